Background: an optimization exercise with open tools, aiming at small area, a short achievable clock period and few clock cycles. Do not read the settings as production practice.
At most, simulation tests tie the RTL to the original design; equivalence was not proved.
Order is by start time. A run may have started before the one above it ended, and the first run may already hold edits.
Not every run is shown, and edits may drop behaviour that the tests do not exercise.
The RTL of run 5 was laid out without a check of its function.
No activity file was given, so power comes from the tool's default toggle rates.

==> design/flow/design.v <==
module alu #(
    parameter INST_W = 4,
    parameter INT_W  = 6,
    parameter FRAC_W = 10,
    parameter DATA_W = INT_W + FRAC_W
)(
    input                      i_clk,
    input                      i_rst_n,
    input                      i_in_valid,
    output                     o_busy,
    input         [INST_W-1:0] i_inst,
    input  signed [DATA_W-1:0] i_data_a,
    input  signed [DATA_W-1:0] i_data_b,
    output                     o_out_valid,
    output        [DATA_W-1:0] o_data
);
localparam S_IDLE = 2'b00;
localparam S_BUSY = 2'b01;
localparam S_OUTPUT = 2'b10;
reg [1:0] state, state_nxt;
reg [INST_W-1:0]    inst, inst_nxt;
reg [DATA_W-1:0]    data_a, data_a_nxt;
reg [DATA_W-1:0]    data_b, data_b_nxt;
reg                 o_busy_reg, o_busy_reg_nxt;
reg                 o_out_valid_reg, o_out_valid_reg_nxt;
reg [DATA_W-1:0]    o_data_reg, o_data_reg_nxt;
reg [$clog2(DATA_W)-1:0] counter, counter_nxt;
reg [35:0] accumulation, accumulation_nxt;
reg accumulation_done, accumulation_done_nxt;
reg [DATA_W-1:0] matrix[0:7];
reg [DATA_W-1:0] matrix_nxt[0:7];
integer i;
genvar gv;
genvar gv1, gv2, gv3;
assign o_busy = o_busy_reg;
assign o_out_valid = o_out_valid_reg;
assign o_data = o_data_reg;
wire [DATA_W-1:0] addition, subtraction;
wire [2*DATA_W-1:0] mul[0:15];
wire [2*DATA_W-1:0] multiplication;
wire [35:0] mac;
wire [11:0] sin_data;  
wire [23:0] pwr2[0:11], pwr2_add;  
wire [21:0] sin_data_pwr2;  
wire [43:0] pwr3[0:21], pwr3_add;  
wire [31:0] sin_data_pwr3;  
wire [63:0] pwr5[0:31], pwr5_add;  
wire [51:0] sin_data_pwr5;  
wire [51:0] first, third, fifth;
wire [103:0] first_mul;  
wire [103:0] third_mul[0:4];  
wire [103:0] fifth_mul[0:1];  
wire [103:0] taylor_add;
wire [61:0] taylor;  
assign addition = data_a + data_b;
assign subtraction = data_a - data_b;
generate
    for (gv=0; gv<16; gv=gv+1) begin : mul_assignment
        if (gv == 0) assign mul[gv] = (data_b[gv]) ? {{DATA_W{data_a[15]}}, data_a} : {(2*DATA_W){1'b0}};
        else assign mul[gv] = (data_b[gv]) ? {{(DATA_W-gv){data_a[15]}}, data_a, {gv{1'b0}}} : {(2*DATA_W){1'b0}};
    end
endgenerate
assign multiplication = mul[0] + mul[1] + mul[2] + mul[3] + mul[4] + mul[5] + mul[6] + mul[7]
                      + mul[8] + mul[9] + mul[10] + mul[11] + mul[12] + mul[13] + mul[14] - mul[15];
assign mac = {{4{multiplication[31]}}, multiplication} + accumulation;
assign sin_data = data_a[11:0];
generate
    for (gv1=0; gv1<12; gv1=gv1+1) begin : pwr2_assignment
        if (gv1 == 0) assign pwr2[gv1] = (sin_data[gv1]) ? {{12{sin_data[11]}}, sin_data} : {24{1'b0}};
        else assign pwr2[gv1] = (sin_data[gv1]) ? {{(12-gv1){sin_data[11]}}, sin_data, {gv1{1'b0}}} : {24{1'b0}};
    end
endgenerate
assign pwr2_add = pwr2[0] + pwr2[1] + pwr2[2] + pwr2[3] + pwr2[4] + pwr2[5] 
                + pwr2[6] + pwr2[7] + pwr2[8] + pwr2[9] + pwr2[10] - pwr2[11];
assign sin_data_pwr2 = pwr2_add[21:0];
generate
    for (gv2=0; gv2<22; gv2=gv2+1) begin : pwr3_assignment
        if (gv2 == 0) assign pwr3[gv2] = (sin_data[gv2]) ? {{22{sin_data_pwr2[21]}}, sin_data_pwr2} : {44{1'b0}};
        else if (gv2 >= 12) assign pwr3[gv2] = (sin_data[11]) ? {{(22-gv2){sin_data_pwr2[21]}}, sin_data_pwr2, {gv2{1'b0}}} : {44{1'b0}};
        else assign pwr3[gv2] = (sin_data[gv2]) ? {{(22-gv2){sin_data_pwr2[21]}}, sin_data_pwr2, {gv2{1'b0}}} : {44{1'b0}};
    end
endgenerate
assign pwr3_add = pwr3[0] + pwr3[1] + pwr3[2] + pwr3[3] + pwr3[4] + pwr3[5] 
                + pwr3[6] + pwr3[7] + pwr3[8] + pwr3[9] + pwr3[10] + pwr3[11]
                + pwr3[12] + pwr3[13] + pwr3[14] + pwr3[15] + pwr3[16] + pwr3[17]
                + pwr3[18] + pwr3[19] + pwr3[20] - pwr3[21];
assign sin_data_pwr3 = pwr3_add[31:0];
generate
    for (gv3=0; gv3<32; gv3=gv3+1) begin : pwr5_assignment
        if (gv3 == 0) assign pwr5[gv3] = (sin_data_pwr2[gv3]) ? {{32{sin_data_pwr3[31]}}, sin_data_pwr3} : {66{1'b0}};
        else if (gv3 >= 22) assign pwr5[gv3] = (sin_data_pwr2[21]) ? {{(32-gv3){sin_data_pwr3[31]}}, sin_data_pwr3, {gv3{1'b0}}} : {66{1'b0}};
        else assign pwr5[gv3] = (sin_data_pwr2[gv3]) ? {{(32-gv3){sin_data_pwr3[31]}}, sin_data_pwr3, {gv3{1'b0}}} : {66{1'b0}};
    end
endgenerate
assign pwr5_add = pwr5[0] + pwr5[1] + pwr5[2] + pwr5[3] + pwr5[4] + pwr5[5] 
                + pwr5[6] + pwr5[7] + pwr5[8] + pwr5[9] + pwr5[10] + pwr5[11]
                + pwr5[12] + pwr5[13] + pwr5[14] + pwr5[15] + pwr5[16] + pwr5[17]
                + pwr5[18] + pwr5[19] + pwr5[20] + pwr5[21] + pwr5[22] + pwr5[23]
                + pwr5[24] + pwr5[25] + pwr5[26] + pwr5[27] + pwr5[28] + pwr5[29]
                + pwr5[30] - pwr5[31];
assign sin_data_pwr5 = pwr5_add[51:0];
assign first = {sin_data, {40{1'b0}}};
assign third = {sin_data_pwr3, {20{1'b0}}};
assign fifth = sin_data_pwr5;
assign first_mul = {{42{first[51]}}, first, {10{1'b0}}};
assign third_mul[0] = {{52{third[51]}}, third};
assign third_mul[1] = {{51{third[51]}}, third, 1'b0};
assign third_mul[2] = {{49{third[51]}}, third, {3{1'b0}}};
assign third_mul[3] = {{47{third[51]}}, third, {5{1'b0}}};
assign third_mul[4] = {{45{third[51]}}, third, {7{1'b0}}};
assign fifth_mul[0] = {{52{fifth[51]}}, fifth};
assign fifth_mul[1] = {{49{fifth[51]}}, fifth, {3{1'b0}}};
assign taylor_add = first_mul - third_mul[0] - third_mul[1] - third_mul[2] - third_mul[3] - third_mul[4] + fifth_mul[0] + fifth_mul[1];
assign taylor = taylor_add[61:0];
always @(*) begin
    state_nxt = state;
    inst_nxt = inst;
    data_a_nxt = data_a;
    data_b_nxt = data_b;
    o_busy_reg_nxt = o_busy_reg;
    o_out_valid_reg_nxt = o_out_valid_reg;
    o_data_reg_nxt = o_data_reg;
    counter_nxt = counter;
    accumulation_nxt = accumulation;
    accumulation_done_nxt = accumulation_done;
    for (i=0; i<8; i=i+1) begin
        matrix_nxt[i] = matrix[i];
    end
    case (state)
    S_IDLE: begin
        if (i_in_valid) begin
            inst_nxt = i_inst;
            if (i_inst == 4'b1001) begin
                if (counter == 4'b0111) begin
                    for(i=0; i<8; i=i+1) begin
                        matrix_nxt[i][1:0] = i_data_a[(14-i*2)+:2];
                    end
                    state_nxt = S_BUSY;
                    counter_nxt = 4'b0000;
                    o_busy_reg_nxt = 1'b1;
                end
                else begin
                    for(i=0; i<8; i=i+1) begin
                        matrix_nxt[i][(14-counter*2)+:2] = i_data_a[(14-i*2)+:2];
                    end
                    counter_nxt = counter + 1;
                end
            end
            else begin
                state_nxt = S_BUSY;
                data_a_nxt = i_data_a;
                data_b_nxt = i_data_b;
                o_busy_reg_nxt = 1'b1;
            end
        end
    end
    S_BUSY: begin
        case (inst)
        4'b0000: begin  
            if (!data_a[15] && !data_b[15]) begin
                if (addition[15]) o_data_reg_nxt = {1'b0, {(DATA_W-1){1'b1}}};
                else o_data_reg_nxt = addition;
            end
            else if (data_a[15] && data_b[15]) begin
                if (!addition[15]) o_data_reg_nxt = {1'b1, {(DATA_W-1){1'b0}}};
                else o_data_reg_nxt = addition;
            end
            else begin
                o_data_reg_nxt = addition;
            end
            state_nxt = S_OUTPUT;
            o_out_valid_reg_nxt = 1'b1;
        end
        4'b0001: begin  
            if (!data_a[15] && data_b[15]) begin
                if (subtraction[15]) o_data_reg_nxt = {1'b0, {(DATA_W-1){1'b1}}};
                else o_data_reg_nxt = subtraction;
            end
            else if (data_a[15] && !data_b[15]) begin
                if (!subtraction[15]) o_data_reg_nxt = {1'b1, {(DATA_W-1){1'b0}}};
                else o_data_reg_nxt = subtraction;
            end
            else begin
                o_data_reg_nxt = subtraction;
            end
            state_nxt = S_OUTPUT;
            o_out_valid_reg_nxt = 1'b1;
        end
        4'b0010: begin  
            if (!accumulation_done) begin
                accumulation_done_nxt = 1'b1;
                if (!multiplication[31] && !accumulation[35]) begin
                    if (mac[35]) accumulation_nxt = {1'b0, {35{1'b1}}};
                    else accumulation_nxt = mac;
                end
                else if (multiplication[31] && accumulation[35]) begin
                    if (!mac[35]) accumulation_nxt = {1'b1, {35{1'b0}}};
                    else accumulation_nxt = mac;
                end
                else begin
                    accumulation_nxt = mac;
                end
            end
            else begin
                accumulation_done_nxt = 1'b0;
                if (accumulation[35] == 1'b0) begin
                    if (accumulation[34:0] >= {{10{1'b0}}, {16{1'b1}}, {9{1'b0}}}) o_data_reg_nxt = {1'b0, {(DATA_W-1){1'b1}}};
                    else if (accumulation[9:0] >= {1'b1, {9{1'b0}}}) o_data_reg_nxt = accumulation[25:10] + 16'b1;
                    else o_data_reg_nxt = accumulation[25:10];
                end
                else begin
                    if (accumulation[34:0] <= {{10{1'b1}}, {16{1'b0}}, {9{1'b1}}}) o_data_reg_nxt = {1'b1, {(DATA_W-1){1'b0}}};
                    else if (accumulation[9:0] >= {1'b1, {9{1'b0}}}) o_data_reg_nxt = accumulation[25:10] + 16'b1;
                    else o_data_reg_nxt = accumulation[25:10];
                end
                state_nxt = S_OUTPUT;
                o_out_valid_reg_nxt = 1'b1;
            end
        end
        4'b0011: begin  
            if (taylor[49:0] >= {1'b1, {49{1'b0}}}) o_data_reg_nxt = {{4{taylor[61]}}, taylor[61:50]} + 12'b1;
            else o_data_reg_nxt = {{4{taylor[61]}}, taylor[61:50]};
            state_nxt = S_OUTPUT;
            o_out_valid_reg_nxt = 1'b1;
        end
        4'b0100: begin  
            for (i=0; i<15; i=i+1) begin
                o_data_reg_nxt[i] = data_a[i] ^ data_a[i+1];
            end
            o_data_reg_nxt[15] = data_a[15];
            state_nxt = S_OUTPUT;
            o_out_valid_reg_nxt = 1'b1;
        end
        4'b0101: begin  
            if (counter == 4'b1111) begin
                if (data_a[0]) begin
                    for (i=0; i<15; i=i+1) begin
                        o_data_reg_nxt[i+1] = data_b[i];
                    end
                    o_data_reg_nxt[0] = ~data_b[15];
                end
                else begin
                    o_data_reg_nxt = data_b;
                end
                state_nxt = S_OUTPUT;
                o_out_valid_reg_nxt = 1'b1;
                counter_nxt = 4'b0000;
            end
            else begin
                if (data_a[0]) begin
                    for (i=0; i<15; i=i+1) begin
                        data_b_nxt[i+1] = data_b[i];
                    end
                    data_b_nxt[0] = ~data_b[15];
                end
                else begin
                    data_b_nxt = data_b;
                end
                data_a_nxt = data_a >> 1;
                counter_nxt = counter + 1;
            end
        end
        4'b0110: begin  
            if (data_b == 4'b0000) begin
                o_data_reg_nxt = data_a;
                state_nxt = S_OUTPUT;
                o_out_valid_reg_nxt = 1'b1;
            end
            else begin
                data_b_nxt = data_b - 1;
                for (i=0; i<15; i=i+1) begin
                    data_a_nxt[i] = data_a[i+1];
                end
                data_a_nxt[15] = data_a[0];
            end
        end
        4'b0111: begin  
            if (data_a[15]) begin
                o_data_reg_nxt = {{12{1'b0}}, counter};
                state_nxt = S_OUTPUT;
                o_out_valid_reg_nxt = 1'b1;
                counter_nxt = 4'b0000;
            end
            else begin
                if (counter == 4'b1111) begin
                    o_data_reg_nxt = {{11{1'b0}}, 5'b10000};
                    state_nxt = S_OUTPUT;
                    o_out_valid_reg_nxt = 1'b1;
                    counter_nxt = 4'b0000;
                end
                else begin
                    data_a_nxt = data_a << 1;
                    counter_nxt = counter + 1;
                end
            end
        end
        4'b1000: begin  
            for (i=0; i<13; i=i+1) begin
                o_data_reg_nxt[i] = (data_a[i+:4] == data_b[(15-i)-:4]);
            end
            o_data_reg_nxt[15:13] = 3'b000;
            state_nxt = S_OUTPUT;
            o_out_valid_reg_nxt = 1'b1;
        end
        4'b1001: begin  
            o_data_reg_nxt = matrix[0];
            counter_nxt = counter + 1;
            state_nxt = S_OUTPUT;
            o_out_valid_reg_nxt = 1'b1;
        end
        default: begin
        end
        endcase
    end
    S_OUTPUT: begin
        if (inst == 4'b1001) begin
            if (counter == 4'b1000) begin
                counter_nxt = 4'b0000;
                state_nxt = S_IDLE;
                o_busy_reg_nxt = 1'b0;
                o_out_valid_reg_nxt = 1'b0;
            end
            else begin
                o_data_reg_nxt = matrix[counter[2:0]];
                counter_nxt = counter + 1;
                o_out_valid_reg_nxt = 1'b1;
            end
        end
        else begin
            state_nxt = S_IDLE;
            o_busy_reg_nxt = 1'b0;
            o_out_valid_reg_nxt = 1'b0;
        end
    end
    default: begin
    end
    endcase
end
always @(posedge i_clk or negedge i_rst_n) begin
    if (!i_rst_n) begin  
        state <= S_IDLE;
        inst <= {INST_W{1'b0}};
        data_a <= {DATA_W{1'b0}};
        data_b <= {DATA_W{1'b0}};
        o_busy_reg <= 1'b0;
        o_out_valid_reg <= 1'b0;
        o_data_reg <= {DATA_W{1'b0}};
        counter <= {($clog2(DATA_W)){1'b0}};
        accumulation <= {36{1'b0}};
        accumulation_done <= 1'b0;
        for (i=0; i<8; i=i+1) begin
            matrix[i] <= {DATA_W{1'b0}};
        end
    end
    else begin
        state <= state_nxt;
        inst <= inst_nxt;
        data_a <= data_a_nxt;
        data_b <= data_b_nxt;
        o_busy_reg <= o_busy_reg_nxt;
        o_out_valid_reg <= o_out_valid_reg_nxt;
        o_data_reg <= o_data_reg_nxt;
        counter <= counter_nxt;
        accumulation <= accumulation_nxt;
        accumulation_done <= accumulation_done_nxt;
        for (i=0; i<8; i=i+1) begin
            matrix[i] <= matrix_nxt[i];
        end
    end
end
endmodule
==> design/flow/run.sh <==
#!/bin/bash
# synth_recipe.tcl (not shown) runs the flow's synth.tcl, then flattens the netlist and writes it again
# the make line also repeats each setting of config.mk as NAME=value (left out here)
make -C /OpenROAD-flow-scripts/flow DESIGN_CONFIG=/design/flow/config.mk WORK_HOME=/design/flow/orfs CLKGATE_MAP_FILE= SYNTH_SCRIPT=/design/flow/synth_recipe.tcl finish
==> design/flow/config.mk <==
export PLATFORM = sky130hd
export DESIGN_NAME = alu
export DESIGN_NICKNAME = alu
export VERILOG_FILES = /design/flow/design.v
export SDC_FILE = /design/flow/constraint.sdc
export NUM_CORES = 4
export LEC_CHECK = 0
export CAP_MARGIN = 20
export CORE_MARGIN = 2
export CORE_UTILIZATION = 40
export SLEW_MARGIN = 20
==> design/flow/constraint.sdc <==
create_clock -name core_clock -period 27.0 [get_ports {i_clk}]
set_input_delay 5.4000 -clock core_clock [delete_from_list [all_inputs] [get_ports {i_clk}]]
set_output_delay 5.4000 -clock core_clock [all_outputs]
set_load 0.01 [all_outputs]
==> qor.yml, run 1 <==
rr_worst_depth: 85
avgSynthCellArea_sq_um: 9.22
first_iter_violations: 4241
grt_usage: 0.244
cts_tree: "done"
overflow: 0
ios: 57
ys_top_cells_by_count: "inv_1, fa_1, nand2_1, ha_1, nor2_1"
cts-root-buf: "clkbuf_16"
syn_inst: 8445
hp-class: "reg -> reg"
ys.flop_type: "dfrtp_1"
ant_nets: 0
slew_headroom: 0.179
gp_congestion: 0.968
routedWlPerCell_um: 21.5
crit_fanout: 30
htree_num_levels: 1
drcViolationCount: 0
top_regs: "matrix: 128 flops, accumulation: 36 flops"
drive_above_1_share: 0.0527
port_buffers: 56
ys_seq_area_frac: 0.0723
slowest_stage: "xnor2_2"
ys_async_sr_fraction: 1.00
rsz0062_at_grt: "false"
synth.most_common_cell: "inv_1"
cpMostUsedCell: "fa_1"
top_register: "matrix"
ys_seq_elements: 225
start_kind: "flip-flop"
status: "complete, no violations"
syn_nets: 10900
yosys.area.top_type: "fa_1"
hold_viol_final: 0
maxSlewViolCount: 0
first_pass_iters: 6
core_sq_um: 193000
grt_max_degree: 104
clock_sinks: 225
first_global_vias: 62800
syn_to_final_growth_pct: 6.40
via_per_inst: 5.28
clockBufferDepth: 3
syn_area_sq_um: 77800
cp-end-kind: "flip-flop"
path_class: "reg -> reg"
vias: 57600
die_area_sq_um: 198000
hold_depth: 1
numCtsBuffers: 26
rows: 161
yosysWarnings: 3
tns_ns: 0
start_util: 0.403
cp_data_required_time_ns: 27.45
antenna_found_initial: 3
fmax_mhz: 39.0
chipWidth_um: 445
grt_pass1_wl_um: 374000
insertion_delay_ns: 0.59
fp.dieH_um: 445
final_nets: 10800
synth_edf_count: 0
tightest_slew_ns: 1.22
ys_top_cells_by_area: "fa_1, ha_1, inv_1"
ctsHoldBuffers: 0
cp.arrival_ns: 26.08
period_needed_ns: 25.63
routed_wl_um: 235000
skew_ns: 0.0355
clkSlewWorstSetupHoldPaths_ns: 0.06
drv_cap: 0
setup_viol: 0
largest_register_ffs: 128
critical_path.max_stage_delay_ns: 0.89
synth_cell_types: 90
dp_hpwl_um: 192000
yosys.area.top_type_share: 0.461
finalCritPeriodShare: 0.949
==> area by class of cell <==
class / count / area [sq um]
fillers: 18900 / 110000
clock inverters: 15 / 210
clock buffers: 33 / 707
flip-flops and latches: 225 / 5650
well taps: 2526 / 3160
inverters: 2131 / 8000
diodes: 3 / 7.51
multi-input cells: 5768 / 63400
repair buffers: 201 / 1660
==> metrics by stage <==
step | std cells | hold WS, ns | utilization | cell area, sq um | setup slack, ns
floorplan | 8445 | 0.461 | - | 77800 | 2.58
global placement | 10800 | 0.464 | 0.424 | 81800 | 0.485
detailed placement | 10800 | 0.468 | 0.424 | 81800 | 0.707
CTS | 10900 | 0.487 | 0.429 | 82700 | 0.641
global route | 10900 | 0.512 | 0.429 | 82800 | 0.0338
finish | 10900 | 0.480 | 0.429 | 82800 | 1.37
==> cells in the final DEF, fill, tap and decap left out, drive strengths merged, types with 71 or more instances in the layout <==
cell / n
a21oi: 263
fa: 1791
inv: 2125
nor2: 331
buf: 146
and2: 159
xor2: 84
a21o: 106
o21ai: 257
mux2: 149
nand2b: 71
ha: 658
xnor2: 202
nand2: 1053
dfrtp: 225
==> critical path, delay by kind of cell, from the launching register on <==
| family | cells | cell delay (ns) |
|---|---|---|
| adders and majority gates | 28 | 12.85 |
| DFF | 1 | 0.67 |
| and+or+nand+nor | 15 | 3.28 |
| xor gates and xnor gates | 5 | 1.78 |
| AOI/OAI and AO/OA | 21 | 4.67 |
| buffers and inverters | 16 | 2.18 |
==> per-layer routing <==
layer  routed length, um  up-vias  global-route usage
li1                    -    25300                   -
met1               98900    30000               0.333
met2              112000     1971               0.409
met3               16500      351              0.0344
met4                7250        2              0.0615
met5                   8        -                   0
==> what timing repair did <==
| action | CTS | global route |
|---|---|---|
| gates resized for setup | 0 | 8 |
| setup buffers | 0 | 2 |
| setup endpoints to repair | 0 | 14 |
==> worst paths after layout <==
path,startpoint,endpoint,slack [ns]
max,data_a[2]$_DFFE_PN0P_,o_data_reg[11]$_DFFE_PN0P_,1.37
min,o_data_reg[0]$_DFFE_PN0P_,o_data_reg[0]$_DFFE_PN0P_,0.48
max reg2reg,data_a[2]$_DFFE_PN0P_,o_data_reg[11]$_DFFE_PN0P_,1.37
min reg2reg,o_data_reg[0]$_DFFE_PN0P_,o_data_reg[0]$_DFFE_PN0P_,0.48
max in group asynchronous,i_rst_n,matrix[3][12]$_DFFE_PN0P_,20.23
min in group asynchronous,i_rst_n,o_busy_reg$_DFFE_PN0P_,4.88
==> kinds of logic after synthesis <==
group | Yosys count | share of synthesized area
adders and majority gates | 2449 | 0.567
muxes | 159 | 0.0228
DFF | 225 | 0.0723
AOI/OAI and AO/OA | 944 | 0.0771
xor gates and xnor gates | 289 | 0.0336
and+or+nand+nor | 1927 | 0.109
buffers and inverters | 2452 | 0.118
Testbench counts, summed over its fixed seeds: cycles 21,628.
Power of run 1 is not shown: default switching activity piles up to over one toggle a cycle in this logic, so the estimate is an artifact.
==> run 2: changes to the inputs <==
==> design/flow/design.v (replaced) <==
module alu #(
    parameter INST_W = 4,
    parameter INT_W  = 6,
    parameter FRAC_W = 10,
    parameter DATA_W = INT_W + FRAC_W
)(
    input                      i_clk,
    input                      i_rst_n,
    input                      i_in_valid,
    output                     o_busy,
    input         [INST_W-1:0] i_inst,
    input  signed [DATA_W-1:0] i_data_a,
    input  signed [DATA_W-1:0] i_data_b,
    output                     o_out_valid,
    output        [DATA_W-1:0] o_data
);
reg        s0_res;       
reg        s0_row;       
reg        s1_res;       
reg        s1_mac;       
reg  [2:0] row_cnt;      
reg  [3:0] t_cnt;        
reg        busy_r;
reg        out_valid_r;
wire acc_row  = i_in_valid && (i_inst == 4'b1001);
wire last_row = acc_row && (row_cnt == 3'd7);
always @(posedge i_clk or negedge i_rst_n) begin
    if (!i_rst_n) begin
        s0_res      <= 1'b0;
        s0_row      <= 1'b0;
        s1_res      <= 1'b0;
        s1_mac      <= 1'b0;
        row_cnt     <= 3'd0;
        t_cnt       <= 4'd0;
        busy_r      <= 1'b0;
        out_valid_r <= 1'b0;
    end else begin
        s0_res      <= i_in_valid && (i_inst != 4'b1001);
        s0_row      <= acc_row;
        s1_res      <= s0_res;
        s1_mac      <= s0_res && (op0 == 4'b0010);
        if (acc_row) row_cnt <= row_cnt + 3'd1;
        if (last_row) t_cnt <= 4'd7;
        else if (t_cnt != 4'd0) t_cnt <= t_cnt + 4'd1;
        busy_r      <= last_row || (busy_r && (t_cnt != 4'd13));
        out_valid_r <= s1_res || t_cnt[3];
    end
end
assign o_busy      = busy_r;
assign o_out_valid = out_valid_r;
reg [3:0]  op0;
reg [15:0] a0, b0;
always @(posedge i_clk) begin
    op0 <= i_inst;
    a0  <= i_data_a;
    b0  <= i_data_b;
end
reg [15:0] m [0:7];
integer i;
always @(posedge i_clk) begin
    if (s0_row) begin
        for (i = 0; i < 8; i = i + 1)
            m[i] <= {m[i][13:0], a0[(14-i*2)+:2]};
    end
end
wire [15:0] add_r = a0 + b0;
wire [15:0] sub_r = a0 - b0;
reg  [15:0] add_s, sub_s;
always @(*) begin
    if (!a0[15] && !b0[15] && add_r[15])      add_s = 16'h7FFF;
    else if (a0[15] && b0[15] && !add_r[15])  add_s = 16'h8000;
    else                                      add_s = add_r;
    if (!a0[15] && b0[15] && sub_r[15])       sub_s = 16'h7FFF;
    else if (a0[15] && !b0[15] && !sub_r[15]) sub_s = 16'h8000;
    else                                      sub_s = sub_r;
end
wire signed [15:0] ma = a0;
wire signed [15:0] mb = b0;
wire signed [31:0] prod = ma * mb;
wire [11:0] sin_x = a0[11:0];
wire [10:0] sin_u = sin_x[11] ? (~sin_x[10:0] + 11'd1) : sin_x[10:0];
wire [12:0] sin_rom;
localparam [2047:0] SIN_T0 = 2048'h71c70e3c78f0e1e1e1f0f83e0f81f01f80ff00ff800fff800007fffffffffff80000fff800ff807f80f7871e38f1c71ce38c739c6739cc663319998cccccc9999b3266cd9366d936c926dbffe003ff007f807f80fc07e07e07c1f83e1f078471e38e71c71ce39c639ce718ce7398ce63399ccc66633333199999999b33332666ccd993266c99326c9b26c9b64db649b6d924924924924925b6d24b6d25b4b696d2d2d2d2d2d2d296b4a5ad294a5294a56b5a95ad4ad4ad5a952a54a952ad5aa55aad56ab55aa955aab556aa9556aaa5556aaa95554aaaad55556aaaaab55555552aaaaaaaaa55555555555555552aaaaaaaaaaaaaaaaaaaaaaaaaaaaaaaaaaaa;
assign sin_rom[0] = SIN_T0[sin_u];
localparam [2047:0] SIN_T1 = 2048'hfc0fe03f80fe01fe00ff801ff800fff8000ffff8000007fffffffffffffffffffff000000ffff8000f7f81fc0fe07e0fc0f83e0783e0f87c3e1e1f0f0f0f1e1e3c3870e1c78e1c70e38e3fffffc00007fff8000fff8007ff801ffc01ff8007e03f07e07e0fc1f83e0f81f0f83e0f07c3e1f0f8783c3c3e1e1e1e1e3c3c3c7870f1e1c3870e1c38f1c38f1c78e3871c71e38e38e38e38e39c71c738e39c738e71ce31ce31ce31ce738c631ce739ce7398c6319ce7318ce6319cc67319cce63399cce673399cce66333998cce6673339998ccce66673333199998cccccc666666633333333339999999999999999ccccccccccccccccccccccccccccccccccccc;
assign sin_rom[1] = SIN_T1[sin_u];
localparam [2047:0] SIN_T2 = 2048'h3ffe0007ffe0001ffff800007fffff800000007fffffffffffffffffffffffffffffffff3fffffff08001fff0007ff000ffc007fc00ff803fe01ff00ff01fe03fc07f01f80fe07f03f03ffffffffff80000000ffffff800001ffffe000078003ff8007ff001ffc00ffe00ffdff007fc01ff007fc03fc01fe01fe03fc03f807f01fe03f80fe03f01fc0fe07f03f81f81fc0fc0fc0fc0fc1f81f83f03e07c0f81f03e0fc1f03e0f83f07c1f07c1f07c1f07c1e0f83e0f07c1e0f87c1e0f07c3e1f0f87c3e1f0f87c3c1e0f0f8783c3e1e0f0f078783c3c1e1e1f0f0f0f87878783c3c3c3c3c1e1e1e1e1e1e1e1e0f0f0f0f0f0f0f0f0f0f0f0f0f0f0f0f0f0f0;
assign sin_rom[2] = SIN_T2[sin_u];
localparam [2047:0] SIN_T3 = 2048'h1ffffffe000000007ffffffffff8000000000000000000000000000000000000000003fffffffffffe0000007fffff000007ffff00003fffe0000fffe0003fff8001fff0007ffc003ffffffffffffffffff000000000001fffffffffffffc000007ffffe00000fffff00000007fffe00007fffc0001fffe0003fffc0007ffe0003fff0003ffe000fff8003ffe001fff000fff000ffe001ffc003ff800ffe003ff001ffc00ffc007fe007fe007fe007fe00ffc00ff801ff007fe00ff803fe00ff803fe00ff803fe00ff007fc03fe00ff007f803fc01fe01ff00ff007f807fc03fc03fc01fe01fe01fe01fe00ff00ff00ff00ff00ff00ff00ff00ff00ff00;
assign sin_rom[3] = SIN_T3[sin_u];
localparam [2047:0] SIN_T4 = 2048'h1fffffffffffffffffff8000000000000000000000000000000000000000003ffffffff00000000007ffffffffff8000000003ffffffff00000003ffffffe0000007fffffdfffffffffffffffffffffffffffffe00000000000000000007ffffffffff0000000000007ffffffff800000001fffffffc00000007ffffffc0000003ffffff0000003fffffe000000ffffff000001fffffc00000fffffc00001fffff000007ffff800007ffff80000fffff00001ffff80000ffffc0000ffffc0000ffffc0000ffff80003ffff00007fffc0001fffe0000ffff80007fffc0003fffe0001fffe0001ffff0000ffff0000ffff0000ffff0000ffff0000;
assign sin_rom[4] = SIN_T4[sin_u];
localparam [2047:0] SIN_T5 = 2048'h7ffffffffffffffffffffffffffffffffffffffffffffffffffffffffffff800000000000000000003fffffffffffffffc00000000000007fffffffffffffffffffffffffffffffffffffffffffffffffffffff8000000000000000001ffff800000000000000001fffffffffffffff800000000000003ffffffffffffc000000000000fffffffffffe00000000000ffffffffffe00000000007fffffffff8000000000fffffffffe000000000fffffffff000000000fffffffff000000003ffffffff800000001ffffffff000000007fffffffc00000001fffffffe00000000ffffffff00000000ffffffff00000000;
assign sin_rom[5] = SIN_T5[sin_u];
localparam [2047:0] SIN_T6 = 2048'h3ffffffffffffffffffffffffffffffffffffffc000000000000000000000000000007fffffffffffffffffffffffffffffffffffffffffffff800000000000000000000000000000000000000000000000001fffffffffffffffffffffffffffffc0000000000000000000000000fffffffffffffffffffffff0000000000000000000007fffffffffffffffffff0000000000000000000ffffffffffffffffff000000000000000003ffffffffffffffffe00000000000000007fffffffffffffffe0000000000000000ffffffffffffffff0000000000000000;
assign sin_rom[6] = SIN_T6[sin_u];
localparam [2047:0] SIN_T7 = 2048'h3ffffffff0000000000000000000000000000000000000000000000000000000000007fffffe0000000000000000000000000000000000000007fffffffffffffffffffffffffffffffffffffffffffffffffe0000000000000000000000000000000000000000000000000000000ffffffffffffffffffffffffffffffffffffffffffff800000000000000000000000000000000000000fffffffffffffffffffffffffffffffffffc0000000000000000000000000000000007ffffffffffffffffffffffffffffffff00000000000000000000000000000000;
assign sin_rom[7] = SIN_T7[sin_u];
localparam [2047:0] SIN_T8 = 2048'h3ffffffffffffffffffffffffffffffffffffffffffffffffffffffffffffffffffff80000000000000000000000000000000000000000000007fffffffffffffffffffffffffffffffffffffffffffffffffffffffffffffffffffffffffffffffffffffffffffffffffffffffff00000000000000000000000000000000000000000000000000000000000000000000000000000000000fffffffffffffffffffffffffffffffffffffffffffffffffffffffffffffffffffff80000000000000000000000000000000000000000000000000000000000000000;
assign sin_rom[8] = SIN_T8[sin_u];
localparam [2047:0] SIN_T9 = 2048'h3ffffffff0000000000000000000000000000000000000000000000000000000000000000001ffffffffffffffffffffffffffffffffffffffffffffffffffffffffffffffffffffffffffffffffffffffffffffffffffffffffffffffffffffffffffffffffffffffffffffffffffffffffffffffffffffffffffffffffffffffffffffffffffffffffffffffffffffffffffffffffffff00000000000000000000000000000000000000000000000000000000000000000000000000000000000000000000000000000000000000000000000000000000000000;
assign sin_rom[9] = SIN_T9[sin_u];
localparam [2047:0] SIN_T10 = 2048'h3ffffffffffffffffffffffffffffffffffffffffffffffffffffffffffffffffffffffffffffffffffffffffffffffffffffffffffffffffff80000000000000000000000000000000000000000000000000000000000000000000000000000000000000000000000000000000000000000000000000000000000000000000000000000000000000000000000000000000000000000000000000000000000000000000000000000000000000000000000000000000000000000000000000000000000000000000000000000000000000000000000000000000000;
assign sin_rom[10] = SIN_T10[sin_u];
localparam [2047:0] SIN_T11 = 2048'hffffffffffffffffffffffffffffffffffffffffffffffffffffffffffffffffffffffffffc00000000000000000000000000000000000000000000000000000000000000000000000000000000000000000000000000000000000000000000000000000000000000000000000000000000000000000000000000000000000000000000000000000000000000000000000000000000000000000000000000000000000000000000000000000000000000000000000000000000000000000000000000000000000000000000000000000000000000000000000000000000000000000000000000000000000000000000000000000000000000000000000000000;
assign sin_rom[11] = SIN_T11[sin_u];
localparam [2047:0] SIN_T12 = 2048'hffffffffffffffffffffffffffffffffffffffffffffffffffffffffffffffffffffffffffc00000000000000000000000000000000000000000000000000000000000000000000000000000000000000000000000000000000000000000000000000000000000000000000000000000000000000000000000000000000000000000000000000000000000000000000000000000000000000000000000000000000000000000000000000000000000000000000000000000000000000000000000000000000000000000000000000000000000000000000000000000000000000000000000000000000000000000000000000000000000000000000000000000;
assign sin_rom[12] = SIN_T12[sin_u];
wire [12:0] sin_s = sin_x[11] ? (~sin_rom + 13'd1) : sin_rom;
wire [15:0] sin_r = (sin_x == 12'h800) ? 16'hF800 : {{3{sin_s[12]}}, sin_s};
wire [15:0] gray_r = a0 ^ {1'b0, a0[15:1]};
reg  [4:0] ones;
integer j;
always @(*) begin
    ones = 5'd0;
    for (j = 0; j < 16; j = j + 1) ones = ones + {4'd0, a0[j]};
end
wire [31:0] lrcw_w = {b0, ~b0} << ones;
wire [15:0] lrcw_r = lrcw_w[31:16];
wire [31:0] rot_w = {a0, a0} >> b0[3:0];
wire [15:0] rot_r = rot_w[15:0];
reg  [4:0] clz;
integer k;
always @(*) begin
    clz = 5'd16;
    for (k = 0; k < 16; k = k + 1) if (a0[k]) clz = 5'd15 - k[4:0];
end
wire [15:0] clz_r = {11'd0, clz};
reg  [15:0] rm_r;
integer n;
always @(*) begin
    for (n = 0; n < 13; n = n + 1) rm_r[n] = (a0[n+:4] == b0[(15-n)-:4]);
    rm_r[15:13] = 3'b000;
end
reg [15:0] res0;
always @(*) begin
    case (op0)
    4'b0000: res0 = add_s;
    4'b0001: res0 = sub_s;
    4'b0011: res0 = sin_r;
    4'b0100: res0 = gray_r;
    4'b0101: res0 = lrcw_r;
    4'b0110: res0 = rot_r;
    4'b0111: res0 = clz_r;
    default: res0 = rm_r;
    endcase
end
reg [31:0] r1;
always @(posedge i_clk) begin
    r1 <= (op0 == 4'b0010) ? prod : {16'd0, res0};
end
reg  [35:0] acc;
wire [35:0] mac = {{4{r1[31]}}, r1} + acc;
reg  [35:0] acc_n;
always @(*) begin
    if (!r1[31] && !acc[35] && mac[35])      acc_n = {1'b0, {35{1'b1}}};
    else if (r1[31] && acc[35] && !mac[35])  acc_n = {1'b1, {35{1'b0}}};
    else                                     acc_n = mac;
end
reg [15:0] mac_r;
always @(*) begin
    if (acc_n[35] == 1'b0) begin
        if (acc_n[34:0] >= {{10{1'b0}}, {16{1'b1}}, {9{1'b0}}}) mac_r = 16'h7FFF;
        else mac_r = acc_n[25:10] + {15'd0, acc_n[9]};
    end else begin
        if (acc_n[34:0] <= {{10{1'b1}}, {16{1'b0}}, {9{1'b1}}}) mac_r = 16'h8000;
        else mac_r = acc_n[25:10] + {15'd0, acc_n[9]};
    end
end
always @(posedge i_clk or negedge i_rst_n) begin
    if (!i_rst_n) acc <= 36'd0;
    else if (s1_mac) acc <= acc_n;
end
reg [15:0] o_data_r;
always @(posedge i_clk) begin
    if (t_cnt[3])    o_data_r <= m[t_cnt[2:0]];
    else if (s1_mac) o_data_r <= mac_r;
    else             o_data_r <= r1[15:0];
end
assign o_data = o_data_r;
endmodule
==> run 2 against run 1 <==
Still clean on timing, DRC and antenna. Area after synthesis down 53%. Worst hold slack lost 0.054 ns. Critical path depth fell by 59. Worst setup slack improved by 17 ns. Final area fell by 53%. Register-to-register slack better by 17 ns. Non-clock buffer count fell by 43. Global-route usage increased by 7.7 points. Cell count is 50% lower. Via count is 37% lower.
==> qor.yml, run 2 <==
status: "complete, no violations"
crit_fanout: 28
yosys.area_share.adder: 0.240
post_cts_resized: 0
synth_top_family_by_area: "compound AO/OA/AOI/OAI gates"
hold_viol_final: 0
antenna_found_initial: 7
synth-simple-area-share: 0.165
critical_path.max_stage_delay_ns: 0.83
hold_ws_ns: 0.425
hp-class: "reg -> reg"
yosys.area.top_type: "fa_1"
insertion_delay_ns: 0.59
top_regs: "m: 128 flops, acc: 36 flops, r1: 32 flops"
dp_hpwl_um: 110000
synth_compound_gate_area_share: 0.248
final_cell_mix: "inv_1, nand2_1, nor2_1"
register_area_sq_um: 6760
routed_wl_um: 153000
synthXorXnorAreaFrac: 0.0312
routedWlPerCell_um: 28.0
maxSlewViolCount: 0
pre_cts_slack_ns: 18.65
finalPower_mw: 4.63
first_global_vias: 34800
syn_inst: 4413
critical-path-top-delay-family: "simple AND/OR/NAND/NOR gates"
syn_area_sq_um: 36300
p_per_area_nw_per_um2: 120
cts-root-buf: "clkbuf_16"
ys_top_cells_by_count: "inv_1, nand2_1, nor2_1, a21oi_1, fa_1"
clock_sinks: 261
drive_above_1_share: 0.0709
drv_cap: 0
clockBufferDepth: 3
ys_top_cells_by_area: "fa_1, edfxtp_1, ha_1"
placed_cells: 5416
critPathBufInv: 8
finalCritPeriodShare: 0.330
ir_worst_vdd_mv: 0.182
syn_to_final_growth_pct: 6.62
start_util: 0.403
top_register: "m"
grt_max_degree: 115
yosys.area.top_type_share: 0.152
overflow: 0
fill_cells: 9089
met2_length_um: 64300
instances_no_fill: 5481
grt_pass1_wl_um: 227000
ys_seq_elements: 261
cp.arrival_ns: 9.36
rows: 110
chipWidth_um: 305
p_leak_nw: 15.9
tns_ns: 0
highest_layer: "met5"
ys_async_sr_fraction: 0.188
vias: 36100
setup_viol: 0
drcViolationCount: 0
first_iter_violations: 5202
slowest_stage: "ha_1"
ys_seq_area_frac: 0.186
gp_congestion: 1.04
final_nets: 4845
ant_nets: 0
slew_headroom: 0.201
ctsHoldBuffers: 0
htree_num_levels: 2
wl_met1_um: 63100
multi_input_area_sq_um: 26300
rsz0062_at_grt: "false"
synth.most_common_cell: "inv_1"
skew_ns: 0.0397
yosysWarnings: 2
fp.dieH_um: 305
start_kind: "flip-flop"
grt_usage: 0.321
avgSynthCellArea_sq_um: 8.22
tightest_slew_ns: 1.19
clkSlewWorstSetupHoldPaths_ns: 0.08
post_cts_buffers: 0
fin_ws_ns: 18.10
post-route-util: 0.430
first_pass_iters: 7
core_sq_um: 90000
cpMostUsedCell: "ha_1"
period_needed_ns: 8.90
port_buffers: 56
dr_wl_met3_um: 17600
via_per_inst: 6.59
largest_register_ffs: 128
ys.flop_type: "edfxtp_1"
final_cell_area_sq_um: 38700
cp-end-kind: "flip-flop"
synth_cell_types: 121
place_area_sq_um: 37600
cts_tree: "done"
path_class: "reg -> reg"
synthMuxAreaShare: 0.0371
numCtsBuffers: 34
syn_nets: 4982
fmax_mhz: 112
synth_edf_count: 128
die_area_sq_um: 93200
cp_data_required_time_ns: 27.46
ios: 57
mostFrequentLayoutCell: "inv_1"
==> run 2: final timing paths <==
| kind | slack, ns | start | depth (start not counted) | endpoint |
|---|---|---|---|---|
| setup / recovery | 18.10 | a0[0]$_DFF_P_ | 26 | r1[12]$_DFF_P_ |
| hold / removal | 0.43 | m[0][7]$_DFFE_PP_ | 0 | m[0][9]$_DFFE_PP_ |
| min in group asynchronous | 4.74 | i_rst_n | 1 | acc[22]$_DFFE_PN0P_ |
| max in group asynchronous | 21.38 | i_rst_n | 2 | s0_row$_DFF_PN0_ |
| hold reg to reg | 0.43 | m[0][7]$_DFFE_PP_ | 0 | m[0][9]$_DFFE_PP_ |
| setup reg to reg | 18.10 | a0[0]$_DFF_P_ | 26 | r1[12]$_DFF_P_ |
==> run 2: layer usage <==
layer,vias up,global-route usage
met3,590,0.0840
met1,17600,0.439
met2,2311,0.475
met5,-,0.00258
met4,10,0.146
li1,15600,-
==> run 2: logic make-up (layout without fill, tap and decap cells) <==
group,count (synthesis),count (layout)
AO/OA/AOI/OAI,1329,1329
XOR/XNOR,127,127
adder cells (fa/ha/maj),533,533
buffers and inverters,785,672
flip-flops,261,261
multiplexers,114,114
other,0,5
AND/OR/NAND/NOR,1264,1264
==> run 2: final cells by class <==
cell class / instances / area share
multi-input combinational: 3367 / 0.680
sequential: 261 / 0.175
inverter: 454 / 0.0441
tap: 1176 / 0.0380
timing repair buffer: 158 / 0.0348
clock buffer: 47 / 0.0238
clock inverter: 13 / 0.00453
antenna: 5 / 0.000323
==> run 2: where the power goes <==
part	leakage [nW]	switching, mW	internal, mW	total, mW
clock	0.517	0.192	0.262	0.453
sequential	2.44	0.0431	0.469	0.512
combinational	13.0	2.28	1.39	3.67
Testbench counts for the RTL of run 2, summed over its fixed seeds: cycles 3,586.
==> run 3: changes to the inputs <==
--- a/design/flow/design.v
+++ b/design/flow/design.v
@@ -16,2 +16,9 @@
 );
+reg [3:0]  op0;
+reg [15:0] a0, b0;
+always @(posedge i_clk) begin
+    op0 <= i_inst;
+    a0  <= i_data_a;
+    b0  <= i_data_b;
+end
 reg        s0_res;       
@@ -22,6 +29,9 @@
 reg  [3:0] t_cnt;        
+reg        row7;         
 reg        busy_r;
 reg        out_valid_r;
+reg        s1_sin;       
+reg        s1_neg;       
 wire acc_row  = i_in_valid && (i_inst == 4'b1001);
-wire last_row = acc_row && (row_cnt == 3'd7);
+wire last_row = acc_row && row7;
 always @(posedge i_clk or negedge i_rst_n) begin
@@ -33,2 +43,5 @@
         row_cnt     <= 3'd0;
+        row7        <= 1'b0;
+        s1_sin      <= 1'b0;
+        s1_neg      <= 1'b0;
         t_cnt       <= 4'd0;
@@ -41,3 +54,8 @@
         s1_mac      <= s0_res && (op0 == 4'b0010);
-        if (acc_row) row_cnt <= row_cnt + 3'd1;
+        if (acc_row) begin
+            row_cnt <= row_cnt + 3'd1;
+            row7    <= (row_cnt == 3'd6);
+        end
+        s1_sin      <= (op0 == 4'b0011);
+        s1_neg      <= a0[11];
         if (last_row) t_cnt <= 4'd7;
@@ -50,9 +68,2 @@
 assign o_out_valid = out_valid_r;
-reg [3:0]  op0;
-reg [15:0] a0, b0;
-always @(posedge i_clk) begin
-    op0 <= i_inst;
-    a0  <= i_data_a;
-    b0  <= i_data_b;
-end
 reg [15:0] m [0:7];
@@ -76,5 +87,391 @@
 end
-wire signed [15:0] ma = a0;
-wire signed [15:0] mb = b0;
-wire signed [31:0] prod = ma * mb;
+wire [15:0] ma = a0;
+wire [15:0] mb = b0;
+wire bm_w1 = mb[1];
+wire bm_w2 = mb[0] ^ 1'b0;
+wire bm_w3 = (mb[1] & ~mb[0] & ~1'b0) | (~mb[1] & mb[0] & 1'b0);
+wire bm_w4 = ((bm_w2 & ma[0])) ^ bm_w1;
+wire bm_w5 = ((bm_w2 & ma[1]) | (bm_w3 & ma[0])) ^ bm_w1;
+wire bm_w6 = ((bm_w2 & ma[2]) | (bm_w3 & ma[1])) ^ bm_w1;
+wire bm_w7 = ((bm_w2 & ma[3]) | (bm_w3 & ma[2])) ^ bm_w1;
+wire bm_w8 = ((bm_w2 & ma[4]) | (bm_w3 & ma[3])) ^ bm_w1;
+wire bm_w9 = ((bm_w2 & ma[5]) | (bm_w3 & ma[4])) ^ bm_w1;
+wire bm_w10 = ((bm_w2 & ma[6]) | (bm_w3 & ma[5])) ^ bm_w1;
+wire bm_w11 = ((bm_w2 & ma[7]) | (bm_w3 & ma[6])) ^ bm_w1;
+wire bm_w12 = ((bm_w2 & ma[8]) | (bm_w3 & ma[7])) ^ bm_w1;
+wire bm_w13 = ((bm_w2 & ma[9]) | (bm_w3 & ma[8])) ^ bm_w1;
+wire bm_w14 = ((bm_w2 & ma[10]) | (bm_w3 & ma[9])) ^ bm_w1;
+wire bm_w15 = ((bm_w2 & ma[11]) | (bm_w3 & ma[10])) ^ bm_w1;
+wire bm_w16 = ((bm_w2 & ma[12]) | (bm_w3 & ma[11])) ^ bm_w1;
+wire bm_w17 = ((bm_w2 & ma[13]) | (bm_w3 & ma[12])) ^ bm_w1;
+wire bm_w18 = ((bm_w2 & ma[14]) | (bm_w3 & ma[13])) ^ bm_w1;
+wire bm_w19 = ((bm_w2 & ma[15]) | (bm_w3 & ma[14])) ^ bm_w1;
+wire bm_w20 = ~(((bm_w2 & ma[15]) | (bm_w3 & ma[15])) ^ bm_w1);
+wire bm_w21 = mb[3];
+wire bm_w22 = mb[2] ^ mb[1];
+wire bm_w23 = (mb[3] & ~mb[2] & ~mb[1]) | (~mb[3] & mb[2] & mb[1]);
+wire bm_w24 = ((bm_w22 & ma[0])) ^ bm_w21;
+wire bm_w25 = ((bm_w22 & ma[1]) | (bm_w23 & ma[0])) ^ bm_w21;
+wire bm_w26 = ((bm_w22 & ma[2]) | (bm_w23 & ma[1])) ^ bm_w21;
+wire bm_w27 = ((bm_w22 & ma[3]) | (bm_w23 & ma[2])) ^ bm_w21;
+wire bm_w28 = ((bm_w22 & ma[4]) | (bm_w23 & ma[3])) ^ bm_w21;
+wire bm_w29 = ((bm_w22 & ma[5]) | (bm_w23 & ma[4])) ^ bm_w21;
+wire bm_w30 = ((bm_w22 & ma[6]) | (bm_w23 & ma[5])) ^ bm_w21;
+wire bm_w31 = ((bm_w22 & ma[7]) | (bm_w23 & ma[6])) ^ bm_w21;
+wire bm_w32 = ((bm_w22 & ma[8]) | (bm_w23 & ma[7])) ^ bm_w21;
+wire bm_w33 = ((bm_w22 & ma[9]) | (bm_w23 & ma[8])) ^ bm_w21;
+wire bm_w34 = ((bm_w22 & ma[10]) | (bm_w23 & ma[9])) ^ bm_w21;
+wire bm_w35 = ((bm_w22 & ma[11]) | (bm_w23 & ma[10])) ^ bm_w21;
+wire bm_w36 = ((bm_w22 & ma[12]) | (bm_w23 & ma[11])) ^ bm_w21;
+wire bm_w37 = ((bm_w22 & ma[13]) | (bm_w23 & ma[12])) ^ bm_w21;
+wire bm_w38 = ((bm_w22 & ma[14]) | (bm_w23 & ma[13])) ^ bm_w21;
+wire bm_w39 = ((bm_w22 & ma[15]) | (bm_w23 & ma[14])) ^ bm_w21;
+wire bm_w40 = ~(((bm_w22 & ma[15]) | (bm_w23 & ma[15])) ^ bm_w21);
+wire bm_w41 = mb[5];
+wire bm_w42 = mb[4] ^ mb[3];
+wire bm_w43 = (mb[5] & ~mb[4] & ~mb[3]) | (~mb[5] & mb[4] & mb[3]);
+wire bm_w44 = ((bm_w42 & ma[0])) ^ bm_w41;
+wire bm_w45 = ((bm_w42 & ma[1]) | (bm_w43 & ma[0])) ^ bm_w41;
+wire bm_w46 = ((bm_w42 & ma[2]) | (bm_w43 & ma[1])) ^ bm_w41;
+wire bm_w47 = ((bm_w42 & ma[3]) | (bm_w43 & ma[2])) ^ bm_w41;
+wire bm_w48 = ((bm_w42 & ma[4]) | (bm_w43 & ma[3])) ^ bm_w41;
+wire bm_w49 = ((bm_w42 & ma[5]) | (bm_w43 & ma[4])) ^ bm_w41;
+wire bm_w50 = ((bm_w42 & ma[6]) | (bm_w43 & ma[5])) ^ bm_w41;
+wire bm_w51 = ((bm_w42 & ma[7]) | (bm_w43 & ma[6])) ^ bm_w41;
+wire bm_w52 = ((bm_w42 & ma[8]) | (bm_w43 & ma[7])) ^ bm_w41;
+wire bm_w53 = ((bm_w42 & ma[9]) | (bm_w43 & ma[8])) ^ bm_w41;
+wire bm_w54 = ((bm_w42 & ma[10]) | (bm_w43 & ma[9])) ^ bm_w41;
+wire bm_w55 = ((bm_w42 & ma[11]) | (bm_w43 & ma[10])) ^ bm_w41;
+wire bm_w56 = ((bm_w42 & ma[12]) | (bm_w43 & ma[11])) ^ bm_w41;
+wire bm_w57 = ((bm_w42 & ma[13]) | (bm_w43 & ma[12])) ^ bm_w41;
+wire bm_w58 = ((bm_w42 & ma[14]) | (bm_w43 & ma[13])) ^ bm_w41;
+wire bm_w59 = ((bm_w42 & ma[15]) | (bm_w43 & ma[14])) ^ bm_w41;
+wire bm_w60 = ~(((bm_w42 & ma[15]) | (bm_w43 & ma[15])) ^ bm_w41);
+wire bm_w61 = mb[7];
+wire bm_w62 = mb[6] ^ mb[5];
+wire bm_w63 = (mb[7] & ~mb[6] & ~mb[5]) | (~mb[7] & mb[6] & mb[5]);
+wire bm_w64 = ((bm_w62 & ma[0])) ^ bm_w61;
+wire bm_w65 = ((bm_w62 & ma[1]) | (bm_w63 & ma[0])) ^ bm_w61;
+wire bm_w66 = ((bm_w62 & ma[2]) | (bm_w63 & ma[1])) ^ bm_w61;
+wire bm_w67 = ((bm_w62 & ma[3]) | (bm_w63 & ma[2])) ^ bm_w61;
+wire bm_w68 = ((bm_w62 & ma[4]) | (bm_w63 & ma[3])) ^ bm_w61;
+wire bm_w69 = ((bm_w62 & ma[5]) | (bm_w63 & ma[4])) ^ bm_w61;
+wire bm_w70 = ((bm_w62 & ma[6]) | (bm_w63 & ma[5])) ^ bm_w61;
+wire bm_w71 = ((bm_w62 & ma[7]) | (bm_w63 & ma[6])) ^ bm_w61;
+wire bm_w72 = ((bm_w62 & ma[8]) | (bm_w63 & ma[7])) ^ bm_w61;
+wire bm_w73 = ((bm_w62 & ma[9]) | (bm_w63 & ma[8])) ^ bm_w61;
+wire bm_w74 = ((bm_w62 & ma[10]) | (bm_w63 & ma[9])) ^ bm_w61;
+wire bm_w75 = ((bm_w62 & ma[11]) | (bm_w63 & ma[10])) ^ bm_w61;
+wire bm_w76 = ((bm_w62 & ma[12]) | (bm_w63 & ma[11])) ^ bm_w61;
+wire bm_w77 = ((bm_w62 & ma[13]) | (bm_w63 & ma[12])) ^ bm_w61;
+wire bm_w78 = ((bm_w62 & ma[14]) | (bm_w63 & ma[13])) ^ bm_w61;
+wire bm_w79 = ((bm_w62 & ma[15]) | (bm_w63 & ma[14])) ^ bm_w61;
+wire bm_w80 = ~(((bm_w62 & ma[15]) | (bm_w63 & ma[15])) ^ bm_w61);
+wire bm_w81 = mb[9];
+wire bm_w82 = mb[8] ^ mb[7];
+wire bm_w83 = (mb[9] & ~mb[8] & ~mb[7]) | (~mb[9] & mb[8] & mb[7]);
+wire bm_w84 = ((bm_w82 & ma[0])) ^ bm_w81;
+wire bm_w85 = ((bm_w82 & ma[1]) | (bm_w83 & ma[0])) ^ bm_w81;
+wire bm_w86 = ((bm_w82 & ma[2]) | (bm_w83 & ma[1])) ^ bm_w81;
+wire bm_w87 = ((bm_w82 & ma[3]) | (bm_w83 & ma[2])) ^ bm_w81;
+wire bm_w88 = ((bm_w82 & ma[4]) | (bm_w83 & ma[3])) ^ bm_w81;
+wire bm_w89 = ((bm_w82 & ma[5]) | (bm_w83 & ma[4])) ^ bm_w81;
+wire bm_w90 = ((bm_w82 & ma[6]) | (bm_w83 & ma[5])) ^ bm_w81;
+wire bm_w91 = ((bm_w82 & ma[7]) | (bm_w83 & ma[6])) ^ bm_w81;
+wire bm_w92 = ((bm_w82 & ma[8]) | (bm_w83 & ma[7])) ^ bm_w81;
+wire bm_w93 = ((bm_w82 & ma[9]) | (bm_w83 & ma[8])) ^ bm_w81;
+wire bm_w94 = ((bm_w82 & ma[10]) | (bm_w83 & ma[9])) ^ bm_w81;
+wire bm_w95 = ((bm_w82 & ma[11]) | (bm_w83 & ma[10])) ^ bm_w81;
+wire bm_w96 = ((bm_w82 & ma[12]) | (bm_w83 & ma[11])) ^ bm_w81;
+wire bm_w97 = ((bm_w82 & ma[13]) | (bm_w83 & ma[12])) ^ bm_w81;
+wire bm_w98 = ((bm_w82 & ma[14]) | (bm_w83 & ma[13])) ^ bm_w81;
+wire bm_w99 = ((bm_w82 & ma[15]) | (bm_w83 & ma[14])) ^ bm_w81;
+wire bm_w100 = ~(((bm_w82 & ma[15]) | (bm_w83 & ma[15])) ^ bm_w81);
+wire bm_w101 = mb[11];
+wire bm_w102 = mb[10] ^ mb[9];
+wire bm_w103 = (mb[11] & ~mb[10] & ~mb[9]) | (~mb[11] & mb[10] & mb[9]);
+wire bm_w104 = ((bm_w102 & ma[0])) ^ bm_w101;
+wire bm_w105 = ((bm_w102 & ma[1]) | (bm_w103 & ma[0])) ^ bm_w101;
+wire bm_w106 = ((bm_w102 & ma[2]) | (bm_w103 & ma[1])) ^ bm_w101;
+wire bm_w107 = ((bm_w102 & ma[3]) | (bm_w103 & ma[2])) ^ bm_w101;
+wire bm_w108 = ((bm_w102 & ma[4]) | (bm_w103 & ma[3])) ^ bm_w101;
+wire bm_w109 = ((bm_w102 & ma[5]) | (bm_w103 & ma[4])) ^ bm_w101;
+wire bm_w110 = ((bm_w102 & ma[6]) | (bm_w103 & ma[5])) ^ bm_w101;
+wire bm_w111 = ((bm_w102 & ma[7]) | (bm_w103 & ma[6])) ^ bm_w101;
+wire bm_w112 = ((bm_w102 & ma[8]) | (bm_w103 & ma[7])) ^ bm_w101;
+wire bm_w113 = ((bm_w102 & ma[9]) | (bm_w103 & ma[8])) ^ bm_w101;
+wire bm_w114 = ((bm_w102 & ma[10]) | (bm_w103 & ma[9])) ^ bm_w101;
+wire bm_w115 = ((bm_w102 & ma[11]) | (bm_w103 & ma[10])) ^ bm_w101;
+wire bm_w116 = ((bm_w102 & ma[12]) | (bm_w103 & ma[11])) ^ bm_w101;
+wire bm_w117 = ((bm_w102 & ma[13]) | (bm_w103 & ma[12])) ^ bm_w101;
+wire bm_w118 = ((bm_w102 & ma[14]) | (bm_w103 & ma[13])) ^ bm_w101;
+wire bm_w119 = ((bm_w102 & ma[15]) | (bm_w103 & ma[14])) ^ bm_w101;
+wire bm_w120 = ~(((bm_w102 & ma[15]) | (bm_w103 & ma[15])) ^ bm_w101);
+wire bm_w121 = mb[13];
+wire bm_w122 = mb[12] ^ mb[11];
+wire bm_w123 = (mb[13] & ~mb[12] & ~mb[11]) | (~mb[13] & mb[12] & mb[11]);
+wire bm_w124 = ((bm_w122 & ma[0])) ^ bm_w121;
+wire bm_w125 = ((bm_w122 & ma[1]) | (bm_w123 & ma[0])) ^ bm_w121;
+wire bm_w126 = ((bm_w122 & ma[2]) | (bm_w123 & ma[1])) ^ bm_w121;
+wire bm_w127 = ((bm_w122 & ma[3]) | (bm_w123 & ma[2])) ^ bm_w121;
+wire bm_w128 = ((bm_w122 & ma[4]) | (bm_w123 & ma[3])) ^ bm_w121;
+wire bm_w129 = ((bm_w122 & ma[5]) | (bm_w123 & ma[4])) ^ bm_w121;
+wire bm_w130 = ((bm_w122 & ma[6]) | (bm_w123 & ma[5])) ^ bm_w121;
+wire bm_w131 = ((bm_w122 & ma[7]) | (bm_w123 & ma[6])) ^ bm_w121;
+wire bm_w132 = ((bm_w122 & ma[8]) | (bm_w123 & ma[7])) ^ bm_w121;
+wire bm_w133 = ((bm_w122 & ma[9]) | (bm_w123 & ma[8])) ^ bm_w121;
+wire bm_w134 = ((bm_w122 & ma[10]) | (bm_w123 & ma[9])) ^ bm_w121;
+wire bm_w135 = ((bm_w122 & ma[11]) | (bm_w123 & ma[10])) ^ bm_w121;
+wire bm_w136 = ((bm_w122 & ma[12]) | (bm_w123 & ma[11])) ^ bm_w121;
+wire bm_w137 = ((bm_w122 & ma[13]) | (bm_w123 & ma[12])) ^ bm_w121;
+wire bm_w138 = ((bm_w122 & ma[14]) | (bm_w123 & ma[13])) ^ bm_w121;
+wire bm_w139 = ((bm_w122 & ma[15]) | (bm_w123 & ma[14])) ^ bm_w121;
+wire bm_w140 = ~(((bm_w122 & ma[15]) | (bm_w123 & ma[15])) ^ bm_w121);
+wire bm_w141 = mb[15];
+wire bm_w142 = mb[14] ^ mb[13];
+wire bm_w143 = (mb[15] & ~mb[14] & ~mb[13]) | (~mb[15] & mb[14] & mb[13]);
+wire bm_w144 = ((bm_w142 & ma[0])) ^ bm_w141;
+wire bm_w145 = ((bm_w142 & ma[1]) | (bm_w143 & ma[0])) ^ bm_w141;
+wire bm_w146 = ((bm_w142 & ma[2]) | (bm_w143 & ma[1])) ^ bm_w141;
+wire bm_w147 = ((bm_w142 & ma[3]) | (bm_w143 & ma[2])) ^ bm_w141;
+wire bm_w148 = ((bm_w142 & ma[4]) | (bm_w143 & ma[3])) ^ bm_w141;
+wire bm_w149 = ((bm_w142 & ma[5]) | (bm_w143 & ma[4])) ^ bm_w141;
+wire bm_w150 = ((bm_w142 & ma[6]) | (bm_w143 & ma[5])) ^ bm_w141;
+wire bm_w151 = ((bm_w142 & ma[7]) | (bm_w143 & ma[6])) ^ bm_w141;
+wire bm_w152 = ((bm_w142 & ma[8]) | (bm_w143 & ma[7])) ^ bm_w141;
+wire bm_w153 = ((bm_w142 & ma[9]) | (bm_w143 & ma[8])) ^ bm_w141;
+wire bm_w154 = ((bm_w142 & ma[10]) | (bm_w143 & ma[9])) ^ bm_w141;
+wire bm_w155 = ((bm_w142 & ma[11]) | (bm_w143 & ma[10])) ^ bm_w141;
+wire bm_w156 = ((bm_w142 & ma[12]) | (bm_w143 & ma[11])) ^ bm_w141;
+wire bm_w157 = ((bm_w142 & ma[13]) | (bm_w143 & ma[12])) ^ bm_w141;
+wire bm_w158 = ((bm_w142 & ma[14]) | (bm_w143 & ma[13])) ^ bm_w141;
+wire bm_w159 = ((bm_w142 & ma[15]) | (bm_w143 & ma[14])) ^ bm_w141;
+wire bm_w160 = ~(((bm_w142 & ma[15]) | (bm_w143 & ma[15])) ^ bm_w141);
+wire bm_w161 = bm_w14 ^ bm_w32;
+wire bm_w162 = bm_w14 & bm_w32;
+wire bm_w163 = bm_w15 ^ bm_w33;
+wire bm_w164 = bm_w15 & bm_w33;
+wire bm_w165 = bm_w16 ^ bm_w34 ^ bm_w52;
+wire bm_w166 = (bm_w16 & bm_w34) | (bm_w16 & bm_w52) | (bm_w34 & bm_w52);
+wire bm_w167 = bm_w70 ^ bm_w88;
+wire bm_w168 = bm_w70 & bm_w88;
+wire bm_w169 = bm_w17 ^ bm_w35 ^ bm_w53;
+wire bm_w170 = (bm_w17 & bm_w35) | (bm_w17 & bm_w53) | (bm_w35 & bm_w53);
+wire bm_w171 = bm_w71 ^ bm_w89;
+wire bm_w172 = bm_w71 & bm_w89;
+wire bm_w173 = bm_w18 ^ bm_w36 ^ bm_w54;
+wire bm_w174 = (bm_w18 & bm_w36) | (bm_w18 & bm_w54) | (bm_w36 & bm_w54);
+wire bm_w175 = bm_w72 ^ bm_w90 ^ bm_w108;
+wire bm_w176 = (bm_w72 & bm_w90) | (bm_w72 & bm_w108) | (bm_w90 & bm_w108);
+wire bm_w177 = bm_w126 ^ bm_w144;
+wire bm_w178 = bm_w126 & bm_w144;
+wire bm_w179 = bm_w19 ^ bm_w37 ^ bm_w55;
+wire bm_w180 = (bm_w19 & bm_w37) | (bm_w19 & bm_w55) | (bm_w37 & bm_w55);
+wire bm_w181 = bm_w73 ^ bm_w91 ^ bm_w109;
+wire bm_w182 = (bm_w73 & bm_w91) | (bm_w73 & bm_w109) | (bm_w91 & bm_w109);
+wire bm_w183 = bm_w127 ^ bm_w145;
+wire bm_w184 = bm_w127 & bm_w145;
+wire bm_w185 = bm_w20 ^ bm_w38 ^ bm_w56;
+wire bm_w186 = (bm_w20 & bm_w38) | (bm_w20 & bm_w56) | (bm_w38 & bm_w56);
+wire bm_w187 = bm_w74 ^ bm_w92 ^ bm_w110;
+wire bm_w188 = (bm_w74 & bm_w92) | (bm_w74 & bm_w110) | (bm_w92 & bm_w110);
+wire bm_w189 = bm_w128 ^ bm_w146 ^ 1'b1;
+wire bm_w190 = (bm_w128 & bm_w146) | (bm_w128 & 1'b1) | (bm_w146 & 1'b1);
+wire bm_w191 = bm_w39 ^ bm_w57 ^ bm_w75;
+wire bm_w192 = (bm_w39 & bm_w57) | (bm_w39 & bm_w75) | (bm_w57 & bm_w75);
+wire bm_w193 = bm_w93 ^ bm_w111 ^ bm_w129;
+wire bm_w194 = (bm_w93 & bm_w111) | (bm_w93 & bm_w129) | (bm_w111 & bm_w129);
+wire bm_w195 = bm_w147 ^ 1'b1;
+wire bm_w196 = bm_w147 & 1'b1;
+wire bm_w197 = bm_w40 ^ bm_w58 ^ bm_w76;
+wire bm_w198 = (bm_w40 & bm_w58) | (bm_w40 & bm_w76) | (bm_w58 & bm_w76);
+wire bm_w199 = bm_w94 ^ bm_w112 ^ bm_w130;
+wire bm_w200 = (bm_w94 & bm_w112) | (bm_w94 & bm_w130) | (bm_w112 & bm_w130);
+wire bm_w201 = bm_w59 ^ bm_w77 ^ bm_w95;
+wire bm_w202 = (bm_w59 & bm_w77) | (bm_w59 & bm_w95) | (bm_w77 & bm_w95);
+wire bm_w203 = bm_w113 ^ bm_w131;
+wire bm_w204 = bm_w113 & bm_w131;
+wire bm_w205 = bm_w60 ^ bm_w78 ^ bm_w96;
+wire bm_w206 = (bm_w60 & bm_w78) | (bm_w60 & bm_w96) | (bm_w78 & bm_w96);
+wire bm_w207 = bm_w79 ^ bm_w97;
+wire bm_w208 = bm_w79 & bm_w97;
+wire bm_w209 = bm_w10 ^ bm_w28;
+wire bm_w210 = bm_w10 & bm_w28;
+wire bm_w211 = bm_w11 ^ bm_w29;
+wire bm_w212 = bm_w11 & bm_w29;
+wire bm_w213 = bm_w12 ^ bm_w30 ^ bm_w48;
+wire bm_w214 = (bm_w12 & bm_w30) | (bm_w12 & bm_w48) | (bm_w30 & bm_w48);
+wire bm_w215 = bm_w66 ^ bm_w84;
+wire bm_w216 = bm_w66 & bm_w84;
+wire bm_w217 = bm_w13 ^ bm_w31 ^ bm_w49;
+wire bm_w218 = (bm_w13 & bm_w31) | (bm_w13 & bm_w49) | (bm_w31 & bm_w49);
+wire bm_w219 = bm_w67 ^ bm_w85;
+wire bm_w220 = bm_w67 & bm_w85;
+wire bm_w221 = bm_w161 ^ bm_w50 ^ bm_w68;
+wire bm_w222 = (bm_w161 & bm_w50) | (bm_w161 & bm_w68) | (bm_w50 & bm_w68);
+wire bm_w223 = bm_w86 ^ bm_w104 ^ bm_w101;
+wire bm_w224 = (bm_w86 & bm_w104) | (bm_w86 & bm_w101) | (bm_w104 & bm_w101);
+wire bm_w225 = bm_w162 ^ bm_w163 ^ bm_w51;
+wire bm_w226 = (bm_w162 & bm_w163) | (bm_w162 & bm_w51) | (bm_w163 & bm_w51);
+wire bm_w227 = bm_w69 ^ bm_w87 ^ bm_w105;
+wire bm_w228 = (bm_w69 & bm_w87) | (bm_w69 & bm_w105) | (bm_w87 & bm_w105);
+wire bm_w229 = bm_w164 ^ bm_w165 ^ bm_w167;
+wire bm_w230 = (bm_w164 & bm_w165) | (bm_w164 & bm_w167) | (bm_w165 & bm_w167);
+wire bm_w231 = bm_w106 ^ bm_w124 ^ bm_w121;
+wire bm_w232 = (bm_w106 & bm_w124) | (bm_w106 & bm_w121) | (bm_w124 & bm_w121);
+wire bm_w233 = bm_w166 ^ bm_w168 ^ bm_w169;
+wire bm_w234 = (bm_w166 & bm_w168) | (bm_w166 & bm_w169) | (bm_w168 & bm_w169);
+wire bm_w235 = bm_w171 ^ bm_w107 ^ bm_w125;
+wire bm_w236 = (bm_w171 & bm_w107) | (bm_w171 & bm_w125) | (bm_w107 & bm_w125);
+wire bm_w237 = bm_w170 ^ bm_w172 ^ bm_w173;
+wire bm_w238 = (bm_w170 & bm_w172) | (bm_w170 & bm_w173) | (bm_w172 & bm_w173);
+wire bm_w239 = bm_w175 ^ bm_w177 ^ bm_w141;
+wire bm_w240 = (bm_w175 & bm_w177) | (bm_w175 & bm_w141) | (bm_w177 & bm_w141);
+wire bm_w241 = bm_w174 ^ bm_w176 ^ bm_w178;
+wire bm_w242 = (bm_w174 & bm_w176) | (bm_w174 & bm_w178) | (bm_w176 & bm_w178);
+wire bm_w243 = bm_w179 ^ bm_w181 ^ bm_w183;
+wire bm_w244 = (bm_w179 & bm_w181) | (bm_w179 & bm_w183) | (bm_w181 & bm_w183);
+wire bm_w245 = bm_w180 ^ bm_w182 ^ bm_w184;
+wire bm_w246 = (bm_w180 & bm_w182) | (bm_w180 & bm_w184) | (bm_w182 & bm_w184);
+wire bm_w247 = bm_w185 ^ bm_w187 ^ bm_w189;
+wire bm_w248 = (bm_w185 & bm_w187) | (bm_w185 & bm_w189) | (bm_w187 & bm_w189);
+wire bm_w249 = bm_w186 ^ bm_w188 ^ bm_w190;
+wire bm_w250 = (bm_w186 & bm_w188) | (bm_w186 & bm_w190) | (bm_w188 & bm_w190);
+wire bm_w251 = bm_w191 ^ bm_w193 ^ bm_w195;
+wire bm_w252 = (bm_w191 & bm_w193) | (bm_w191 & bm_w195) | (bm_w193 & bm_w195);
+wire bm_w253 = bm_w192 ^ bm_w194 ^ bm_w196;
+wire bm_w254 = (bm_w192 & bm_w194) | (bm_w192 & bm_w196) | (bm_w194 & bm_w196);
+wire bm_w255 = bm_w197 ^ bm_w199 ^ bm_w148;
+wire bm_w256 = (bm_w197 & bm_w199) | (bm_w197 & bm_w148) | (bm_w199 & bm_w148);
+wire bm_w257 = bm_w198 ^ bm_w200 ^ bm_w201;
+wire bm_w258 = (bm_w198 & bm_w200) | (bm_w198 & bm_w201) | (bm_w200 & bm_w201);
+wire bm_w259 = bm_w203 ^ bm_w149 ^ 1'b1;
+wire bm_w260 = (bm_w203 & bm_w149) | (bm_w203 & 1'b1) | (bm_w149 & 1'b1);
+wire bm_w261 = bm_w202 ^ bm_w204 ^ bm_w205;
+wire bm_w262 = (bm_w202 & bm_w204) | (bm_w202 & bm_w205) | (bm_w204 & bm_w205);
+wire bm_w263 = bm_w114 ^ bm_w132 ^ bm_w150;
+wire bm_w264 = (bm_w114 & bm_w132) | (bm_w114 & bm_w150) | (bm_w132 & bm_w150);
+wire bm_w265 = bm_w206 ^ bm_w207 ^ bm_w115;
+wire bm_w266 = (bm_w206 & bm_w207) | (bm_w206 & bm_w115) | (bm_w207 & bm_w115);
+wire bm_w267 = bm_w133 ^ bm_w151 ^ 1'b1;
+wire bm_w268 = (bm_w133 & bm_w151) | (bm_w133 & 1'b1) | (bm_w151 & 1'b1);
+wire bm_w269 = bm_w208 ^ bm_w80 ^ bm_w98;
+wire bm_w270 = (bm_w208 & bm_w80) | (bm_w208 & bm_w98) | (bm_w80 & bm_w98);
+wire bm_w271 = bm_w116 ^ bm_w134 ^ bm_w152;
+wire bm_w272 = (bm_w116 & bm_w134) | (bm_w116 & bm_w152) | (bm_w134 & bm_w152);
+wire bm_w273 = bm_w99 ^ bm_w117 ^ bm_w135;
+wire bm_w274 = (bm_w99 & bm_w117) | (bm_w99 & bm_w135) | (bm_w117 & bm_w135);
+wire bm_w275 = bm_w153 ^ 1'b1;
+wire bm_w276 = bm_w153 & 1'b1;
+wire bm_w277 = bm_w100 ^ bm_w118 ^ bm_w136;
+wire bm_w278 = (bm_w100 & bm_w118) | (bm_w100 & bm_w136) | (bm_w118 & bm_w136);
+wire bm_w279 = bm_w119 ^ bm_w137;
+wire bm_w280 = bm_w119 & bm_w137;
+wire bm_w281 = bm_w8 ^ bm_w26;
+wire bm_w282 = bm_w8 & bm_w26;
+wire bm_w283 = bm_w9 ^ bm_w27;
+wire bm_w284 = bm_w9 & bm_w27;
+wire bm_w285 = bm_w209 ^ bm_w46 ^ bm_w64;
+wire bm_w286 = (bm_w209 & bm_w46) | (bm_w209 & bm_w64) | (bm_w46 & bm_w64);
+wire bm_w287 = bm_w210 ^ bm_w211 ^ bm_w47;
+wire bm_w288 = (bm_w210 & bm_w211) | (bm_w210 & bm_w47) | (bm_w211 & bm_w47);
+wire bm_w289 = bm_w212 ^ bm_w213 ^ bm_w215;
+wire bm_w290 = (bm_w212 & bm_w213) | (bm_w212 & bm_w215) | (bm_w213 & bm_w215);
+wire bm_w291 = bm_w214 ^ bm_w216 ^ bm_w217;
+wire bm_w292 = (bm_w214 & bm_w216) | (bm_w214 & bm_w217) | (bm_w216 & bm_w217);
+wire bm_w293 = bm_w218 ^ bm_w220 ^ bm_w221;
+wire bm_w294 = (bm_w218 & bm_w220) | (bm_w218 & bm_w221) | (bm_w220 & bm_w221);
+wire bm_w295 = bm_w222 ^ bm_w224 ^ bm_w225;
+wire bm_w296 = (bm_w222 & bm_w224) | (bm_w222 & bm_w225) | (bm_w224 & bm_w225);
+wire bm_w297 = bm_w226 ^ bm_w228 ^ bm_w229;
+wire bm_w298 = (bm_w226 & bm_w228) | (bm_w226 & bm_w229) | (bm_w228 & bm_w229);
+wire bm_w299 = bm_w230 ^ bm_w232 ^ bm_w233;
+wire bm_w300 = (bm_w230 & bm_w232) | (bm_w230 & bm_w233) | (bm_w232 & bm_w233);
+wire bm_w301 = bm_w234 ^ bm_w236 ^ bm_w237;
+wire bm_w302 = (bm_w234 & bm_w236) | (bm_w234 & bm_w237) | (bm_w236 & bm_w237);
+wire bm_w303 = bm_w238 ^ bm_w240 ^ bm_w241;
+wire bm_w304 = (bm_w238 & bm_w240) | (bm_w238 & bm_w241) | (bm_w240 & bm_w241);
+wire bm_w305 = bm_w242 ^ bm_w244 ^ bm_w245;
+wire bm_w306 = (bm_w242 & bm_w244) | (bm_w242 & bm_w245) | (bm_w244 & bm_w245);
+wire bm_w307 = bm_w246 ^ bm_w248 ^ bm_w249;
+wire bm_w308 = (bm_w246 & bm_w248) | (bm_w246 & bm_w249) | (bm_w248 & bm_w249);
+wire bm_w309 = bm_w250 ^ bm_w252 ^ bm_w253;
+wire bm_w310 = (bm_w250 & bm_w252) | (bm_w250 & bm_w253) | (bm_w252 & bm_w253);
+wire bm_w311 = bm_w254 ^ bm_w256 ^ bm_w257;
+wire bm_w312 = (bm_w254 & bm_w256) | (bm_w254 & bm_w257) | (bm_w256 & bm_w257);
+wire bm_w313 = bm_w258 ^ bm_w260 ^ bm_w261;
+wire bm_w314 = (bm_w258 & bm_w260) | (bm_w258 & bm_w261) | (bm_w260 & bm_w261);
+wire bm_w315 = bm_w262 ^ bm_w264 ^ bm_w265;
+wire bm_w316 = (bm_w262 & bm_w264) | (bm_w262 & bm_w265) | (bm_w264 & bm_w265);
+wire bm_w317 = bm_w266 ^ bm_w268 ^ bm_w269;
+wire bm_w318 = (bm_w266 & bm_w268) | (bm_w266 & bm_w269) | (bm_w268 & bm_w269);
+wire bm_w319 = bm_w270 ^ bm_w272 ^ bm_w273;
+wire bm_w320 = (bm_w270 & bm_w272) | (bm_w270 & bm_w273) | (bm_w272 & bm_w273);
+wire bm_w321 = bm_w274 ^ bm_w276 ^ bm_w277;
+wire bm_w322 = (bm_w274 & bm_w276) | (bm_w274 & bm_w277) | (bm_w276 & bm_w277);
+wire bm_w323 = bm_w278 ^ bm_w279 ^ bm_w155;
+wire bm_w324 = (bm_w278 & bm_w279) | (bm_w278 & bm_w155) | (bm_w279 & bm_w155);
+wire bm_w325 = bm_w280 ^ bm_w120 ^ bm_w138;
+wire bm_w326 = (bm_w280 & bm_w120) | (bm_w280 & bm_w138) | (bm_w120 & bm_w138);
+wire bm_w327 = bm_w139 ^ bm_w157;
+wire bm_w328 = bm_w139 & bm_w157;
+wire bm_w329 = bm_w6 ^ bm_w24;
+wire bm_w330 = bm_w6 & bm_w24;
+wire bm_w331 = bm_w7 ^ bm_w25;
+wire bm_w332 = bm_w7 & bm_w25;
+wire bm_w333 = bm_w281 ^ bm_w44 ^ bm_w41;
+wire bm_w334 = (bm_w281 & bm_w44) | (bm_w281 & bm_w41) | (bm_w44 & bm_w41);
+wire bm_w335 = bm_w282 ^ bm_w283 ^ bm_w45;
+wire bm_w336 = (bm_w282 & bm_w283) | (bm_w282 & bm_w45) | (bm_w283 & bm_w45);
+wire bm_w337 = bm_w284 ^ bm_w285 ^ bm_w61;
+wire bm_w338 = (bm_w284 & bm_w285) | (bm_w284 & bm_w61) | (bm_w285 & bm_w61);
+wire bm_w339 = bm_w286 ^ bm_w287 ^ bm_w65;
+wire bm_w340 = (bm_w286 & bm_w287) | (bm_w286 & bm_w65) | (bm_w287 & bm_w65);
+wire bm_w341 = bm_w288 ^ bm_w289 ^ bm_w81;
+wire bm_w342 = (bm_w288 & bm_w289) | (bm_w288 & bm_w81) | (bm_w289 & bm_w81);
+wire bm_w343 = bm_w290 ^ bm_w291 ^ bm_w219;
+wire bm_w344 = (bm_w290 & bm_w291) | (bm_w290 & bm_w219) | (bm_w291 & bm_w219);
+wire bm_w345 = bm_w292 ^ bm_w293 ^ bm_w223;
+wire bm_w346 = (bm_w292 & bm_w293) | (bm_w292 & bm_w223) | (bm_w293 & bm_w223);
+wire bm_w347 = bm_w294 ^ bm_w295 ^ bm_w227;
+wire bm_w348 = (bm_w294 & bm_w295) | (bm_w294 & bm_w227) | (bm_w295 & bm_w227);
+wire bm_w349 = bm_w296 ^ bm_w297 ^ bm_w231;
+wire bm_w350 = (bm_w296 & bm_w297) | (bm_w296 & bm_w231) | (bm_w297 & bm_w231);
+wire bm_w351 = bm_w298 ^ bm_w299 ^ bm_w235;
+wire bm_w352 = (bm_w298 & bm_w299) | (bm_w298 & bm_w235) | (bm_w299 & bm_w235);
+wire bm_w353 = bm_w300 ^ bm_w301 ^ bm_w239;
+wire bm_w354 = (bm_w300 & bm_w301) | (bm_w300 & bm_w239) | (bm_w301 & bm_w239);
+wire bm_w355 = bm_w302 ^ bm_w303 ^ bm_w243;
+wire bm_w356 = (bm_w302 & bm_w303) | (bm_w302 & bm_w243) | (bm_w303 & bm_w243);
+wire bm_w357 = bm_w304 ^ bm_w305 ^ bm_w247;
+wire bm_w358 = (bm_w304 & bm_w305) | (bm_w304 & bm_w247) | (bm_w305 & bm_w247);
+wire bm_w359 = bm_w306 ^ bm_w307 ^ bm_w251;
+wire bm_w360 = (bm_w306 & bm_w307) | (bm_w306 & bm_w251) | (bm_w307 & bm_w251);
+wire bm_w361 = bm_w308 ^ bm_w309 ^ bm_w255;
+wire bm_w362 = (bm_w308 & bm_w309) | (bm_w308 & bm_w255) | (bm_w309 & bm_w255);
+wire bm_w363 = bm_w310 ^ bm_w311 ^ bm_w259;
+wire bm_w364 = (bm_w310 & bm_w311) | (bm_w310 & bm_w259) | (bm_w311 & bm_w259);
+wire bm_w365 = bm_w312 ^ bm_w313 ^ bm_w263;
+wire bm_w366 = (bm_w312 & bm_w313) | (bm_w312 & bm_w263) | (bm_w313 & bm_w263);
+wire bm_w367 = bm_w314 ^ bm_w315 ^ bm_w267;
+wire bm_w368 = (bm_w314 & bm_w315) | (bm_w314 & bm_w267) | (bm_w315 & bm_w267);
+wire bm_w369 = bm_w316 ^ bm_w317 ^ bm_w271;
+wire bm_w370 = (bm_w316 & bm_w317) | (bm_w316 & bm_w271) | (bm_w317 & bm_w271);
+wire bm_w371 = bm_w318 ^ bm_w319 ^ bm_w275;
+wire bm_w372 = (bm_w318 & bm_w319) | (bm_w318 & bm_w275) | (bm_w319 & bm_w275);
+wire bm_w373 = bm_w320 ^ bm_w321 ^ bm_w154;
+wire bm_w374 = (bm_w320 & bm_w321) | (bm_w320 & bm_w154) | (bm_w321 & bm_w154);
+wire bm_w375 = bm_w322 ^ bm_w323 ^ 1'b1;
+wire bm_w376 = (bm_w322 & bm_w323) | (bm_w322 & 1'b1) | (bm_w323 & 1'b1);
+wire bm_w377 = bm_w324 ^ bm_w325 ^ bm_w156;
+wire bm_w378 = (bm_w324 & bm_w325) | (bm_w324 & bm_w156) | (bm_w325 & bm_w156);
+wire bm_w379 = bm_w326 ^ bm_w327 ^ 1'b1;
+wire bm_w380 = (bm_w326 & bm_w327) | (bm_w326 & 1'b1) | (bm_w327 & 1'b1);
+wire bm_w381 = bm_w328 ^ bm_w140 ^ bm_w158;
+wire bm_w382 = (bm_w328 & bm_w140) | (bm_w328 & bm_w158) | (bm_w140 & bm_w158);
+wire bm_w383 = bm_w159 ^ 1'b1;
+wire bm_w384 = bm_w159 & 1'b1;
+wire [31:0] bm_x = {1'b1, bm_w384, bm_w382, bm_w380, bm_w378, bm_w376, bm_w374, bm_w372, bm_w370, bm_w368, bm_w366, bm_w364, bm_w362, bm_w360, bm_w358, bm_w356, bm_w354, bm_w352, bm_w350, bm_w348, bm_w346, bm_w344, bm_w342, bm_w340, bm_w338, bm_w336, bm_w334, bm_w332, bm_w330, bm_w329, bm_w5, bm_w4};
+wire [31:0] bm_y = {1'b0, bm_w160, bm_w383, bm_w381, bm_w379, bm_w377, bm_w375, bm_w373, bm_w371, bm_w369, bm_w367, bm_w365, bm_w363, bm_w361, bm_w359, bm_w357, bm_w355, bm_w353, bm_w351, bm_w349, bm_w347, bm_w345, bm_w343, bm_w341, bm_w339, bm_w337, bm_w335, bm_w333, bm_w331, bm_w21, 1'b0, bm_w1};
+wire [31:0] prod = bm_x + bm_y;
 wire [11:0] sin_x = a0[11:0];
@@ -108,4 +505,3 @@
 assign sin_rom[12] = SIN_T12[sin_u];
-wire [12:0] sin_s = sin_x[11] ? (~sin_rom + 13'd1) : sin_rom;
-wire [15:0] sin_r = (sin_x == 12'h800) ? 16'hF800 : {{3{sin_s[12]}}, sin_s};
+wire [12:0] sin_m = {sin_rom[12], sin_rom[11] | (sin_x == 12'h800), sin_rom[10:0]};
 wire [15:0] gray_r = a0 ^ {1'b0, a0[15:1]};
@@ -139,3 +535,3 @@
     4'b0001: res0 = sub_s;
-    4'b0011: res0 = sin_r;
+    4'b0011: res0 = {3'b000, sin_m};
     4'b0100: res0 = gray_r;
@@ -173,2 +569,3 @@
 end
+wire [12:0] sin_s = s1_neg ? (~r1[12:0] + 13'd1) : r1[12:0];
 reg [15:0] o_data_r;
@@ -177,2 +574,3 @@
     else if (s1_mac) o_data_r <= mac_r;
+    else if (s1_sin) o_data_r <= {{3{sin_s[12]}}, sin_s};
     else             o_data_r <= r1[15:0];
--- a/design/flow/config.mk
+++ b/design/flow/config.mk
@@ -7,2 +7,3 @@
 export LEC_CHECK = 0
+export ABC_AREA = 1
 export CAP_MARGIN = 20
==> run 3 against run 2 <==
Still clean on timing, DRC and antenna. Utilization is 0.78 points higher. Die area is 16% lower. Worst setup slack better by 1.6 ns. Register-to-register slack better by 2.1 ns. Total power down 19%. Sequential power is 5.7% higher. Maximum frequency is 23% higher. Global-route usage decreased by 0.086 points. Critical path depth shrank 19. Area after synthesis down 16%. Critical endpoint is now t_cnt[1]$_DFFE_PN0P_. Highest routed layer unchanged.
==> qor.yml, run 3 <==
insertion_delay_ns: 0.58
critPathBufInv: 2
post-route-util: 0.438
drive_above_1_share: 0.0478
maxSlewViolCount: 0
cp.arrival_ns: 7.72
ys_top_cells_by_area: "nand2_1, edfxtp_1, ha_1"
mostFrequentLayoutCell: "nand2_1"
ys_seq_elements: 264
dp_hpwl_um: 95300
ys_async_sr_fraction: 0.197
synth_cell_types: 63
setup_viol: 0
syn_area_sq_um: 30400
crit_chain: "clkdlybuf4s50_1 -> nand2_1 -> nor3_1 -> nand2_1 -> nor2_1 -> inv_1 -> o211ai_1"
post_cts_buffers: 0
routed_wl_um: 129000
grt_pass1_wl_um: 194000
diodes: 0
drv_cap: 0
clockBufferDepth: 3
finalPower_mw: 3.74
synth_edf_count: 128
power_frac_clock: 0.122
ir_worst_vdd_mv: 0.119
top_regs: "m: 128 flops, acc: 36 flops, r1: 32 flops"
fmax_mhz: 138
grt_usage: 0.321
ant_nets: 0
cp-end-kind: "flip-flop"
syn_nets: 4918
ctsHoldBuffers: 0
numCtsBuffers: 34
slowest_stage: "nor3_1"
cts-root-buf: "clkbuf_16"
syn_to_final_growth_pct: 8.82
yosysWarnings: 2
htree_num_levels: 2
rows: 101
chipWidth_um: 280
path_class: "in -> reg"
cp_data_required_time_ns: 27.46
rsz0062_at_grt: "false"
finalCritPeriodShare: 0.269
final_cell_mix: "nand2_1, inv_1, o21ai_0"
overflow: 0
ios: 57
p_per_area_nw_per_um2: 113
critical_path.max_stage_delay_ns: 0.96
slew_headroom: 0.139
ys_seq_area_frac: 0.224
ys.flop_type: "edfxtp_1"
clock_sinks: 264
fp.dieH_um: 280
critical-path-top-delay-family: "simple AND/OR/NAND/NOR gates"
tns_ns: 0
port_buffers: 56
first_global_vias: 31400
skew_ns: 0.0463
start_util: 0.402
core_sq_um: 75700
final_nets: 4862
p_comb_frac: 0.733
avgSynthCellArea_sq_um: 6.60
placed_cells: 5498
crit_fanout: 5
status: "complete, no violations"
gp_congestion: 1.03
largest_register_ffs: 128
period_needed_ns: 7.25
first_pass_iters: 9
grt_max_degree: 67
top_register: "m"
fin_ws_ns: 19.75
instances_no_fill: 5560
post_cts_resized: 0
vias: 33600
cpMostUsedCell: "nand2_1"
seqPwrFrac: 0.145
yosys.area.top_type_share: 0.154
hp-class: "reg -> reg"
antenna_found_initial: 3
syn_inst: 4612
first_iter_violations: 4541
cts_tree: "done"
synth.most_common_cell: "nand2_1"
drcViolationCount: 0
start_kind: "input pin"
clkSlewWorstSetupHoldPaths_ns: 0.06
power.net_switching_mw: 2.12
die_area_sq_um: 78300
ys_top_cells_by_count: "nand2_1, inv_1, o21ai_0, nor2_1, a21oi_1"
tightest_slew_ns: 1.28
switching_share: 0.566
hold_viol_final: 0
p_leak_nw: 15.1
via_per_inst: 6.05
yosys.area.top_type: "nand2_1"
routedWlPerCell_um: 23.1
pre_cts_slack_ns: 19.35
p_int_mw: 1.62
[run 3: cell types whose count changed in the layout (fill, tap and decap cells not counted), sizes merged, moves of 40 or more]
cell,change
xor2,+136
nand3,+206
a21o,-43
nor3,-53
ha,-84
nand2,+854
o21ai,+122
o22ai,+77
a211oi,-52
nor4,-40
fa,-179
mux2i,-57
xnor2,-62
[run 3: worst paths after layout]
kind	from	end	slack (ns)	cells past startpoint
max in group asynchronous	i_rst_n	s0_row$_DFF_PN0_	21.43	2
setup reg to reg	a0[12]$_DFF_P_	r1[8]$_DFF_P_	20.16	23
hold / removal	s0_res$_DFF_PN0_	s1_res$_DFF_PN0_	0.39	0
setup / recovery	i_inst[3]	t_cnt[1]$_DFFE_PN0P_	19.75	7
min in group asynchronous	i_rst_n	out_valid_r$_DFF_PN0_	4.98	2
hold reg to reg	s0_res$_DFF_PN0_	s1_res$_DFF_PN0_	0.39	0
[run 3: cell families after synthesis]
family | Yosys count | synth area share
AO/OA/AOI/OAI | 1093 | 0.210
XOR/XNOR | 201 | 0.0583
adder cells (fa/ha/maj) | 267 | 0.133
buffers and inverters | 728 | 0.0928
flip-flops | 264 | 0.224
multiplexers | 6 | 0.00197
AND/OR/NAND/NOR | 2053 | 0.280
[run 3: through the flow]
stage | instance area [sq um] | hold WS (ns)
2_1_floorplan | 30400 | 0.354
3_3_place_gp | 32000 | 0.373
3_5_place_dp | 32000 | 0.374
4_1_cts | 33100 | 0.386
5_1_grt | 33100 | 0.398
6_report | 33100 | 0.385
[run 3: layout make-up]
cell class / instances / area (sq um)
well taps: 978 / 1220
fillers: 8026 / 42600
flip-flops and latches: 264 / 6830
inverters: 490 / 1840
multi-input cells: 3620 / 20900
repair buffers: 146 / 1230
clock buffers: 47 / 961
clock inverters: 15 / 170
[run 3: power by group through the flow]
stage / Combinational (mW) / Sequential, mW / Clock, mW
after detailed placement: 2.67 / 0.548 / 0
after global routing: 3.05 / 0.548 / 0.482
final: 2.74 / 0.541 / 0.457
after floorplan: 1.93 / 0.527 / 0
after global placement: 2.66 / 0.547 / 0
after CTS: 2.69 / 0.541 / 0.467
[run 3: per-layer routing]
| metal | vias up | share of wire | GRT usage |
|---|---|---|---|
| met4 | 2 | 0.049 | 0.131 |
| met5 | - | 0.00023 | 0 |
| met1 | 15600 | 0.42 | 0.448 |
| met2 | 2103 | 0.41 | 0.477 |
| li1 | 15500 | - | - |
| met3 | 427 | 0.11 | 0.0689 |
Testbench counts for the RTL of run 3, summed over its fixed seeds: cycles 3,586.
==> run 4: changes to the inputs <==
--- a/design/flow/design.v
+++ b/design/flow/design.v
@@ -16,26 +16,26 @@
 );
+reg        v0;
 reg [3:0]  op0;
 reg [15:0] a0, b0;
+reg        busy_r;
 always @(posedge i_clk) begin
     op0 <= i_inst;
-    a0  <= i_data_a;
     b0  <= i_data_b;
+    if (!busy_r) a0 <= i_data_a;
 end
-reg        s0_res;       
-reg        s0_row;       
 reg        s1_res;       
 reg        s1_mac;       
+reg        s1_sin;       
+reg        s1_neg;       
 reg  [2:0] row_cnt;      
 reg  [3:0] t_cnt;        
-reg        row7;         
-reg        busy_r;
 reg        out_valid_r;
-reg        s1_sin;       
-reg        s1_neg;       
-wire acc_row  = i_in_valid && (i_inst == 4'b1001);
-wire last_row = acc_row && row7;
+wire s0_res  = v0 && (op0 != 4'b1001);
+wire s0_row  = v0 && (op0 == 4'b1001);
+wire s0_last = s0_row && (row_cnt == 3'd7);
+wire rows7   = s0_row ? (row_cnt == 3'd6) : (row_cnt == 3'd7);
+wire mac0    = s0_res && (op0 == 4'b0010);
 always @(posedge i_clk or negedge i_rst_n) begin
     if (!i_rst_n) begin
-        s0_res      <= 1'b0;
-        s0_row      <= 1'b0;
+        v0          <= 1'b0;
         s1_res      <= 1'b0;
@@ -43,5 +43,2 @@
         row_cnt     <= 3'd0;
-        row7        <= 1'b0;
-        s1_sin      <= 1'b0;
-        s1_neg      <= 1'b0;
         t_cnt       <= 4'd0;
@@ -50,15 +47,9 @@
     end else begin
-        s0_res      <= i_in_valid && (i_inst != 4'b1001);
-        s0_row      <= acc_row;
+        v0          <= i_in_valid;
         s1_res      <= s0_res;
-        s1_mac      <= s0_res && (op0 == 4'b0010);
-        if (acc_row) begin
-            row_cnt <= row_cnt + 3'd1;
-            row7    <= (row_cnt == 3'd6);
-        end
-        s1_sin      <= (op0 == 4'b0011);
-        s1_neg      <= a0[11];
-        if (last_row) t_cnt <= 4'd7;
+        s1_mac      <= mac0;
+        if (s0_row) row_cnt <= row_cnt + 3'd1;
+        if (s0_last) t_cnt <= 4'd8;
         else if (t_cnt != 4'd0) t_cnt <= t_cnt + 4'd1;
-        busy_r      <= last_row || (busy_r && (t_cnt != 4'd13));
+        busy_r      <= (i_in_valid && rows7) || (busy_r && (t_cnt != 4'd13));
         out_valid_r <= s1_res || t_cnt[3];
@@ -66,22 +57,26 @@
 end
+always @(posedge i_clk) begin
+    s1_sin <= (op0 == 4'b0011);
+    s1_neg <= a0[11];
+end
 assign o_busy      = busy_r;
 assign o_out_valid = out_valid_r;
-reg [15:0] m [0:7];
+reg [13:0] m [0:7];
+reg [3:0]  r7lo;
 integer i;
 always @(posedge i_clk) begin
-    if (s0_row) begin
+    if (s0_row && !s0_last) begin
         for (i = 0; i < 8; i = i + 1)
-            m[i] <= {m[i][13:0], a0[(14-i*2)+:2]};
+            m[i] <= {m[i][11:0], a0[(14-i*2)+:2]};
     end
+    if (s0_last) r7lo <= a0[3:0];
 end
-wire [15:0] add_r = a0 + b0;
-wire [15:0] sub_r = a0 - b0;
-reg  [15:0] add_s, sub_s;
+wire        is_sub = op0[0];
+wire [15:0] bx     = is_sub ? ~b0 : b0;
+wire [15:0] sum_r  = a0 + bx + {15'd0, is_sub};
+reg  [15:0] addsub_r;
 always @(*) begin
-    if (!a0[15] && !b0[15] && add_r[15])      add_s = 16'h7FFF;
-    else if (a0[15] && b0[15] && !add_r[15])  add_s = 16'h8000;
-    else                                      add_s = add_r;
-    if (!a0[15] && b0[15] && sub_r[15])       sub_s = 16'h7FFF;
-    else if (a0[15] && !b0[15] && !sub_r[15]) sub_s = 16'h8000;
-    else                                      sub_s = sub_r;
+    if (!a0[15] && !bx[15] && sum_r[15])      addsub_r = 16'h7FFF;
+    else if (a0[15] && bx[15] && !sum_r[15])  addsub_r = 16'h8000;
+    else                                      addsub_r = sum_r;
 end
@@ -507,12 +502,14 @@
 wire [15:0] gray_r = a0 ^ {1'b0, a0[15:1]};
-reg  [4:0] ones;
+reg  [4:0] zeros;
 integer j;
 always @(*) begin
-    ones = 5'd0;
-    for (j = 0; j < 16; j = j + 1) ones = ones + {4'd0, a0[j]};
+    zeros = 5'd0;
+    for (j = 0; j < 16; j = j + 1) zeros = zeros + {4'd0, ~a0[j]};
 end
-wire [31:0] lrcw_w = {b0, ~b0} << ones;
-wire [15:0] lrcw_r = lrcw_w[31:16];
-wire [31:0] rot_w = {a0, a0} >> b0[3:0];
-wire [15:0] rot_r = rot_w[15:0];
+wire        is_lrcw = (op0 == 4'b0101);
+wire [15:0] fs_hi   = is_lrcw ? b0 : a0;
+wire [15:0] fs_lo   = is_lrcw ? ~b0 : a0;
+wire [4:0]  fs_sh   = is_lrcw ? zeros : {1'b0, b0[3:0]};
+wire [31:0] fs_w    = {fs_hi, fs_lo} >> fs_sh;
+wire [15:0] fs_r    = fs_w[15:0];
 reg  [4:0] clz;
@@ -533,10 +530,8 @@
     case (op0)
-    4'b0000: res0 = add_s;
-    4'b0001: res0 = sub_s;
-    4'b0011: res0 = {3'b000, sin_m};
-    4'b0100: res0 = gray_r;
-    4'b0101: res0 = lrcw_r;
-    4'b0110: res0 = rot_r;
-    4'b0111: res0 = clz_r;
-    default: res0 = rm_r;
+    4'b0000, 4'b0001: res0 = addsub_r;
+    4'b0011:          res0 = {3'b000, sin_m};
+    4'b0100:          res0 = gray_r;
+    4'b0101, 4'b0110: res0 = fs_r;
+    4'b0111:          res0 = clz_r;
+    default:          res0 = rm_r;
     endcase
@@ -544,5 +539,3 @@
 reg [31:0] r1;
-always @(posedge i_clk) begin
-    r1 <= (op0 == 4'b0010) ? prod : {16'd0, res0};
-end
+always @(posedge i_clk) r1 <= (op0 == 4'b0010) ? prod : {16'd0, res0};
 reg  [35:0] acc;
@@ -555,2 +548,6 @@
 end
+always @(posedge i_clk or negedge i_rst_n) begin
+    if (!i_rst_n) acc <= 36'd0;
+    else if (s1_mac) acc <= acc_n;
+end
 reg [15:0] mac_r;
@@ -565,10 +562,9 @@
 end
-always @(posedge i_clk or negedge i_rst_n) begin
-    if (!i_rst_n) acc <= 36'd0;
-    else if (s1_mac) acc <= acc_n;
-end
 wire [12:0] sin_s = s1_neg ? (~r1[12:0] + 13'd1) : r1[12:0];
+wire [2:0]  tc    = t_cnt[2:0];
+wire [1:0]  t_lst = (tc == 3'd6) ? r7lo[3:2] : (tc == 3'd7) ? r7lo[1:0] : a0[(14-tc*2)+:2];
+wire [15:0] t_col = {m[tc], t_lst};
 reg [15:0] o_data_r;
 always @(posedge i_clk) begin
-    if (t_cnt[3])    o_data_r <= m[t_cnt[2:0]];
+    if (t_cnt[3])    o_data_r <= t_col;
     else if (s1_mac) o_data_r <= mac_r;
==> run 4 against run 3 <==
Clock-buffer cell count down 4. Worst hold slack better by 0.059 ns. Register-to-register slack worse by 0.13 ns. Critical path depth down 6. Highest routed layer unchanged.
==> qor.yml, run 4 <==
post_cts_resized: 0
instances_no_fill: 5380
ios: 57
path_class: "reg -> out"
ys_seq_elements: 250
first_pass_iters: 9
syn_to_final_growth_pct: 8.34
drcViolationCount: 0
skew_ns: 0.0422
slowest_stage: "clkdlybuf4s50_1"
synth.most_common_cell: "nand2_1"
dp_hpwl_um: 94100
syn_nets: 4756
ys.flop_type: "edfxtp_1"
clock_sinks: 250
placed_cells: 5322
grt_max_degree: 81
numCtsBuffers: 30
hp-class: "reg -> reg"
crit_fanout: 3
rsz0062_at_grt: "false"
clkSlewWorstSetupHoldPaths_ns: 0.06
drive_above_1_share: 0.0514
chipWidth_um: 277
ys_async_sr_fraction: 0.192
cp_data_required_time_ns: 21.60
ys_top_cells_by_area: "nand2_1, edfxtp_1, ha_1"
setup_viol: 0
synth_cell_types: 65
yosys.area.top_type_share: 0.148
cp.arrival_ns: 1.57
ys_top_cells_by_count: "nand2_1, inv_1, o21ai_0, nor2_1, a21oi_1"
mostFrequentLayoutCell: "nand2_1"
yosysWarnings: 2
antenna_found_initial: 4
register_area_sq_um: 6570
period_needed_ns: 6.97
drv_cap: 0
hold_viol_final: 0
routed_wl_um: 128000
fmax_mhz: 143
start_util: 0.406
syn_area_sq_um: 29700
fp.dieH_um: 277
critPathBufInv: 1
ys_seq_area_frac: 0.221
post_cts_buffers: 0
ctsHoldBuffers: 0
overflow: 0
crit_chain: "clkdlybuf4s50_1"
htree_num_levels: 1
critical-path-top-delay-family: "buffers and inverters"
grt_pass1_wl_um: 192000
final_nets: 4685
cts-root-buf: "clkbuf_16"
cp-end-kind: "primary output"
cts_tree: "done"
finalCritPeriodShare: 0.258
clockBufferDepth: 3
first_iter_violations: 4819
gp_congestion: 1.05
synth_edf_count: 132
rows: 99
slew_headroom: 0.176
grt_usage: 0.323
avgSynthCellArea_sq_um: 6.66
yosys.area.top_type: "nand2_1"
top_regs: "m: 112 flops, acc: 36 flops, r1: 32 flops"
insertion_delay_ns: 0.61
core_sq_um: 73300
final_cell_area_sq_um: 32200
die_area_sq_um: 76600
top_register: "m"
largest_register_ffs: 112
first_global_vias: 30600
ant_nets: 0
maxSlewViolCount: 0
start_kind: "flip-flop"
critical_path.max_stage_delay_ns: 0.57
syn_inst: 4467
tns_ns: 0
routedWlPerCell_um: 23.8
final_cell_mix: "nand2_1, inv_1, o21ai_0"
vias: 32800
tightest_slew_ns: 1.23
fill_cells: 7767
port_buffers: 56
via_per_inst: 6.10
multi_input_area_sq_um: 20400
place_area_sq_um: 31200
status: "complete, no violations"
## run 4: logic make-up (layout without fill, tap and decap cells)
group,count (synthesis),after routing,share of synthesized area
buffers and inverters,719,672,0.0954
AND/OR/NAND/NOR,1939,1939,0.273
adder cells (fa/ha/maj),250,250,0.129
AO/OA/AOI/OAI,1082,1082,0.215
flip-flops,250,250,0.221
multiplexers,7,7,0.00236
XOR/XNOR,220,220,0.0648
other,0,1,0
## run 4: final timing paths
check | cells after the start | startpoint | slack, ns | endpoint
max in group asynchronous | 2 | i_rst_n | 21.56 | s1_mac$_DFF_PN0_
hold reg to reg | 0 | m[0][4]$_DFFE_PP_ | 0.44 | m[0][6]$_DFFE_PP_
setup reg to reg | 22 | a0[13]$_DFFE_PN_ | 20.03 | r1[9]$_DFF_P_
min in group asynchronous | 2 | i_rst_n | 4.93 | acc[12]$_DFFE_PN0P_
setup / recovery | 1 | busy_r$_DFF_PN0_ | 20.03 | o_busy
hold / removal | 0 | m[0][4]$_DFFE_PP_ | 0.44 | m[0][6]$_DFFE_PP_
## run 4: metal layers
layer,share of wire,wire (um),up-vias,global-route usage
li1,-,-,15000,-
met1,0.41,53000,15300,0.444
met2,0.42,54200,2115,0.490
met3,0.12,14800,442,0.0700
met4,0.048,6170,4,0.135
met5,0.00022,28,-,0
## run 4: final cells by class
type | count | area share
multi-input cells | 3498 | 0.634
flip-flops and latches | 250 | 0.204
inverters | 472 | 0.0550
repair buffers | 144 | 0.0384
well taps | 959 | 0.0372
clock buffers | 43 | 0.0261
clock inverters | 13 | 0.00509
diodes | 1 | 0.0000776
## run 4: through the flow
stage / util / hold slack, ns / worst slack, ns
global placement: 0.425 / 0.430 / 20.38
floorplan: - / 0.410 / 20.69
global route: 0.439 / 0.452 / 19.60
finish: 0.439 / 0.444 / 20.03
CTS: 0.439 / 0.447 / 20.01
detailed placement: 0.425 / 0.432 / 20.25
Testbench counts for the RTL of run 4, summed over its fixed seeds: cycles 3,586.
Power of run 4 is left out: the tool's default activity adds up to more than one toggle a clock period on the data nets, which glitch-free logic cannot reach.
==> run 5: changes to the inputs <==
--- a/design/flow/design.v
+++ b/design/flow/design.v
@@ -502,8 +502,27 @@
 wire [15:0] gray_r = a0 ^ {1'b0, a0[15:1]};
-reg  [4:0] zeros;
-integer j;
-always @(*) begin
-    zeros = 5'd0;
-    for (j = 0; j < 16; j = j + 1) zeros = zeros + {4'd0, ~a0[j]};
-end
+wire pc_w1 = ~a0[0] ^ ~a0[1] ^ ~a0[2];
+wire pc_w2 = (~a0[0] & ~a0[1]) | (~a0[0] & ~a0[2]) | (~a0[1] & ~a0[2]);
+wire pc_w3 = ~a0[3] ^ ~a0[4] ^ ~a0[5];
+wire pc_w4 = (~a0[3] & ~a0[4]) | (~a0[3] & ~a0[5]) | (~a0[4] & ~a0[5]);
+wire pc_w5 = ~a0[6] ^ ~a0[7] ^ ~a0[8];
+wire pc_w6 = (~a0[6] & ~a0[7]) | (~a0[6] & ~a0[8]) | (~a0[7] & ~a0[8]);
+wire pc_w7 = ~a0[9] ^ ~a0[10] ^ ~a0[11];
+wire pc_w8 = (~a0[9] & ~a0[10]) | (~a0[9] & ~a0[11]) | (~a0[10] & ~a0[11]);
+wire pc_w9 = ~a0[12] ^ ~a0[13] ^ ~a0[14];
+wire pc_w10 = (~a0[12] & ~a0[13]) | (~a0[12] & ~a0[14]) | (~a0[13] & ~a0[14]);
+wire pc_w11 = pc_w1 ^ pc_w3 ^ pc_w5;
+wire pc_w12 = (pc_w1 & pc_w3) | (pc_w1 & pc_w5) | (pc_w3 & pc_w5);
+wire pc_w13 = pc_w7 ^ pc_w9 ^ ~a0[15];
+wire pc_w14 = (pc_w7 & pc_w9) | (pc_w7 & ~a0[15]) | (pc_w9 & ~a0[15]);
+wire pc_w15 = pc_w2 ^ pc_w4 ^ pc_w6;
+wire pc_w16 = (pc_w2 & pc_w4) | (pc_w2 & pc_w6) | (pc_w4 & pc_w6);
+wire pc_w17 = pc_w12 ^ pc_w14 ^ pc_w15;
+wire pc_w18 = (pc_w12 & pc_w14) | (pc_w12 & pc_w15) | (pc_w14 & pc_w15);
+wire pc_w19 = pc_w17 ^ pc_w8 ^ pc_w10;
+wire pc_w20 = (pc_w17 & pc_w8) | (pc_w17 & pc_w10) | (pc_w8 & pc_w10);
+wire pc_w21 = pc_w20 ^ pc_w18 ^ pc_w16;
+wire pc_w22 = (pc_w20 & pc_w18) | (pc_w20 & pc_w16) | (pc_w18 & pc_w16);
+wire [4:0] pc_x = {1'b0, pc_w22, pc_w21, pc_w19, pc_w11};
+wire [4:0] pc_y = {1'b0, 1'b0, 1'b0, 1'b0, pc_w13};
+wire [4:0] zeros = pc_x + pc_y;
 wire        is_lrcw = (op0 == 4'b0101);
==> design/flow/flow/run.sh (new file) <==
#!/bin/bash
# The standard layout, with faster port buffers and timing repair aimed
# at a shorter period than the design's (the SDC itself is unchanged).
set -euo pipefail
bash standard.sh \
  BUFFER_PORTS_ARGS="-buffer_cell sky130_fd_sc_hd__buf_4" \
  SETUP_SLACK_MARGIN=20.5 \
  finish > standard.log 2>&1
==> design/flow/standard.sh (new file) <==
#!/bin/bash
# synth_recipe.tcl (not shown) runs the flow's synth.tcl, then flattens the netlist and writes it again
# the make line also repeats each setting of config.mk as NAME=value (left out here)
make -C /OpenROAD-flow-scripts/flow DESIGN_CONFIG=/design/flow/config.mk WORK_HOME=/design/flow/orfs CLKGATE_MAP_FILE= SYNTH_SCRIPT=/design/flow/synth_recipe.tcl "${@:-finish}"
removed: design/flow/run.sh
==> run 5 against run 4 <==
Global-route usage shrank 0.59 points. Final area shrank 0.87%. Synthesized cell count shrank 0.43%. Wire length shrank 1.7%. Critical path depth is the same. First-iteration DRC count shrank 6.7%. Cell count shrank 0.48%. Highest routed layer is now met4.
==> qor.yml, run 5 <==
mostFrequentLayoutCell: "nand2_1"
cp_data_required_time_ns: 21.60
antenna_found_initial: 1
die_area_sq_um: 76400
diodes: 0
syn_inst: 4448
min_from: "m[0][1]$_DFFE_PP_"
drv_cap: 0
hold_depth: 0
fill_cells: 7719
final_cell_mix: "nand2_1, inv_1, o21ai_0"
instances_no_fill: 5354
chipWidth_um: 276
ant_nets: 0
ys_top_cells_by_count: "nand2_1, inv_1, o21ai_0, nor2_1, a21oi_1"
dp_hpwl_um: 92700
overflow: 0
gp_congestion: 1.03
clock_sinks: 250
period_needed_ns: 6.54
hp-class: "reg -> reg"
start_kind: "flip-flop"
setup_viol: 0
grt_max_degree: 67
r2r_end: "r1[1]$_DFF_P_"
core_sq_um: 73200
synth_edf_count: 132
tightest_slew_ns: 1.16
whs_endpoint: "m[0][3]$_DFFE_PP_"
maxSlewViolCount: 0
drcViolationCount: 0
crit_fanout: 2
avgSynthCellArea_sq_um: 6.67
critPathLaunch: "busy_r$_DFF_PN0_"
largest_register_ffs: 112
critical_path.max_stage_delay_ns: 0.44
rows: 99
syn_area_sq_um: 29700
ys_async_sr_fraction: 0.192
cp-end-kind: "primary output"
rsz0062_at_grt: "true"
path_class: "reg -> out"
pre_cts_slack_ns: 20.50
hold_viol_final: 0
syn_nets: 4742
slew_headroom: 0.223
insertion_delay_ns: 0.60
grt_pass1_wl_um: 189000
status: "complete, no violations"
ys_top_cells_by_area: "nand2_1, edfxtp_1, ha_1"
fmax_mhz: 153
cts-root-buf: "clkbuf_16"
via_per_inst: 6.11
slowest_stage: "dfrtp_2"
vias: 32700
top_regs: "m: 112 flops, acc: 36 flops, r1: 32 flops"
grt_usage: 0.317
ys_seq_area_frac: 0.221
syn_to_final_growth_pct: 7.67
fin_ws_ns: 20.46
critical-path-top-delay-family: "flip-flops"
clockBufferDepth: 3
fp.dieH_um: 276
ys_seq_elements: 250
first_iter_violations: 4497
cts_tree: "done"
clkSlewWorstSetupHoldPaths_ns: 0.06
ys.flop_type: "edfxtp_1"
drive_above_1_share: 0.0621
cp.arrival_ns: 1.14
tns_ns: 0
crit_chain: "buf_6"
routedWlPerCell_um: 23.5
first_pass_iters: 9
ff2ff_setup_slack_ns: 20.75
yosys.area.top_type: "nand2_1"
routed_wl_um: 126000
yosys.area.top_type_share: 0.142
numCtsBuffers: 29
rr_worst_depth: 21
htree_num_levels: 1
critPathBufInv: 1
synth.most_common_cell: "nand2_1"
worstReg2RegStart: "a0[2]$_DFFE_PN_"
final_nets: 4666
ios: 57
port_buffers: 56
skew_ns: 0.0281
yosysWarnings: 2
first_global_vias: 30700
top_register: "m"
start_util: 0.405
finalCritPeriodShare: 0.242
placed_cells: 5297
synth_cell_types: 66
[run 5: routing by layer]
| layer | wire length, um | part of all wire | vias up | GRT usage |
|---|---|---|---|---|
| li1 | - | - | 15000 | - |
| met1 | 51800 | 0.41 | 15100 | 0.433 |
| met2 | 53600 | 0.43 | 2118 | 0.488 |
| met3 | 14400 | 0.11 | 478 | 0.0656 |
| met4 | 6150 | 0.049 | 0 | 0.125 |
| met5 | 0 | 0 | - | 0 |
[run 5: final cells by class]
class,instances,area [sq um],area share
clock buffer,46,900,0.0282
clock inverter,8,101,0.00317
inverter,476,1790,0.0560
multi-input combinational,3483,20400,0.638
sequential,250,6570,0.206
tap,959,1200,0.0376
timing repair buffer,132,998,0.0313
[run 5: worst max path at each step]
stage	end	slack, ns	cells past startpoint
global placement	r1[24]$_SDFF_PN0_	20.70	22
global route	o_busy	20.43	1
CTS	o_busy	20.43	1
finish	o_busy	20.46	1
detailed placement	r1[24]$_SDFF_PN0_	20.50	23
floorplan	m[0][0]$_DFFE_PP_	20.74	4
[run 5: per-stage QoR]
step / hold slack, ns / cell area (sq um) / utilization
4_1_cts: 0.441 / 31900 / 0.436
5_1_grt: 0.444 / 31900 / 0.436
3_3_place_gp: 0.423 / 30900 / 0.422
3_5_place_dp: 0.426 / 30900 / 0.422
2_1_floorplan: 0.410 / 29700 / -
6_report: 0.438 / 31900 / 0.436
[run 5: repair_timing]
| item | in CTS | in global routing |
|---|---|---|
| hold buffers | 0 | 0 |
| buffers inserted | 1 | 0 |
| endpoints found under the setup margin | 3 | 8 |
| gates resized for setup | 3 | 5 |
| pin swaps | 0 | 0 |
[run 5: logic make-up (layout without fill, tap and decap cells)]
logic type      after synthesis  after routing  synth area share
compound gates             1122           1122             0.224
xor+xnor                    205            205            0.0605
fa+ha+maj                   255            255             0.132
buf+inv                     715            662            0.0943
flops                       250            250             0.221
mux                           7              7           0.00240
simple gates               1894           1894             0.265
Power of run 5 is not shown: the default activity estimate is doubtful for this run.
==> run 6: changes to the inputs <==
--- a/design/flow/design.v
+++ b/design/flow/design.v
@@ -526,9 +526,13 @@
 wire [4:0] pc_y = {1'b0, 1'b0, 1'b0, 1'b0, pc_w13};
-wire [4:0] zeros = pc_x + pc_y;
+wire [4:0]  zeros   = pc_x + pc_y;
 wire        is_lrcw = (op0 == 4'b0101);
-wire [15:0] fs_hi   = is_lrcw ? b0 : a0;
-wire [15:0] fs_lo   = is_lrcw ? ~b0 : a0;
-wire [4:0]  fs_sh   = is_lrcw ? zeros : {1'b0, b0[3:0]};
-wire [31:0] fs_w    = {fs_hi, fs_lo} >> fs_sh;
-wire [15:0] fs_r    = fs_w[15:0];
+wire [15:0] rt_src  = is_lrcw ? b0 : a0;
+wire [3:0]  rt_amt  = is_lrcw ? zeros[3:0] : b0[3:0];
+wire [31:0] rt_w    = {rt_src, rt_src} >> rt_amt;
+reg  [15:0] lr_mask;
+integer j;
+always @(*) begin
+    for (j = 0; j < 16; j = j + 1) lr_mask[j] = is_lrcw && ({1'b0, zeros} < 6'd16 - j[5:0]);
+end
+wire [15:0] fs_r    = rt_w[15:0] ^ lr_mask;
 reg  [4:0] clz;
--- a/design/flow/config.mk
+++ b/design/flow/config.mk
@@ -10,3 +10,5 @@
 export CORE_MARGIN = 2
-export CORE_UTILIZATION = 40
+export CORE_UTILIZATION = 55
+export CTS_CLUSTER_DIAMETER = 80
+export CTS_CLUSTER_SIZE = 40
 export SLEW_MARGIN = 20
==> run 6 against run 5 <==
Clock skew rose by 0.037 ns. Critical path depth is the same. Maximum frequency up 0.34%. Worst setup slack better by 0.022 ns. Sequential share of layout area rose by 0.48 points. Via count fell by 1.1%.
==> qor.yml, run 6 <==
pre_cts_slack_ns: 19.83
ys_top_cells_by_area: "nand2_1, edfxtp_1, ha_1"
path_class: "reg -> out"
syn_to_final_growth_pct: 6.95
tightest_slew_ns: 1.14
clockBufferDepth: 3
chipWidth_um: 235
grt_usage: 0.419
maxSlewViolCount: 0
critPathBufInv: 1
clkSlewWorstSetupHoldPaths_ns: 0.11
ant_nets: 0
yosys.area.top_type: "nand2_1"
yosysWarnings: 2
syn_area_sq_um: 29200
drive_above_1_share: 0.0743
ff2ff_setup_slack_ns: 20.75
grt_pass1_wl_um: 176000
gp_congestion: 1.10
synthMuxAreaShare: 0.00103
critical-path-top-delay-family: "flip-flops"
cp_data_required_time_ns: 21.60
antenna_found_initial: 1
whs_endpoint: "m[6][5]$_DFFE_PP_"
final_cell_mix: "nand2_1, inv_1, nor2_1"
top_regs: "m: 112 flops, acc: 36 flops, r1: 32 flops"
rr_worst_depth: 25
fp.dieH_um: 235
ys_seq_area_frac: 0.225
synth.most_common_cell: "nand2_1"
critical_path.max_stage_delay_ns: 0.41
synthXorXnorAreaFrac: 0.0629
synth_top_family_by_area: "simple AND/OR/NAND/NOR gates"
htree_num_levels: 1
start_kind: "flip-flop"
port_buffers: 56
slew_headroom: 0.239
overflow: 0
yosys.area.top_type_share: 0.142
final_nets: 4630
hp-class: "reg -> reg"
critPathLaunch: "busy_r$_DFF_PN0_"
dp_hpwl_um: 86100
worstReg2RegStart: "a0[11]$_DFFE_PN_"
routed_wl_um: 119000
ys.flop_type: "edfxtp_1"
rows: 84
status: "complete, no violations"
fmax_mhz: 153
min_from: "m[6][3]$_DFFE_PP_"
first_iter_violations: 4979
clock_sinks: 250
ys_top_cells_by_count: "nand2_1, inv_1, nor2_1, o21ai_0, a21oi_1"
rsz0062_at_grt: "true"
mostFrequentLayoutCell: "nand2_1"
cp-end-kind: "primary output"
numCtsBuffers: 20
largest_register_ffs: 112
die_area_sq_um: 55000
cp.arrival_ns: 1.12
skew_ns: 0.0651
fin_ws_ns: 20.48
start_util: 0.556
synth_edf_count: 132
yosys.area_share.adder: 0.134
hold_depth: 0
r2r_end: "r1[30]$_SDFF_PN0_"
core_sq_um: 52600
ys_seq_elements: 250
routedWlPerCell_um: 23.6
hold_ws_ns: 0.432
period_needed_ns: 6.52
drv_cap: 0
first_pass_iters: 10
tns_ns: 0
first_global_vias: 29300
via_per_inst: 6.42
syn_nets: 4678
cts_tree: "done"
grt_max_degree: 81
ctsHoldBuffers: 0
hold_viol_final: 0
vias: 32400
insertion_delay_ns: 0.59
top_register: "m"
avgSynthCellArea_sq_um: 6.67
setup_viol: 0
slowest_stage: "dfrtp_1"
synth_compound_gate_area_share: 0.213
finalCritPeriodShare: 0.241
ios: 57
syn_inst: 4384
drcViolationCount: 0
synth-simple-area-share: 0.267
crit_chain: "buf_6"
cts-root-buf: "clkbuf_16"
ys_async_sr_fraction: 0.192
crit_fanout: 2
synth_cell_types: 70
-- run 6: cell count changes in the layout (fill, tap and decap cells not counted), sizes merged, moves of 6 or more --
| cell | change |
|---|---|
| a21oi | -9 |
| nor2 | +9 |
| o221ai | -8 |
| a22oi | +7 |
| buf | +24 |
| nor3 | -7 |
| xor2 | +8 |
| clkbuf | -26 |
| o211ai | +9 |
| o21ai | -12 |
| clkinvlp | +8 |
| inv | +22 |
| nand2 | -12 |
| a21o | -6 |
-- run 6: layer usage --
| metal | vias up | part of all wire | track usage | wire length (um) |
|---|---|---|---|---|
| li1 | 14700 | - | - | - |
| met1 | 14900 | 0.40 | 0.584 | 47900 |
| met2 | 2350 | 0.40 | 0.595 | 47600 |
| met3 | 448 | 0.15 | 0.154 | 18000 |
| met4 | 2 | 0.043 | 0.143 | 5160 |
| met5 | - | 0.00052 | 0 | 62 |
-- run 6: final cells by class --
cell class	instances	area (sq um)
clock buffers	20	500
clock inverters	16	270
multi-input cells	3409	19900
inverters	496	1900
fillers	5165	21300
diodes	1	2.50
well taps	688	861
flip-flops and latches	250	6580
repair buffers	156	1190
repair inverters	3	15.0
-- run 6: how the worst max path moves through the flow --
stage                                    to  slack, ns  depth (start not counted)
after global placement    r1[30]$_SDFF_PN0_      19.92                         25
final                                o_busy      20.48                          1
after CTS                 r1[30]$_SDFF_PN0_      20.42                         25
after global routing      r1[30]$_SDFF_PN0_      20.45                         24
after floorplan           m[0][0]$_DFFE_PP_      20.56                          9
after detailed placement  r1[30]$_SDFF_PN0_      19.83                         25
-- run 6: cells by family (layout without fill, tap and decap cells) --
kind of cell | after synthesis | count (layout)
other | 0 | 1
AND/OR/NAND/NOR | 1877 | 1877
buffers and inverters | 726 | 691
AO/OA/AOI/OAI | 1064 | 1065
XOR/XNOR | 209 | 209
multiplexers | 3 | 3
adder cells (fa/ha/maj) | 255 | 255
flip-flops | 250 | 250
-- run 6: per-stage QoR --
step | utilization | std cells | instance area [sq um]
2_1_floorplan | - | 4384 | 29200
3_3_place_gp | 0.573 | 4969 | 30100
3_5_place_dp | 0.573 | 4969 | 30100
4_1_cts | 0.588 | 5006 | 30900
5_1_grt | 0.595 | 5039 | 31300
6_report | 0.595 | 5039 | 31300
-- run 6: what timing repair did --
item,4_1_cts,5_1_grt
gates resized for setup,8,28
pin swaps,0,3
setup buffers,1,28
setup endpoints to repair,13,21
gates cloned,0,4
-- run 6: worst register-to-register path, cell delays in order, from the launching register on --
cell      delay, ns
edfxtp_1       0.48
buf_4          0.44
inv_1          0.12
buf_4          0.27
o22ai_1        0.27
xor2_1         0.20
fa_1           0.45
fa_1           0.47
fa_1           0.49
inv_1          0.05
fa_1           0.46
ha_1           0.47
nand2_1        0.11
nor2_1         0.16
nor3b_1        0.28
nand4_1        0.12
nand3_1        0.15
nand3_1        0.08
nand2_1        0.11
a21oi_1        0.11
o21ai_0        0.27
a31oi_1        0.18
nor2_1         0.11
o21ai_0        0.10
a21oi_1        0.15
nor2_1         0.06
Testbench counts for the RTL of run 6, summed over its fixed seeds: cycles 3,586.
Power of run 6 is not shown: default switching activity piles up to over one toggle a cycle in this logic, so the estimate is an artifact.
==> run 7: changes to the inputs <==
--- a/design/flow/config.mk
+++ b/design/flow/config.mk
@@ -10,5 +10,3 @@
 export CORE_MARGIN = 2
-export CORE_UTILIZATION = 55
-export CTS_CLUSTER_DIAMETER = 80
-export CTS_CLUSTER_SIZE = 40
+export CORE_UTILIZATION = 40
 export SLEW_MARGIN = 20
==> run 7 against run 6 <==
Maximum frequency is 0.16% lower. Worst hold slack barely moved. Synthesized cell count is the same. Highest routed layer unchanged. First-iteration DRC count shrank 7.9%. Clock skew down 0.024 ns. Global-route usage decreased by 10 points. Wire length increased by 3.4%. Area after synthesis unchanged. Utilization fell by 16 points. Worst setup slack lost 0.010 ns.
==> qor.yml, run 7 <==
ios: 57
overflow: 0
dp_hpwl_um: 90400
drive_above_1_share: 0.0721
drcViolationCount: 0
synthMuxAreaShare: 0.00103
synth.most_common_cell: "nand2_1"
top_regs: "m: 112 flops, acc: 36 flops, r1: 32 flops"
gp_congestion: 1.05
start_util: 0.403
status: "complete, no violations"
drv_cap: 0
first_global_vias: 30000
first_pass_iters: 7
mostFrequentLayoutCell: "nand2_1"
largest_register_ffs: 112
synth_top_family_by_area: "simple AND/OR/NAND/NOR gates"
dr_wl_met3_um: 13800
grt_max_degree: 64
critical_path.max_stage_delay_ns: 0.43
die_area_sq_um: 75200
maxSlewViolCount: 0
routedWlPerCell_um: 23.1
cp.arrival_ns: 1.13
port_buffers: 56
ctsHoldBuffers: 0
start_kind: "flip-flop"
path_class: "reg -> out"
ys_top_cells_by_count: "nand2_1, inv_1, nor2_1, o21ai_0, a21oi_1"
syn_area_sq_um: 29200
hp-class: "reg -> reg"
yosys.area_share.adder: 0.134
cp-end-kind: "primary output"
core_sq_um: 72600
top_register: "m"
syn_nets: 4678
yosysWarnings: 2
yosys.area.top_type: "nand2_1"
setup_viol: 0
slew_headroom: 0.304
cts_tree: "done"
ys_seq_area_frac: 0.225
clockBufferDepth: 3
avgSynthCellArea_sq_um: 6.67
highest_layer: "met5"
insertion_delay_ns: 0.60
clkSlewWorstSetupHoldPaths_ns: 0.06
ys_top_cells_by_area: "nand2_1, edfxtp_1, ha_1"
slowest_stage: "dfrtp_2"
htree_num_levels: 1
synthXorXnorAreaFrac: 0.0629
first_iter_violations: 4585
final_nets: 4624
ys.flop_type: "edfxtp_1"
chipWidth_um: 274
tns_ns: 0
cts-root-buf: "clkbuf_16"
met2_length_um: 52000
ys_seq_elements: 250
ys_async_sr_fraction: 0.192
ant_nets: 0
synth-simple-area-share: 0.267
grt_usage: 0.318
final_cell_mix: "nand2_1, inv_1, nor2_1"
syn_to_final_growth_pct: 8.25
clock_sinks: 250
synth_cell_types: 70
antenna_found_initial: 2
routed_wl_um: 123000
rows: 99
tightest_slew_ns: 1.04
synth_edf_count: 132
via_per_inst: 6.02
synth_compound_gate_area_share: 0.213
hold_viol_final: 0
numCtsBuffers: 29
rsz0062_at_grt: "true"
crit_fanout: 2
critPathBufInv: 1
yosys.area.top_type_share: 0.142
hold_ws_ns: 0.432
fmax_mhz: 153
period_needed_ns: 6.53
wl_met1_um: 51000
finalCritPeriodShare: 0.242
grt_pass1_wl_um: 185000
syn_inst: 4384
skew_ns: 0.0410
fp.dieH_um: 274
vias: 32000
critical-path-top-delay-family: "flip-flops"
crit_chain: "buf_6"
cp_data_required_time_ns: 21.60
run 7: changes by cell type in the layout (fill, tap and decap cells not counted), moves of 2 or more:
cell,change
buf_4,-11
clkbuf_16,+9
clkinv_2,+8
clkbuf_1,+6
inv_8,-4
clkinv_1,+3
clkinv_16,-3
clkinvlp_2,-3
inv_6,-3
inv_1,+2
nor2_1,+2
nor2_2,-2
run 7: what timing repair did:
| item | CTS | global route |
|---|---|---|
| setup buffers | 1 | 18 |
| resized for setup | 8 | 24 |
| pin swaps | 0 | 1 |
| endpoints found under the setup margin | 5 | 21 |
| hold endpoints to repair | 0 | 0 |
| gates cloned | 0 | 1 |
run 7: path summary, 6_finish.rpt:
path | depth (start not counted) | slack, ns | start | endpoint
setup / recovery | 1 | 20.47 | busy_r$_DFF_PN0_ | o_busy
hold / removal | 1 | 0.43 | s1_res$_DFF_PN0_ | out_valid_r$_DFF_PN0_
setup reg to reg | 24 | 20.74 | b0[2]$_DFF_P_ | r1[30]$_SDFF_PN0_
hold reg to reg | 1 | 0.43 | s1_res$_DFF_PN0_ | out_valid_r$_DFF_PN0_
max in group asynchronous | 1 | 21.63 | i_rst_n | busy_r$_DFF_PN0_
min in group asynchronous | 1 | 4.85 | i_rst_n | acc[13]$_DFFE_PN0P_
run 7: cell type report:
cell class | count | area [sq um]
fill | 7761 | 40900
sequential | 250 | 6580
multi-input combinational | 3409 | 19900
clock inverter | 19 | 194
tap | 959 | 1200
antenna | 1 | 2.50
clock buffer | 35 | 748
inverter | 496 | 1890
timing repair buffer | 144 | 1090
run 7: kinds of logic after synthesis:
| logic type | Yosys count |
|---|---|
| multiplexers | 3 |
| adder cells (fa/ha/maj) | 255 |
| AO/OA/AOI/OAI | 1064 |
| XOR/XNOR | 209 |
| AND/OR/NAND/NOR | 1877 |
| flip-flops | 250 |
| buffers and inverters | 726 |
run 7: per-layer routing:
metal	up-vias	track usage
met1	14800	0.441
met3	428	0.0600
met4	2	0.135
li1	14700	-
met2	2040	0.483
met5	-	0
run 7: through the flow:
| step | setup WS, ns | cell area [sq um] | utilization | cells |
|---|---|---|---|---|
| floorplan | 20.56 | 29200 | - | 4384 |
| finish | 20.47 | 31600 | 0.436 | 5313 |
| detailed placement | 20.16 | 30400 | 0.419 | 5238 |
| global route | 20.28 | 31600 | 0.436 | 5312 |
| global placement | 20.26 | 30400 | 0.419 | 5238 |
| CTS | 20.45 | 31400 | 0.433 | 5293 |
run 7: worst reg2reg max path: cells and delay by family, from the launching register on:
family	cells	cell delay, ns
AND/OR/NAND/NOR	11	1.80
XOR/XNOR	1	0.19
adder cells (fa/ha/maj)	5	2.40
buffers and inverters	1	0.06
flip-flops	1	0.74
AO/OA/AOI/OAI	6	0.94
Power of run 7 is left out for the same reason.
==> run 8: changes to the inputs <==
--- a/design/flow/design.v
+++ b/design/flow/design.v
@@ -19,3 +19,4 @@
 reg [15:0] a0, b0;
-reg        busy_r;
+reg        busy_r;       
+reg        busy_i;       
 always @(posedge i_clk) begin
@@ -23,3 +24,3 @@
     b0  <= i_data_b;
-    if (!busy_r) a0 <= i_data_a;
+    if (!busy_i) a0 <= i_data_a;
 end
@@ -37,2 +38,3 @@
 wire mac0    = s0_res && (op0 == 4'b0010);
+wire last_in = i_in_valid && rows7;
 always @(posedge i_clk or negedge i_rst_n) begin
@@ -45,2 +47,3 @@
         busy_r      <= 1'b0;
+        busy_i      <= 1'b0;
         out_valid_r <= 1'b0;
@@ -51,6 +54,7 @@
         if (s0_row) row_cnt <= row_cnt + 3'd1;
-        if (s0_last) t_cnt <= 4'd8;
+        if (last_in) t_cnt <= 4'd9;
         else if (t_cnt != 4'd0) t_cnt <= t_cnt + 4'd1;
-        busy_r      <= (i_in_valid && rows7) || (busy_r && (t_cnt != 4'd13));
-        out_valid_r <= s1_res || t_cnt[3];
+        busy_r      <= last_in || (busy_r && (t_cnt != 4'd13));
+        busy_i      <= last_in || (busy_i && (t_cnt != 4'd13));
+        out_valid_r <= last_in || s1_res || t_cnt[3];
     end
@@ -64,3 +68,3 @@
 reg [13:0] m [0:7];
-reg [3:0]  r7lo;
+reg [1:0]  r7lo;
 integer i;
@@ -71,3 +75,3 @@
     end
-    if (s0_last) r7lo <= a0[3:0];
+    if (s0_last) r7lo <= a0[1:0];
 end
@@ -587,7 +591,10 @@
 wire [2:0]  tc    = t_cnt[2:0];
-wire [1:0]  t_lst = (tc == 3'd6) ? r7lo[3:2] : (tc == 3'd7) ? r7lo[1:0] : a0[(14-tc*2)+:2];
+wire [1:0]  t_lst = (tc == 3'd7) ? r7lo : a0[(14-tc*2)+:2];
 wire [15:0] t_col = {m[tc], t_lst};
+wire [15:0] t_0   = s0_row ? {m[0][11:0], a0[15:14], i_data_a[15:14]}
+                           : {m[0], i_data_a[15:14]};
 reg [15:0] o_data_r;
 always @(posedge i_clk) begin
-    if (t_cnt[3])    o_data_r <= t_col;
+    if (last_in)     o_data_r <= t_0;
+    else if (t_cnt[3]) o_data_r <= t_col;
     else if (s1_mac) o_data_r <= mac_r;
==> run 8 against run 7 <==
Worst hold slack gained 0.013 ns. Area after synthesis grew 1.4%. Clock skew shrank 0.0054 ns.
==> qor.yml, run 8 <==
start_kind: "flip-flop"
numCtsBuffers: 29
tightest_slew_ns: 1.17
grt_usage: 0.315
largest_register_ffs: 112
grt_max_degree: 66
cts-root-buf: "clkbuf_16"
start_util: 0.405
grt_use_met1: 0.430
dp_hpwl_um: 91600
chipWidth_um: 276
via_per_inst: 6.03
synth-simple-area-share: 0.264
avgSynthCellArea_sq_um: 6.68
ys_async_sr_fraction: 0.197
ant_nets: 0
rsz0062_at_grt: "true"
cts_tree: "done"
synth_top_family_by_area: "simple AND/OR/NAND/NOR gates"
tns_ns: 0
fill_cells: 7811
maxSlewViolCount: 0
routed_wl_um: 125000
vias: 32300
hold_viol_final: 0
drv_cap: 0
htree_num_levels: 1
syn_to_final_growth_pct: 7.82
port_buffers: 56
drive_above_1_share: 0.0710
fmax_mhz: 154
ys_seq_area_frac: 0.220
status: "complete, no violations"
drcViolationCount: 0
register_area_sq_um: 6540
die_area_sq_um: 76300
routedWlPerCell_um: 23.4
insertion_delay_ns: 0.61
crit_fanout: 29
cp.arrival_ns: 7.07
gp_congestion: 1.05
clkSlewWorstSetupHoldPaths_ns: 0.08
ys.flop_type: "edfxtp_1"
synth_compound_gate_area_share: 0.214
clockBufferDepth: 3
ys_top_cells_by_area: "nand2_1, edfxtp_1, ha_1"
final_cell_mix: "nand2_1, inv_1, nor2_1"
synth_cell_types: 67
skew_ns: 0.0356
cp-end-kind: "flip-flop"
mostFrequentLayoutCell: "nand2_1"
synthMuxAreaShare: 0.000760
synth_edf_count: 130
path_class: "reg -> reg"
ios: 57
rows: 99
yosys.area_share.adder: 0.132
syn_area_sq_um: 29600
yosys.area.top_type: "nand2_1"
synth.most_common_cell: "nand2_1"
first_global_vias: 30400
fp.dieH_um: 276
grt_pass1_wl_um: 187000
clock_sinks: 249
syn_nets: 4732
finalCritPeriodShare: 0.241
cp_data_required_time_ns: 27.56
first_iter_violations: 4358
yosys.area.top_type_share: 0.137
grtUsageMet2: 0.478
yosysWarnings: 2
core_sq_um: 73200
top_regs: "m: 112 flops, acc: 36 flops, r1: 32 flops"
ys_top_cells_by_count: "nand2_1, inv_1, nor2_1, o21ai_0, a21oi_1"
period_needed_ns: 6.51
ys_seq_elements: 249
overflow: 0
use_met3: 0.0693
setup_viol: 0
multi_input_area_sq_um: 20200
hp-class: "reg -> reg"
synthXorXnorAreaFrac: 0.0674
top_usage_layer: "met2"
first_pass_iters: 8
final_nets: 4665
slew_headroom: 0.216
top_register: "m"
syn_inst: 4438
antenna_found_initial: 4
run 8: changes by cell type in the layout (fill, tap and decap cells not counted), moves of 6 or more:
cell,change
nand2_2,+17
xnor2_1,+16
a21oi_1,+7
nand4_1,+10
o21ai_0,-33
a21oi_2,+6
a211oi_1,+21
clkinvlp_4,-6
o211ai_1,-7
inv_1,+36
nand2_1,-29
o21ai_1,+8
or2_2,-6
a22o_1,+7
run 8: worst paths after layout:
path,slack [ns],depth (start not counted),start,end
min in group asynchronous,4.88,1,i_rst_n,acc[1]$_DFFE_PN0P_
max in group asynchronous,21.61,1,i_rst_n,acc[28]$_DFFE_PN0P_
max,20.49,26,a0[0]$_DFFE_PN_,r1[0]$_DFF_P_
min,0.44,0,m[4][0]$_DFFE_PP_,m[4][2]$_DFFE_PP_
min reg2reg,0.44,0,m[4][0]$_DFFE_PP_,m[4][2]$_DFFE_PP_
max reg2reg,20.49,26,a0[0]$_DFFE_PN_,r1[0]$_DFF_P_
run 8: layout make-up:
cell class                      instances  share of cell area
Clock buffer                           39              0.0258
Timing Repair Buffer                  143              0.0345
Tap cell                              959              0.0376
Sequential cell                       249               0.205
Clock inverter                         15             0.00454
Multi-Input combinational cell       3427               0.632
Timing Repair inverter                  1            0.000157
Antenna cell                            1           0.0000783
Inverter                              520              0.0613
run 8: metrics by stage:
step / hold slack, ns / setup slack [ns] / utilization / area [sq um] / std cells
after global placement: 0.430 / 19.85 / 0.422 / 30900 / 5294
after detailed placement: 0.432 / 19.80 / 0.422 / 30900 / 5295
after floorplan: 0.412 / 20.51 / - / 29600 / 4438
after CTS: 0.447 / 20.45 / 0.436 / 31900 / 5350
after global routing: 0.451 / 20.40 / 0.436 / 32000 / 5353
final: 0.444 / 20.49 / 0.436 / 32000 / 5354
run 8: metal layers:
layer	up-vias	wire, um
li1	14800	-
met3	486	14000
met2	2018	52500
met5	-	54
met1	15000	52000
met4	8	6660
run 8: kinds of logic after synthesis:
kind of cell               after synthesis
adders and majority gates              255
muxes                                    2
and+or+nand+nor                       1870
DFF                                    249
xor gates and xnor gates               228
AOI/OAI and AO/OA                     1072
buffers and inverters                  762
run 8: what timing repair did:
| item | in CTS | in global routing |
|---|---|---|
| endpoints found under the setup margin | 24 | 24 |
| endpoints found under the hold margin | 0 | 0 |
| pin swaps | 0 | 0 |
| gates resized for setup | 7 | 7 |
| hold buffers | 0 | 0 |
| gates cloned | 0 | 1 |
| setup buffers | 1 | 2 |
run 8: critical path, cell delays in order, from the launching register on:
cell,delay (ns)
edfxtp_1,0.36
buf_4,0.27
inv_1,0.10
buf_4,0.36
ha_1,0.56
inv_1,0.25
ha_1,0.33
nand2_1,0.08
o21ai_2,0.05
buf_4,0.29
nor2_1,0.68
inv_1,0.25
nand2_1,0.44
inv_1,0.19
nand2_1,0.17
nand2_1,0.08
nand2_1,0.06
nand3_1,0.07
o311ai_0,0.78
nand3_1,0.24
o21ai_1,0.23
nand3_1,0.18
nand2_1,0.14
inv_1,0.06
nand4_1,0.06
nand2_1,0.08
nand2_1,0.06
Testbench counts for the RTL of run 8, summed over its fixed seeds: cycles 3,420.
Power of run 8 is left out for the same reason.
==> run 9: changes to the inputs <==
--- a/design/flow/config.mk
+++ b/design/flow/config.mk
@@ -11,2 +11,4 @@
 export CORE_UTILIZATION = 40
+export CTS_CLUSTER_DIAMETER = 200
+export CTS_CLUSTER_SIZE = 22
 export SLEW_MARGIN = 20
==> run 9 against run 8 <==
Worst setup slack improved by 0.040 ns. Register-to-register slack improved by 0.05 ns. Sequential cell count unchanged. Die area unchanged. Synthesized cell count did not move. Utilization is 0.76 points lower.
==> qor.yml, run 9 <==
status: "complete, no violations"
ys_top_cells_by_area: "nand2_1, edfxtp_1, ha_1"
routedWlPerCell_um: 23.4
fmax_mhz: 155
clock_sinks: 249
ys_async_sr_fraction: 0.197
slew_headroom: 0.196
hold_ws_ns: 0.447
antenna_found_initial: 5
cp.arrival_ns: 1.07
ys_top_cells_by_count: "nand2_1, inv_1, nor2_1, o21ai_0, a21oi_1"
numCtsBuffers: 15
ys_seq_elements: 249
tightest_slew_ns: 1.20
grt_usage: 0.314
critical-path-top-delay-family: "flip-flops"
yosys.area.top_type: "nand2_1"
largest_register_ffs: 112
maxSlewViolCount: 0
overflow: 0
drv_cap: 0
syn_to_final_growth_pct: 5.94
grt_max_degree: 66
die_area_sq_um: 76300
first_global_vias: 30200
skew_ns: 0.0397
routed_wl_um: 125000
drive_above_1_share: 0.0639
setup_viol: 0
start_util: 0.405
vias: 32300
avgSynthCellArea_sq_um: 6.68
synth.most_common_cell: "nand2_1"
grt_pass1_wl_um: 186000
cp_data_required_time_ns: 21.60
yosysWarnings: 2
crit_chain: "buf_4"
yosys.area.top_type_share: 0.137
port_buffers: 56
crit_fanout: 1
fill_cells: 7871
cts_tree: "done"
hp-class: "reg -> reg"
dp_hpwl_um: 91600
syn_nets: 4732
drcViolationCount: 0
core_sq_um: 73200
clkSlewWorstSetupHoldPaths_ns: 0.09
critPathBufInv: 1
ys_seq_area_frac: 0.220
ant_nets: 0
gp_congestion: 1.05
mostFrequentLayoutCell: "nand2_1"
top_regs: "m: 112 flops, acc: 36 flops, r1: 32 flops"
critical_path.max_stage_delay_ns: 0.39
period_needed_ns: 6.47
cts-root-buf: "clkbuf_16"
clockBufferDepth: 3
synth_edf_count: 130
syn_inst: 4438
rsz0062_at_grt: "true"
htree_num_levels: 1
ys.flop_type: "edfxtp_1"
insertion_delay_ns: 0.54
cp-end-kind: "primary output"
finalCritPeriodShare: 0.240
fp.dieH_um: 276
fin_ws_ns: 20.53
pre_cts_slack_ns: 19.80
slowest_stage: "dfxtp_1"
final_cell_mix: "nand2_1, inv_1, nor2_1"
first_iter_violations: 4179
post-route-util: 0.429
chipWidth_um: 276
syn_area_sq_um: 29600
rows: 99
tns_ns: 0
ios: 57
final_nets: 4649
path_class: "reg -> out"
start_kind: "flip-flop"
hold_viol_final: 0
synth_cell_types: 67
top_register: "m"
first_pass_iters: 8
via_per_inst: 6.06
==> run 9: cell counts after synthesis <==
Identical to the previous run, type by type.
==> run 9: path summary, 6_finish.rpt <==
kind                                     startpoint                   to  slack [ns]  cells after the start
worst max register to register      a0[0]$_DFFE_PN_        r1[0]$_DFF_P_       20.54                     26
worst max-delay path            o_data_r[1]$_DFF_P_            o_data[1]       20.53                      1
min in group asynchronous                   i_rst_n   acc[0]$_DFFE_PN0P_        4.92                      1
max in group asynchronous                   i_rst_n  acc[30]$_DFFE_PN0P_       21.58                      1
worst min-delay path              m[2][6]$_DFFE_PP_    m[2][8]$_DFFE_PP_        0.45                      0
worst min register to register    m[2][6]$_DFFE_PP_    m[2][8]$_DFFE_PP_        0.45                      0
==> run 9: final cells by class <==
class | instances | area, sq um | area share
diodes | 1 | 2.50 | 0.0000797
clock buffers | 23 | 405 | 0.0129
clock inverters | 3 | 30.0 | 0.000956
inverters | 520 | 1960 | 0.0624
multi-input cells | 3427 | 20200 | 0.643
flip-flops and latches | 249 | 6530 | 0.208
well taps | 959 | 1200 | 0.0382
repair buffers | 141 | 1080 | 0.0345
repair inverters | 1 | 5.00 | 0.000159
==> run 9: metrics by stage <==
stage	area [sq um]	std cells
6_report	31400	5324
2_1_floorplan	29600	4438
5_1_grt	31400	5323
4_1_cts	31400	5321
3_3_place_gp	30900	5294
3_5_place_dp	30900	5295
==> run 9: repair_timing <==
item	in CTS	in global routing
resized for setup	3	7
gates cloned	0	1
buffers inserted	0	1
hold buffers	0	0
setup endpoints to repair	21	21
==> run 9: layer usage <==
layer	track usage	vias to the layer above	wire [um]
met1	0.430	15000	52000
li1	-	14800	-
met5	0	-	50
met3	0.0666	444	13700
met4	0.138	8	6210
met2	0.475	2058	52600
==> run 9: logic make-up (layout without fill, tap and decap cells) <==
kind of cell,Yosys count,count (layout),synth area share
AOI/OAI and AO/OA,1072,1072,0.214
xor gates and xnor gates,228,228,0.0674
adders and majority gates,255,255,0.132
buffers and inverters,762,688,0.102
DFF,249,249,0.220
muxes,2,2,0.000760
other,0,1,0
and+or+nand+nor,1870,1870,0.264
Power of run 9 is left out for the same reason.
==> run 10: changes to the inputs <==
--- a/design/flow/design.v
+++ b/design/flow/design.v
@@ -86,2 +86,3 @@
 end
+reg  [35:0] acc;
 wire [15:0] ma = a0;
@@ -248,168 +249,168 @@
 wire bm_w160 = ~(((bm_w142 & ma[15]) | (bm_w143 & ma[15])) ^ bm_w141);
-wire bm_w161 = bm_w14 ^ bm_w32;
-wire bm_w162 = bm_w14 & bm_w32;
-wire bm_w163 = bm_w15 ^ bm_w33;
-wire bm_w164 = bm_w15 & bm_w33;
-wire bm_w165 = bm_w16 ^ bm_w34 ^ bm_w52;
-wire bm_w166 = (bm_w16 & bm_w34) | (bm_w16 & bm_w52) | (bm_w34 & bm_w52);
-wire bm_w167 = bm_w70 ^ bm_w88;
-wire bm_w168 = bm_w70 & bm_w88;
-wire bm_w169 = bm_w17 ^ bm_w35 ^ bm_w53;
-wire bm_w170 = (bm_w17 & bm_w35) | (bm_w17 & bm_w53) | (bm_w35 & bm_w53);
-wire bm_w171 = bm_w71 ^ bm_w89;
-wire bm_w172 = bm_w71 & bm_w89;
-wire bm_w173 = bm_w18 ^ bm_w36 ^ bm_w54;
-wire bm_w174 = (bm_w18 & bm_w36) | (bm_w18 & bm_w54) | (bm_w36 & bm_w54);
-wire bm_w175 = bm_w72 ^ bm_w90 ^ bm_w108;
-wire bm_w176 = (bm_w72 & bm_w90) | (bm_w72 & bm_w108) | (bm_w90 & bm_w108);
-wire bm_w177 = bm_w126 ^ bm_w144;
-wire bm_w178 = bm_w126 & bm_w144;
-wire bm_w179 = bm_w19 ^ bm_w37 ^ bm_w55;
-wire bm_w180 = (bm_w19 & bm_w37) | (bm_w19 & bm_w55) | (bm_w37 & bm_w55);
-wire bm_w181 = bm_w73 ^ bm_w91 ^ bm_w109;
-wire bm_w182 = (bm_w73 & bm_w91) | (bm_w73 & bm_w109) | (bm_w91 & bm_w109);
-wire bm_w183 = bm_w127 ^ bm_w145;
-wire bm_w184 = bm_w127 & bm_w145;
-wire bm_w185 = bm_w20 ^ bm_w38 ^ bm_w56;
-wire bm_w186 = (bm_w20 & bm_w38) | (bm_w20 & bm_w56) | (bm_w38 & bm_w56);
-wire bm_w187 = bm_w74 ^ bm_w92 ^ bm_w110;
-wire bm_w188 = (bm_w74 & bm_w92) | (bm_w74 & bm_w110) | (bm_w92 & bm_w110);
-wire bm_w189 = bm_w128 ^ bm_w146 ^ 1'b1;
-wire bm_w190 = (bm_w128 & bm_w146) | (bm_w128 & 1'b1) | (bm_w146 & 1'b1);
-wire bm_w191 = bm_w39 ^ bm_w57 ^ bm_w75;
-wire bm_w192 = (bm_w39 & bm_w57) | (bm_w39 & bm_w75) | (bm_w57 & bm_w75);
-wire bm_w193 = bm_w93 ^ bm_w111 ^ bm_w129;
-wire bm_w194 = (bm_w93 & bm_w111) | (bm_w93 & bm_w129) | (bm_w111 & bm_w129);
-wire bm_w195 = bm_w147 ^ 1'b1;
-wire bm_w196 = bm_w147 & 1'b1;
-wire bm_w197 = bm_w40 ^ bm_w58 ^ bm_w76;
-wire bm_w198 = (bm_w40 & bm_w58) | (bm_w40 & bm_w76) | (bm_w58 & bm_w76);
-wire bm_w199 = bm_w94 ^ bm_w112 ^ bm_w130;
-wire bm_w200 = (bm_w94 & bm_w112) | (bm_w94 & bm_w130) | (bm_w112 & bm_w130);
-wire bm_w201 = bm_w59 ^ bm_w77 ^ bm_w95;
-wire bm_w202 = (bm_w59 & bm_w77) | (bm_w59 & bm_w95) | (bm_w77 & bm_w95);
-wire bm_w203 = bm_w113 ^ bm_w131;
-wire bm_w204 = bm_w113 & bm_w131;
-wire bm_w205 = bm_w60 ^ bm_w78 ^ bm_w96;
-wire bm_w206 = (bm_w60 & bm_w78) | (bm_w60 & bm_w96) | (bm_w78 & bm_w96);
-wire bm_w207 = bm_w79 ^ bm_w97;
-wire bm_w208 = bm_w79 & bm_w97;
-wire bm_w209 = bm_w10 ^ bm_w28;
-wire bm_w210 = bm_w10 & bm_w28;
-wire bm_w211 = bm_w11 ^ bm_w29;
-wire bm_w212 = bm_w11 & bm_w29;
-wire bm_w213 = bm_w12 ^ bm_w30 ^ bm_w48;
-wire bm_w214 = (bm_w12 & bm_w30) | (bm_w12 & bm_w48) | (bm_w30 & bm_w48);
-wire bm_w215 = bm_w66 ^ bm_w84;
-wire bm_w216 = bm_w66 & bm_w84;
-wire bm_w217 = bm_w13 ^ bm_w31 ^ bm_w49;
-wire bm_w218 = (bm_w13 & bm_w31) | (bm_w13 & bm_w49) | (bm_w31 & bm_w49);
-wire bm_w219 = bm_w67 ^ bm_w85;
-wire bm_w220 = bm_w67 & bm_w85;
-wire bm_w221 = bm_w161 ^ bm_w50 ^ bm_w68;
-wire bm_w222 = (bm_w161 & bm_w50) | (bm_w161 & bm_w68) | (bm_w50 & bm_w68);
-wire bm_w223 = bm_w86 ^ bm_w104 ^ bm_w101;
-wire bm_w224 = (bm_w86 & bm_w104) | (bm_w86 & bm_w101) | (bm_w104 & bm_w101);
-wire bm_w225 = bm_w162 ^ bm_w163 ^ bm_w51;
-wire bm_w226 = (bm_w162 & bm_w163) | (bm_w162 & bm_w51) | (bm_w163 & bm_w51);
-wire bm_w227 = bm_w69 ^ bm_w87 ^ bm_w105;
-wire bm_w228 = (bm_w69 & bm_w87) | (bm_w69 & bm_w105) | (bm_w87 & bm_w105);
-wire bm_w229 = bm_w164 ^ bm_w165 ^ bm_w167;
-wire bm_w230 = (bm_w164 & bm_w165) | (bm_w164 & bm_w167) | (bm_w165 & bm_w167);
-wire bm_w231 = bm_w106 ^ bm_w124 ^ bm_w121;
-wire bm_w232 = (bm_w106 & bm_w124) | (bm_w106 & bm_w121) | (bm_w124 & bm_w121);
-wire bm_w233 = bm_w166 ^ bm_w168 ^ bm_w169;
-wire bm_w234 = (bm_w166 & bm_w168) | (bm_w166 & bm_w169) | (bm_w168 & bm_w169);
-wire bm_w235 = bm_w171 ^ bm_w107 ^ bm_w125;
-wire bm_w236 = (bm_w171 & bm_w107) | (bm_w171 & bm_w125) | (bm_w107 & bm_w125);
-wire bm_w237 = bm_w170 ^ bm_w172 ^ bm_w173;
-wire bm_w238 = (bm_w170 & bm_w172) | (bm_w170 & bm_w173) | (bm_w172 & bm_w173);
-wire bm_w239 = bm_w175 ^ bm_w177 ^ bm_w141;
-wire bm_w240 = (bm_w175 & bm_w177) | (bm_w175 & bm_w141) | (bm_w177 & bm_w141);
-wire bm_w241 = bm_w174 ^ bm_w176 ^ bm_w178;
-wire bm_w242 = (bm_w174 & bm_w176) | (bm_w174 & bm_w178) | (bm_w176 & bm_w178);
-wire bm_w243 = bm_w179 ^ bm_w181 ^ bm_w183;
-wire bm_w244 = (bm_w179 & bm_w181) | (bm_w179 & bm_w183) | (bm_w181 & bm_w183);
-wire bm_w245 = bm_w180 ^ bm_w182 ^ bm_w184;
-wire bm_w246 = (bm_w180 & bm_w182) | (bm_w180 & bm_w184) | (bm_w182 & bm_w184);
-wire bm_w247 = bm_w185 ^ bm_w187 ^ bm_w189;
-wire bm_w248 = (bm_w185 & bm_w187) | (bm_w185 & bm_w189) | (bm_w187 & bm_w189);
-wire bm_w249 = bm_w186 ^ bm_w188 ^ bm_w190;
-wire bm_w250 = (bm_w186 & bm_w188) | (bm_w186 & bm_w190) | (bm_w188 & bm_w190);
-wire bm_w251 = bm_w191 ^ bm_w193 ^ bm_w195;
-wire bm_w252 = (bm_w191 & bm_w193) | (bm_w191 & bm_w195) | (bm_w193 & bm_w195);
-wire bm_w253 = bm_w192 ^ bm_w194 ^ bm_w196;
-wire bm_w254 = (bm_w192 & bm_w194) | (bm_w192 & bm_w196) | (bm_w194 & bm_w196);
-wire bm_w255 = bm_w197 ^ bm_w199 ^ bm_w148;
-wire bm_w256 = (bm_w197 & bm_w199) | (bm_w197 & bm_w148) | (bm_w199 & bm_w148);
-wire bm_w257 = bm_w198 ^ bm_w200 ^ bm_w201;
-wire bm_w258 = (bm_w198 & bm_w200) | (bm_w198 & bm_w201) | (bm_w200 & bm_w201);
-wire bm_w259 = bm_w203 ^ bm_w149 ^ 1'b1;
-wire bm_w260 = (bm_w203 & bm_w149) | (bm_w203 & 1'b1) | (bm_w149 & 1'b1);
-wire bm_w261 = bm_w202 ^ bm_w204 ^ bm_w205;
-wire bm_w262 = (bm_w202 & bm_w204) | (bm_w202 & bm_w205) | (bm_w204 & bm_w205);
-wire bm_w263 = bm_w114 ^ bm_w132 ^ bm_w150;
-wire bm_w264 = (bm_w114 & bm_w132) | (bm_w114 & bm_w150) | (bm_w132 & bm_w150);
-wire bm_w265 = bm_w206 ^ bm_w207 ^ bm_w115;
-wire bm_w266 = (bm_w206 & bm_w207) | (bm_w206 & bm_w115) | (bm_w207 & bm_w115);
-wire bm_w267 = bm_w133 ^ bm_w151 ^ 1'b1;
-wire bm_w268 = (bm_w133 & bm_w151) | (bm_w133 & 1'b1) | (bm_w151 & 1'b1);
-wire bm_w269 = bm_w208 ^ bm_w80 ^ bm_w98;
-wire bm_w270 = (bm_w208 & bm_w80) | (bm_w208 & bm_w98) | (bm_w80 & bm_w98);
-wire bm_w271 = bm_w116 ^ bm_w134 ^ bm_w152;
-wire bm_w272 = (bm_w116 & bm_w134) | (bm_w116 & bm_w152) | (bm_w134 & bm_w152);
-wire bm_w273 = bm_w99 ^ bm_w117 ^ bm_w135;
-wire bm_w274 = (bm_w99 & bm_w117) | (bm_w99 & bm_w135) | (bm_w117 & bm_w135);
-wire bm_w275 = bm_w153 ^ 1'b1;
-wire bm_w276 = bm_w153 & 1'b1;
-wire bm_w277 = bm_w100 ^ bm_w118 ^ bm_w136;
-wire bm_w278 = (bm_w100 & bm_w118) | (bm_w100 & bm_w136) | (bm_w118 & bm_w136);
-wire bm_w279 = bm_w119 ^ bm_w137;
-wire bm_w280 = bm_w119 & bm_w137;
-wire bm_w281 = bm_w8 ^ bm_w26;
-wire bm_w282 = bm_w8 & bm_w26;
-wire bm_w283 = bm_w9 ^ bm_w27;
-wire bm_w284 = bm_w9 & bm_w27;
-wire bm_w285 = bm_w209 ^ bm_w46 ^ bm_w64;
-wire bm_w286 = (bm_w209 & bm_w46) | (bm_w209 & bm_w64) | (bm_w46 & bm_w64);
-wire bm_w287 = bm_w210 ^ bm_w211 ^ bm_w47;
-wire bm_w288 = (bm_w210 & bm_w211) | (bm_w210 & bm_w47) | (bm_w211 & bm_w47);
-wire bm_w289 = bm_w212 ^ bm_w213 ^ bm_w215;
-wire bm_w290 = (bm_w212 & bm_w213) | (bm_w212 & bm_w215) | (bm_w213 & bm_w215);
-wire bm_w291 = bm_w214 ^ bm_w216 ^ bm_w217;
-wire bm_w292 = (bm_w214 & bm_w216) | (bm_w214 & bm_w217) | (bm_w216 & bm_w217);
-wire bm_w293 = bm_w218 ^ bm_w220 ^ bm_w221;
-wire bm_w294 = (bm_w218 & bm_w220) | (bm_w218 & bm_w221) | (bm_w220 & bm_w221);
-wire bm_w295 = bm_w222 ^ bm_w224 ^ bm_w225;
-wire bm_w296 = (bm_w222 & bm_w224) | (bm_w222 & bm_w225) | (bm_w224 & bm_w225);
-wire bm_w297 = bm_w226 ^ bm_w228 ^ bm_w229;
-wire bm_w298 = (bm_w226 & bm_w228) | (bm_w226 & bm_w229) | (bm_w228 & bm_w229);
-wire bm_w299 = bm_w230 ^ bm_w232 ^ bm_w233;
-wire bm_w300 = (bm_w230 & bm_w232) | (bm_w230 & bm_w233) | (bm_w232 & bm_w233);
-wire bm_w301 = bm_w234 ^ bm_w236 ^ bm_w237;
-wire bm_w302 = (bm_w234 & bm_w236) | (bm_w234 & bm_w237) | (bm_w236 & bm_w237);
-wire bm_w303 = bm_w238 ^ bm_w240 ^ bm_w241;
-wire bm_w304 = (bm_w238 & bm_w240) | (bm_w238 & bm_w241) | (bm_w240 & bm_w241);
-wire bm_w305 = bm_w242 ^ bm_w244 ^ bm_w245;
-wire bm_w306 = (bm_w242 & bm_w244) | (bm_w242 & bm_w245) | (bm_w244 & bm_w245);
-wire bm_w307 = bm_w246 ^ bm_w248 ^ bm_w249;
-wire bm_w308 = (bm_w246 & bm_w248) | (bm_w246 & bm_w249) | (bm_w248 & bm_w249);
-wire bm_w309 = bm_w250 ^ bm_w252 ^ bm_w253;
-wire bm_w310 = (bm_w250 & bm_w252) | (bm_w250 & bm_w253) | (bm_w252 & bm_w253);
-wire bm_w311 = bm_w254 ^ bm_w256 ^ bm_w257;
-wire bm_w312 = (bm_w254 & bm_w256) | (bm_w254 & bm_w257) | (bm_w256 & bm_w257);
-wire bm_w313 = bm_w258 ^ bm_w260 ^ bm_w261;
-wire bm_w314 = (bm_w258 & bm_w260) | (bm_w258 & bm_w261) | (bm_w260 & bm_w261);
-wire bm_w315 = bm_w262 ^ bm_w264 ^ bm_w265;
-wire bm_w316 = (bm_w262 & bm_w264) | (bm_w262 & bm_w265) | (bm_w264 & bm_w265);
-wire bm_w317 = bm_w266 ^ bm_w268 ^ bm_w269;
-wire bm_w318 = (bm_w266 & bm_w268) | (bm_w266 & bm_w269) | (bm_w268 & bm_w269);
-wire bm_w319 = bm_w270 ^ bm_w272 ^ bm_w273;
-wire bm_w320 = (bm_w270 & bm_w272) | (bm_w270 & bm_w273) | (bm_w272 & bm_w273);
-wire bm_w321 = bm_w274 ^ bm_w276 ^ bm_w277;
-wire bm_w322 = (bm_w274 & bm_w276) | (bm_w274 & bm_w277) | (bm_w276 & bm_w277);
-wire bm_w323 = bm_w278 ^ bm_w279 ^ bm_w155;
-wire bm_w324 = (bm_w278 & bm_w279) | (bm_w278 & bm_w155) | (bm_w279 & bm_w155);
-wire bm_w325 = bm_w280 ^ bm_w120 ^ bm_w138;
-wire bm_w326 = (bm_w280 & bm_w120) | (bm_w280 & bm_w138) | (bm_w120 & bm_w138);
+wire bm_w161 = bm_w18 ^ bm_w36;
+wire bm_w162 = bm_w18 & bm_w36;
+wire bm_w163 = bm_w19 ^ bm_w37;
+wire bm_w164 = bm_w19 & bm_w37;
+wire bm_w165 = bm_w20 ^ bm_w38 ^ bm_w56;
+wire bm_w166 = (bm_w20 & bm_w38) | (bm_w20 & bm_w56) | (bm_w38 & bm_w56);
+wire bm_w167 = bm_w39 ^ bm_w57;
+wire bm_w168 = bm_w39 & bm_w57;
+wire bm_w169 = bm_w12 ^ bm_w30;
+wire bm_w170 = bm_w12 & bm_w30;
+wire bm_w171 = bm_w13 ^ bm_w31;
+wire bm_w172 = bm_w13 & bm_w31;
+wire bm_w173 = bm_w14 ^ bm_w32 ^ bm_w50;
+wire bm_w174 = (bm_w14 & bm_w32) | (bm_w14 & bm_w50) | (bm_w32 & bm_w50);
+wire bm_w175 = bm_w68 ^ bm_w86;
+wire bm_w176 = bm_w68 & bm_w86;
+wire bm_w177 = bm_w15 ^ bm_w33 ^ bm_w51;
+wire bm_w178 = (bm_w15 & bm_w33) | (bm_w15 & bm_w51) | (bm_w33 & bm_w51);
+wire bm_w179 = bm_w69 ^ bm_w87;
+wire bm_w180 = bm_w69 & bm_w87;
+wire bm_w181 = bm_w16 ^ bm_w34 ^ bm_w52;
+wire bm_w182 = (bm_w16 & bm_w34) | (bm_w16 & bm_w52) | (bm_w34 & bm_w52);
+wire bm_w183 = bm_w70 ^ bm_w88 ^ bm_w106;
+wire bm_w184 = (bm_w70 & bm_w88) | (bm_w70 & bm_w106) | (bm_w88 & bm_w106);
+wire bm_w185 = bm_w124 ^ bm_w121;
+wire bm_w186 = bm_w124 & bm_w121;
+wire bm_w187 = bm_w17 ^ bm_w35 ^ bm_w53;
+wire bm_w188 = (bm_w17 & bm_w35) | (bm_w17 & bm_w53) | (bm_w35 & bm_w53);
+wire bm_w189 = bm_w71 ^ bm_w89 ^ bm_w107;
+wire bm_w190 = (bm_w71 & bm_w89) | (bm_w71 & bm_w107) | (bm_w89 & bm_w107);
+wire bm_w191 = bm_w125 ^ acc[13];
+wire bm_w192 = bm_w125 & acc[13];
+wire bm_w193 = bm_w161 ^ bm_w54 ^ bm_w72;
+wire bm_w194 = (bm_w161 & bm_w54) | (bm_w161 & bm_w72) | (bm_w54 & bm_w72);
+wire bm_w195 = bm_w90 ^ bm_w108 ^ bm_w126;
+wire bm_w196 = (bm_w90 & bm_w108) | (bm_w90 & bm_w126) | (bm_w108 & bm_w126);
+wire bm_w197 = bm_w144 ^ bm_w141 ^ acc[14];
+wire bm_w198 = (bm_w144 & bm_w141) | (bm_w144 & acc[14]) | (bm_w141 & acc[14]);
+wire bm_w199 = bm_w162 ^ bm_w163 ^ bm_w55;
+wire bm_w200 = (bm_w162 & bm_w163) | (bm_w162 & bm_w55) | (bm_w163 & bm_w55);
+wire bm_w201 = bm_w73 ^ bm_w91 ^ bm_w109;
+wire bm_w202 = (bm_w73 & bm_w91) | (bm_w73 & bm_w109) | (bm_w91 & bm_w109);
+wire bm_w203 = bm_w127 ^ bm_w145 ^ acc[15];
+wire bm_w204 = (bm_w127 & bm_w145) | (bm_w127 & acc[15]) | (bm_w145 & acc[15]);
+wire bm_w205 = bm_w164 ^ bm_w165 ^ bm_w74;
+wire bm_w206 = (bm_w164 & bm_w165) | (bm_w164 & bm_w74) | (bm_w165 & bm_w74);
+wire bm_w207 = bm_w92 ^ bm_w110 ^ bm_w128;
+wire bm_w208 = (bm_w92 & bm_w110) | (bm_w92 & bm_w128) | (bm_w110 & bm_w128);
+wire bm_w209 = bm_w146 ^ acc[16] ^ 1'b1;
+wire bm_w210 = (bm_w146 & acc[16]) | (bm_w146 & 1'b1) | (acc[16] & 1'b1);
+wire bm_w211 = bm_w166 ^ bm_w167 ^ bm_w75;
+wire bm_w212 = (bm_w166 & bm_w167) | (bm_w166 & bm_w75) | (bm_w167 & bm_w75);
+wire bm_w213 = bm_w93 ^ bm_w111 ^ bm_w129;
+wire bm_w214 = (bm_w93 & bm_w111) | (bm_w93 & bm_w129) | (bm_w111 & bm_w129);
+wire bm_w215 = bm_w147 ^ acc[17] ^ 1'b1;
+wire bm_w216 = (bm_w147 & acc[17]) | (bm_w147 & 1'b1) | (acc[17] & 1'b1);
+wire bm_w217 = bm_w168 ^ bm_w40 ^ bm_w58;
+wire bm_w218 = (bm_w168 & bm_w40) | (bm_w168 & bm_w58) | (bm_w40 & bm_w58);
+wire bm_w219 = bm_w76 ^ bm_w94 ^ bm_w112;
+wire bm_w220 = (bm_w76 & bm_w94) | (bm_w76 & bm_w112) | (bm_w94 & bm_w112);
+wire bm_w221 = bm_w130 ^ bm_w148 ^ acc[18];
+wire bm_w222 = (bm_w130 & bm_w148) | (bm_w130 & acc[18]) | (bm_w148 & acc[18]);
+wire bm_w223 = bm_w59 ^ bm_w77 ^ bm_w95;
+wire bm_w224 = (bm_w59 & bm_w77) | (bm_w59 & bm_w95) | (bm_w77 & bm_w95);
+wire bm_w225 = bm_w113 ^ bm_w131 ^ bm_w149;
+wire bm_w226 = (bm_w113 & bm_w131) | (bm_w113 & bm_w149) | (bm_w131 & bm_w149);
+wire bm_w227 = acc[19] ^ 1'b1;
+wire bm_w228 = acc[19] & 1'b1;
+wire bm_w229 = bm_w60 ^ bm_w78 ^ bm_w96;
+wire bm_w230 = (bm_w60 & bm_w78) | (bm_w60 & bm_w96) | (bm_w78 & bm_w96);
+wire bm_w231 = bm_w114 ^ bm_w132 ^ bm_w150;
+wire bm_w232 = (bm_w114 & bm_w132) | (bm_w114 & bm_w150) | (bm_w132 & bm_w150);
+wire bm_w233 = bm_w79 ^ bm_w97 ^ bm_w115;
+wire bm_w234 = (bm_w79 & bm_w97) | (bm_w79 & bm_w115) | (bm_w97 & bm_w115);
+wire bm_w235 = bm_w133 ^ bm_w151;
+wire bm_w236 = bm_w133 & bm_w151;
+wire bm_w237 = bm_w80 ^ bm_w98 ^ bm_w116;
+wire bm_w238 = (bm_w80 & bm_w98) | (bm_w80 & bm_w116) | (bm_w98 & bm_w116);
+wire bm_w239 = bm_w99 ^ bm_w117;
+wire bm_w240 = bm_w99 & bm_w117;
+wire bm_w241 = bm_w8 ^ bm_w26;
+wire bm_w242 = bm_w8 & bm_w26;
+wire bm_w243 = bm_w9 ^ bm_w27;
+wire bm_w244 = bm_w9 & bm_w27;
+wire bm_w245 = bm_w10 ^ bm_w28 ^ bm_w46;
+wire bm_w246 = (bm_w10 & bm_w28) | (bm_w10 & bm_w46) | (bm_w28 & bm_w46);
+wire bm_w247 = bm_w64 ^ bm_w61;
+wire bm_w248 = bm_w64 & bm_w61;
+wire bm_w249 = bm_w11 ^ bm_w29 ^ bm_w47;
+wire bm_w250 = (bm_w11 & bm_w29) | (bm_w11 & bm_w47) | (bm_w29 & bm_w47);
+wire bm_w251 = bm_w65 ^ acc[7];
+wire bm_w252 = bm_w65 & acc[7];
+wire bm_w253 = bm_w169 ^ bm_w48 ^ bm_w66;
+wire bm_w254 = (bm_w169 & bm_w48) | (bm_w169 & bm_w66) | (bm_w48 & bm_w66);
+wire bm_w255 = bm_w84 ^ bm_w81 ^ acc[8];
+wire bm_w256 = (bm_w84 & bm_w81) | (bm_w84 & acc[8]) | (bm_w81 & acc[8]);
+wire bm_w257 = bm_w170 ^ bm_w171 ^ bm_w49;
+wire bm_w258 = (bm_w170 & bm_w171) | (bm_w170 & bm_w49) | (bm_w171 & bm_w49);
+wire bm_w259 = bm_w67 ^ bm_w85 ^ acc[9];
+wire bm_w260 = (bm_w67 & bm_w85) | (bm_w67 & acc[9]) | (bm_w85 & acc[9]);
+wire bm_w261 = bm_w172 ^ bm_w173 ^ bm_w175;
+wire bm_w262 = (bm_w172 & bm_w173) | (bm_w172 & bm_w175) | (bm_w173 & bm_w175);
+wire bm_w263 = bm_w104 ^ bm_w101 ^ acc[10];
+wire bm_w264 = (bm_w104 & bm_w101) | (bm_w104 & acc[10]) | (bm_w101 & acc[10]);
+wire bm_w265 = bm_w174 ^ bm_w176 ^ bm_w177;
+wire bm_w266 = (bm_w174 & bm_w176) | (bm_w174 & bm_w177) | (bm_w176 & bm_w177);
+wire bm_w267 = bm_w179 ^ bm_w105 ^ acc[11];
+wire bm_w268 = (bm_w179 & bm_w105) | (bm_w179 & acc[11]) | (bm_w105 & acc[11]);
+wire bm_w269 = bm_w178 ^ bm_w180 ^ bm_w181;
+wire bm_w270 = (bm_w178 & bm_w180) | (bm_w178 & bm_w181) | (bm_w180 & bm_w181);
+wire bm_w271 = bm_w183 ^ bm_w185 ^ acc[12];
+wire bm_w272 = (bm_w183 & bm_w185) | (bm_w183 & acc[12]) | (bm_w185 & acc[12]);
+wire bm_w273 = bm_w182 ^ bm_w184 ^ bm_w186;
+wire bm_w274 = (bm_w182 & bm_w184) | (bm_w182 & bm_w186) | (bm_w184 & bm_w186);
+wire bm_w275 = bm_w187 ^ bm_w189 ^ bm_w191;
+wire bm_w276 = (bm_w187 & bm_w189) | (bm_w187 & bm_w191) | (bm_w189 & bm_w191);
+wire bm_w277 = bm_w188 ^ bm_w190 ^ bm_w192;
+wire bm_w278 = (bm_w188 & bm_w190) | (bm_w188 & bm_w192) | (bm_w190 & bm_w192);
+wire bm_w279 = bm_w193 ^ bm_w195 ^ bm_w197;
+wire bm_w280 = (bm_w193 & bm_w195) | (bm_w193 & bm_w197) | (bm_w195 & bm_w197);
+wire bm_w281 = bm_w194 ^ bm_w196 ^ bm_w198;
+wire bm_w282 = (bm_w194 & bm_w196) | (bm_w194 & bm_w198) | (bm_w196 & bm_w198);
+wire bm_w283 = bm_w199 ^ bm_w201 ^ bm_w203;
+wire bm_w284 = (bm_w199 & bm_w201) | (bm_w199 & bm_w203) | (bm_w201 & bm_w203);
+wire bm_w285 = bm_w200 ^ bm_w202 ^ bm_w204;
+wire bm_w286 = (bm_w200 & bm_w202) | (bm_w200 & bm_w204) | (bm_w202 & bm_w204);
+wire bm_w287 = bm_w205 ^ bm_w207 ^ bm_w209;
+wire bm_w288 = (bm_w205 & bm_w207) | (bm_w205 & bm_w209) | (bm_w207 & bm_w209);
+wire bm_w289 = bm_w206 ^ bm_w208 ^ bm_w210;
+wire bm_w290 = (bm_w206 & bm_w208) | (bm_w206 & bm_w210) | (bm_w208 & bm_w210);
+wire bm_w291 = bm_w211 ^ bm_w213 ^ bm_w215;
+wire bm_w292 = (bm_w211 & bm_w213) | (bm_w211 & bm_w215) | (bm_w213 & bm_w215);
+wire bm_w293 = bm_w212 ^ bm_w214 ^ bm_w216;
+wire bm_w294 = (bm_w212 & bm_w214) | (bm_w212 & bm_w216) | (bm_w214 & bm_w216);
+wire bm_w295 = bm_w217 ^ bm_w219 ^ bm_w221;
+wire bm_w296 = (bm_w217 & bm_w219) | (bm_w217 & bm_w221) | (bm_w219 & bm_w221);
+wire bm_w297 = bm_w218 ^ bm_w220 ^ bm_w222;
+wire bm_w298 = (bm_w218 & bm_w220) | (bm_w218 & bm_w222) | (bm_w220 & bm_w222);
+wire bm_w299 = bm_w223 ^ bm_w225 ^ bm_w227;
+wire bm_w300 = (bm_w223 & bm_w225) | (bm_w223 & bm_w227) | (bm_w225 & bm_w227);
+wire bm_w301 = bm_w224 ^ bm_w226 ^ bm_w228;
+wire bm_w302 = (bm_w224 & bm_w226) | (bm_w224 & bm_w228) | (bm_w226 & bm_w228);
+wire bm_w303 = bm_w229 ^ bm_w231 ^ acc[20];
+wire bm_w304 = (bm_w229 & bm_w231) | (bm_w229 & acc[20]) | (bm_w231 & acc[20]);
+wire bm_w305 = bm_w230 ^ bm_w232 ^ bm_w233;
+wire bm_w306 = (bm_w230 & bm_w232) | (bm_w230 & bm_w233) | (bm_w232 & bm_w233);
+wire bm_w307 = bm_w235 ^ acc[21] ^ 1'b1;
+wire bm_w308 = (bm_w235 & acc[21]) | (bm_w235 & 1'b1) | (acc[21] & 1'b1);
+wire bm_w309 = bm_w234 ^ bm_w236 ^ bm_w237;
+wire bm_w310 = (bm_w234 & bm_w236) | (bm_w234 & bm_w237) | (bm_w236 & bm_w237);
+wire bm_w311 = bm_w134 ^ bm_w152 ^ acc[22];
+wire bm_w312 = (bm_w134 & bm_w152) | (bm_w134 & acc[22]) | (bm_w152 & acc[22]);
+wire bm_w313 = bm_w238 ^ bm_w239 ^ bm_w135;
+wire bm_w314 = (bm_w238 & bm_w239) | (bm_w238 & bm_w135) | (bm_w239 & bm_w135);
+wire bm_w315 = bm_w153 ^ acc[23] ^ 1'b1;
+wire bm_w316 = (bm_w153 & acc[23]) | (bm_w153 & 1'b1) | (acc[23] & 1'b1);
+wire bm_w317 = bm_w240 ^ bm_w100 ^ bm_w118;
+wire bm_w318 = (bm_w240 & bm_w100) | (bm_w240 & bm_w118) | (bm_w100 & bm_w118);
+wire bm_w319 = bm_w136 ^ bm_w154 ^ acc[24];
+wire bm_w320 = (bm_w136 & bm_w154) | (bm_w136 & acc[24]) | (bm_w154 & acc[24]);
+wire bm_w321 = bm_w119 ^ bm_w137 ^ bm_w155;
+wire bm_w322 = (bm_w119 & bm_w137) | (bm_w119 & bm_w155) | (bm_w137 & bm_w155);
+wire bm_w323 = acc[25] ^ 1'b1;
+wire bm_w324 = acc[25] & 1'b1;
+wire bm_w325 = bm_w120 ^ bm_w138 ^ bm_w156;
+wire bm_w326 = (bm_w120 & bm_w138) | (bm_w120 & bm_w156) | (bm_w138 & bm_w156);
 wire bm_w327 = bm_w139 ^ bm_w157;
@@ -420,57 +421,140 @@
 wire bm_w332 = bm_w7 & bm_w25;
-wire bm_w333 = bm_w281 ^ bm_w44 ^ bm_w41;
-wire bm_w334 = (bm_w281 & bm_w44) | (bm_w281 & bm_w41) | (bm_w44 & bm_w41);
-wire bm_w335 = bm_w282 ^ bm_w283 ^ bm_w45;
-wire bm_w336 = (bm_w282 & bm_w283) | (bm_w282 & bm_w45) | (bm_w283 & bm_w45);
-wire bm_w337 = bm_w284 ^ bm_w285 ^ bm_w61;
-wire bm_w338 = (bm_w284 & bm_w285) | (bm_w284 & bm_w61) | (bm_w285 & bm_w61);
-wire bm_w339 = bm_w286 ^ bm_w287 ^ bm_w65;
-wire bm_w340 = (bm_w286 & bm_w287) | (bm_w286 & bm_w65) | (bm_w287 & bm_w65);
-wire bm_w341 = bm_w288 ^ bm_w289 ^ bm_w81;
-wire bm_w342 = (bm_w288 & bm_w289) | (bm_w288 & bm_w81) | (bm_w289 & bm_w81);
-wire bm_w343 = bm_w290 ^ bm_w291 ^ bm_w219;
-wire bm_w344 = (bm_w290 & bm_w291) | (bm_w290 & bm_w219) | (bm_w291 & bm_w219);
-wire bm_w345 = bm_w292 ^ bm_w293 ^ bm_w223;
-wire bm_w346 = (bm_w292 & bm_w293) | (bm_w292 & bm_w223) | (bm_w293 & bm_w223);
-wire bm_w347 = bm_w294 ^ bm_w295 ^ bm_w227;
-wire bm_w348 = (bm_w294 & bm_w295) | (bm_w294 & bm_w227) | (bm_w295 & bm_w227);
-wire bm_w349 = bm_w296 ^ bm_w297 ^ bm_w231;
-wire bm_w350 = (bm_w296 & bm_w297) | (bm_w296 & bm_w231) | (bm_w297 & bm_w231);
-wire bm_w351 = bm_w298 ^ bm_w299 ^ bm_w235;
-wire bm_w352 = (bm_w298 & bm_w299) | (bm_w298 & bm_w235) | (bm_w299 & bm_w235);
-wire bm_w353 = bm_w300 ^ bm_w301 ^ bm_w239;
-wire bm_w354 = (bm_w300 & bm_w301) | (bm_w300 & bm_w239) | (bm_w301 & bm_w239);
-wire bm_w355 = bm_w302 ^ bm_w303 ^ bm_w243;
-wire bm_w356 = (bm_w302 & bm_w303) | (bm_w302 & bm_w243) | (bm_w303 & bm_w243);
-wire bm_w357 = bm_w304 ^ bm_w305 ^ bm_w247;
-wire bm_w358 = (bm_w304 & bm_w305) | (bm_w304 & bm_w247) | (bm_w305 & bm_w247);
-wire bm_w359 = bm_w306 ^ bm_w307 ^ bm_w251;
-wire bm_w360 = (bm_w306 & bm_w307) | (bm_w306 & bm_w251) | (bm_w307 & bm_w251);
-wire bm_w361 = bm_w308 ^ bm_w309 ^ bm_w255;
-wire bm_w362 = (bm_w308 & bm_w309) | (bm_w308 & bm_w255) | (bm_w309 & bm_w255);
-wire bm_w363 = bm_w310 ^ bm_w311 ^ bm_w259;
-wire bm_w364 = (bm_w310 & bm_w311) | (bm_w310 & bm_w259) | (bm_w311 & bm_w259);
-wire bm_w365 = bm_w312 ^ bm_w313 ^ bm_w263;
-wire bm_w366 = (bm_w312 & bm_w313) | (bm_w312 & bm_w263) | (bm_w313 & bm_w263);
-wire bm_w367 = bm_w314 ^ bm_w315 ^ bm_w267;
-wire bm_w368 = (bm_w314 & bm_w315) | (bm_w314 & bm_w267) | (bm_w315 & bm_w267);
-wire bm_w369 = bm_w316 ^ bm_w317 ^ bm_w271;
-wire bm_w370 = (bm_w316 & bm_w317) | (bm_w316 & bm_w271) | (bm_w317 & bm_w271);
-wire bm_w371 = bm_w318 ^ bm_w319 ^ bm_w275;
-wire bm_w372 = (bm_w318 & bm_w319) | (bm_w318 & bm_w275) | (bm_w319 & bm_w275);
-wire bm_w373 = bm_w320 ^ bm_w321 ^ bm_w154;
-wire bm_w374 = (bm_w320 & bm_w321) | (bm_w320 & bm_w154) | (bm_w321 & bm_w154);
-wire bm_w375 = bm_w322 ^ bm_w323 ^ 1'b1;
-wire bm_w376 = (bm_w322 & bm_w323) | (bm_w322 & 1'b1) | (bm_w323 & 1'b1);
-wire bm_w377 = bm_w324 ^ bm_w325 ^ bm_w156;
-wire bm_w378 = (bm_w324 & bm_w325) | (bm_w324 & bm_w156) | (bm_w325 & bm_w156);
-wire bm_w379 = bm_w326 ^ bm_w327 ^ 1'b1;
-wire bm_w380 = (bm_w326 & bm_w327) | (bm_w326 & 1'b1) | (bm_w327 & 1'b1);
+wire bm_w333 = bm_w241 ^ bm_w44 ^ bm_w41;
+wire bm_w334 = (bm_w241 & bm_w44) | (bm_w241 & bm_w41) | (bm_w44 & bm_w41);
+wire bm_w335 = bm_w242 ^ bm_w243 ^ bm_w45;
+wire bm_w336 = (bm_w242 & bm_w243) | (bm_w242 & bm_w45) | (bm_w243 & bm_w45);
+wire bm_w337 = bm_w244 ^ bm_w245 ^ bm_w247;
+wire bm_w338 = (bm_w244 & bm_w245) | (bm_w244 & bm_w247) | (bm_w245 & bm_w247);
+wire bm_w339 = bm_w246 ^ bm_w248 ^ bm_w249;
+wire bm_w340 = (bm_w246 & bm_w248) | (bm_w246 & bm_w249) | (bm_w248 & bm_w249);
+wire bm_w341 = bm_w250 ^ bm_w252 ^ bm_w253;
+wire bm_w342 = (bm_w250 & bm_w252) | (bm_w250 & bm_w253) | (bm_w252 & bm_w253);
+wire bm_w343 = bm_w254 ^ bm_w256 ^ bm_w257;
+wire bm_w344 = (bm_w254 & bm_w256) | (bm_w254 & bm_w257) | (bm_w256 & bm_w257);
+wire bm_w345 = bm_w258 ^ bm_w260 ^ bm_w261;
+wire bm_w346 = (bm_w258 & bm_w260) | (bm_w258 & bm_w261) | (bm_w260 & bm_w261);
+wire bm_w347 = bm_w262 ^ bm_w264 ^ bm_w265;
+wire bm_w348 = (bm_w262 & bm_w264) | (bm_w262 & bm_w265) | (bm_w264 & bm_w265);
+wire bm_w349 = bm_w266 ^ bm_w268 ^ bm_w269;
+wire bm_w350 = (bm_w266 & bm_w268) | (bm_w266 & bm_w269) | (bm_w268 & bm_w269);
+wire bm_w351 = bm_w270 ^ bm_w272 ^ bm_w273;
+wire bm_w352 = (bm_w270 & bm_w272) | (bm_w270 & bm_w273) | (bm_w272 & bm_w273);
+wire bm_w353 = bm_w274 ^ bm_w276 ^ bm_w277;
+wire bm_w354 = (bm_w274 & bm_w276) | (bm_w274 & bm_w277) | (bm_w276 & bm_w277);
+wire bm_w355 = bm_w278 ^ bm_w280 ^ bm_w281;
+wire bm_w356 = (bm_w278 & bm_w280) | (bm_w278 & bm_w281) | (bm_w280 & bm_w281);
+wire bm_w357 = bm_w282 ^ bm_w284 ^ bm_w285;
+wire bm_w358 = (bm_w282 & bm_w284) | (bm_w282 & bm_w285) | (bm_w284 & bm_w285);
+wire bm_w359 = bm_w286 ^ bm_w288 ^ bm_w289;
+wire bm_w360 = (bm_w286 & bm_w288) | (bm_w286 & bm_w289) | (bm_w288 & bm_w289);
+wire bm_w361 = bm_w290 ^ bm_w292 ^ bm_w293;
+wire bm_w362 = (bm_w290 & bm_w292) | (bm_w290 & bm_w293) | (bm_w292 & bm_w293);
+wire bm_w363 = bm_w294 ^ bm_w296 ^ bm_w297;
+wire bm_w364 = (bm_w294 & bm_w296) | (bm_w294 & bm_w297) | (bm_w296 & bm_w297);
+wire bm_w365 = bm_w298 ^ bm_w300 ^ bm_w301;
+wire bm_w366 = (bm_w298 & bm_w300) | (bm_w298 & bm_w301) | (bm_w300 & bm_w301);
+wire bm_w367 = bm_w302 ^ bm_w304 ^ bm_w305;
+wire bm_w368 = (bm_w302 & bm_w304) | (bm_w302 & bm_w305) | (bm_w304 & bm_w305);
+wire bm_w369 = bm_w306 ^ bm_w308 ^ bm_w309;
+wire bm_w370 = (bm_w306 & bm_w308) | (bm_w306 & bm_w309) | (bm_w308 & bm_w309);
+wire bm_w371 = bm_w310 ^ bm_w312 ^ bm_w313;
+wire bm_w372 = (bm_w310 & bm_w312) | (bm_w310 & bm_w313) | (bm_w312 & bm_w313);
+wire bm_w373 = bm_w314 ^ bm_w316 ^ bm_w317;
+wire bm_w374 = (bm_w314 & bm_w316) | (bm_w314 & bm_w317) | (bm_w316 & bm_w317);
+wire bm_w375 = bm_w318 ^ bm_w320 ^ bm_w321;
+wire bm_w376 = (bm_w318 & bm_w320) | (bm_w318 & bm_w321) | (bm_w320 & bm_w321);
+wire bm_w377 = bm_w322 ^ bm_w324 ^ bm_w325;
+wire bm_w378 = (bm_w322 & bm_w324) | (bm_w322 & bm_w325) | (bm_w324 & bm_w325);
+wire bm_w379 = bm_w326 ^ bm_w327 ^ acc[27];
+wire bm_w380 = (bm_w326 & bm_w327) | (bm_w326 & acc[27]) | (bm_w327 & acc[27]);
 wire bm_w381 = bm_w328 ^ bm_w140 ^ bm_w158;
 wire bm_w382 = (bm_w328 & bm_w140) | (bm_w328 & bm_w158) | (bm_w140 & bm_w158);
-wire bm_w383 = bm_w159 ^ 1'b1;
-wire bm_w384 = bm_w159 & 1'b1;
-wire [31:0] bm_x = {1'b1, bm_w384, bm_w382, bm_w380, bm_w378, bm_w376, bm_w374, bm_w372, bm_w370, bm_w368, bm_w366, bm_w364, bm_w362, bm_w360, bm_w358, bm_w356, bm_w354, bm_w352, bm_w350, bm_w348, bm_w346, bm_w344, bm_w342, bm_w340, bm_w338, bm_w336, bm_w334, bm_w332, bm_w330, bm_w329, bm_w5, bm_w4};
-wire [31:0] bm_y = {1'b0, bm_w160, bm_w383, bm_w381, bm_w379, bm_w377, bm_w375, bm_w373, bm_w371, bm_w369, bm_w367, bm_w365, bm_w363, bm_w361, bm_w359, bm_w357, bm_w355, bm_w353, bm_w351, bm_w349, bm_w347, bm_w345, bm_w343, bm_w341, bm_w339, bm_w337, bm_w335, bm_w333, bm_w331, bm_w21, 1'b0, bm_w1};
-wire [31:0] prod = bm_x + bm_y;
+wire bm_w383 = bm_w159 ^ acc[29];
+wire bm_w384 = bm_w159 & acc[29];
+wire bm_w385 = bm_w4 ^ bm_w1;
+wire bm_w386 = bm_w4 & bm_w1;
+wire bm_w387 = bm_w5 ^ acc[1];
+wire bm_w388 = bm_w5 & acc[1];
+wire bm_w389 = bm_w329 ^ bm_w21 ^ acc[2];
+wire bm_w390 = (bm_w329 & bm_w21) | (bm_w329 & acc[2]) | (bm_w21 & acc[2]);
+wire bm_w391 = bm_w330 ^ bm_w331 ^ acc[3];
+wire bm_w392 = (bm_w330 & bm_w331) | (bm_w330 & acc[3]) | (bm_w331 & acc[3]);
+wire bm_w393 = bm_w332 ^ bm_w333 ^ acc[4];
+wire bm_w394 = (bm_w332 & bm_w333) | (bm_w332 & acc[4]) | (bm_w333 & acc[4]);
+wire bm_w395 = bm_w334 ^ bm_w335 ^ acc[5];
+wire bm_w396 = (bm_w334 & bm_w335) | (bm_w334 & acc[5]) | (bm_w335 & acc[5]);
+wire bm_w397 = bm_w336 ^ bm_w337 ^ acc[6];
+wire bm_w398 = (bm_w336 & bm_w337) | (bm_w336 & acc[6]) | (bm_w337 & acc[6]);
+wire bm_w399 = bm_w338 ^ bm_w339 ^ bm_w251;
+wire bm_w400 = (bm_w338 & bm_w339) | (bm_w338 & bm_w251) | (bm_w339 & bm_w251);
+wire bm_w401 = bm_w340 ^ bm_w341 ^ bm_w255;
+wire bm_w402 = (bm_w340 & bm_w341) | (bm_w340 & bm_w255) | (bm_w341 & bm_w255);
+wire bm_w403 = bm_w342 ^ bm_w343 ^ bm_w259;
+wire bm_w404 = (bm_w342 & bm_w343) | (bm_w342 & bm_w259) | (bm_w343 & bm_w259);
+wire bm_w405 = bm_w344 ^ bm_w345 ^ bm_w263;
+wire bm_w406 = (bm_w344 & bm_w345) | (bm_w344 & bm_w263) | (bm_w345 & bm_w263);
+wire bm_w407 = bm_w346 ^ bm_w347 ^ bm_w267;
+wire bm_w408 = (bm_w346 & bm_w347) | (bm_w346 & bm_w267) | (bm_w347 & bm_w267);
+wire bm_w409 = bm_w348 ^ bm_w349 ^ bm_w271;
+wire bm_w410 = (bm_w348 & bm_w349) | (bm_w348 & bm_w271) | (bm_w349 & bm_w271);
+wire bm_w411 = bm_w350 ^ bm_w351 ^ bm_w275;
+wire bm_w412 = (bm_w350 & bm_w351) | (bm_w350 & bm_w275) | (bm_w351 & bm_w275);
+wire bm_w413 = bm_w352 ^ bm_w353 ^ bm_w279;
+wire bm_w414 = (bm_w352 & bm_w353) | (bm_w352 & bm_w279) | (bm_w353 & bm_w279);
+wire bm_w415 = bm_w354 ^ bm_w355 ^ bm_w283;
+wire bm_w416 = (bm_w354 & bm_w355) | (bm_w354 & bm_w283) | (bm_w355 & bm_w283);
+wire bm_w417 = bm_w356 ^ bm_w357 ^ bm_w287;
+wire bm_w418 = (bm_w356 & bm_w357) | (bm_w356 & bm_w287) | (bm_w357 & bm_w287);
+wire bm_w419 = bm_w358 ^ bm_w359 ^ bm_w291;
+wire bm_w420 = (bm_w358 & bm_w359) | (bm_w358 & bm_w291) | (bm_w359 & bm_w291);
+wire bm_w421 = bm_w360 ^ bm_w361 ^ bm_w295;
+wire bm_w422 = (bm_w360 & bm_w361) | (bm_w360 & bm_w295) | (bm_w361 & bm_w295);
+wire bm_w423 = bm_w362 ^ bm_w363 ^ bm_w299;
+wire bm_w424 = (bm_w362 & bm_w363) | (bm_w362 & bm_w299) | (bm_w363 & bm_w299);
+wire bm_w425 = bm_w364 ^ bm_w365 ^ bm_w303;
+wire bm_w426 = (bm_w364 & bm_w365) | (bm_w364 & bm_w303) | (bm_w365 & bm_w303);
+wire bm_w427 = bm_w366 ^ bm_w367 ^ bm_w307;
+wire bm_w428 = (bm_w366 & bm_w367) | (bm_w366 & bm_w307) | (bm_w367 & bm_w307);
+wire bm_w429 = bm_w368 ^ bm_w369 ^ bm_w311;
+wire bm_w430 = (bm_w368 & bm_w369) | (bm_w368 & bm_w311) | (bm_w369 & bm_w311);
+wire bm_w431 = bm_w370 ^ bm_w371 ^ bm_w315;
+wire bm_w432 = (bm_w370 & bm_w371) | (bm_w370 & bm_w315) | (bm_w371 & bm_w315);
+wire bm_w433 = bm_w372 ^ bm_w373 ^ bm_w319;
+wire bm_w434 = (bm_w372 & bm_w373) | (bm_w372 & bm_w319) | (bm_w373 & bm_w319);
+wire bm_w435 = bm_w374 ^ bm_w375 ^ bm_w323;
+wire bm_w436 = (bm_w374 & bm_w375) | (bm_w374 & bm_w323) | (bm_w375 & bm_w323);
+wire bm_w437 = bm_w376 ^ bm_w377 ^ acc[26];
+wire bm_w438 = (bm_w376 & bm_w377) | (bm_w376 & acc[26]) | (bm_w377 & acc[26]);
+wire bm_w439 = bm_w378 ^ bm_w379 ^ 1'b1;
+wire bm_w440 = (bm_w378 & bm_w379) | (bm_w378 & 1'b1) | (bm_w379 & 1'b1);
+wire bm_w441 = bm_w380 ^ bm_w381 ^ acc[28];
+wire bm_w442 = (bm_w380 & bm_w381) | (bm_w380 & acc[28]) | (bm_w381 & acc[28]);
+wire bm_w443 = bm_w382 ^ bm_w383 ^ 1'b1;
+wire bm_w444 = (bm_w382 & bm_w383) | (bm_w382 & 1'b1) | (bm_w383 & 1'b1);
+wire bm_w445 = bm_w384 ^ bm_w160 ^ acc[30];
+wire bm_w446 = (bm_w384 & bm_w160) | (bm_w384 & acc[30]) | (bm_w160 & acc[30]);
+wire bm_w447 = acc[31] ^ 1'b1;
+wire bm_w448 = acc[31] & 1'b1;
+wire bm_w449 = acc[32] ^ 1'b1;
+wire bm_w450 = acc[32] & 1'b1;
+wire bm_w451 = acc[33] ^ 1'b1;
+wire bm_w452 = acc[33] & 1'b1;
+wire bm_w453 = acc[34] ^ 1'b1;
+wire bm_w454 = acc[34] & 1'b1;
+wire bm_w455 = acc[35] ^ 1'b1;
+wire bm_w456 = acc[35] & 1'b1;
+wire [35:0] bm_x = {bm_w454, bm_w452, bm_w450, bm_w448, bm_w446, bm_w444, bm_w442, bm_w440, bm_w438, bm_w436, bm_w434, bm_w432, bm_w430, bm_w428, bm_w426, bm_w424, bm_w422, bm_w420, bm_w418, bm_w416, bm_w414, bm_w412, bm_w410, bm_w408, bm_w406, bm_w404, bm_w402, bm_w400, bm_w398, bm_w396, bm_w394, bm_w392, bm_w390, bm_w388, bm_w386, bm_w385};
+wire [35:0] bm_y = {bm_w455, bm_w453, bm_w451, bm_w449, bm_w447, bm_w445, bm_w443, bm_w441, bm_w439, bm_w437, bm_w435, bm_w433, bm_w431, bm_w429, bm_w427, bm_w425, bm_w423, bm_w421, bm_w419, bm_w417, bm_w415, bm_w413, bm_w411, bm_w409, bm_w407, bm_w405, bm_w403, bm_w401, bm_w399, bm_w397, bm_w395, bm_w393, bm_w391, bm_w389, bm_w387, acc[0]};
+wire [35:0] mac   = bm_x + bm_y;
+wire        psign = (a0[15] ^ b0[15]) && (|a0) && (|b0);
+reg  [35:0] acc_n;
+always @(*) begin
+    if (!psign && !acc[35] && mac[35])      acc_n = {1'b0, {35{1'b1}}};
+    else if (psign && acc[35] && !mac[35])  acc_n = {1'b1, {35{1'b0}}};
+    else                                    acc_n = mac;
+end
+always @(posedge i_clk or negedge i_rst_n) begin
+    if (!i_rst_n) acc <= 36'd0;
+    else if (mac0) acc <= acc_n;
+end
 wire [11:0] sin_x = a0[11:0];
@@ -565,24 +649,12 @@
 end
-reg [31:0] r1;
-always @(posedge i_clk) r1 <= (op0 == 4'b0010) ? prod : {16'd0, res0};
-reg  [35:0] acc;
-wire [35:0] mac = {{4{r1[31]}}, r1} + acc;
-reg  [35:0] acc_n;
-always @(*) begin
-    if (!r1[31] && !acc[35] && mac[35])      acc_n = {1'b0, {35{1'b1}}};
-    else if (r1[31] && acc[35] && !mac[35])  acc_n = {1'b1, {35{1'b0}}};
-    else                                     acc_n = mac;
-end
-always @(posedge i_clk or negedge i_rst_n) begin
-    if (!i_rst_n) acc <= 36'd0;
-    else if (s1_mac) acc <= acc_n;
-end
+reg [15:0] r1;
+always @(posedge i_clk) r1 <= res0;
 reg [15:0] mac_r;
 always @(*) begin
-    if (acc_n[35] == 1'b0) begin
-        if (acc_n[34:0] >= {{10{1'b0}}, {16{1'b1}}, {9{1'b0}}}) mac_r = 16'h7FFF;
-        else mac_r = acc_n[25:10] + {15'd0, acc_n[9]};
+    if (acc[35] == 1'b0) begin
+        if (acc[34:0] >= {{10{1'b0}}, {16{1'b1}}, {9{1'b0}}}) mac_r = 16'h7FFF;
+        else mac_r = acc[25:10] + {15'd0, acc[9]};
     end else begin
-        if (acc_n[34:0] <= {{10{1'b1}}, {16{1'b0}}, {9{1'b1}}}) mac_r = 16'h8000;
-        else mac_r = acc_n[25:10] + {15'd0, acc_n[9]};
+        if (acc[34:0] <= {{10{1'b1}}, {16{1'b0}}, {9{1'b1}}}) mac_r = 16'h8000;
+        else mac_r = acc[25:10] + {15'd0, acc[9]};
     end
@@ -601,3 +673,3 @@
     else if (s1_sin) o_data_r <= {{3{sin_s[12]}}, sin_s};
-    else             o_data_r <= r1[15:0];
+    else             o_data_r <= r1;
 end
--- a/design/flow/config.mk
+++ b/design/flow/config.mk
@@ -11,4 +11,2 @@
 export CORE_UTILIZATION = 40
-export CTS_CLUSTER_DIAMETER = 200
-export CTS_CLUSTER_SIZE = 22
 export SLEW_MARGIN = 20
==> run 10 against run 9 <==
First-iteration DRC count is 4.5% lower. Sequential share of layout area down 0.90 points. Critical endpoint is now o_busy. Cell count is essentially flat. Clock-buffer cell count rose by 4. Clock skew down 0.0048 ns.
==> qor.yml, run 10 <==
status: "complete, no violations"
overflow: 0
hold_viol_final: 0
ys_seq_area_frac: 0.214
drive_above_1_share: 0.0744
ys_seq_elements: 233
syn_area_sq_um: 29000
hp-class: "reg -> reg"
vias: 31300
drcViolationCount: 0
maxSlewViolCount: 0
port_buffers: 56
start_kind: "flip-flop"
mostFrequentLayoutCell: "nand2_1"
insertion_delay_ns: 0.59
ys.flop_type: "edfxtp_1"
synth_top_family_by_area: "simple AND/OR/NAND/NOR gates"
slowest_stage: "dfrtp_1"
first_global_vias: 29700
cp_data_required_time_ns: 21.60
cts_tree: "done"
grt_usage: 0.324
syn_to_final_growth_pct: 7.81
cp.arrival_ns: 1.11
ios: 57
cts-root-buf: "clkbuf_16"
grt_pass1_wl_um: 185000
ctsHoldBuffers: 0
yosys.area_share.adder: 0.145
ys_async_sr_fraction: 0.210
chipWidth_um: 273
crit_fanout: 2
critPathBufInv: 1
cp-end-kind: "primary output"
clockBufferDepth: 3
via_per_inst: 5.88
first_iter_violations: 3989
avgSynthCellArea_sq_um: 6.59
yosys.area.top_type_share: 0.176
fp.dieH_um: 273
largest_register_ffs: 112
grt_max_degree: 69
crit_chain: "buf_6"
synth_compound_gate_area_share: 0.157
antenna_found_initial: 5
critical_path.max_stage_delay_ns: 0.42
ys_top_cells_by_area: "nand2_1, edfxtp_1, fa_1"
tns_ns: 0
first_pass_iters: 7
ff2ff_setup_slack_ns: 20.77
yosysWarnings: 2
ys_top_cells_by_count: "nand2_1, inv_1, nand3_1, nor2_1, a21oi_1"
synth_edf_count: 130
syn_inst: 4398
core_sq_um: 71600
rsz0062_at_grt: "true"
drv_cap: 0
synthXorXnorAreaFrac: 0.0701
ant_nets: 0
tightest_slew_ns: 1.15
fmax_mhz: 154
routedWlPerCell_um: 23.3
path_class: "reg -> out"
skew_ns: 0.0349
clock_sinks: 233
final_nets: 4653
htree_num_levels: 1
rows: 98
top_regs: "m: 112 flops, acc: 36 flops"
yosys.area.top_type: "nand2_1"
synth.most_common_cell: "nand2_1"
top_register: "m"
period_needed_ns: 6.51
synth_cell_types: 64
critical-path-top-delay-family: "flip-flops"
start_util: 0.405
setup_viol: 0
finalCritPeriodShare: 0.241
syn_nets: 4700
clkSlewWorstSetupHoldPaths_ns: 0.06
numCtsBuffers: 25
final_cell_mix: "nand2_1, inv_1, nand3_1"
routed_wl_um: 124000
die_area_sq_um: 74600
gp_congestion: 1.07
dp_hpwl_um: 90800
slew_headroom: 0.223
synthMuxAreaShare: 0.00112
synth-simple-area-share: 0.314
run 10: cell count changes in the layout (fill, tap and decap cells not counted), sizes merged, moves of 27 or more:
| cell | delta |
|---|---|
| nand3 | +108 |
| inv | -67 |
| a31oi | -30 |
| fa | +27 |
| o21ai | -78 |
| nor2 | -75 |
| nand2 | +270 |
run 10: metrics by stage:
stage | instances | utilization | setup slack [ns] | instance area [sq um] | hold WS (ns)
floorplan | 4398 | - | 20.50 | 29000 | 0.412
global placement | 5236 | 0.419 | 19.51 | 30000 | 0.428
detailed placement | 5236 | 0.419 | 19.34 | 30000 | 0.433
CTS | 5288 | 0.432 | 20.44 | 30900 | 0.447
global route | 5321 | 0.436 | 20.44 | 31200 | 0.447
finish | 5322 | 0.436 | 20.49 | 31300 | 0.446
run 10: area by class of cell:
class                      instances  area (sq um)
fill                            7656         40400
multi-input combinational       3475         20000
sequential                       233          6220
inverter                         456          1750
timing repair buffer             160          1230
tap                              950          1190
clock buffer                      27           633
clock inverter                    19           181
antenna                            2          5.00
run 10: worst paths after layout:
check,startpoint,to,depth (start not counted)
worst min-delay path,m[5][3]$_DFFE_PP_,m[5][5]$_DFFE_PP_,0
max in group asynchronous,i_rst_n,acc[2]$_DFFE_PN0P_,1
worst max register to register,a0[14]$_DFFE_PN_,acc[23]$_DFFE_PN0P_,24
worst min register to register,m[5][3]$_DFFE_PP_,m[5][5]$_DFFE_PP_,0
min in group asynchronous,i_rst_n,t_cnt[1]$_DFFE_PN0P_,1
worst max-delay path,busy_r$_DFF_PN0_,o_busy,1
run 10: per-layer routing:
layer  track usage  vias to the layer above  part of all wire
met2         0.514                     1783              0.44
met3        0.0518                      454             0.092
met4         0.197                        2             0.070
li1              -                    14400                 -
met1         0.415                    14700              0.40
met5             0                        -          0.000081
run 10: timing repair:
| action | 4_1_cts | 5_1_grt |
|---|---|---|
| setup buffers | 6 | 31 |
| gates resized for setup | 20 | 22 |
| hold endpoints to repair | 0 | 0 |
| pin swaps | 1 | 3 |
| endpoints found under the setup margin | 39 | 36 |
| cloned | 0 | 0 |
run 10: kinds of logic (layout without fill, tap and decap cells):
kind of cell,after synthesis,in the layout
XOR/XNOR,232,232
buffers and inverters,690,662
AO/OA/AOI/OAI,804,804
other,0,2
multiplexers,3,3
AND/OR/NAND/NOR,2173,2173
adder cells (fa/ha/maj),263,263
flip-flops,233,233
Testbench counts for the RTL of run 10, summed over its fixed seeds: cycles 3,420.
Power of run 10 is left out for the same reason.
==> run 11: changes to the inputs <==
--- a/design/flow/design.v
+++ b/design/flow/design.v
@@ -26,2 +26,5 @@
 end
+reg [10:0] u0;
+always @(posedge i_clk)
+    u0 <= i_data_a[11] ? (~i_data_a[10:0] + 11'd1) : i_data_a[10:0];
 reg        s1_res;       
@@ -560,3 +563,3 @@
 wire [11:0] sin_x = a0[11:0];
-wire [10:0] sin_u = sin_x[11] ? (~sin_x[10:0] + 11'd1) : sin_x[10:0];
+wire [10:0] sin_u = u0;
 wire [12:0] sin_rom;
==> run 11 against run 10 <==
Critical path depth is the same. Area after synthesis grew 1.8%. Clock skew grew 0.00099 ns. Non-clock buffer count shrank 10. Worst hold slack lost 0.0042 ns. Via count grew 0.59%. First-iteration DRC count grew 2.9%. Final area grew 2.3%. Synthesized cell count grew 1.3%. Utilization grew 0.17 points. Sequential cell count grew 11. Cell count grew 1.2%. Highest routed layer is now met4.
==> qor.yml, run 11 <==
gp_congestion: 1.07
htree_num_levels: 1
first_global_vias: 29800
port_buffers: 56
drv_cap: 0
synth_edf_count: 130
routedWlPerCell_um: 22.8
top_regs: "m: 112 flops, acc: 36 flops"
mostFrequentLayoutCell: "nand2_1"
slowest_stage: "dfrtp_1"
grt_pass1_wl_um: 184000
tightest_slew_ns: 1.14
ys_top_cells_by_count: "nand2_1, inv_1, nand3_1, nor2_1, o21ai_0"
ys_seq_area_frac: 0.218
fill_cells: 7670
slew_headroom: 0.235
cp_data_required_time_ns: 21.60
clockBufferDepth: 3
synth.most_common_cell: "nand2_1"
skew_ns: 0.0359
critPathBufInv: 1
core_sq_um: 73000
critPathLaunch: "busy_r$_DFF_PN0_"
first_iter_violations: 4104
yosys.area.top_type_share: 0.176
syn_nets: 4759
hp-class: "reg -> reg"
ant_nets: 0
hold_ws_ns: 0.442
insertion_delay_ns: 0.62
synth_cell_types: 66
hold_viol_final: 0
clkSlewWorstSetupHoldPaths_ns: 0.06
syn_inst: 4457
status: "complete, no violations"
syn_to_final_growth_pct: 8.32
period_needed_ns: 6.51
drive_above_1_share: 0.0739
fmax_mhz: 154
rr_worst_depth: 26
ctsHoldBuffers: 0
ys_top_cells_by_area: "nand2_1, edfxtp_1, fa_1"
die_area_sq_um: 76000
tns_ns: 0
maxSlewViolCount: 0
ff2ff_setup_slack_ns: 20.83
crit_chain: "buf_6"
crit_fanout: 2
cp_num_cells: 1
vias: 31500
antenna_found_initial: 2
top_register: "m"
cp.arrival_ns: 1.11
yosys.area.top_type: "nand2_1"
critPathCapture: "o_busy"
min_from: "m[6][6]$_DFFE_PP_"
chipWidth_um: 276
avgSynthCellArea_sq_um: 6.62
start_util: 0.404
first_pass_iters: 9
worstReg2RegStart: "b0[13]$_DFF_P_"
r2r_end: "acc[25]$_DFFE_PN0P_"
overflow: 0
ios: 57
fp.dieH_um: 276
ys_seq_elements: 244
setup_viol: 0
clock_sinks: 244
grt_max_degree: 80
start_kind: "flip-flop"
yosysWarnings: 2
critical-path-top-delay-family: "flip-flops"
dp_hpwl_um: 91300
final_cell_mix: "nand2_1, inv_1, nand3_1"
final_nets: 4705
rows: 99
routed_wl_um: 123000
cp-end-kind: "primary output"
grt_usage: 0.316
finalCritPeriodShare: 0.241
ys.flop_type: "edfxtp_1"
cts-root-buf: "clkbuf_16"
numCtsBuffers: 30
via_per_inst: 5.85
critical_path.max_stage_delay_ns: 0.40
cts_tree: "done"
drcViolationCount: 0
syn_area_sq_um: 29500
path_class: "reg -> out"
rsz0062_at_grt: "true"
ys_async_sr_fraction: 0.201
largest_register_ffs: 112
## run 11: cell count changes after synthesis, moves of 21 or more
cell	before	now
a21oi_1	268	210
o21ai_1	84	35
nand3_1	328	365
o21ai_0	192	216
nand2_1	1361	1383
inv_1	428	449
## run 11: layout make-up
class | count | area, sq um | area share
repair inverters | 1 | 5.00 | 0.000157
repair buffers | 150 | 1180 | 0.0368
diodes | 1 | 2.50 | 0.0000783
inverters | 479 | 1830 | 0.0573
clock buffers | 35 | 779 | 0.0244
multi-input cells | 3497 | 20200 | 0.633
clock inverters | 20 | 269 | 0.00842
well taps | 959 | 1200 | 0.0375
flip-flops and latches | 244 | 6460 | 0.202
## run 11: layer usage
layer,vias up,part of all wire,GRT usage
li1,14600,-,-
met1,14500,0.40,0.418
met2,1955,0.43,0.486
met3,455,0.10,0.0636
met4,0,0.062,0.164
met5,-,0,0
## run 11: stage by stage
stage | worst slack, ns | util | cell area [sq um] | cells
final | 20.49 | 0.438 | 32000 | 5386
after global routing | 20.45 | 0.438 | 32000 | 5385
after CTS | 20.45 | 0.433 | 31600 | 5358
after detailed placement | 20.15 | 0.418 | 30500 | 5302
after global placement | 20.29 | 0.418 | 30500 | 5300
after floorplan | 20.57 | - | 29500 | 4457
## run 11: logic make-up (layout without fill, tap and decap cells)
family,after synthesis,in the layout,share of synthesized area
other cells,0,1,0
compound gates,740,740,0.146
mux,2,2,0.000763
flops,244,244,0.218
xor+xnor,240,240,0.0712
buf+inv,718,685,0.101
fa+ha+maj,263,263,0.143
simple gates,2250,2252,0.320
## run 11: what timing repair did
item	4_1_cts	5_1_grt
endpoints found under the setup margin	45	53
setup buffers	1	24
cloned	0	3
pin swaps	0	2
gates resized for setup	18	28
## run 11: worst min-delay path by stage
stage | cells after the start | endpoint | slack, ns
after floorplan | 1 | out_valid_r$_DFF_PN0_ | 0.41
after global placement | 0 | m[3][9]$_DFFE_PP_ | 0.43
after detailed placement | 0 | m[1][13]$_DFFE_PP_ | 0.43
after CTS | 0 | m[6][8]$_DFFE_PP_ | 0.44
after global routing | 0 | m[6][8]$_DFFE_PP_ | 0.44
final | 0 | m[6][8]$_DFFE_PP_ | 0.44
Testbench counts for the RTL of run 11, summed over its fixed seeds: cycles 3,420.
Power of run 11 is left out for the same reason.
==> run 12: changes to the inputs <==
--- a/design/flow/design.v
+++ b/design/flow/design.v
@@ -26,5 +26,2 @@
 end
-reg [10:0] u0;
-always @(posedge i_clk)
-    u0 <= i_data_a[11] ? (~i_data_a[10:0] + 11'd1) : i_data_a[10:0];
 reg        s1_res;       
@@ -563,3 +560,3 @@
 wire [11:0] sin_x = a0[11:0];
-wire [10:0] sin_u = u0;
+wire [10:0] sin_u = sin_x[11] ? (~sin_x[10:0] + 11'd1) : sin_x[10:0];
 wire [12:0] sin_rom;
--- a/design/flow/flow/run.sh
+++ b/design/flow/flow/run.sh
@@ -6,3 +6,3 @@
   BUFFER_PORTS_ARGS="-buffer_cell sky130_fd_sc_hd__buf_4" \
-  SETUP_SLACK_MARGIN=20.5 \
+  SETUP_SLACK_MARGIN=20.7 \
   finish > standard.log 2>&1
==> run 12 against run 11 <==
Still clean on timing, DRC and antenna. Worst hold slack improved by 0.0034 ns. First-iteration DRC count increased by 4.0%. Sequential share of layout area shrank 0.45 points. Critical path depth unchanged. Cell count fell by 1.1%. Maximum frequency decreased by 0.23%. Largest cell class unchanged. Highest routed layer is now met5.
==> qor.yml, run 12 <==
synthXorXnorAreaFrac: 0.0701
routed_wl_um: 126000
synth_compound_gate_area_share: 0.157
first_global_vias: 29800
post-route-util: 0.441
yosys.area.top_type_share: 0.176
ant_nets: 0
yosys.area_share.adder: 0.145
syn_inst: 4398
antenna_found_initial: 3
critPathLaunch: "busy_r$_DFF_PN0_"
synthMuxAreaShare: 0.00112
status: "complete, no violations"
path_class: "reg -> out"
top_regs: "m: 112 flops, acc: 36 flops"
ys_seq_area_frac: 0.214
ys_top_cells_by_area: "nand2_1, edfxtp_1, fa_1"
grt_usage: 0.326
start_util: 0.405
cp.arrival_ns: 1.13
fill_cells: 7691
fmax_mhz: 153
routedWlPerCell_um: 23.6
cp-end-kind: "primary output"
ys.flop_type: "edfxtp_1"
syn_nets: 4700
via_per_inst: 5.90
worstReg2RegStart: "b0[9]$_DFF_P_"
final_nets: 4661
clock_sinks: 233
skew_ns: 0.00970
synth.most_common_cell: "nand2_1"
setup_viol: 0
cts_tree: "done"
fp.dieH_um: 273
synth_edf_count: 130
drive_above_1_share: 0.0845
crit_fanout: 2
slowest_stage: "dfrtp_1"
numCtsBuffers: 25
yosys.area.top_type: "nand2_1"
syn_to_final_growth_pct: 9.02
final_cell_mix: "nand2_1, inv_1, nand3_1"
port_buffers: 56
finalCritPeriodShare: 0.242
overflow: 0
critical_path.max_stage_delay_ns: 0.42
yosysWarnings: 2
insertion_delay_ns: 0.57
largest_register_ffs: 112
drcViolationCount: 0
vias: 31400
synth-simple-area-share: 0.314
grt_pass1_wl_um: 186000
crit_chain: "buf_6"
dp_hpwl_um: 90800
critPathBufInv: 1
syn_area_sq_um: 29000
mostFrequentLayoutCell: "nand2_1"
cts-root-buf: "clkbuf_16"
critical-path-top-delay-family: "flip-flops"
drv_cap: 0
ys_async_sr_fraction: 0.210
ys_top_cells_by_count: "nand2_1, inv_1, nand3_1, nor2_1, a21oi_1"
slew_headroom: 0.206
start_kind: "flip-flop"
hold_viol_final: 0
first_pass_iters: 8
gp_congestion: 1.02
clkSlewWorstSetupHoldPaths_ns: 0.06
synth_cell_types: 64
tightest_slew_ns: 1.19
ys_seq_elements: 233
maxSlewViolCount: 0
rsz0062_at_grt: "true"
core_sq_um: 71600
die_area_sq_um: 74600
top_register: "m"
grt_max_degree: 64
tns_ns: 0
synth_top_family_by_area: "simple AND/OR/NAND/NOR gates"
first_iter_violations: 4268
htree_num_levels: 1
avgSynthCellArea_sq_um: 6.59
hp-class: "reg -> reg"
period_needed_ns: 6.53
min_from: "m[4][9]$_DFFE_PP_"
rows: 98
chipWidth_um: 273
cp_data_required_time_ns: 21.60
clockBufferDepth: 3
ios: 57
## run 12: cell count changes after synthesis, sizes merged, moves of 10 or more
cell	before	now
nor2	323	301
xor2	198	187
o21ai	255	288
clkbuf	109	99
nand2	1401	1390
dfxtp	65	54
o211ai	37	27
inv	468	449
nand3	369	332
a21oi	212	268
## run 12: final timing paths
| kind | end | depth (start not counted) | slack (ns) |
|---|---|---|---|
| min reg2reg | m[4][11]$_DFFE_PP_ | 0 | 0.45 |
| max | o_busy | 1 | 20.47 |
| min | m[4][11]$_DFFE_PP_ | 0 | 0.45 |
| min in group asynchronous | busy_r$_DFF_PN0_ | 1 | 4.87 |
| max reg2reg | acc[22]$_DFFE_PN0P_ | 26 | 20.94 |
| max in group asynchronous | acc[11]$_DFFE_PN0P_ | 1 | 21.51 |
## run 12: worst register-to-register path, cell delays in order (launching register included)
cell and delay [ns]:
dfxtp_1 0.33, buf_6 0.26, clkinvlp_4 0.25, buf_4 0.20, o21ai_4 0.21, buf_4 0.19, buf_4 0.13, o22ai_1 0.07
xor2_1 0.20, fa_1 0.54, inv_1 0.06, fa_1 0.38, inv_1 0.08, fa_1 0.41, inv_1 0.08, fa_1 0.42
ha_1 0.38, a21oi_1 0.15, inv_1 0.07, a21oi_1 0.22, inv_1 0.07, a21oi_1 0.36, o21ai_0 0.33, a21oi_1 0.26
xnor2_1 0.14, nand2_1 0.07, a21oi_1 0.13
## run 12: layer usage
metal | global-route usage | wire length, um | up-vias
met2 | 0.513 | 55400 | 1945
met4 | 0.192 | 8350 | 2
met5 | 0 | 15 | -
li1 | - | - | 14400
met3 | 0.0427 | 12500 | 442
met1 | 0.427 | 49500 | 14600
## run 12: layout make-up
cell class,count,area [sq um],share of cell area
Clock inverter,13,139,0.00439
Sequential cell,233,6240,0.197
Multi-Input combinational cell,3476,20100,0.637
Timing Repair inverter,5,30.0,0.000950
Clock buffer,33,741,0.0234
Inverter,456,1780,0.0562
Tap cell,950,1190,0.0376
Antenna cell,1,2.50,0.0000792
Timing Repair Buffer,162,1350,0.0426
## run 12: logic make-up (layout without fill, tap and decap cells)
logic type      after synthesis  count (layout)
buf+inv                     690             669
other cells                   0               1
flops                       233             233
compound gates              804             804
xor+xnor                    232             232
fa+ha+maj                   263             263
mux                           3               3
simple gates               2173            2174
## run 12: per-stage QoR
step	worst slack [ns]	area, sq um	std cells	hold WS, ns
floorplan	20.79	29000	4398	0.412
global placement	19.77	29900	5226	0.427
detailed placement	19.64	29900	5227	0.432
CTS	20.44	31100	5283	0.447
global route	20.44	31600	5328	0.452
finish	20.47	31600	5329	0.446
## run 12: repair_timing
action	CTS	global route
pin swaps	3	9
endpoints found under the hold margin	0	0
buffers inserted	10	39
setup endpoints to repair	53	53
cloned	0	6
hold buffers	0	0
resized for setup	54	56
Testbench counts for the RTL of run 12, summed over its fixed seeds: cycles 3,420.
Power of run 12 is left out for the same reason.
==> run 13: changes to the inputs <==
--- a/design/flow/flow/run.sh
+++ b/design/flow/flow/run.sh
@@ -6,3 +6,3 @@
   BUFFER_PORTS_ARGS="-buffer_cell sky130_fd_sc_hd__buf_4" \
-  SETUP_SLACK_MARGIN=20.7 \
+  SETUP_SLACK_MARGIN=20.6 \
   finish > standard.log 2>&1
==> run 13 against run 12 <==
Still clean. Maximum frequency about the same. Wire length decreased by 0.23%. Critical path depth unchanged. Synthesized cell count unchanged. Worst setup slack got worse by 0.0044 ns. Largest cell class unchanged.
==> qor.yml, run 13 <==
status: "complete, no violations"
numCtsBuffers: 25
cts-root-buf: "clkbuf_16"
yosys.area.top_type: "nand2_1"
antenna_found_initial: 2
critical-path-top-delay-family: "flip-flops"
skew_ns: 0.0106
first_iter_violations: 4238
largest_register_ffs: 112
first_global_vias: 29700
vias: 31500
crit_fanout: 2
grt_max_degree: 64
syn_nets: 4700
rsz0062_at_grt: "true"
core_sq_um: 71600
synth.most_common_cell: "nand2_1"
port_buffers: 56
die_area_sq_um: 74600
path_class: "reg -> out"
cp-end-kind: "primary output"
grt_usage: 0.325
highest_layer: "met5"
met2_length_um: 55200
ant_nets: 0
slowest_stage: "dfrtp_1"
r2r_end: "acc[25]$_DFFE_PN0P_"
ys_top_cells_by_area: "nand2_1, edfxtp_1, fa_1"
final_cell_mix: "nand2_1, inv_1, nand3_1"
dp_hpwl_um: 90800
setup_viol: 0
overflow: 0
synth_cell_types: 64
syn_inst: 4398
drcViolationCount: 0
drv_cap: 0
cp.arrival_ns: 1.13
ys_seq_area_frac: 0.214
ios: 57
slew_headroom: 0.216
gp_congestion: 1.02
critPathBufInv: 1
rr_worst_depth: 26
pre_cts_slack_ns: 19.64
maxSlewViolCount: 0
routed_wl_um: 125000
synth_edf_count: 130
dr_wl_met3_um: 12300
start_kind: "flip-flop"
ys.flop_type: "edfxtp_1"
final_nets: 4648
via_per_inst: 5.92
ys_seq_elements: 233
first_pass_iters: 6
clock_sinks: 233
top_register: "m"
min_from: "s1_res$_DFF_PN0_"
cts_tree: "done"
hp-class: "reg -> reg"
mostFrequentLayoutCell: "nand2_1"
finalCritPeriodShare: 0.242
htree_num_levels: 1
final_cell_area_sq_um: 31500
fin_ws_ns: 20.47
period_needed_ns: 6.53
place_area_sq_um: 29900
grt_pass1_wl_um: 186000
avgSynthCellArea_sq_um: 6.59
drive_above_1_share: 0.0811
fill_cells: 7711
wl_met1_um: 49400
cp_data_required_time_ns: 21.60
clkSlewWorstSetupHoldPaths_ns: 0.06
tns_ns: 0
syn_to_final_growth_pct: 8.57
yosysWarnings: 2
tightest_slew_ns: 1.17
insertion_delay_ns: 0.57
hold_viol_final: 0
ys_async_sr_fraction: 0.210
fmax_mhz: 153
yosys.area.top_type_share: 0.176
fp.dieH_um: 273
routedWlPerCell_um: 23.6
ff2ff_setup_slack_ns: 20.81
top_regs: "m: 112 flops, acc: 36 flops"
syn_area_sq_um: 29000
critical_path.max_stage_delay_ns: 0.43
ys_top_cells_by_count: "nand2_1, inv_1, nand3_1, nor2_1, a21oi_1"
worstReg2RegStart: "b0[9]$_DFF_P_"
whs_endpoint: "out_valid_r$_DFF_PN0_"
crit_chain: "buf_6"
chipWidth_um: 273
rows: 98
start_util: 0.405
hold_depth: 1
clockBufferDepth: 3
## run 13: cell counts after synthesis
No cell type changed its count.
## run 13: final cells by class
cell class,count,area [sq um],area share
multi-input cells,3475,20100,0.639
flip-flops and latches,233,6240,0.198
inverters,456,1780,0.0564
repair buffers,150,1250,0.0396
well taps,950,1190,0.0378
clock buffers,33,741,0.0235
clock inverters,13,139,0.00441
repair inverters,5,32.5,0.00103
diodes,2,5.00,0.000159
## run 13: metal layers
layer,vias up,global-route usage
li1,14400,-
met1,14700,0.426
met2,1910,0.513
met3,463,0.0448
met4,2,0.191
met5,-,0
## run 13: per-stage QoR
stage | std cells | utilization | hold WS [ns]
2_1_floorplan | 4398 | - | 0.412
3_3_place_gp | 5226 | 0.418 | 0.427
3_5_place_dp | 5227 | 0.418 | 0.432
4_1_cts | 5275 | 0.433 | 0.447
5_1_grt | 5315 | 0.439 | 0.452
6_report | 5317 | 0.439 | 0.445
## run 13: cell families after synthesis
logic type	count (synthesis)	synth area share
muxes	3	0.00112
AOI/OAI and AO/OA	804	0.157
buffers and inverters	690	0.0979
adders and majority gates	263	0.145
xor gates and xnor gates	232	0.0701
and+or+nand+nor	2173	0.314
DFF	233	0.214
## run 13: how the worst max path moves through the flow
stage | startpoint | slack, ns | end | cells after the start
finish | busy_r$_DFF_PN0_ | 20.47 | o_busy | 1
CTS | busy_r$_DFF_PN0_ | 20.44 | o_busy | 1
floorplan | i_in_valid | 20.79 | o_data_r[11]$_DFF_P_ | 7
detailed placement | b0[15]$_DFF_P_ | 19.64 | acc[15]$_DFFE_PN0P_ | 23
global route | busy_r$_DFF_PN0_ | 20.44 | o_busy | 1
global placement | b0[3]$_DFF_P_ | 19.77 | acc[21]$_DFFE_PN0P_ | 28
## run 13: repair_timing
item                       4_1_cts  5_1_grt
hold buffers                     0        0
pin swaps                        1        4
setup endpoints to repair       53       49
setup buffers                    2       35
resized for setup               47       55
gates cloned                     0        5
Power of run 13 is left out for the same reason.
==> run 14: changes to the inputs <==
--- a/design/flow/design.v
+++ b/design/flow/design.v
@@ -56,3 +56,3 @@
         else if (t_cnt != 4'd0) t_cnt <= t_cnt + 4'd1;
-        busy_r      <= last_in || (busy_r && (t_cnt != 4'd13));
+        busy_r      <= last_in || (t_cnt[3] && (t_cnt[2:0] != 3'd0) && (t_cnt[2:0] < 3'd5));
         busy_i      <= last_in || (busy_i && (t_cnt != 4'd13));
==> design/flow/flow/run.sh (replaced) <==
#!/bin/bash
# The standard layout, with faster port buffers, timing repair aimed at
# a shorter period than the design's (the SDC itself is unchanged), and a
# clock tree built without dummy loads.
set -euo pipefail
bash standard.sh \
  BUFFER_PORTS_ARGS="-buffer_cell sky130_fd_sc_hd__buf_4" \
  SETUP_SLACK_MARGIN=20.5 \
  CTS_ARGS="-sink_clustering_enable -repair_clock_nets -dont_use_dummy_load" \
  finish > standard.log 2>&1
--- a/design/flow/config.mk
+++ b/design/flow/config.mk
@@ -10,3 +10,3 @@
 export CORE_MARGIN = 2
-export CORE_UTILIZATION = 40
+export CORE_UTILIZATION = 50
 export SLEW_MARGIN = 20
==> run 14 against run 13 <==
Worst setup slack improved by 0.021 ns. Final area down 3.7%. Via count fell by 2.0%. Global-route usage up 8.1 points. Utilization is 9.8 points higher. Cell count shrank 7.3%. First-iteration DRC count is 9.3% lower. Register-to-register slack improved by 0.04 ns. Worst hold slack got worse by 0.0061 ns. Sequential cell count is the same. Clock-buffer cell count fell by 6. Maximum frequency is 0.32% higher.
==> qor.yml, run 14 <==
status: "complete, no violations"
avgSynthCellArea_sq_um: 6.74
cp_data_required_time_ns: 21.60
crit_chain: "buf_6"
maxSlewViolCount: 0
via_per_inst: 6.25
synth_cell_types: 65
die_area_sq_um: 59000
insertion_delay_ns: 0.57
finalCritPeriodShare: 0.241
hp-class: "reg -> reg"
fmax_mhz: 154
ys_top_cells_by_area: "nand2_1, edfxtp_1, fa_1"
synth.most_common_cell: "nand2_1"
chipWidth_um: 243
largest_register_ffs: 112
final_cell_mix: "nand2_1, inv_1, nand3_1"
top_register: "m"
hold_viol_final: 0
slowest_stage: "dfrtp_1"
critical-path-top-delay-family: "flip-flops"
clockBufferDepth: 3
gp_congestion: 1.06
ys_seq_area_frac: 0.218
crit_fanout: 1
syn_area_sq_um: 28500
start_util: 0.506
dp_hpwl_um: 89700
critical_path.max_stage_delay_ns: 0.41
antenna_found_initial: 4
first_global_vias: 29300
cts-root-buf: "clkbuf_16"
slew_headroom: 0.195
ant_nets: 0
first_pass_iters: 8
core_sq_um: 56400
skew_ns: 0.0465
ios: 57
fp.dieH_um: 243
tns_ns: 0
vias: 30800
ys.flop_type: "edfxtp_1"
setup_viol: 0
syn_to_final_growth_pct: 6.25
grt_usage: 0.406
grt_pass1_wl_um: 183000
first_iter_violations: 3845
port_buffers: 56
fill_cells: 5856
ys_top_cells_by_count: "nand2_1, inv_1, nand3_1, nor2_1, a21oi_1"
final_nets: 4467
cts_tree: "done"
yosys.area.top_type_share: 0.161
clkSlewWorstSetupHoldPaths_ns: 0.06
rows: 87
yosys.area.top_type: "nand2_1"
syn_inst: 4236
drive_above_1_share: 0.0721
tightest_slew_ns: 1.20
overflow: 0
ys_seq_elements: 233
numCtsBuffers: 27
rsz0062_at_grt: "true"
critPathBufInv: 1
cp-end-kind: "primary output"
clock_sinks: 233
syn_nets: 4528
grt_max_degree: 90
start_kind: "flip-flop"
routedWlPerCell_um: 24.9
mostFrequentLayoutCell: "nand2_1"
htree_num_levels: 1
routed_wl_um: 123000
drcViolationCount: 0
top_regs: "m: 112 flops, acc: 36 flops"
synth_edf_count: 130
period_needed_ns: 6.51
cp.arrival_ns: 1.11
yosysWarnings: 2
ys_async_sr_fraction: 0.210
path_class: "reg -> out"
drv_cap: 0
## run 14: path summary, 6_finish.rpt
check | from | to | slack (ns) | depth (start not counted)
hold / removal | m[5][9]$_DFFE_PP_ | m[5][11]$_DFFE_PP_ | 0.44 | 0
min in group asynchronous | i_rst_n | row_cnt[1]$_DFFE_PN0P_ | 4.86 | 1
hold reg to reg | m[5][9]$_DFFE_PP_ | m[5][11]$_DFFE_PP_ | 0.44 | 0
max in group asynchronous | i_rst_n | acc[31]$_DFFE_PN0P_ | 21.64 | 1
setup / recovery | busy_r$_DFF_PN0_ | o_busy | 20.49 | 1
setup reg to reg | b0[15]$_DFF_P_ | acc[8]$_DFFE_PN0P_ | 20.85 | 24
## run 14: kinds of logic (layout without fill, tap and decap cells)
group / count (synthesis) / count (layout) / synth area share
XOR/XNOR: 234 / 234 / 0.0727
other: 0 / 1 / 0
multiplexers: 5 / 5 / 0.00180
flip-flops: 233 / 233 / 0.218
AO/OA/AOI/OAI: 814 / 814 / 0.165
adder cells (fa/ha/maj): 253 / 253 / 0.143
buffers and inverters: 669 / 606 / 0.0986
AND/OR/NAND/NOR: 2028 / 2028 / 0.301
## run 14: per-layer routing
metal	up-vias	wire length, um	global-route usage
met1	14200	46800	0.519
met4	2	11000	0.298
li1	14000	-	-
met3	637	12600	0.0698
met5	-	16	0
met2	2013	52100	0.620
## run 14: layout make-up
cell class / count / area (sq um) / share of cell area
Tap cell: 756 / 946 / 0.0312
Antenna cell: 1 / 2.50 / 0.0000825
Timing Repair Buffer: 145 / 1120 / 0.0370
Clock buffer: 27 / 676 / 0.0223
Multi-Input combinational cell: 3334 / 19700 / 0.648
Sequential cell: 233 / 6230 / 0.205
Inverter: 434 / 1690 / 0.0559
## run 14: repair_timing
item                                    CTS  global route
hold buffers                              0             0
pin swaps                                 0             5
gates cloned                              0             0
gates resized for setup                  14            41
setup buffers                             0            26
endpoints found under the setup margin   38            36
## run 14: through the flow
stage	utilization	hold slack [ns]	cell area [sq um]	setup WS, ns	cells
after global routing	0.538	0.441	30300	20.44	4930
after global placement	0.519	0.431	29200	19.70	4876
after floorplan	-	0.412	28500	20.83	4236
after detailed placement	0.519	0.433	29200	19.58	4876
after CTS	0.531	0.438	30000	20.45	4903
final	0.538	0.439	30300	20.49	4930
Testbench counts for the RTL of run 14, summed over its fixed seeds: cycles 3,420.
Power of run 14 is left out for the same reason.
==> run 15: changes to the inputs <==
--- a/design/flow/config.mk
+++ b/design/flow/config.mk
@@ -10,3 +10,3 @@
 export CORE_MARGIN = 2
-export CORE_UTILIZATION = 50
+export CORE_UTILIZATION = 40
 export SLEW_MARGIN = 20
==> run 15 against run 14 <==
Still clean. Wire length up 0.44%. Maximum frequency about the same. Sequential cell count unchanged. Clock skew down 0.023 ns. Global-route usage down 8.1 points. Cell count up 3.7%. Area after synthesis unchanged. Final area up 0.54%. Clock-buffer cell count down 1. First-iteration DRC count up 12%. Critical path depth unchanged. Critical endpoint unchanged.
==> qor.yml, run 15 <==
cts_tree: "done"
final_cell_mix: "nand2_1, inv_1, nand3_1"
maxSlewViolCount: 0
final_nets: 4465
setup_viol: 0
core_sq_um: 70300
crit_chain: "buf_6"
tns_ns: 0
ys_top_cells_by_area: "nand2_1, edfxtp_1, fa_1"
cp_data_required_time_ns: 21.60
routed_wl_um: 123000
start_kind: "flip-flop"
synthXorXnorAreaFrac: 0.0727
path_class: "reg -> out"
synth-simple-area-share: 0.301
ys_top_cells_by_count: "nand2_1, inv_1, nand3_1, nor2_1, a21oi_1"
mostFrequentLayoutCell: "nand2_1"
rr_worst_depth: 23
routedWlPerCell_um: 24.1
die_area_sq_um: 73500
ys_async_sr_fraction: 0.210
port_buffers: 56
ys_seq_elements: 233
syn_area_sq_um: 28500
cp.arrival_ns: 1.11
ctsHoldBuffers: 0
synth_top_family_by_area: "simple AND/OR/NAND/NOR gates"
r2r_end: "r1[2]$_DFF_P_"
fmax_mhz: 154
antenna_found_initial: 1
hold_viol_final: 0
vias: 30700
via_per_inst: 6.00
cp_num_cells: 1
start_util: 0.406
cts-root-buf: "clkbuf_16"
rsz0062_at_grt: "true"
synth_compound_gate_area_share: 0.165
numCtsBuffers: 26
critPathCapture: "o_busy"
status: "complete, no violations"
critPathBufInv: 1
first_iter_violations: 4290
ant_nets: 0
first_pass_iters: 6
top_regs: "m: 112 flops, acc: 36 flops"
grt_max_degree: 86
gp_congestion: 1.02
worstReg2RegStart: "a0[1]$_DFFE_PN_"
yosysWarnings: 2
syn_nets: 4528
cp-end-kind: "primary output"
ys.flop_type: "edfxtp_1"
insertion_delay_ns: 0.56
clkSlewWorstSetupHoldPaths_ns: 0.06
critPathLaunch: "busy_r$_DFF_PN0_"
skew_ns: 0.0238
hp-class: "reg -> reg"
avgSynthCellArea_sq_um: 6.74
synthMuxAreaShare: 0.00180
first_global_vias: 28600
finalCritPeriodShare: 0.241
syn_inst: 4236
ys_seq_area_frac: 0.218
period_needed_ns: 6.51
slowest_stage: "dfrtp_1"
critical_path.max_stage_delay_ns: 0.41
grt_pass1_wl_um: 183000
grt_usage: 0.325
syn_to_final_growth_pct: 6.83
drcViolationCount: 0
synth_cell_types: 65
overflow: 0
htree_num_levels: 1
drv_cap: 0
clockBufferDepth: 3
critical-path-top-delay-family: "flip-flops"
yosys.area.top_type: "nand2_1"
slew_headroom: 0.185
synth_edf_count: 130
synth.most_common_cell: "nand2_1"
largest_register_ffs: 112
fp.dieH_um: 271
dp_hpwl_um: 90900
ios: 57
crit_fanout: 1
yosys.area.top_type_share: 0.161
top_register: "m"
clock_sinks: 233
yosys.area_share.adder: 0.143
chipWidth_um: 271
tightest_slew_ns: 1.22
ff2ff_setup_slack_ns: 20.58
drive_above_1_share: 0.0717
rows: 97
[run 15: repair_timing]
| item | CTS | global route |
|---|---|---|
| resized for setup | 19 | 39 |
| setup buffers | 5 | 21 |
| pin swaps | 2 | 1 |
| endpoints found under the setup margin | 41 | 36 |
[run 15: cells by family (layout without fill, tap and decap cells)]
logic type	after synthesis	count (layout)
simple gates	2028	2028
xor+xnor	234	234
fa+ha+maj	253	253
flops	233	233
mux	5	5
buf+inv	669	604
other cells	0	2
compound gates	814	814
[run 15: metal layers]
metal / global-route usage / vias up / wire, um
li1: - / 14000 / -
met1: 0.465 / 14400 / 52300
met2: 0.472 / 1988 / 50900
met3: 0.0797 / 314 / 14900
met4: 0.117 / 0 / 5020
met5: 0 / - / 0
[run 15: worst min path at each step]
stage                            startpoint               endpoint  slack [ns]  depth (start not counted)
after floorplan            s1_res$_DFF_PN0_  out_valid_r$_DFF_PN0_        0.41                          1
after global placement    m[6][5]$_DFFE_PP_      m[6][7]$_DFFE_PP_        0.43                          0
after detailed placement  m[5][7]$_DFFE_PP_      m[5][9]$_DFFE_PP_        0.43                          0
after CTS                 m[5][7]$_DFFE_PP_      m[5][9]$_DFFE_PP_        0.45                          0
after global routing      m[1][5]$_DFFE_PP_      m[1][7]$_DFFE_PP_        0.46                          0
final                     m[5][7]$_DFFE_PP_      m[5][9]$_DFFE_PP_        0.45                          0
[run 15: stage by stage]
stage	setup slack [ns]	instance area (sq um)	hold WS, ns	cells	utilization
after floorplan	20.83	28500	0.412	4236	-
after global placement	19.76	29400	0.431	5059	0.419
after detailed placement	19.68	29400	0.434	5059	0.419
after CTS	20.47	30200	0.445	5090	0.430
after global routing	20.47	30500	0.456	5111	0.434
final	20.49	30500	0.445	5113	0.434
[run 15: area by class of cell]
cell class	instances	area [sq um]
multi-input combinational	3334	19600
tap	940	1180
sequential	233	6220
timing repair buffer	144	1110
fill	7456	39800
inverter	434	1670
antenna	2	5.00
clock buffer	26	651
Power of run 15 is left out for the same reason.
==> run 16: changes to the inputs <==
==> design/flow/flow/run.sh (replaced) <==
#!/bin/bash
# The standard layout, with faster port buffers, timing repair aimed at
# a shorter period than the design's (the SDC itself is unchanged), and a
# clock tree built without dummy loads and with smaller leaf buffers.
set -euo pipefail
bash standard.sh \
  BUFFER_PORTS_ARGS="-buffer_cell sky130_fd_sc_hd__buf_2" \
  SETUP_SLACK_MARGIN=20.5 \
  CTS_ARGS="-sink_clustering_enable -repair_clock_nets -dont_use_dummy_load -sink_clustering_buffer sky130_fd_sc_hd__clkbuf_8" \
  finish > standard.log 2>&1
--- a/design/flow/config.mk
+++ b/design/flow/config.mk
@@ -10,3 +10,3 @@
 export CORE_MARGIN = 2
-export CORE_UTILIZATION = 40
+export CORE_UTILIZATION = 50
 export SLEW_MARGIN = 20
==> run 16 against run 15 <==
Still clean. Global-route usage is 8.2 points higher. First-iteration DRC count is 12% lower. Wire length hardly changed. Non-clock buffer count is 8 higher. Critical path depth stayed put. Sequential share of layout area is 0.21 points higher. Register-to-register slack better by 0.19 ns. Die area is 20% lower. Worst hold slack worse by 0.0021 ns. Area after synthesis stayed put. Utilization is 10 points higher. Worst setup slack better by 0.041 ns.
==> qor.yml, run 16 <==
status: "complete, no violations"
yosys.area.top_type: "nand2_1"
start_kind: "flip-flop"
multi_input_area_sq_um: 19700
critical_path.max_stage_delay_ns: 0.38
synth_cell_types: 65
ff2ff_setup_slack_ns: 20.77
final_nets: 4490
placed_cells: 4875
drive_above_1_share: 0.0779
register_area_sq_um: 6230
cts-root-buf: "clkbuf_16"
synth_edf_count: 130
htree_num_levels: 2
insertion_delay_ns: 0.53
first_pass_iters: 8
port_buffers: 56
top_usage_layer: "met2"
grt_usage: 0.407
ys_seq_area_frac: 0.218
r2r_end: "acc[8]$_DFFE_PN0P_"
routedWlPerCell_um: 24.9
cp.arrival_ns: 1.06
crit_fanout: 1
finalCritPeriodShare: 0.239
slew_headroom: 0.257
start_util: 0.506
min_from: "m[5][2]$_DFFE_PP_"
top_register: "m"
crit_chain: "buf_2"
avgSynthCellArea_sq_um: 6.74
hold_depth: 0
ctsHoldBuffers: 0
first_global_vias: 29200
syn_inst: 4236
critical-path-top-delay-family: "flip-flops"
first_iter_violations: 3757
mostFrequentLayoutCell: "nand2_1"
via_per_inst: 6.21
slowest_stage: "dfxtp_1"
routed_wl_um: 123000
instances_no_fill: 4952
cp-end-kind: "primary output"
rr_worst_depth: 24
ys_seq_elements: 233
clock_sinks: 233
numCtsBuffers: 43
fill_cells: 5832
gp_congestion: 1.06
clkSlewWorstSetupHoldPaths_ns: 0.06
top_regs: "m: 112 flops, acc: 36 flops"
period_needed_ns: 6.46
yosys.area.top_type_share: 0.161
largest_register_ffs: 112
hold_viol_final: 0
ant_nets: 0
rsz0062_at_grt: "true"
fp.dieH_um: 243
maxSlewViolCount: 0
syn_to_final_growth_pct: 5.79
grt_max_degree: 90
ios: 57
grtUsageMet2: 0.635
hp-class: "reg -> reg"
dp_hpwl_um: 91000
use_met3: 0.0806
synth.most_common_cell: "nand2_1"
grt_pass1_wl_um: 183000
critPathBufInv: 1
yosysWarnings: 2
clockBufferDepth: 3
tightest_slew_ns: 1.11
whs_endpoint: "m[5][4]$_DFFE_PP_"
ys_top_cells_by_area: "nand2_1, edfxtp_1, fa_1"
tns_ns: 0
ys_top_cells_by_count: "nand2_1, inv_1, nand3_1, nor2_1, a21oi_1"
grt_use_met1: 0.508
overflow: 0
drv_cap: 0
rows: 87
fmax_mhz: 155
skew_ns: 0.0498
setup_viol: 0
final_cell_mix: "nand2_1, inv_1, nand3_1"
cp_data_required_time_ns: 21.60
diodes: 0
ys_async_sr_fraction: 0.210
syn_area_sq_um: 28500
vias: 30800
syn_nets: 4528
ys.flop_type: "edfxtp_1"
cts_tree: "done"
path_class: "reg -> out"
drcViolationCount: 0
chipWidth_um: 243
antenna_found_initial: 4
worstReg2RegStart: "b0[0]$_DFF_P_"
die_area_sq_um: 59000
core_sq_um: 56400
[run 16: cell counts after synthesis]
No cell type changed its count.
[run 16: timing repair]
| item | in CTS | in global routing |
|---|---|---|
| pin swaps | 0 | 5 |
| setup buffers | 5 | 29 |
| setup endpoints to repair | 36 | 36 |
| gates resized for setup | 23 | 33 |
[run 16: per-layer routing]
layer  vias to the layer above  wire (um)
li1                      14000          -
met1                     14200      47100
met2                      1955      53600
met3                       577      12300
met4                         0      10200
met5                         -          0
[run 16: logic make-up after synthesis]
group                      count (synthesis)  share of synthesized area
muxes                                      5                    0.00180
AOI/OAI and AO/OA                        814                      0.165
xor gates and xnor gates                 234                     0.0727
adders and majority gates                253                      0.143
DFF                                      233                      0.218
and+or+nand+nor                         2028                      0.301
buffers and inverters                    669                     0.0986
[run 16: area by class of cell]
type                    instances  share of cell area
flip-flops and latches        233               0.206
well taps                     756              0.0313
repair buffers                152              0.0341
multi-input cells            3334               0.652
inverters                     434              0.0553
clock buffers                  43              0.0215
[run 16: metrics by stage]
stage	utilization	setup WS, ns	hold slack, ns	cell area, sq um
global route	0.535	20.50	0.448	30200
global placement	0.516	19.56	0.430	29100
finish	0.535	20.54	0.443	30200
CTS	0.529	20.51	0.442	29800
detailed placement	0.516	19.38	0.434	29100
floorplan	-	20.83	0.412	28500
[run 16: how the worst max path moves through the flow]
stage | startpoint | to | slack [ns] | cells past startpoint
4_1_cts | o_data_r[0]$_DFF_P_ | o_data[0] | 20.51 | 1
3_3_place_gp | b0[5]$_DFF_P_ | acc[2]$_DFFE_PN0P_ | 19.56 | 27
6_report | o_data_r[0]$_DFF_P_ | o_data[0] | 20.54 | 1
2_1_floorplan | i_in_valid | o_data_r[6]$_DFF_P_ | 20.83 | 6
3_5_place_dp | b0[5]$_DFF_P_ | acc[17]$_DFFE_PN0P_ | 19.38 | 27
5_1_grt | b0[9]$_DFF_P_ | acc[2]$_DFFE_PN0P_ | 20.50 | 26
Power of run 16 is left out for the same reason.
==> run 17: changes to the inputs <==
--- a/design/flow/flow/run.sh
+++ b/design/flow/flow/run.sh
@@ -6,3 +6,3 @@
 bash standard.sh \
-  BUFFER_PORTS_ARGS="-buffer_cell sky130_fd_sc_hd__buf_2" \
+  BUFFER_PORTS_ARGS="-buffer_cell sky130_fd_sc_hd__buf_4" \
   SETUP_SLACK_MARGIN=20.5 \
==> run 17 against run 16 <==
Still clean on timing, DRC and antenna. Utilization increased by 0.10 points. Register-to-register slack better by 0.08 ns. Worst hold slack got worse by 0.042 ns. Final area up 0.19%. Critical path depth unchanged. Die area is the same. Via count increased by 0.21%. Worst setup slack worse by 0.030 ns. Cell count shrank 0.20%. Maximum frequency decreased by 0.47%. Non-clock buffer count is 14 lower.
==> qor.yml, run 17 <==
path_class: "reg -> out"
start_kind: "flip-flop"
period_needed_ns: 6.50
use_met3: 0.0804
cts-root-buf: "clkbuf_16"
dp_hpwl_um: 89700
cp.arrival_ns: 1.10
clockBufferDepth: 3
synth.most_common_cell: "nand2_1"
largest_register_ffs: 112
cp-end-kind: "primary output"
hold_viol_final: 0
critical_path.max_stage_delay_ns: 0.42
yosys.area_share.adder: 0.143
synth_top_family_by_area: "simple AND/OR/NAND/NOR gates"
synth_compound_gate_area_share: 0.165
syn_nets: 4528
start_util: 0.506
tns_ns: 0
synthMuxAreaShare: 0.00180
avgSynthCellArea_sq_um: 6.74
rsz0062_at_grt: "true"
hp-class: "reg -> reg"
fmax_mhz: 154
setup_viol: 0
pre_cts_slack_ns: 19.58
overflow: 0
core_sq_um: 56400
chipWidth_um: 243
mostFrequentLayoutCell: "nand2_1"
critical-path-top-delay-family: "flip-flops"
ys_top_cells_by_count: "nand2_1, inv_1, nand3_1, nor2_1, a21oi_1"
drv_cap: 0
die_area_sq_um: 59000
ff2ff_setup_slack_ns: 20.85
final_nets: 4477
ys_async_sr_fraction: 0.210
routedWlPerCell_um: 24.9
gp_congestion: 1.06
first_iter_violations: 4073
skew_ns: 0.0624
first_pass_iters: 7
synth_cell_types: 65
top_regs: "m: 112 flops, acc: 36 flops"
top_usage_layer: "met2"
syn_to_final_growth_pct: 5.99
hold_ws_ns: 0.401
clkSlewWorstSetupHoldPaths_ns: 0.06
grt_use_met1: 0.512
ios: 57
synth-simple-area-share: 0.301
critPathBufInv: 1
synth_edf_count: 130
crit_fanout: 1
first_global_vias: 29500
ys_seq_area_frac: 0.218
clock_sinks: 233
syn_inst: 4236
tightest_slew_ns: 1.10
grt_pass1_wl_um: 183000
crit_chain: "buf_6"
slowest_stage: "dfrtp_1"
final_cell_mix: "nand2_1, inv_1, nand3_1"
port_buffers: 56
fp.dieH_um: 243
top_register: "m"
maxSlewViolCount: 0
grt_usage: 0.408
syn_area_sq_um: 28500
yosys.area.top_type_share: 0.161
fin_ws_ns: 20.50
ant_nets: 0
finalCritPeriodShare: 0.241
status: "complete, no violations"
fill_cells: 5839
routed_wl_um: 123000
htree_num_levels: 2
synthXorXnorAreaFrac: 0.0727
yosys.area.top_type: "nand2_1"
via_per_inst: 6.24
grt_max_degree: 90
numCtsBuffers: 44
ys_seq_elements: 233
vias: 30800
cp_data_required_time_ns: 21.60
drive_above_1_share: 0.0734
cts_tree: "done"
ys.flop_type: "edfxtp_1"
drcViolationCount: 0
antenna_found_initial: 4
slew_headroom: 0.269
yosysWarnings: 2
ys_top_cells_by_area: "nand2_1, edfxtp_1, fa_1"
insertion_delay_ns: 0.54
rows: 87
grtUsageMet2: 0.625
## run 17: layout make-up
type | count | area [sq um] | share of cell area
clock buffer | 44 | 662 | 0.0219
sequential | 233 | 6220 | 0.206
tap | 756 | 946 | 0.0313
antenna | 3 | 7.51 | 0.000248
inverter | 434 | 1690 | 0.0559
multi-input combinational | 3334 | 19700 | 0.650
timing repair buffer | 138 | 1060 | 0.0352
## run 17: cell families (layout without fill, tap and decap cells)
group,count (synthesis),after routing
flops,233,233
compound gates,814,814
xor+xnor,234,234
buf+inv,669,616
other cells,0,3
mux,5,5
simple gates,2028,2028
fa+ha+maj,253,253
## run 17: path summary, 6_finish.rpt
path | start | to | depth (start not counted)
worst min register to register | m[6][9]$_DFFE_PP_ | m[6][11]$_DFFE_PP_ | 0
max in group asynchronous | i_rst_n | acc[26]$_DFFE_PN0P_ | 1
worst min-delay path | m[6][9]$_DFFE_PP_ | m[6][11]$_DFFE_PP_ | 0
min in group asynchronous | i_rst_n | row_cnt[1]$_DFFE_PN0P_ | 1
worst max-delay path | busy_r$_DFF_PN0_ | o_busy | 1
worst max register to register | b0[7]$_DFF_P_ | acc[21]$_DFFE_PN0P_ | 21
## run 17: layer usage
metal / up-vias / wire (um)
met5: - / 11
met4: 2 / 10600
met3: 613 / 12700
met2: 2058 / 52400
met1: 14200 / 47200
li1: 14000 / -
## run 17: timing repair
item / CTS / global route
hold buffers: 0 / 0
pin swaps: 0 / 4
buffers inserted: 1 / 18
resized for setup: 13 / 37
hold endpoints to repair: 0 / 0
setup endpoints to repair: 37 / 36
## run 17: stage by stage
step	util	cells	instance area (sq um)
floorplan	-	4236	28500
global placement	0.519	4876	29200
detailed placement	0.519	4876	29200
CTS	0.531	4921	29900
global route	0.536	4941	30200
finish	0.536	4942	30200
Power of run 17 is left out for the same reason.
==> run 18: changes to the inputs <==
--- a/design/flow/flow/run.sh
+++ b/design/flow/flow/run.sh
@@ -6,3 +6,3 @@
 bash standard.sh \
-  BUFFER_PORTS_ARGS="-buffer_cell sky130_fd_sc_hd__buf_4" \
+  BUFFER_PORTS_ARGS="-buffer_cell sky130_fd_sc_hd__buf_2" \
   SETUP_SLACK_MARGIN=20.5 \
--- a/design/flow/config.mk
+++ b/design/flow/config.mk
@@ -10,3 +10,3 @@
 export CORE_MARGIN = 2
-export CORE_UTILIZATION = 50
+export CORE_UTILIZATION = 60
 export SLEW_MARGIN = 20
==> run 18 against run 17 <==
Still clean. Via count rose by 3.0%. Synthesized cell count did not move. Maximum frequency grew 0.40%.
==> qor.yml, run 18 <==
dr_wl_met3_um: 15900
met2_length_um: 50500
cp_data_required_time_ns: 21.60
grt_usage: 0.469
synth_edf_count: 130
syn_to_final_growth_pct: 4.97
ys.flop_type: "edfxtp_1"
yosysWarnings: 2
fp.dieH_um: 222
period_needed_ns: 6.47
core_sq_um: 46800
antenna_found_initial: 3
start_util: 0.610
rows: 79
critical_path.max_stage_delay_ns: 0.40
rsz0062_at_grt: "false"
slew_headroom: 0.152
status: "complete, no violations"
wl_met1_um: 41700
ys_seq_elements: 233
final_cell_mix: "nand2_1, inv_1, nand3_1"
drive_above_1_share: 0.0787
ys_seq_area_frac: 0.218
first_iter_violations: 4965
setup_viol: 0
tns_ns: 0
clkSlewWorstSetupHoldPaths_ns: 0.06
skew_ns: 0.0432
routed_wl_um: 119000
cts-root-buf: "clkbuf_16"
synth_cell_types: 65
clock_sinks: 233
maxSlewViolCount: 0
chipWidth_um: 222
hp-class: "reg -> reg"
first_pass_iters: 9
yosys.area.top_type: "nand2_1"
yosys.area.top_type_share: 0.161
clockBufferDepth: 3
fmax_mhz: 155
mostFrequentLayoutCell: "nand2_1"
crit_chain: "buf_2"
cp.arrival_ns: 1.07
finalCritPeriodShare: 0.240
syn_nets: 4528
ys_async_sr_fraction: 0.210
ys_top_cells_by_area: "nand2_1, edfxtp_1, fa_1"
first_global_vias: 29700
ant_nets: 0
start_kind: "flip-flop"
numCtsBuffers: 40
ctsHoldBuffers: 0
avgSynthCellArea_sq_um: 6.74
dp_hpwl_um: 84800
insertion_delay_ns: 0.53
top_regs: "m: 112 flops, acc: 36 flops"
highest_layer: "met4"
crit_fanout: 1
cp-end-kind: "primary output"
path_class: "reg -> out"
routedWlPerCell_um: 24.8
syn_inst: 4236
placed_cells: 4720
slowest_stage: "dfrtp_1"
die_area_sq_um: 49300
grt_pass1_wl_um: 177000
port_buffers: 56
critPathBufInv: 1
largest_register_ffs: 112
ys_top_cells_by_count: "nand2_1, inv_1, nand3_1, nor2_1, a21oi_1"
drv_cap: 0
critical-path-top-delay-family: "flip-flops"
hold_viol_final: 0
syn_area_sq_um: 28500
gp_congestion: 1.07
overflow: 0
via_per_inst: 6.62
cts_tree: "done"
grt_max_degree: 83
vias: 31800
top_register: "m"
instances_no_fill: 4800
htree_num_levels: 2
synth.most_common_cell: "nand2_1"
final_nets: 4485
ios: 57
tightest_slew_ns: 1.27
drcViolationCount: 0
==> run 18: path summary, 6_finish.rpt <==
| kind | startpoint | to | slack, ns | depth (start not counted) |
|---|---|---|---|---|
| min reg2reg | m[6][7]$_DFFE_PP_ | m[6][9]$_DFFE_PP_ | 0.41 | 0 |
| max in group asynchronous | i_rst_n | acc[28]$_DFFE_PN0P_ | 21.52 | 2 |
| max reg2reg | a0[14]$_DFFE_PN_ | acc[4]$_DFFE_PN0P_ | 20.63 | 22 |
| min in group asynchronous | i_rst_n | row_cnt[0]$_DFFE_PN0P_ | 4.99 | 2 |
| min | m[6][7]$_DFFE_PP_ | m[6][9]$_DFFE_PP_ | 0.41 | 0 |
| max | busy_r$_DFF_PN0_ | o_busy | 20.53 | 1 |
==> run 18: repair_timing <==
action,in CTS,in global routing
pin swaps,1,5
gates resized for setup,18,50
cloned,0,3
setup buffers,2,33
endpoints found under the setup margin,36,35
==> run 18: cell families (layout without fill, tap and decap cells) <==
| family | count (synthesis) | in the layout | share of synthesized area |
|---|---|---|---|
| muxes | 5 | 5 | 0.00180 |
| AOI/OAI and AO/OA | 814 | 814 | 0.165 |
| buffers and inverters | 669 | 624 | 0.0986 |
| and+or+nand+nor | 2028 | 2028 | 0.301 |
| other | 0 | 2 | 0 |
| adders and majority gates | 253 | 253 | 0.143 |
| xor gates and xnor gates | 234 | 234 | 0.0727 |
| DFF | 233 | 233 | 0.218 |
==> run 18: per-stage QoR <==
| step | hold slack, ns | setup WS, ns | utilization | cell area (sq um) |
|---|---|---|---|---|
| 6_report | 0.414 | 20.53 | 0.641 | 30000 |
| 5_1_grt | 0.423 | 20.42 | 0.641 | 30000 |
| 4_1_cts | 0.409 | 20.51 | 0.632 | 29500 |
| 3_5_place_dp | 0.434 | 19.56 | 0.617 | 28900 |
| 3_3_place_gp | 0.428 | 19.43 | 0.617 | 28800 |
| 2_1_floorplan | 0.412 | 20.83 | - | 28500 |
==> run 18: cell type report <==
class / instances / area (sq um)
diodes: 2 / 5.00
clock buffers: 40 / 607
fillers: 4380 / 16800
inverters: 434 / 1690
multi-input cells: 3334 / 19700
flip-flops and latches: 233 / 6230
well taps: 607 / 759
repair buffers: 147 / 982
repair inverters: 3 / 16.3
==> run 18: layer usage <==
layer | up-vias | global-route usage
li1 | 14000 | -
met1 | 14400 | 0.573
met2 | 2572 | 0.714
met3 | 796 | 0.117
met4 | 0 | 0.358
met5 | - | 0
Power of run 18 is left out for the same reason.

-- re-timing with driven ports --
No port has a modelled driver above. Below, the same layouts with a new extraction and two added sets of constraints. Step 1 (the two cells are an assumption about what drives the block):
set clk [get_ports {i_clk}]
set_driving_cell -lib_cell sky130_fd_sc_hd__clkbuf_16 $clk
set_driving_cell -lib_cell sky130_fd_sc_hd__buf_2 [delete_from_list [all_inputs] $clk]
Step 2, shift: input delay + t, output delay - t, t = (earliest + latest rising clock arrival at the registers) / 2. This alone moves slack from input paths to output paths. Three values: ideal, step 1, step 2; two values: the first two.
run	shift t [ns]	setup WS [ns]	hold slack, ns	clock arrival spread, ns
run 1	0.619	1.367 / 1.367 / 1.367	0.480 / 0.480 / 0.480	0.035 / 0.036
run 2	0.635	18.102 / 18.102 / 18.102	0.425 / 0.425 / 0.425	0.040 / 0.040
run 3	0.617	19.746 / 19.786 / 19.169	0.385 / 0.385 / 0.385	0.051 / 0.052
run 4	0.655	20.026 / 19.961 / 20.029	0.444 / 0.444 / 0.444	0.043 / 0.043
run 5	0.651	20.458 / 20.389 / 20.750	0.438 / 0.438 / 0.438	0.031 / 0.031
run 6	0.619	20.481 / 20.415 / 20.748	0.432 / 0.432 / 0.432	0.066 / 0.065
run 7	0.645	20.470 / 20.407 / 20.742	0.432 / 0.432 / 0.432	0.041 / 0.041
run 8	0.663	20.492 / 20.427 / 20.167	0.444 / 0.444 / 0.444	0.036 / 0.036
run 9	0.593	20.533 / 20.460 / 20.190	0.447 / 0.447 / 0.447	0.043 / 0.043
run 10	0.623	20.486 / 20.431 / 20.345	0.446 / 0.446 / 0.446	0.037 / 0.037
run 11	0.662	20.488 / 20.423 / 20.305	0.442 / 0.442 / 0.442	0.037 / 0.036
run 12	0.625	20.473 / 20.414 / 20.291	0.446 / 0.446 / 0.446	0.011 / 0.011
run 13	0.625	20.468 / 20.409 / 20.294	0.445 / 0.445 / 0.445	0.013 / 0.013
run 14	0.607	20.489 / 20.431 / 20.288	0.439 / 0.439 / 0.439	0.046 / 0.046
run 15	0.606	20.495 / 20.433 / 20.158	0.445 / 0.445 / 0.445	0.024 / 0.024
run 16	0.566	20.535 / 20.478 / 20.375	0.443 / 0.443 / 0.443	0.050 / 0.050
run 17	0.564	20.505 / 20.449 / 20.354	0.401 / 0.401 / 0.401	0.070 / 0.070
run 18	0.561	20.531 / 20.479 / 20.356	0.414 / 0.414 / 0.414	0.046 / 0.046
After both steps setup and hold are still met in every run listed. For run 3, which loses most, drivers alone change the setup slack by +0.040 ns; drivers and shift together by -0.577 ns.
